From an optimization exercise on the open Yosys and OpenROAD flow, aimed at small area; shortcuts taken in it are not production practice. RTL that was checked went through simulation tests only; none was proved equivalent to the original. Order is by start time. A run may have started before the one above it ended, and the first run may already hold edits. Not every run is shown, and edits may drop behaviour that the tests do not exercise. Function not checked in runs 9, 18 and 19: the RTL went through the layout flow alone. In runs 5 to 19 the design's own scripts or RTL, not TritonCTS, make the clock network. No driver is modelled on the clock port, so clock power and skew are understated where the tree is cut down; a real chip needs a root buffer or a tree.

## flow/run.sh

```bash
#!/bin/bash
# synth_recipe.tcl (not shown) runs the flow's synth.tcl, then flattens the netlist and writes it again
# the make line also repeats each setting of config.mk as NAME=value (left out here)
make -C /OpenROAD-flow-scripts/flow DESIGN_CONFIG=/design/flow/config.mk WORK_HOME=/design/flow/orfs CLKGATE_MAP_FILE= SYNTH_SCRIPT=/design/flow/synth_recipe.tcl finish
```

## flow/config.mk

```make
export PLATFORM = sky130hd
export DESIGN_NAME = i2c_drive
export DESIGN_NICKNAME = i2c_drive
export VERILOG_FILES = /design/flow/design.v
export SDC_FILE = /design/flow/constraint.sdc
export NUM_CORES = 4
export LEC_CHECK = 0
export CAP_MARGIN = 20
export CORE_MARGIN = 2
export CORE_UTILIZATION = 40
export SLEW_MARGIN = 20
```

## flow/constraint.sdc

```tcl
create_clock -name core_clock -period 5.0 [get_ports {clk}]
set_input_delay 1.0000 -clock core_clock [delete_from_list [all_inputs] [get_ports {clk}]]
set_output_delay 1.0000 -clock core_clock [all_outputs]
set_load 0.01 [all_outputs]
```

## flow/design.v

```verilog
module i2c_drive(clk,rst_n,bit_ctrl,i2c_enable,i2c_rh_wl,i2c_addr,i2c_data_w,i2c_data_r,i2c_done,scl,sda_in,sda_out,sda_dir);
	input clk;
	input rst_n;
	input bit_ctrl;
	input i2c_enable;
	input i2c_rh_wl;
	input [15:0] i2c_addr;
	input [7:0] i2c_data_w;
	output reg [7:0] i2c_data_r;
	output reg i2c_done;
	output reg scl;
	input sda_in;		 
	output reg sda_out;	 
	output reg sda_dir;	 
	parameter idle=8'b0000_0001,send_addr=8'b0000_0010,addr_16=8'b0000_0100,addr_8=8'b0000_1000,
		data_wr=8'b0001_0000,addr_rd=8'b0010_0000,data_rd=8'b0100_0000,stop=8'b1000_0000;
	parameter slave_addr=7'b1010000;
	reg st_done;		 
	reg wr_flag;		 
	reg [6:0] cnt;		 
	reg [7:0] state;	 
	reg [7:0] next_state;	 
	reg [15:0] addr_t;	 
	reg [7:0] data_r;	 
	reg [7:0] data_wr_t;	 
	always @(posedge clk or negedge rst_n)
		begin
			if(!rst_n)
				state<=idle;
			else
				state<=next_state;
		end
	always @(*)
		begin
			case(state)
				idle:begin
					if(i2c_enable)
						next_state<=send_addr;
					else
						next_state<=idle;
					end
				send_addr:begin
					if(st_done)
						begin
							if(bit_ctrl==1'b1)
								next_state<=addr_16;
							else
								next_state<=addr_8;
						end
					else
						next_state<=send_addr;
					end
				addr_16:begin
					if(st_done)
						next_state<=addr_8;
					else
						next_state<=addr_16;
					end
				addr_8:begin
					if(st_done)
						begin
							if(wr_flag==1'b0)
								next_state<=data_wr;
							else
								next_state<=addr_rd;
						end
					else
						next_state<=addr_8;
					end
				data_wr:begin
					if(st_done)
						next_state<=stop;
					else
						next_state<=data_wr;
					end
				stop:begin
					if(st_done)
						next_state<=idle;
					else
						next_state<=stop;
					end
				addr_rd:begin
					if(st_done)
						next_state<=data_rd;
					else
						next_state<=addr_rd;
					end
				data_rd:begin
					if(st_done)
						next_state<=stop;
					else
						next_state<=data_rd;
					end
				default:next_state<=idle;
			endcase
		end
	always @(posedge clk or negedge rst_n)
		begin
			if(!rst_n)
				begin
					scl<=1'b1;
					sda_out<=1'b1;
					sda_dir<=1'b1;
					i2c_done<=1'b0;
					cnt<=7'd0;
					st_done<=1'b0;
					data_r<=8'd0;
					i2c_data_r<=8'd0;
					wr_flag<=1'b0;
					addr_t<=16'd0;
					data_wr_t<=8'd0;
				end
			else
				begin
					st_done<=1'b0;
					cnt<=cnt+1'b1;
					case(state)
						idle:begin
							scl<=1'b1;
							sda_out<=1'b1;
							sda_dir<=1'b1;
							i2c_done<=1'b0;
							cnt<=7'd0;
							if(i2c_enable)
								begin
									wr_flag<=i2c_rh_wl;
									addr_t<=i2c_addr;
									data_wr_t<=i2c_data_w;
								end
							end
						send_addr:begin
							case(cnt)
								7'd1:sda_out<=1'b0;
								7'd3:scl<=1'b0;
								7'd4:sda_out<=slave_addr[6];
								7'd5:scl<=1'b1;
								7'd7:scl<=1'b0;
								7'd8:sda_out<=slave_addr[5];
								7'd9:scl<=1'b1;
								7'd11:scl<=1'b0;
								7'd12:sda_out<=slave_addr[4];
								7'd13:scl<=1'b1;
								7'd15:scl<=1'b0;
								7'd16:sda_out<=slave_addr[3];
								7'd17:scl<=1'b1;
								7'd19:scl<=1'b0;
								7'd20:sda_out<=slave_addr[2];
								7'd21:scl<=1'b1;
								7'd23:scl<=1'b0;
								7'd24:sda_out<=slave_addr[1];
								7'd25:scl<=1'b1;
								7'd27:scl<=1'b0;
								7'd28:sda_out<=slave_addr[0];
								7'd29:scl<=1'b1;
								7'd31:scl<=1'b0;
								7'd32:sda_out<=1'b0;	 
								7'd33:scl<=1'b1;
								7'd35:scl<=1'b0;
								7'd36:begin
									sda_dir<=1'b0;	 
									sda_out<=1'b1;
									end
								7'd37:scl<=1'b1;
								7'd38:st_done<=1'b1;
								7'd39:begin
									scl<=1'b0;
									cnt<=7'd0;
									end
								default:;
							endcase
							end
						addr_16:begin
							case(cnt)
								7'd0:begin
									sda_dir<=1'b1;
									sda_out<=addr_t[15];
									end
								7'd1:scl<=1'b1;
								7'd3:scl<=1'b0;
								7'd4:sda_out<=addr_t[14];
								7'd5:scl<=1'b1;
								7'd7:scl<=1'b0;
								7'd8:sda_out<=addr_t[13];
								7'd9:scl<=1'b1;
								7'd11:scl<=1'b0;
								7'd12:sda_out<=addr_t[12];
								7'd13:scl<=1'b1;
								7'd15:scl<=1'b0;
								7'd16:sda_out<=addr_t[11];
								7'd17:scl<=1'b1;
								7'd19:scl<=1'b0;
								7'd20:sda_out<=addr_t[10];
								7'd21:scl<=1'b1;
								7'd23:scl<=1'b0;
								7'd24:sda_out<=addr_t[9];
								7'd25:scl<=1'b1;
								7'd27:scl<=1'b0;
								7'd28:sda_out<=addr_t[8];
								7'd29:scl<=1'b1;
								7'd31:scl<=1'b0;
								7'd32:begin
									sda_dir<=1'b0;	 
									sda_out<=1'b1;
									end
								7'd33:scl<=1'b1;
								7'd34:st_done<=1'b1;
								7'd35:begin
									scl<=1'b0;
									cnt<=7'd0;
									end
								default:;
							endcase
							end
						addr_8:begin
							case(cnt)
								7'd0:begin
									sda_dir<=1'b1;
									sda_out<=addr_t[7];
									end
								7'd1:scl<=1'b1;
								7'd3:scl<=1'b0;
								7'd4:sda_out<=addr_t[6];
								7'd5:scl<=1'b1;
								7'd7:scl<=1'b0;
								7'd8:sda_out<=addr_t[5];
								7'd9:scl<=1'b1;
								7'd11:scl<=1'b0;
								7'd12:sda_out<=addr_t[4];
								7'd13:scl<=1'b1;
								7'd15:scl<=1'b0;
								7'd16:sda_out<=addr_t[3];
								7'd17:scl<=1'b1;
								7'd19:scl<=1'b0;
								7'd20:sda_out<=addr_t[2];
								7'd21:scl<=1'b1;
								7'd23:scl<=1'b0;
								7'd24:sda_out<=addr_t[1];
								7'd25:scl<=1'b1;
								7'd27:scl<=1'b0;
								7'd28:sda_out<=addr_t[0];
								7'd29:scl<=1'b1;
								7'd31:scl<=1'b0;
								7'd32:begin
									sda_dir<=1'b0;	 
									sda_out<=1'b1;
									end
								7'd33:scl<=1'b1;
								7'd34:st_done<=1'b1;
								7'd35:begin
									scl<=1'b0;
									cnt<=7'd0;
									end
								default:;
							endcase
							end
						data_wr:begin
							case(cnt)
								7'd0:begin
									sda_out<=data_wr_t[7];
									sda_dir<=1'b1;
									end
								7'd1:scl<=1'b1;
								7'd3:scl<=1'b0;
								7'd4:sda_out<=data_wr_t[6];
								7'd5:scl<=1'b1;
								7'd7:scl<=1'b0;
								7'd8:sda_out<=data_wr_t[5];
								7'd9:scl<=1'b1;
								7'd11:scl<=1'b0;
								7'd12:sda_out<=data_wr_t[4];
								7'd13:scl<=1'b1;
								7'd15:scl<=1'b0;
								7'd16:sda_out<=data_wr_t[3];
								7'd17:scl<=1'b1;
								7'd19:scl<=1'b0;
								7'd20:sda_out<=data_wr_t[2];
								7'd21:scl<=1'b1;
								7'd23:scl<=1'b0;
								7'd24:sda_out<=data_wr_t[1];
								7'd25:scl<=1'b1;
								7'd27:scl<=1'b0;
								7'd28:sda_out<=data_wr_t[0];
								7'd29:scl<=1'b1;
								7'd31:scl<=1'b0;
								7'd32:begin
									sda_dir<=1'b0;	 
									sda_out<=1'b1;
									end
								7'd33:scl<=1'b1;
								7'd34:st_done<=1'b1;
								7'd35:begin
									scl<=1'b0;
									cnt<=7'd0;
									end
								default:;
							endcase
							end
						addr_rd:begin
							case(cnt)
								7'd0:begin
									sda_dir<=1'b1;
									sda_out<=1'b1;
									end
								7'd1:scl<=1'b1;
								7'd2:sda_out<=1'b0;	 
								7'd3:scl<=1'b0;
								7'd4:sda_out<=slave_addr[6];
								7'd5:scl<=1'b1;
								7'd7:scl<=1'b0;
								7'd8:sda_out<=slave_addr[5];
								7'd9:scl<=1'b1;
								7'd11:scl<=1'b0;
								7'd12:sda_out<=slave_addr[4];
								7'd13:scl<=1'b1;
								7'd15:scl<=1'b0;
								7'd16:sda_out<=slave_addr[3];
								7'd17:scl<=1'b1;
								7'd19:scl<=1'b0;
								7'd20:sda_out<=slave_addr[2];
								7'd21:scl<=1'b1;
								7'd23:scl<=1'b0;
								7'd24:sda_out<=slave_addr[1];
								7'd25:scl<=1'b1;
								7'd27:scl<=1'b0;
								7'd28:sda_out<=slave_addr[0];
								7'd29:scl<=1'b1;
								7'd31:scl<=1'b0;
								7'd32:sda_out<=1'b1;	 
								7'd33:scl<=1'b1;
								7'd35:scl<=1'b0;
								7'd36:begin
									sda_dir<=1'b0;	 
									sda_out<=1'b1;
									end
								7'd37:scl<=1'b1;
								7'd38:st_done<=1'b1;
								7'd39:begin
									scl<=1'b0;
									cnt<=7'd0;
									end
								default:;
							endcase
							end
						data_rd:begin
							case(cnt)
								7'd0:sda_dir<=1'b0;
								7'd1:begin
									data_r[7]<=sda_in;
									scl<=1'b1;
									end
								7'd3:scl<=1'b0;
								7'd5:begin
									data_r[6]<=sda_in;
									scl<=1'b1;
									end
								7'd7:scl<=1'b0;
								7'd9:begin
									data_r[5]<=sda_in;
									scl<=1'b1;
									end
								7'd11:scl<=1'b0;
								7'd13:begin
									data_r[4]<=sda_in;
									scl<=1'b1;
									end
								7'd15:scl<=1'b0;
								7'd17:begin
									data_r[3]<=sda_in;
									scl<=1'b1;
									end
								7'd19:scl<=1'b0;
								7'd21:begin
									data_r[2]<=sda_in;
									scl<=1'b1;
									end
								7'd23:scl<=1'b0;
								7'd25:begin
									data_r[1]<=sda_in;
									scl<=1'b1;
									end
								7'd27:scl<=1'b0;
								7'd29:begin
									data_r[0]<=sda_in;
									scl<=1'b1;
									end
								7'd31:scl<=1'b0;
								7'd32:begin
									sda_dir<=1'b1;		 
									sda_out<=1'b1;
									end
								7'd33:scl<=1'b1;
								7'd34:st_done<=1'b1;
								7'd35:begin
									scl<=1'b0;
									cnt<=7'd0;
									i2c_data_r<=data_r;
									end
								default:;
							endcase
							end
						stop:begin
							case(cnt)
								7'd0:begin
									sda_dir<=1'b1;
									sda_out<=1'b0;
									end
								7'd1:scl<=1'b1;
								7'd3:sda_out<=1'b1;
								7'd15:st_done<=1'b1;
								7'd16:begin
									cnt<=7'd0;
									i2c_done<=1'b1;
									end
								default:;
							endcase
							end
					endcase
				end
		end
endmodule
```

==> run notes, run 1 <==
status finished clean; CTS HTree Levels 3; grt ovf 0; number of setup buffers added after CTS 0; DRT Wirelength 7.99 mm; Net Count, Synth between 300 and 400; Post-CTS Resized 0; Synth Instances 327; layout cells sized above 1 between 20% and 30%; unrepaired setup endpoints after global routing no; synth warn 1; FF+latch count, synth 61; main combinational cell family by area after synthesis simple AND/OR/NAND/NOR gates; max-slew violations 0; Final period util a little over half; initial antenna violation count 0; synthesized-area fraction occupied by xor and xnor cells under 10%; worst setup margin between 2 and 2.5 ns; R2R Setup Slk between 2 and 2.5 ns; peak per-stage delay on the critical path between 0.9 and 1 ns; Synth-to-Final Area Change 18.8%; GRT Util Overall 17.6%; Seq/Total Area, Yosys around 44%; CTS root buf clkbuf_8; vias in the first global route between 2000 and 3000; Initial Utilization 41.6%; Port Buf Inserts 41; Worst path most repeated cell mux2_2; CTS sink cnt 61; ys flop type dfrtp_1; Fmax achieved roughly 0.37 GHz; Final ANT Viol Nets 0; cts hold-fix bufs 0; Synth Area in Compound Gates 11.1%; DR vias about 2700; Synth Area in Simple Gates about a fifth; Final Hold Fails 0; Final TNS setup 0 ns; Slew HR about a third; Pre-Repair DR Iteration Count 4; Netlist Area Pre-Place around 3400 um^2; clock period minus worst slack roughly 2.7 ns; RD Place Congestion between 0.8 and 0.9; final count of negative-setup-slack endpoints 0; Adder-Cell Fraction of Synth Area 1.45%; EDFF count, synth 0; core area a little over 8000 um^2; critical path startpoint category register; num rows 33; post-placement setup slack between 2 and 2.5 ns; CP cell instances mux2_2 > a221oi_1 > a211oi_1 > or4b_1 > mux2_2; Crit Path Class register to register; WP data required 5.27 ns; Slew @ Worst Pin just under 1 ns; post-synthesis mux area share 16.7%; Final nets roughly 390; worst hold path class register to register; distinct cell type count after synthesis 63; mean post-synth cell area between 10 and 15 um^2; CP endpoint kind register; largest net degree at the start of global routing 62; antenna diode count 0; Worst Clk Skew between 0.01 and 0.015 ns; first-pass GRT wire length 13.5 mm; WP data arrival 2.94 ns; maximum clock insertion buffer count 2; chip height between 90 and 100 um; ys async rst share 100%; DIE AREA roughly 9400 um^2; MaxCap Viol Count 0; Crit-path slowest cell dfrtp_1; Num CTS Buffers 9; Die Wd around 97 um; WL per Instance 17.0 um; DP Wirelength about 5.5 mm; # fillers slightly below 800; worst-skew pair later-pin latency approximately 0.34 ns; Clock transition at path regs 0.07 ns; CTS tree yes; vias per cell about 5.7; DR DRC count 0; DRC marker count from the first detailed-route iteration 191; IO Pins 42; Critical Path Fanout Max 27
-- final cells by class --
cell class / count / area [um^2] / share of cell area, %
inverter: 7 / 26.3 / 0.641
clock buffer: 9 / 124 / 3.02
multi-input combinational: 238 / 1800 / 43.8
sequential: 61 / 1530 / 37.4
timing repair buffer: 42 / 413 / 10.1
clock inverter: 7 / 75.1 / 1.83
tap: 105 / 131 / 3.21
-- logic make-up (layout without fill, tap and decap cells) --
logic type	count (synthesis)	in the layout
AND/OR/NAND/NOR	122	122
adder cells (fa/ha/maj)	4	4
buffers and inverters	28	65
AO/OA/AOI/OAI	52	52
multiplexers	50	50
flip-flops	61	61
XOR/XNOR	10	10
-- synth_stat cells, drive strengths merged (6+ instances only) --
library cell | instances | share of area (%)
nor2b | 6 | 1.1
xor2 | 7 | 1.8
nand2 | 23 | 2.5
clkbuf | 8 | 0.87
nor3 | 10 | 1.9
mux2 | 48 | 16
buf | 13 | 2.2
o21ai | 13 | 1.9
nand3 | 12 | 1.7
nor2 | 31 | 3.5
inv | 7 | 0.76
nand4 | 9 | 1.6
dfrtp | 57 | 41
-- critical path: cells and delay by family (launching register included) --
| family | cells | cell delay [ns] |
|---|---|---|
| muxes | 2 | 0.71 |
| and+or+nand+nor | 1 | 0.47 |
| AOI/OAI and AO/OA | 2 | 0.43 |
| DFF | 1 | 0.99 |
-- layer usage --
metal	vias to the layer above	wire length (um)	GRT usage, %
met4	0	102	5.96
met1	1320	3900	25.3
met2	51	3690	26.7
li1	1275	-	-
met3	8	294	3.68
met5	-	0	0
-- placed cells by master, fill, tap and decap left out, drive strengths merged, types with 3 or more instances in the layout --
cell type	instances
a31oi	3
a21oi	4
nand4	9
mux2	48
inv	8
o2111ai	4
nand2b	4
o2111a	3
dfstp	4
nor2b	6
nand4b	4
and2	3
dfrtp	57
clkdlybuf4s50	40
a32oi	3
o21ai	13
xor2	7
and3	3
a311oi	3
nand2	23
nor3b	3
xnor2	3
nand3	12
nor2	31
clkbuf	9
ha	4
nor3	10
clkinv	5
-- through the flow --
stage               area [um^2]  utilization [%]  instances  hold WS [ns]
floorplan                  3450                -        327         0.470
CTS                        4090             49.3        469         0.500
global route               4100             49.4        469         0.512
global placement           3890             46.9        453         0.480
detailed placement         3890             46.9        453         0.484
finish                     4100             49.4        469         0.501
-- state kept, by name (all words and copies together) (netlist names), 7 cells and up --
name and flops:
addr_t 16, cnt 7, data_r 8, data_wr_t 8, i2c_data_r 8, state 8
-- final timing paths --
path                            from      endpoint  depth (start not counted)
setup / recovery              cnt[2]       sda_out                          5
max in group asynchronous      rst_n        cnt[1]                          2
hold / removal             addr_t[2]     addr_t[2]                          1
min in group asynchronous      rst_n  data_wr_t[7]                          2
hold reg to reg            addr_t[2]     addr_t[2]                          1
setup reg to reg              cnt[2]       sda_out                          5
Power of run 1 is not shown: the default activity estimate is doubtful for this run.
==> run 2: changes to the inputs <==
==> flow/design.v (replaced) <==
module i2c_drive(clk,rst_n,bit_ctrl,i2c_enable,i2c_rh_wl,i2c_addr,i2c_data_w,i2c_data_r,i2c_done,scl,sda_in,sda_out,sda_dir);
	input clk;
	input rst_n;
	input bit_ctrl;
	input i2c_enable;
	input i2c_rh_wl;
	input [15:0] i2c_addr;
	input [7:0] i2c_data_w;
	output reg [7:0] i2c_data_r;
	output i2c_done;
	output scl;
	input sda_in;
	output sda_out;
	output sda_dir;
	localparam IDLE=3'd0, SA=3'd1, A16=3'd2, A8=3'd3, DW=3'd4, AR=3'd5, DR=3'd6, STOP=3'd7;
	reg [2:0] state;
	reg [3:0] slot;		 
	reg [1:0] g;		 
	reg wr_flag;		 
	reg [15:0] addr_t;
	reg [7:0] sh;		 
	wire qa = g==2'b00;	 
	wire qd = g==2'b10;	 
	wire s_idle = state==IDLE;
	wire s_sa   = state==SA;
	wire s_a16  = state==A16;
	wire s_a8   = state==A8;
	wire s_dw   = state==DW;
	wire s_ar   = state==AR;
	wire s_dr   = state==DR;
	wire s_stop = state==STOP;
	wire lng = s_sa | s_ar;
	wire [3:0] last = s_stop ? 4'd3 : lng ? 4'd9 : 4'd8;
	wire ph_end = qd & (slot==last);
	wire shift = ~slot[3] & ((qd & s_dw) | (qa & s_dr));
	always @(posedge clk) begin
		if (s_idle) begin
			addr_t <= i2c_addr;
			sh <= i2c_data_w;
			wr_flag <= i2c_rh_wl;
		end else if (shift)
			sh <= {sh[6:0], sda_in};
	end
	always @(posedge clk) begin
		if (s_idle)
			slot <= 4'd15;
		else if (ph_end)
			slot <= 4'd0;
		else if (qd)
			slot <= slot + 4'd1;
	end
	always @(posedge clk or negedge rst_n) begin
		if (!rst_n) begin
			state <= IDLE;
			g <= 2'b10;
		end else begin
			g <= s_idle ? 2'b10 : {g[0], ~g[1]};
			case (state)
				IDLE: if (i2c_enable) state <= SA;
				SA:   if (ph_end) state <= bit_ctrl ? A16 : A8;
				A16:  if (ph_end) state <= A8;
				A8:   if (ph_end) state <= wr_flag ? AR : DW;
				DW:   if (ph_end) state <= STOP;
				AR:   if (ph_end) state <= DR;
				DR:   if (ph_end) state <= STOP;
				STOP: if (ph_end) state <= IDLE;
			endcase
		end
	end
	always @(posedge clk or negedge rst_n) begin
		if (!rst_n)
			i2c_data_r <= 8'd0;
		else if (s_dr & slot[3] & g==2'b11)
			i2c_data_r <= sh;
	end
	assign i2c_done = s_idle & ~g[1];
	assign scl = g[0] | s_idle | (s_sa & (slot==4'd15 | (slot==4'd0 & ~qd))) | (s_stop & ~(slot==4'd0 & qa));
	assign sda_dir = s_dr ? slot[3] : ~(slot==last & (lng | s_a16 | s_a8 | s_dw));
	reg bitv;
	always @(*) begin
		case (state)
			SA:   bitv = slot==4'd0 ? qa : (slot[0] & (~slot[2] | slot[3]));
			AR:   bitv = slot==4'd0 ? ~g[1] : (slot[0] & (~slot[2] | slot[3])) | (slot[3] & ~slot[0]);
			A16:  bitv = addr_t[{1'b1, ~slot[2:0]}];
			A8:   bitv = addr_t[{1'b0, ~slot[2:0]}];
			DW:   bitv = sh[7];
			STOP: bitv = slot!=4'd0 | qd;
			default: bitv = 1'b1;
		endcase
	end
	assign sda_out = bitv;
endmodule
==> run notes, run 2 <==
status finished clean; Clock transition at path regs 0.08 ns (about the same); Fmax achieved 0.274 GHz (-27%); maximum clock insertion buffer count 2 (unchanged); number of setup buffers added after CTS 0 (unchanged); Synth-to-Final Area Change 29.2%; vias per cell 5.31 (-6.2%); most common cell in the netlist edfxtp_1; DR DRC count 0 (unchanged); mean post-synth cell area 12.6 um^2 (+19%); EDFF count, synth 25 (+25); worst-skew pair later-pin latency 0.28 ns (-0.06 ns); CP cell instances inv_1 > ha_1 > nor3b_1 > nand2_1 > o21ai_0 > and3_1 > o211ai_1 > clkdlybuf4s50_1; CTS HTree Levels 2 (-1); commonest non-fill, non-tap cell in the layout clkdlybuf4s50_1; WP data required 4.00 ns (-1.27 ns); Net Count, Synth 190 (-47%); Storage cell area 1160 um^2 (-24%); Final ANT Viol Nets 0 (unchanged); largest registers addr_t: 16 flops, i2c_data_r: 8 flops, sh: 8 flops; Critical Path Fanout Max 15 (-44%); distinct cell type count after synthesis 45 (-29%); Synth area leader edfxtp_1; GRT Util Overall 15.9% (-1.7 points); Post-CTS Resized 0 (unchanged); Largest register FFs 16 (unchanged); DP Wirelength 2.83 mm (-49%); vias in the first global route 1412 (-46%); Buffers & Inverters on Critical Path 2 (+2); Num CTS Buffers 5 (-4); IO Pins 42 (unchanged); Synth Instances 158 (-52%); Worst Clk Skew 0.00165 ns (-0.0106 ns); max-slew violations 0 (unchanged); Netlist Area Pre-Place 1990 um^2 (-42%); WP data arrival 2.65 ns (-0.29 ns); unrepaired setup endpoints after global routing no; DR vias 1396 (-47%); Seq/Total Area, Yosys 58.3% (+14 points); MaxCap Viol Count 0 (unchanged); DRT Wirelength 3.99 mm (-50%); num rows 25 (-24%); Synth top area share 37.8% (-3.5 points); Die Wd 74.5 um (-23%); layout cells sized above 1 17.3% (-4.9 points); WL per Instance 15.2 um (-11%); Slew HR 51.1% (+17 points); grt ovf 0 (unchanged); worst hold path class register to register; chip height 74.5 um (-23%); Slew @ Worst Pin 0.731 ns (-0.259 ns); CP delay by family, top flip-flops; core area 4750 um^2 (-43%); DRC marker count from the first detailed-route iteration 136 (-29%); # fillers 433 (-44%); RD Place Congestion 0.851 (-2.4%); top cells by area, synth edfxtp_1 (38%), dfrtp_1 (15%), mux2_2 (9.6%); final count of negative-setup-slack endpoints 0 (unchanged); Crit Path Class register to output pin; initial antenna violation count 0 (unchanged); largest net degree at the start of global routing 34 (-45%); synth cell count leaders edfxtp_1 (25), mux2_2 (17), dfrtp_1 (12), nand2_1 (12); CTS root buf clkbuf_8; Final TNS setup 0 ns (unchanged); synth warn 1 (unchanged); CTS tree yes; multi-input logic area 759 um^2 (-58%); clock period minus worst slack 3.65 ns (+0.978 ns); Final period util 73.0% (+20 points); antenna diode count 0 (unchanged); ys async rst share 31.0% (-69 points); Core Util, Final 54.0% (+4.6 points); CTS sink cnt 42 (-31%); ys flop type edfxtp_1; Biggest register addr_t; DIE AREA 5540 um^2 (-41%); critical path startpoint category register; Final nets 227 (-42%); commonest non-fill, non-tap cells in the layout clkdlybuf4s50_1 (41), edfxtp_1 (25), mux2_2 (17); Pre-Repair DR Iteration Count 4 (unchanged); first-pass GRT wire length 6.63 mm (-51%); Port Buf Inserts 41 (unchanged); cts hold-fix bufs 0 (unchanged); Final Hold Fails 0 (unchanged); peak per-stage delay on the critical path 0.70 ns (-0.29 ns); FF+latch count, synth 42 (-31%); Crit-path slowest cell dfxtp_1; Initial Utilization 41.8% (+0.20 points); CP endpoint kind output pin
-- run 2: area by class of cell --
| cell class | count | area share (%) |
|---|---|---|
| timing repair buffer | 42 | 16.3 |
| tap | 67 | 3.27 |
| clock inverter | 3 | 2.49 |
| sequential | 42 | 45.1 |
| inverter | 4 | 0.585 |
| multi-input combinational | 100 | 29.6 |
| clock buffer | 5 | 2.68 |
-- run 2: worst paths after layout --
check	startpoint	end	slack [ns]	cells after the start
worst max-delay path	slot[0]	sda_out	1.35	8
worst min-delay path	sh[3]	i2c_data_r[3]	0.51	1
worst max register to register	state[1]	sh[0]	2.57	4
worst min register to register	sh[3]	i2c_data_r[3]	0.51	1
max in group asynchronous	rst_n	i2c_data_r[1]	3.51	1
min in group asynchronous	rst_n	i2c_data_r[7]	1.09	1
-- run 2: cells by family after synthesis --
logic type                 count (synthesis)  share of synthesized area [%]
adders and majority gates                  2                           1.26
DFF                                       42                           58.3
and+or+nand+nor                           45                           11.6
muxes                                     21                           14.2
buffers and inverters                     16                           3.78
AOI/OAI and AO/OA                         31                           10.5
xor gates and xnor gates                   1                          0.441
-- run 2: stage by stage --
stage	hold WS, ns	area [um^2]	instances	setup WS [ns]
finish	0.509	2570	263	1.35
global route	0.530	2570	263	1.10
CTS	0.511	2570	263	1.32
detailed placement	0.493	2430	255	1.65
global placement	0.484	2430	255	1.73
floorplan	0.477	1990	158	2.52
-- run 2: routing by layer --
layer  part of all wire [%]  GRT usage (%)
met1                     44           21.8
met2                     50           24.0
met3                    5.0           4.34
met4                    1.6           6.94
met5                      0              0
Power of run 2 is not shown: the default activity estimate is doubtful for this run.
==> run 3: changes to the inputs <==
==> flow/flow/run.sh (new file) <==
#!/bin/bash
set -euo pipefail
export BUFFER_PORTS_ARGS="-buffer_cell sky130_fd_sc_hd__buf_1"
export CTS_ARGS="-sink_clustering_enable -repair_clock_nets -dont_use_dummy_load"
bash standard.sh > flow_standard.log 2>&1
==> flow/standard.sh (new file) <==
#!/bin/bash
# synth_recipe.tcl (not shown) runs the flow's synth.tcl, then flattens the netlist and writes it again
# the make line also repeats each setting of config.mk as NAME=value (left out here)
make -C /OpenROAD-flow-scripts/flow DESIGN_CONFIG=/design/flow/config.mk WORK_HOME=/design/flow/orfs CLKGATE_MAP_FILE= SYNTH_SCRIPT=/design/flow/synth_recipe.tcl "${@:-finish}"
removed: flow/run.sh
==> run notes, run 3 <==
commonest non-fill, non-tap cell in the layout buf_1; Biggest register addr_t; critical path startpoint category register; Net Count, Synth 190 (unchanged); DR vias 1374 (-1.6%); Slew @ Worst Pin 0.711 ns (-0.0195 ns); Synth Instances 158 (unchanged); Slew HR 52.6% (+1.5 points); Pre-Repair DR Iteration Count 4 (unchanged); mean post-synth cell area 12.6 um^2 (unchanged); CP endpoint kind output pin; ys flop type edfxtp_1; worst-skew pair later-pin latency 0.29 ns (about the same); CTS tree yes; Initial Utilization 41.8% (unchanged); R2R Path Start state[2]; synth warn 1 (unchanged); WP data required 4.00 ns (about the same); Clock transition at path regs 0.07 ns (about the same); core area 4750 um^2 (unchanged); CTS HTree Levels 2 (unchanged); vias in the first global route 1308 (-7.4%); peak per-stage delay on the critical path 0.70 ns (about the same); commonest non-fill, non-tap cells in the layout buf_1 (41), edfxtp_1 (25), mux2_2 (17); Fmax achieved 0.303 GHz (+11%); layout cells sized above 1 16.6% (-0.77 points); maximum clock insertion buffer count 2 (unchanged); Final TNS setup 0 ns (unchanged); Crit Path Class register to output pin; Reg-to-Reg End sh[2]; most common cell in the netlist edfxtp_1; worst hold path depth 1 (unchanged); EDFF count, synth 25 (unchanged); DRT Wirelength 3.73 mm (-6.6%); Final nets 227 (unchanged); DR DRC count 0 (unchanged); Synth-to-Final Area Change 13.1%; num rows 25 (unchanged); Final Hold Fails 0 (unchanged); Num CTS Buffers 5 (unchanged); GRT Util Overall 14.9% (-1.0 points); max-slew violations 0 (unchanged); RD Place Congestion 0.901 (+5.8%); Synth area leader edfxtp_1; hold worst-path end i2c_data_r[4]; Die Wd 74.5 um (unchanged); largest net degree at the start of global routing 34 (unchanged); top cells by area, synth edfxtp_1 (38%), dfrtp_1 (15%), mux2_2 (9.6%); DIE AREA 5540 um^2 (unchanged); Post-CTS Resized 0 (unchanged); clock period minus worst slack 3.30 ns (-0.351 ns); grt ovf 0 (unchanged); chip height 74.5 um (unchanged); FF+latch count, synth 42 (unchanged); Final ANT Viol Nets 0 (unchanged); status finished clean; number of setup buffers added after CTS 0 (unchanged); CTS root buf clkbuf_8; Largest register FFs 16 (unchanged); initial antenna violation count 0 (unchanged); WP data arrival 2.30 ns (-0.35 ns); WL per Instance 14.3 um (-5.5%); R2R depth 4 (unchanged); worst hold path class register to register; Port Buf Inserts 41 (unchanged); Seq/Total Area, Yosys 58.3% (unchanged); DRC marker count from the first detailed-route iteration 70 (-49%); antenna diode count 0 (unchanged); cts hold-fix bufs 0 (unchanged); Final period util 66.0% (-7.0 points); R2R Setup Slk 2.64 ns (+0.07 ns); ys async rst share 31.0% (unchanged); MaxCap Viol Count 0 (unchanged); Critical Path Fanout Max 15 (unchanged); vias per cell 5.28 (-0.44%); Worst Clk Skew 0.0162 ns (+0.0145 ns); IO Pins 42 (unchanged); unrepaired setup endpoints after global routing no; CTS sink cnt 42 (unchanged); CP cell instances inv_1 > ha_1 > nor2_1 > a211oi_1 > o211a_1 > nor4_1 > o211ai_1 > buf_1; final count of negative-setup-slack endpoints 0 (unchanged); Hold WS 0.503 ns (-0.00638 ns); DP Wirelength 2.67 mm (-5.7%); Crit-path slowest cell dfxtp_1; distinct cell type count after synthesis 45 (unchanged); synth cell count leaders edfxtp_1 (25), mux2_2 (17), dfrtp_1 (12), nand2_1 (12); Netlist Area Pre-Place 1990 um^2 (unchanged); beginning of the worst hold path sh[4]; Synth top area share 37.8% (unchanged); largest registers addr_t: 16 flops, i2c_data_r: 8 flops, sh: 8 flops; first-pass GRT wire length 6.22 mm (-6.2%)
run 3: cell count changes in the layout (fill, tap and decap cells not counted), sizes merged:
cell,change
bufinv,-2
buf,+41
clkinv,-1
clkdlybuf4s50,-41
run 3: worst max-delay path, delay by kind of cell (launching register included):
kind | cells | cell delay (ns)
AOI/OAI and AO/OA | 3 | 0.42
buffers and inverters | 2 | 0.26
DFF | 1 | 0.70
adders and majority gates | 1 | 0.26
and+or+nand+nor | 2 | 0.37
run 3: worst max path at each step:
stage               startpoint       to  slack [ns]  depth (start not counted)
floorplan              slot[0]  sda_out        2.52                          5
global placement       slot[0]  sda_out        2.07                          8
detailed placement     slot[0]  sda_out        2.00                          8
CTS                    slot[0]  sda_out        1.69                          8
global route           slot[0]  sda_out        1.45                          8
finish                 slot[0]  sda_out        1.70                          8
run 3: final cells by class:
cell class,instances,area (um^2)
clock buffers,5,68.8
fillers,464,2510
inverters,4,15.0
multi-input cells,100,759
flip-flops and latches,42,1160
well taps,67,83.8
repair buffers,42,161
run 3: cell families (layout without fill, tap and decap cells):
group	Yosys count	count (layout)	synth area share (%)
simple gates	45	45	11.6
xor+xnor	1	1	0.441
fa+ha+maj	2	2	1.26
compound gates	31	31	10.5
flops	42	42	58.3
buf+inv	16	51	3.78
mux	21	21	14.2
run 3: per-layer routing:
| metal | wire length (um) | global-route usage, % |
|---|---|---|
| met4 | 53 | 5.36 |
| met5 | 0 | 0 |
| met3 | 177 | 3.39 |
| met1 | 1650 | 20.8 |
| met2 | 1850 | 23.1 |
run 3: stage by stage:
stage               util [%]  setup slack, ns  std cells  instance area [um^2]
floorplan                  -             2.52        158                  1990
global placement        45.8             2.07        255                  2180
detailed placement      45.8             2.00        255                  2180
CTS                     47.2             1.69        260                  2250
global route            47.2             1.45        260                  2250
finish                  47.2             1.70        260                  2250
Power of run 3 is not shown: the default activity estimate is doubtful for this run.
==> run 4: changes to the inputs <==
==> flow/flow/run.sh (replaced) <==
#!/bin/bash
# The standard layout with three changes:
#  - Yosys's technology mapping (abc) uses an area-oriented script
#    (flow/abc_area_map.script) in place of ORFS's delay-oriented one;
#  - ports are buffered with the smallest buffer (buf_1);
#  - the clock tree has no dummy loads.
# Registers come from the standard synthesis unchanged (abc maps only the
# combinational logic).
set -euo pipefail
here=$(pwd)
rm -rf "$here/orfs_scripts"
cp -r "$FLOW_HOME/scripts" "$here/orfs_scripts"
cp "$here/flow/abc_area_map.script" "$here/orfs_scripts/abc_speed.script"
cp "$here/flow/abc_area_map.script" "$here/orfs_scripts/abc_area.script"
export SCRIPTS_DIR="$here/orfs_scripts"
export BUFFER_PORTS_ARGS="-buffer_cell sky130_fd_sc_hd__buf_1"
export CTS_ARGS="-sink_clustering_enable -repair_clock_nets -dont_use_dummy_load"
bash standard.sh > "$here/flow_standard.log" 2>&1
==> flow/flow/abc_area_map.script (new file) <==
strash
dch -f
map -a
strash
dch -f
map -a
==> run notes, run 4 <==
MaxCap Viol Count 0 (unchanged); Final ANT Viol Nets 0 (unchanged); Critical Path Fanout Max 13 (-2); worst hold path class register to register; core area 4410 um^2 (-7.2%); vias in the first global route 1387 (+6.0%); worst-skew pair later-pin latency 0.28 ns (about the same); DP Wirelength 2.83 mm (+6.0%); Pre-Repair DR Iteration Count 4 (unchanged); Slew @ Worst Pin 0.788 ns (+0.0770 ns); post-placement setup slack 1.93 ns (-0.0675 ns); Seq/Total Area, Yosys 62.3% (+4.0 points); number of setup buffers added after CTS 0 (unchanged); DIE AREA 5210 um^2 (-6.1%); IO Pins 42 (unchanged); EDFF count, synth 25 (unchanged); worst setup margin 1.62 ns (-0.0815 ns); Synth Instances 176 (+11%); layout cells sized above 1 7.59% (-9.0 points); Final nets 258 (+14%); antenna diode count 0 (unchanged); initial antenna violation count 0 (unchanged); clock period minus worst slack 3.38 ns (+0.0815 ns); Num CTS Buffers 5 (unchanged); RD Place Congestion 0.846 (-6.1%); Slew HR 47.4% (-5.1 points); grt ovf 0 (unchanged); Final Hold Fails 0 (unchanged); CTS tree yes; maximum clock insertion buffer count 2 (unchanged); WP data required 4.00 ns (about the same); Synth top area share 40.4% (+2.6 points); Net Count, Synth 208 (+9.5%); DR vias 1475 (+7.4%); DRC marker count from the first detailed-route iteration 143 (+100%); Fmax achieved 0.296 GHz (-2.4%); Final period util 67.6% (+1.6 points); chip height 72.2 um (-3.1%); num rows 24 (-4.0%); cts hold-fix bufs 0 (unchanged); GRT Util Overall 16.5% (+1.5 points); synth cell count leaders nand2_1 (35), edfxtp_1 (25), nor2_1 (22); commonest non-fill, non-tap cell in the layout buf_1; largest registers addr_t: 16 flops, i2c_data_r: 8 flops, sh: 8 flops; unrepaired setup endpoints after global routing no; # fillers 426 (-8.2%); CP cell instances clkinv_1 > ha_1 > nand2_1 > nor2_1 > nand2_1 > nand2_1 > a21oi_1 > o2111ai_1 > buf_1; Initial Utilization 42.1% (+0.33 points); DRT Wirelength 3.91 mm (+5.0%); Final TNS setup 0 ns (unchanged); mean post-synth cell area 10.6 um^2 (-16%); Synth area leader edfxtp_1; distinct cell type count after synthesis 23 (-49%); Non-Filler Instances 276 (+6.2%); commonest non-fill, non-tap cells in the layout buf_1 (41), nand2_1 (35), edfxtp_1 (25); Biggest register addr_t; most common cell in the netlist nand2_1; Largest register FFs 16 (unchanged); CTS HTree Levels 2 (unchanged); placed cell areas 2090 um^2 (-3.9%); Worst path most repeated cell nand2_1; first-pass GRT wire length 6.55 mm (+5.3%); ys async rst share 31.0% (unchanged); WL per Instance 14.2 um (-1.1%); Cells after DPL 271 (+6.3%); FF+latch count, synth 42 (unchanged); status finished clean; top cells by area, synth edfxtp_1 (40%), dfrtp_1 (16%), nand2_1 (7.1%); max-slew violations 0 (unchanged); CTS root buf clkbuf_8; vias per cell 5.34 (+1.1%); Worst Clk Skew 0.0101 ns (-0.00610 ns); WP data arrival 2.38 ns (+0.08 ns); Design Area, Final 2160 um^2 (-3.8%); Netlist Area Pre-Place 1860 um^2 (-6.4%); Port Buf Inserts 41 (unchanged); Crit-path slowest cell dfxtp_1; CP endpoint kind output pin; Post-CTS Resized 0 (unchanged); DR DRC count 0 (unchanged); critical path startpoint category register; final count of negative-setup-slack endpoints 0 (unchanged); largest net degree at the start of global routing 32 (-5.9%); peak per-stage delay on the critical path 0.61 ns (-0.09 ns); CTS sink cnt 42 (unchanged); Crit Path Class register to output pin; Clock transition at path regs 0.07 ns (about the same); ys flop type edfxtp_1; Synth-to-Final Area Change 16.3%; synth warn 1 (unchanged); Die Wd 72.2 um (-3.1%)
-- run 4: changes by cell type after synthesis, sizes merged, moves of 3 or more --
cell    delta
a31oi      +4
mux2       -9
nand2     +23
mux4       -4
nor2b      -3
o221ai     +4
buf        -6
nor2      +13
clkbuf     -6
o21ai      +9
clkinv    +15
inv        -4
xor2       +3
-- run 4: final cells by class --
class	instances	area [um^2]	area share (%)
Timing Repair Buffer	43	169	7.82
Sequential cell	42	1160	53.6
Clock buffer	5	68.8	3.18
Tap cell	52	65.1	3.01
Inverter	15	56.3	2.61
Multi-Input combinational cell	119	644	29.8
-- run 4: final timing paths --
path,slack (ns),from,endpoint,cells after the start
max,1.62,slot[0],sda_out,9
min reg2reg,0.51,i2c_data_r[5],i2c_data_r[5],1
max in group asynchronous,3.73,rst_n,state[2],1
min in group asynchronous,0.77,rst_n,i2c_data_r[0],1
min,0.51,i2c_data_r[5],i2c_data_r[5],1
max reg2reg,2.40,slot[0],state[2],9
-- run 4: cell families after synthesis --
kind of cell / Yosys count / synth area share [%]
simple gates: 69 / 14.9
flops: 42 / 62.3
compound gates: 37 / 12.2
buf+inv: 15 / 3.03
mux: 8 / 4.85
xor+xnor: 3 / 1.41
fa+ha+maj: 2 / 1.35
-- run 4: metal layers --
metal	GRT usage, %	vias to the layer above	wire [um]	part of all wire, %
li1	-	726	-	-
met1	22.2	697	1790	46
met2	25.1	46	1850	47
met3	4.58	6	218	5.6
met4	7.13	0	60	1.5
met5	0	-	0	0
-- run 4: critical path, delay by kind of cell (launching register included) --
kind,cells,cell delay [ns]
adders and majority gates,1,0.34
DFF,1,0.61
and+or+nand+nor,4,0.33
AOI/OAI and AO/OA,2,0.25
buffers and inverters,2,0.57
-- run 4: per-stage QoR --
step / utilization (%) / hold WS, ns
floorplan: - / 0.475
global placement: 47.4 / 0.490
detailed placement: 47.4 / 0.493
CTS: 49.0 / 0.509
global route: 49.0 / 0.527
finish: 49.0 / 0.506
Power of run 4 is not shown: the default activity estimate is doubtful for this run.
==> run 5: changes to the inputs <==
==> flow/flow/run.sh (replaced) <==
#!/bin/bash
# The standard layout (standard.sh) with these changes:
#  - Yosys's technology mapping (abc) uses an area-oriented script
#    (flow/abc_area_map.script) in place of ORFS's delay-oriented one; the
#    registers come from the standard synthesis unchanged, abc maps only the
#    combinational logic;
#  - ports are buffered with the smallest buffer (buf_1);
#  - the clock tree is built by flow/manual_cts.tcl: the clock port drives one
#    root buffer, which drives one leaf buffer per cluster of registers.
# ORFS's scripts are copied here and patched; each tool's log stays in
# orfs/logs, and make's output in flow_standard.log.
set -euo pipefail
here=$(pwd)
rm -rf "$here/orfs_scripts"
cp -r "$FLOW_HOME/scripts" "$here/orfs_scripts"
cp "$here/flow/abc_area_map.script" "$here/orfs_scripts/abc_speed.script"
cp "$here/flow/abc_area_map.script" "$here/orfs_scripts/abc_area.script"
python3 - "$here/orfs_scripts/cts.tcl" "$here/flow/manual_cts.tcl" <<'PY'
import sys
p, m = sys.argv[1], sys.argv[2]
s = open(p).read()
old = "log_cmd clock_tree_synthesis {*}$cts_args"
assert old in s
s = s.replace(old, "source %s\nmanual_clock_tree sky130_fd_sc_hd__clkbuf_1 sky130_fd_sc_hd__clkbuf_8 3\ndetailed_placement" % m)
open(p, "w").write(s)
PY
export SCRIPTS_DIR="$here/orfs_scripts"
export BUFFER_PORTS_ARGS="-buffer_cell sky130_fd_sc_hd__buf_1"
bash standard.sh > "$here/flow_standard.log" 2>&1
==> flow/flow/abc_area_map.script (replaced) <==
strash
&get -n
&deepsyn -T 20
&put
dch -f
amap
==> flow/flow/manual_cts.tcl (new file) <==
# A two-level clock tree: the clock port drives one root buffer, which drives
# one leaf buffer per cluster of registers (k-means on the clock pins'
# locations); each leaf buffer sits at its cluster's centre.
proc mcts_connect { block master name in_net sinks x y } {
  set buf [odb::dbInst_create $block $master $name]
  set net [odb::dbNet_create $block "clknet_$name"]
  $net setSigType CLOCK
  foreach it $sinks {
    $it disconnect
    $it connect $net
  }
  [$buf findITerm A] connect $in_net
  [$buf findITerm X] connect $net
  $buf setLocation [expr { int($x) }] [expr { int($y) }]
  $buf setPlacementStatus PLACED
}

proc manual_clock_tree { root_name leaf_name k } {
  set block [ord::get_db_block]
  set db [ord::get_db]
  set port_net [[$block findBTerm clk] getNet]
  $port_net setSigType CLOCK
  set sinks {}
  set xs {}
  set ys {}
  foreach it [$port_net getITerms] {
    lappend sinks $it
    set loc [[$it getInst] getLocation]
    lappend xs [lindex $loc 0]
    lappend ys [lindex $loc 1]
  }
  set n [llength $sinks]
  # k-means, seeded with evenly spaced sinks sorted by x
  set order [lsort -integer -indices $xs]
  set cx {}
  set cy {}
  for { set c 0 } { $c < $k } { incr c } {
    set i [lindex $order [expr { int(($c + 0.5) * $n / $k) }]]
    lappend cx [lindex $xs $i]
    lappend cy [lindex $ys $i]
  }
  for { set iter 0 } { $iter < 50 } { incr iter } {
    set asg {}
    for { set i 0 } { $i < $n } { incr i } {
      set best 0
      set bd 1e30
      for { set c 0 } { $c < $k } { incr c } {
        set d [expr { abs([lindex $xs $i] - [lindex $cx $c]) + abs([lindex $ys $i] - [lindex $cy $c]) }]
        if { $d < $bd } { set bd $d; set best $c }
      }
      lappend asg $best
    }
    set ncx {}
    set ncy {}
    for { set c 0 } { $c < $k } { incr c } {
      set sx 0.0; set sy 0.0; set m 0
      for { set i 0 } { $i < $n } { incr i } {
        if { [lindex $asg $i] == $c } {
          set sx [expr { $sx + [lindex $xs $i] }]
          set sy [expr { $sy + [lindex $ys $i] }]
          incr m
        }
      }
      if { $m > 0 } {
        lappend ncx [expr { $sx / $m }]
        lappend ncy [expr { $sy / $m }]
      } else {
        lappend ncx [lindex $cx $c]
        lappend ncy [lindex $cy $c]
      }
    }
    set cx $ncx
    set cy $ncy
  }
  set root_net_sinks {}
  set leaf_master [$db findMaster $leaf_name]
  set rx 0.0; set ry 0.0
  for { set c 0 } { $c < $k } { incr c } {
    set cs {}
    for { set i 0 } { $i < $n } { incr i } {
      if { [lindex $asg $i] == $c } { lappend cs [lindex $sinks $i] }
    }
    if { [llength $cs] == 0 } { continue }
    # the leaf buffer's input starts on the port net; it moves to the root's net below
    mcts_connect $block $leaf_master "clkbuf_1_${c}_clk" $port_net $cs [lindex $cx $c] [lindex $cy $c]
    lappend root_net_sinks [[$block findInst "clkbuf_1_${c}_clk"] findITerm A]
    set rx [expr { $rx + [lindex $cx $c] }]
    set ry [expr { $ry + [lindex $cy $c] }]
    puts "manual clock tree: leaf $c $leaf_name drives [llength $cs] sinks"
  }
  set kk [llength $root_net_sinks]
  mcts_connect $block [$db findMaster $root_name] "clkbuf_0_clk" $port_net $root_net_sinks [expr { $rx / $kk }] [expr { $ry / $kk }]
  puts "manual clock tree: root $root_name drives $kk leaves"
}
==> run notes, run 5 <==
status finished clean; synth cell count leaders edfxtp_1 (25), nor2_1 (19), clkinv_1 (18); EDFF count, synth 25 (unchanged); met1 GRT Util 22.6% (+0.41 points); Reg-to-Reg End sh[6]; worst hold path depth 1 (unchanged); M2 GR Usage 26.7% (+1.7 points); R2R depth 6 (-3); worst hold path class register to register; GRT Util Overall 15.9% (-0.60 points); largest net degree at the start of global routing 30 (-6.3%); number of setup buffers added after CTS 0 (unchanged); CP delay by family, top buffers and inverters; vias in the first global route 1362 (-1.8%); grt ovf 0 (unchanged); WL per Instance 15.8 um (+11%); final count of negative-setup-slack endpoints 0 (unchanged); clock period minus worst slack 3.67 ns (+0.290 ns); MaxCap Viol Count 0 (unchanged); Final TNS setup 0 ns (unchanged); WP data required 4.00 ns (about the same); largest registers addr_t: 16 flops, i2c_data_r: 8 flops, sh: 8 flops; Worst Clk Skew 0.0114 ns (+0.00134 ns); layout cells sized above 1 3.59% (-4.0 points); hold worst-path end i2c_data_r[7]; Crit-path slowest cell clkinv_1; Final ANT Viol Nets 0 (unchanged); CP endpoint kind output pin; critical path startpoint category register; Biggest register addr_t; Top Usage Layer GRT met2; mean post-synth cell area 12.0 um^2 (+14%); Seq/Total Area, Yosys 65.2% (+2.9 points); Post-CTS Resized 0 (unchanged); Synth-to-Final Area Change 15.9%; chip height 70.6 um (-2.1%); FF+latch count, synth 42 (unchanged); initial antenna violation count 0 (unchanged); num rows 24 (unchanged); Buffers & Inverters on Critical Path 4 (+2); Clock transition at path regs 0.10 ns (+0.03 ns); antenna diode count 0 (unchanged); DR DRC count 0 (unchanged); CP cell instances clkinv_1 > nand2_1 > nor2_2 > buf_4 > clkinv_1 > nand2_1 > nor2_1 > o21ai_0 > buf_1; DR vias 1363 (-7.6%); ys flop type edfxtp_1; RD Place Congestion 0.944 (+12%); Pre-Repair DR Iteration Count 4 (unchanged); Port Buf Inserts 41 (unchanged); Netlist Area Pre-Place 1780 um^2 (-4.4%); commonest non-fill, non-tap cells in the layout buf_1 (41), edfxtp_1 (25), clkinv_1 (18), nor2_1 (18), dfrtp_1 (12); most common cell in the netlist edfxtp_1; Largest register FFs 16 (unchanged); Slew @ Worst Pin 0.817 ns (+0.0286 ns); DRT Wirelength 3.90 mm (-0.33%); # fillers 430 (+0.94%); R2R Setup Slk 2.37 ns (-0.03 ns); Final Hold Fails 0 (unchanged); max-slew violations 0 (unchanged); worst-skew pair later-pin latency 0.49 ns (+0.21 ns); Synth top area share 42.3% (+1.9 points); IO Pins 42 (unchanged); Crit Path Class register to output pin; Die Wd 70.6 um (-2.1%); Final period util 73.4% (+5.8 points); ys async rst share 31.0% (unchanged); unrepaired setup endpoints after global routing no; Final nets 229 (-11%); Fmax achieved 0.272 GHz (-7.9%); beginning of the worst hold path i2c_data_r[7]; Synth area leader edfxtp_1; vias per cell 5.52 (+3.3%); distinct cell type count after synthesis 28 (+22%); commonest non-fill, non-tap cell in the layout buf_1; GR Layer Usage met3 1.85% (-2.7 points); R2R Path Start state[1]; DP Wirelength 2.91 mm (+2.9%); DIE AREA 4990 um^2 (-4.2%); Slew HR 45.2% (-2.3 points); Critical Path Fanout Max 29 (+16); DRC marker count from the first detailed-route iteration 131 (-8.4%); synth warn 1 (unchanged); cts hold-fix bufs 0 (unchanged); top cells by area, synth edfxtp_1 (42%), dfrtp_1 (17%), dfxtp_1 (4.5%); Net Count, Synth 180 (-13%); first-pass GRT wire length 6.57 mm (+0.31%); WP data arrival 2.67 ns (+0.29 ns); peak per-stage delay on the critical path 0.49 ns (-0.12 ns); Synth Instances 148 (-16%); core area 4320 um^2 (-2.0%); Initial Utilization 41.1% (-1.0 points)
==> run 5: cell count changes after synthesis, sizes merged, moves of 3 or more <==
cell    previous run  this run
o22a               0         8
o21ai             16         9
clkinv            15        18
nor3               7         4
xor2               3         0
a22o               1         8
mux2               8         0
a21oi              7         1
nand2             35        10
nor2              22        19
==> run 5: final cells by class <==
class	instances	area, um^2	area share (%)
Inverter	18	67.6	3.28
Timing Repair Buffer	43	169	8.21
Buffer	4	45.0	2.19
Sequential cell	42	1160	56.3
Multi-Input combinational cell	88	553	26.9
Tap cell	52	65.1	3.16
==> run 5: per-layer routing <==
metal,vias to the layer above,part of all wire (%)
met1,654,44
met4,0,2.2
met3,7,5.3
met2,38,48
li1,664,-
met5,-,0
==> run 5: worst max path at each step <==
| stage | startpoint | endpoint | slack (ns) | cells past startpoint |
|---|---|---|---|---|
| floorplan | state[1] | sda_dir | 1.16 | 5 |
| global placement | state[1] | scl | 1.92 | 9 |
| detailed placement | state[1] | scl | 1.84 | 9 |
| CTS | state[1] | scl | 1.85 | 9 |
| global route | state[1] | scl | 1.02 | 9 |
| finish | state[1] | scl | 1.33 | 9 |
==> run 5: cells by family (layout without fill, tap and decap cells) <==
family / after synthesis / in the layout / share of synthesized area (%)
compound gates: 47 / 47 / 20.4
flops: 42 / 42 / 65.2
simple gates: 39 / 39 / 9.23
buf+inv: 18 / 65 / 3.81
fa+ha+maj: 2 / 2 / 1.41
==> run 5: per-stage QoR <==
| stage | utilization (%) | setup slack [ns] | std cells | hold slack [ns] | cell area (um^2) |
|---|---|---|---|---|---|
| floorplan | - | 1.16 | 148 | 0.476 | 1780 |
| global placement | 46.5 | 1.92 | 243 | 0.490 | 2010 |
| detailed placement | 46.5 | 1.84 | 243 | 0.504 | 2010 |
| CTS | 47.6 | 1.85 | 247 | 0.504 | 2060 |
| global route | 47.6 | 1.02 | 247 | 0.543 | 2060 |
| finish | 47.6 | 1.33 | 247 | 0.519 | 2060 |
==> run 5: worst register-to-register path: stages, from the launching register on <==
cell and delay, ns:
dfrtp_1 0.42, clkinv_1 0.14, nand2_1 0.13, nor2_2 0.09, buf_4 0.33, clkinv_1 0.50
o21ai_1 0.64
Power of run 5 is not shown: the default activity estimate is doubtful for this run.
==> run 6: changes to the inputs <==
--- a/flow/config.mk
+++ b/flow/config.mk
@@ -5,7 +5,7 @@
 export SDC_FILE = /design/flow/constraint.sdc
 export NUM_CORES = 4
 export LEC_CHECK = 0
-export CAP_MARGIN = 20
+export CAP_MARGIN = 0
 export CORE_MARGIN = 2
 export CORE_UTILIZATION = 40
-export SLEW_MARGIN = 20
+export SLEW_MARGIN = 0
==> run notes, run 6 <==
Worst Clk Skew 0.0115 ns (+0.0000452 ns); Netlist Area Pre-Place 1780 um^2 (unchanged); unrepaired setup endpoints after global routing no; largest net degree at the start of global routing 30 (unchanged); FF+latch count, synth 42 (unchanged); final count of negative-setup-slack endpoints 0 (unchanged); EDFF count, synth 25 (unchanged); Biggest register addr_t; Critical Path Fanout Max 29 (unchanged); mean post-synth cell area 12.0 um^2 (unchanged); Pre-Repair DR Iteration Count 4 (unchanged); commonest non-fill, non-tap cell in the layout buf_1; IO Pins 42 (unchanged); DR vias 1374 (+0.81%); critical path startpoint category register; top cells by area, synth edfxtp_1 (42%), dfrtp_1 (17%), dfxtp_1 (4.5%); vias in the first global route 1362 (unchanged); Final TNS setup 0 ns (unchanged); Die Wd 70.6 um (unchanged); commonest non-fill, non-tap cells in the layout buf_1 (41), edfxtp_1 (25), clkinv_1 (18), nor2_1 (18), dfrtp_1 (12); Port Buf Inserts 41 (unchanged); worst hold path class register to register; clock period minus worst slack 3.69 ns (+0.0198 ns); status finished clean; number of setup buffers added after CTS 0 (unchanged); # fillers 430 (unchanged); worst-skew pair later-pin latency 0.49 ns (about the same); cts hold-fix bufs 0 (unchanged); post-placement setup slack 1.84 ns (+0.00286 ns); antenna diode count 0 (unchanged); multi-input logic area 553 um^2 (unchanged); Synth-to-Final Area Change 15.9% (unchanged); worst setup margin 1.31 ns (-0.0198 ns); synth cell count leaders edfxtp_1 (25), nor2_1 (19), clkinv_1 (18); Critical Path Start state[1]; Fmax achieved 0.271 GHz (-0.54%); Final nets 229 (unchanged); DIE AREA 4990 um^2 (unchanged); Net Count, Synth 180 (unchanged); ys async rst share 31.0% (unchanged); first-pass GRT wire length 6.57 mm (unchanged); Storage cell area 1160 um^2 (unchanged); synth warn 1 (unchanged); Synth top area share 42.3% (unchanged); Post-CTS Resized 0 (unchanged); grt ovf 0 (unchanged); layout cells sized above 1 3.59% (unchanged); R2R Path Start state[1]; RD Place Congestion 0.944 (unchanged); Slew @ Worst Pin 1.28 ns (+0.460 ns); DRT Wirelength 3.91 mm (+0.26%); most common cell in the netlist edfxtp_1; Slew HR 14.0% (-31 points); Cells after DPL 243 (unchanged); Clock transition at path regs 0.10 ns (about the same); GRT Util Overall 15.9% (unchanged); Final ANT Viol Nets 0 (unchanged); Final period util 73.8% (+0.40 points); Seq/Total Area, Yosys 65.2% (unchanged); vias per cell 5.56 (+0.81%); Initial Utilization 41.1% (unchanged); initial antenna violation count 0 (unchanged); WL per Instance 15.8 um (+0.26%); MaxCap Viol Count 0 (unchanged); Non-Filler Instances 247 (unchanged); ys flop type edfxtp_1; distinct cell type count after synthesis 28 (unchanged); WP data required 4.00 ns (about the same); largest registers addr_t: 16 flops, i2c_data_r: 8 flops, sh: 8 flops; Synth Instances 148 (unchanged); Final Hold Fails 0 (unchanged); beginning of the worst hold path i2c_data_r[7]; chip height 70.6 um (unchanged); DR DRC count 0 (unchanged); Largest register FFs 16 (unchanged); Crit Path Class register to output pin; CP endpoint kind output pin; worst hold path depth 1 (unchanged); Synth area leader edfxtp_1; num rows 24 (unchanged); max-slew violations 0 (unchanged); DRC marker count from the first detailed-route iteration 130 (-0.76%); R2R depth 6 (unchanged); core area 4320 um^2 (unchanged); DP Wirelength 2.91 mm (unchanged); WP data arrival 2.69 ns (+0.02 ns)
## run 6: cell counts after synthesis
No cell type changed its count.
## run 6: kinds of logic (layout without fill, tap and decap cells)
| logic type | Yosys count | in the layout | synth area share, % |
|---|---|---|---|
| compound gates | 47 | 47 | 20.4 |
| flops | 42 | 42 | 65.2 |
| simple gates | 39 | 39 | 9.23 |
| buf+inv | 18 | 65 | 3.81 |
| fa+ha+maj | 2 | 2 | 1.41 |
## run 6: cell type report
type	instances	area share [%]
flip-flops and latches	42	56.3
multi-input cells	88	26.9
repair buffers	43	8.21
inverters	18	3.28
well taps	52	3.16
plain buffers	4	2.19
## run 6: worst max-delay path, stage by stage (launching register included)
cell and delay (ns):
dfrtp_1 0.43, clkinv_1 0.14, nand2_1 0.13, nor2_2 0.09
buf_4 0.33, clkinv_1 0.50, nand2_1 0.25, nor2_1 0.05
o21ai_0 0.09, buf_1 0.18
## run 6: worst paths after layout
check,end,slack (ns)
min reg2reg,i2c_data_r[7],0.52
min in group asynchronous,i2c_data_r[0],0.53
min,i2c_data_r[7],0.52
max in group asynchronous,i2c_data_r[7],3.99
max reg2reg,sh[6],2.32
max,scl,1.31
## run 6: layer usage
metal  up-vias  share of wire (%)  track usage, %
met3         7                5.4            1.85
met1       657                 44            22.6
met5         -                  0               0
met2        44                 48            26.7
met4         0                2.2            3.14
li1        666                  -               -
## run 6: through the flow
step           util [%]  area [um^2]  hold slack, ns
2_1_floorplan         -         1780           0.476
3_3_place_gp       46.5         2010           0.490
3_5_place_dp       46.5         2010           0.504
4_1_cts            47.6         2060           0.504
5_1_grt            47.6         2060           0.543
6_report           47.6         2060           0.518
Power of run 6 is not shown: the default activity estimate is doubtful for this run.
==> run 7: changes to the inputs <==
--- a/flow/config.mk
+++ b/flow/config.mk
@@ -7,5 +7,5 @@
 export LEC_CHECK = 0
 export CAP_MARGIN = 0
 export CORE_MARGIN = 2
-export CORE_UTILIZATION = 40
+export CORE_UTILIZATION = 65
 export SLEW_MARGIN = 0
==> run notes, run 7 <==
status finished clean; critical path startpoint category register; Net Count, Synth 180 (unchanged); Synth Instances 148 (unchanged); Pre-Repair DR Iteration Count 4 (unchanged); Slew HR 17.3% (+3.3 points); initial antenna violation count 0 (unchanged); R2R Setup Slk 2.32 ns (about the same); Slew @ Worst Pin 1.23 ns (-0.0486 ns); most common cell in the netlist edfxtp_1; ys flop type edfxtp_1; WP data required 4.00 ns (about the same); number of setup buffers added after CTS 0 (unchanged); RD Place Congestion 0.950 (+0.54%); ys async rst share 31.0% (unchanged); Worst Clk Skew 0.0144 ns (+0.00294 ns); WL per Instance 16.4 um (+3.6%); Final ANT Viol Nets 0 (unchanged); CP cell instances clkinv_1 > nand2_1 > nor2_2 > buf_4 > clkinv_1 > nand2_1 > nor2_1 > o21ai_0 > buf_1; DR vias 1428 (+3.9%); Fmax achieved 0.276 GHz (+1.9%); Final nets 229 (unchanged); DR DRC count 0 (unchanged); Seq/Total Area, Yosys 65.2% (unchanged); Crit Path Class register to output pin; WP data arrival 2.62 ns (-0.07 ns); Final period util 72.4% (-1.4 points); Critical Path Fanout Max 29 (unchanged); GRT Util Overall 24.6% (+8.7 points); unrepaired setup endpoints after global routing no; chip height 56.3 um (-20%); synth cell count leaders edfxtp_1 (25), nor2_1 (19), clkinv_1 (18); mean post-synth cell area 12.0 um^2 (unchanged); Synth-to-Final Area Change 14.3%; worst-skew pair later-pin latency 0.46 ns (-0.03 ns); Largest register FFs 16 (unchanged); Port Buf Inserts 41 (unchanged); MaxCap Viol Count 0 (unchanged); CP endpoint kind output pin; Crit-path slowest cell clkinv_1; DRT Wirelength 3.69 mm (-5.6%); Synth area leader edfxtp_1; grt ovf 0 (unchanged); worst hold path depth 1 (unchanged); worst hold path class register to register; DP Wirelength 2.77 mm (-4.9%); largest registers addr_t: 16 flops, i2c_data_r: 8 flops, sh: 8 flops; largest net degree at the start of global routing 30 (unchanged); first-pass GRT wire length 6.33 mm (-3.7%); Final Hold Fails 0 (unchanged); clock period minus worst slack 3.62 ns (-0.0679 ns); IO Pins 42 (unchanged); Synth top area share 42.3% (unchanged); distinct cell type count after synthesis 28 (unchanged); Clock transition at path regs 0.09 ns (about the same); Die Wd 56.3 um (-20%); num rows 18 (-25%); commonest non-fill, non-tap cell in the layout buf_1; max-slew violations 0 (unchanged); # fillers 167 (-61%); R2R depth 6 (unchanged); DRC marker count from the first detailed-route iteration 118 (-9.2%); final count of negative-setup-slack endpoints 0 (unchanged); EDFF count, synth 25 (unchanged); Post-CTS Resized 0 (unchanged); cts hold-fix bufs 0 (unchanged); FF+latch count, synth 42 (unchanged); core area 2520 um^2 (-42%); vias in the first global route 1420 (+4.3%); synth warn 1 (unchanged); DIE AREA 3170 um^2 (-37%); Netlist Area Pre-Place 1780 um^2 (unchanged); Biggest register addr_t; vias per cell 6.35 (+14%); Initial Utilization 70.4% (+29 points); layout cells sized above 1 3.59% (unchanged); Final TNS setup 0 ns (unchanged); antenna diode count 0 (unchanged); peak per-stage delay on the critical path 0.49 ns (about the same); commonest non-fill, non-tap cells in the layout buf_1 (41), edfxtp_1 (25), clkinv_1 (18), nor2_1 (18), dfrtp_1 (12); top cells by area, synth edfxtp_1 (42%), dfrtp_1 (17%), dfxtp_1 (4.5%)
-- run 7: path summary, 6_finish.rpt --
path | start | to
min reg2reg | i2c_data_r[3] | i2c_data_r[3]
max in group asynchronous | rst_n | i2c_data_r[2]
min | i2c_data_r[3] | i2c_data_r[3]
max reg2reg | state[1] | sh[2]
max | state[1] | scl
min in group asynchronous | rst_n | i2c_data_r[5]
-- run 7: area by class of cell --
| type | count | area, um^2 | share of cell area [%] |
|---|---|---|---|
| flip-flops and latches | 42 | 1160 | 57.0 |
| multi-input cells | 88 | 553 | 27.3 |
| repair buffers | 43 | 169 | 8.32 |
| inverters | 18 | 67.6 | 3.33 |
| plain buffers | 4 | 45.0 | 2.22 |
| well taps | 30 | 37.5 | 1.85 |
-- run 7: critical path: cells and delay by family, from the launching register on --
family          cells  cell delay, ns
buf+inv             4            1.12
simple gates        4            0.52
flops               1            0.43
compound gates      1            0.07
-- run 7: stage by stage --
step / hold WS, ns / instances / worst slack (ns) / utilization, % / cell area (um^2)
global placement: 0.483 / 221 / 1.96 / 78.7 / 1980
finish: 0.516 / 225 / 1.38 / 80.5 / 2030
floorplan: 0.476 / 148 / 1.16 / - / 1780
detailed placement: 0.501 / 221 / 1.93 / 78.7 / 1980
global route: 0.534 / 225 / 1.16 / 80.5 / 2030
CTS: 0.501 / 225 / 1.92 / 80.5 / 2030
-- run 7: kinds of logic (layout without fill, tap and decap cells) --
family / after synthesis / after routing / synth area share, %
buffers and inverters: 18 / 65 / 3.81
DFF: 42 / 42 / 65.2
and+or+nand+nor: 39 / 39 / 9.23
AOI/OAI and AO/OA: 47 / 47 / 20.4
adders and majority gates: 2 / 2 / 1.41
-- run 7: metal layers --
layer,up-vias,GRT usage (%),wire (um)
li1,665,-,-
met1,662,32.2,1460
met4,0,7.82,87
met2,88,42.9,1830
met3,13,3.23,308
met5,-,0,0
Power of run 7 is not shown: the default activity estimate is doubtful for this run.
==> run 8: changes to the inputs <==
--- a/flow/flow/run.sh
+++ b/flow/flow/run.sh
@@ -21,7 +21,7 @@
 s = open(p).read()
 old = "log_cmd clock_tree_synthesis {*}$cts_args"
 assert old in s
-s = s.replace(old, "source %s\nmanual_clock_tree sky130_fd_sc_hd__clkbuf_1 sky130_fd_sc_hd__clkbuf_8 3\ndetailed_placement" % m)
+s = s.replace(old, "source %s\nmanual_clock_tree sky130_fd_sc_hd__clkbuf_1 sky130_fd_sc_hd__buf_6 3\ndetailed_placement" % m)
 open(p, "w").write(s)
 PY
 export SCRIPTS_DIR="$here/orfs_scripts"
--- a/flow/config.mk
+++ b/flow/config.mk
@@ -5,7 +5,7 @@
 export SDC_FILE = /design/flow/constraint.sdc
 export NUM_CORES = 4
 export LEC_CHECK = 0
-export CAP_MARGIN = 0
+export CAP_MARGIN = 20
 export CORE_MARGIN = 2
 export CORE_UTILIZATION = 65
-export SLEW_MARGIN = 0
+export SLEW_MARGIN = 20
==> run notes, run 8 <==
status finished clean; worst hold path class register to register; Cells after DPL 221 (unchanged); vias in the first global route 1420 (unchanged); post-synthesis mux area share 0% (unchanged); R2R Path Start state[1]; Synth Area in Simple Gates 9.23% (unchanged); synth warn 1 (unchanged); num rows 18 (unchanged); distinct cell type count after synthesis 28 (unchanged); final count of negative-setup-slack endpoints 0 (unchanged); number of setup buffers added after CTS 0 (unchanged); chip height 56.3 um (unchanged); IO Pins 42 (unchanged); WP data arrival 2.58 ns (-0.04 ns); cts hold-fix bufs 0 (unchanged); Seq/Total Area, Yosys 65.2% (unchanged); Non-Filler Instances 225 (unchanged); max-slew violations 0 (unchanged); placed cell areas 1980 um^2 (unchanged); Synth top area share 42.3% (unchanged); unrepaired setup endpoints after global routing no; Fmax achieved 0.279 GHz (+1.1%); first-pass GRT wire length 6.33 mm (unchanged); Final nets 229 (unchanged); FF+latch count, synth 42 (unchanged); Initial Utilization 70.4% (unchanged); Synth area leader edfxtp_1; Pre-Repair DR Iteration Count 4 (unchanged); Biggest register addr_t; Design Area, Final 2020 um^2 (-0.37%); Crit Path Class register to output pin; peak per-stage delay on the critical path 0.48 ns (about the same); synthesized-area fraction occupied by xor and xnor cells 0% (unchanged); grt ovf 0 (unchanged); Clock transition at path regs 0.10 ns (about the same); most common cell in the netlist edfxtp_1; EDFF count, synth 25 (unchanged); Post-CTS Resized 0 (unchanged); layout cells sized above 1 3.59% (unchanged); Worst Clk Skew 0.0157 ns (+0.00128 ns); DP Wirelength 2.77 mm (unchanged); WP data required 4.00 ns (about the same); top cells by area, synth edfxtp_1 (42%), dfrtp_1 (17%), dfxtp_1 (4.5%); antenna diode count 0 (unchanged); Final Hold Fails 0 (unchanged); Hold WS 0.517 ns (+0.000992 ns); Final TNS setup 0 ns (unchanged); worst hold path depth 1 (unchanged); R2R depth 6 (unchanged); Largest register FFs 16 (unchanged); Port Buf Inserts 41 (unchanged); WL per Instance 16.3 um (-0.30%); hold worst-path end i2c_data_r[3]; beginning of the worst hold path i2c_data_r[3]; critical path startpoint category register; mean post-synth cell area 12.0 um^2 (unchanged); Synth-to-Final Area Change 13.9%; Net Count, Synth 180 (unchanged); CP endpoint kind output pin; DRC marker count from the first detailed-route iteration 108 (-8.5%); Slew HR 47.0% (+30 points); R2R Setup Slk 2.38 ns (+0.06 ns); initial antenna violation count 0 (unchanged); CP cell instances clkinv_1 > nand2_1 > nor2_2 > buf_4 > clkinv_1 > nand2_1 > nor2_1 > o21ai_0 > buf_1; GRT Util Overall 24.6% (unchanged); Synth Instances 148 (unchanged); MaxCap Viol Count 0 (unchanged); ys async rst share 31.0% (unchanged); Reg-to-Reg End sh[2]; Final period util 71.7% (-0.77 points); # fillers 168 (+0.60%); RD Place Congestion 0.950 (unchanged); DIE AREA 3170 um^2 (unchanged); vias per cell 6.33 (-0.21%); DRT Wirelength 3.68 mm (-0.30%); main combinational cell family by area after synthesis compound AO/OA/AOI/OAI gates; largest net degree at the start of global routing 30 (unchanged); commonest non-fill, non-tap cells in the layout buf_1 (41), edfxtp_1 (25), clkinv_1 (18), nor2_1 (18), dfrtp_1 (12); ys flop type edfxtp_1; DR DRC count 0 (unchanged); DR vias 1425 (-0.21%); Synth Area in Compound Gates 20.4% (unchanged); core area 2520 um^2 (unchanged); Slew @ Worst Pin 0.789 ns (-0.439 ns); Netlist Area Pre-Place 1780 um^2 (unchanged); Critical Path Fanout Max 29 (unchanged); Die Wd 56.3 um (unchanged); Adder-Cell Fraction of Synth Area 1.41% (unchanged); Crit-path slowest cell clkinv_1; clock period minus worst slack 3.58 ns (-0.0385 ns); commonest non-fill, non-tap cell in the layout buf_1; largest registers addr_t: 16 flops, i2c_data_r: 8 flops, sh: 8 flops; Final ANT Viol Nets 0 (unchanged); synth cell count leaders edfxtp_1 (25), nor2_1 (19), clkinv_1 (18); worst-skew pair later-pin latency 0.43 ns (-0.03 ns)
run 8: cell type report:
cell class	count	area (um^2)	share of cell area (%)
tap	30	37.5	1.86
inverter	18	67.6	3.34
sequential	42	1160	57.2
timing repair buffer	43	169	8.35
multi-input combinational	88	553	27.4
buffer	4	37.5	1.86
run 8: worst max path at each step:
stage / cells after the start / to / startpoint
4_1_cts: 9 / scl / state[1]
3_3_place_gp: 9 / scl / state[1]
3_5_place_dp: 9 / scl / state[1]
5_1_grt: 9 / scl / state[1]
6_report: 9 / scl / state[1]
2_1_floorplan: 5 / sda_dir / state[1]
run 8: critical path: cells and delay by family (launching register included):
family	cells	cell delay (ns)
buffers and inverters	4	1.11
AOI/OAI and AO/OA	1	0.07
and+or+nand+nor	4	0.51
DFF	1	0.43
run 8: routing by layer:
layer	share of wire [%]	global-route usage (%)
met1	40	32.2
met2	50	42.9
met3	7.4	3.23
met4	2.7	7.82
met5	0	0
run 8: logic make-up after synthesis:
family,Yosys count
AO/OA/AOI/OAI,47
adder cells (fa/ha/maj),2
buffers and inverters,18
flip-flops,42
AND/OR/NAND/NOR,39
run 8: stage by stage:
step	setup WS, ns	util (%)
after floorplan	1.16	-
after global placement	1.96	78.7
after detailed placement	1.93	78.7
after CTS	1.92	80.2
after global routing	1.17	80.2
final	1.42	80.2
Power of run 8 is not shown: the default activity estimate is doubtful for this run.
==> run 9: changes to the inputs <==
--- a/flow/design.v
+++ b/flow/design.v
@@ -33,13 +33,11 @@
 	wire [3:0] last = s_stop ? 4'd3 : lng ? 4'd9 : 4'd8;
 	wire ph_end = qd & (slot==last);
 	wire shift = ~slot[3] & ((qd & s_dw) | (qa & s_dr));
+	wire hold = ~s_idle & ~shift;
 	always @(posedge clk) begin
-		if (s_idle) begin
-			addr_t <= i2c_addr;
-			sh <= i2c_data_w;
-			wr_flag <= i2c_rh_wl;
-		end else if (shift)
-			sh <= {sh[6:0], sda_in};
+		addr_t <= ({16{s_idle}} & i2c_addr) | ({16{~s_idle}} & addr_t);
+		wr_flag <= (s_idle & i2c_rh_wl) | (~s_idle & wr_flag);
+		sh <= ({8{s_idle}} & i2c_data_w) | ({8{shift}} & {sh[6:0], sda_in}) | ({8{hold}} & sh);
 	end
 	always @(posedge clk) begin
 		if (s_idle)
==> run notes, run 9 <==
ys async rst share 31.0% (unchanged); WL per Instance 15.6 um (-4.3%); max-slew violations 0 (unchanged); Slew @ Worst Pin 0.815 ns (+0.0260 ns); CP endpoint kind output pin; Fmax achieved 0.301 GHz (+8.0%); final count of negative-setup-slack endpoints 0 (unchanged); WP data arrival 2.32 ns (-0.26 ns); Synth Area in Simple Gates 15.3% (+6.1 points); status finished clean; Clock transition at path regs 0.12 ns (+0.02 ns); FF+latch count, synth 42 (unchanged); Net Count, Synth 210 (+17%); unrepaired setup endpoints after global routing no; DIE AREA 3140 um^2 (-0.85%); Crit Path Class register to output pin; ys flop type edfxtp_1; Final ANT Viol Nets 0 (unchanged); commonest non-fill, non-tap cells in the layout buf_1 (41), nor2_1 (29), nand2_1 (23); Final nets 259 (+13%); post-synthesis mux area share 0% (unchanged); top cells by area, synth edfxtp_1 (29%), dfrtp_1 (17%), dfxtp_1 (14%); EDFF count, synth 17 (-32%); number of setup buffers added after CTS 0 (unchanged); Netlist Area Pre-Place 1760 um^2 (-0.92%); DP Wirelength 3.00 mm (+8.4%); first-pass GRT wire length 6.74 mm (+6.5%); Critical Path Fanout Max 28 (-3.4%); DR vias 1540 (+8.1%); grt ovf 0 (unchanged); worst hold path class register to register; vias per cell 6.04 (-4.6%); Buffers & Inverters on Critical Path 4 (unchanged); Seq/Total Area, Yosys 61.2% (-3.9 points); Die Wd 56.0 um (-0.43%); commonest non-fill, non-tap cell in the layout buf_1; most common cell in the netlist nor2_1; vias in the first global route 1474 (+3.8%); Final period util 66.4% (-5.3 points); IO Pins 42 (unchanged); CP delay by family, top buffers and inverters; RD Place Congestion 0.991 (+4.4%); main combinational cell family by area after synthesis compound AO/OA/AOI/OAI gates; cts hold-fix bufs 0 (unchanged); Initial Utilization 69.7% (-0.64 points); MaxCap Viol Count 0 (unchanged); synthesized-area fraction occupied by xor and xnor cells 0% (unchanged); worst-skew pair later-pin latency 0.45 ns (+0.02 ns); Worst path most repeated cell nand2_1; Adder-Cell Fraction of Synth Area 1.42% (+0.013 points); Final Hold Fails 0 (unchanged); peak per-stage delay on the critical path 0.47 ns (about the same); initial antenna violation count 0 (unchanged); num rows 18 (unchanged); Synth Area in Compound Gates 17.6% (-2.8 points); Synth top area share 29.0% (-13 points); WP data required 4.00 ns (about the same); Final TNS setup 0 ns (unchanged); largest net degree at the start of global routing 29 (-3.3%); synth cell count leaders nor2_1 (30), nand2_1 (23), clkinv_1 (21); antenna diode count 0 (unchanged); critical path startpoint category register; layout cells sized above 1 3.56% (-0.034 points); Port Buf Inserts 41 (unchanged); mean post-synth cell area 9.88 um^2 (-18%); clock period minus worst slack 3.32 ns (-0.264 ns); Worst Clk Skew 0.0434 ns (+0.0277 ns); GRT Util Overall 26.5% (+1.9 points); DRT Wirelength 3.99 mm (+8.4%); core area 2520 um^2 (unchanged); Synth area leader edfxtp_1; Crit-path slowest cell dfrtp_1; Synth Instances 178 (+20%); CP cell instances clkinv_1 > nand2_1 > nor2_2 > buf_4 > clkinv_1 > nand2_1 > a21oi_1 > nand2_1 > buf_1; Post-CTS Resized 0 (unchanged); Pre-Repair DR Iteration Count 5 (+1); DR DRC count 0 (unchanged); Core Util, Final 79.8% (-0.40 points); distinct cell type count after synthesis 27 (-3.6%); DRC marker count from the first detailed-route iteration 202 (+87%); Synth-to-Final Area Change 14.4%; chip height 56.0 um (-0.43%); synth warn 1 (unchanged); Slew HR 45.6% (-1.4 points)
## run 9: changes by cell type after synthesis, sizes merged, moves of 4 or more
cell,change
a22o,-8
nand2,+13
a21oi,+13
o221ai,+4
dfxtp,+8
nor2,+11
edfxtp,-8
o22a,-6
## run 9: worst paths after layout
path                            startpoint             to  slack, ns  cells after the start
worst max register to register    state[0]       state[2]       2.46                     10
worst max-delay path              state[2]            scl       1.68                      9
worst min register to register       sh[0]  i2c_data_r[0]       0.46                      2
max in group asynchronous            rst_n           g[0]       3.84                      1
min in group asynchronous            rst_n       state[1]       0.60                      1
worst min-delay path                 sh[0]  i2c_data_r[0]       0.46                      2
## run 9: tightest hold or removal path: stages (launching register included)
cell and delay, ns:
dfxtp_1 0.32, clkinv_1 0.06, a21oi_1 0.06
## run 9: final cells by class
cell class / instances / area (um^2)
fill: 180 / 510
tap: 30 / 37.5
sequential: 42 / 1080
inverter: 21 / 78.8
buffer: 4 / 37.5
multi-input combinational: 115 / 612
timing repair buffer: 43 / 169
## run 9: cell families (layout without fill, tap and decap cells)
logic type | Yosys count | in the layout
buffers and inverters | 21 | 68
AOI/OAI and AO/OA | 47 | 47
adders and majority gates | 2 | 2
and+or+nand+nor | 66 | 66
DFF | 42 | 42
## run 9: routing by layer
layer  vias to the layer above  global-route usage (%)  wire length [um]
li1                        735                       -                 -
met1                       691                    37.6              1620
met2                        91                    43.4              1940
met3                        23                    2.09               266
met4                         0                    8.84               163
met5                         -                       0                 0
## run 9: stage by stage
stage	cells	worst slack [ns]	hold slack, ns	cell area (um^2)
final	255	1.68	0.463	2010
after floorplan	178	1.53	0.424	1760
after detailed placement	251	2.19	0.445	1970
after global placement	251	2.22	0.436	1970
after CTS	255	2.18	0.445	2010
after global routing	255	1.42	0.501	2010
Power of run 9 is not shown: the default activity estimate is doubtful for this run.
==> run 10: changes to the inputs <==
--- a/flow/design.v
+++ b/flow/design.v
@@ -17,8 +17,7 @@
 	reg [3:0] slot;		 
 	reg [1:0] g;		 
 	reg wr_flag;		 
-	reg [15:0] addr_t;
-	reg [7:0] sh;		 
+	reg [23:0] sh;		 
 	wire qa = g==2'b00;	 
 	wire qd = g==2'b10;	 
 	wire s_idle = state==IDLE;
@@ -32,12 +31,13 @@
 	wire lng = s_sa | s_ar;
 	wire [3:0] last = s_stop ? 4'd3 : lng ? 4'd9 : 4'd8;
 	wire ph_end = qd & (slot==last);
-	wire shift = ~slot[3] & ((qd & s_dw) | (qa & s_dr));
+	wire shift = ~slot[3] & ((qd & (s_a16 | s_a8 | s_dw | (s_sa & ~bit_ctrl))) | (qa & s_dr));
+	always @(posedge clk)
+		if (s_idle)
+			wr_flag <= i2c_rh_wl;
 	wire hold = ~s_idle & ~shift;
 	always @(posedge clk) begin
-		addr_t <= ({16{s_idle}} & i2c_addr) | ({16{~s_idle}} & addr_t);
-		wr_flag <= (s_idle & i2c_rh_wl) | (~s_idle & wr_flag);
-		sh <= ({8{s_idle}} & i2c_data_w) | ({8{shift}} & {sh[6:0], sda_in}) | ({8{hold}} & sh);
+		sh <= ({24{s_idle}} & {i2c_addr, i2c_data_w}) | ({24{shift}} & {sh[22:0], sda_in}) | ({24{hold}} & sh);
 	end
 	always @(posedge clk) begin
 		if (s_idle)
@@ -69,7 +69,7 @@
 		if (!rst_n)
 			i2c_data_r <= 8'd0;
 		else if (s_dr & slot[3] & g==2'b11)
-			i2c_data_r <= sh;
+			i2c_data_r <= sh[7:0];
 	end
 	assign i2c_done = s_idle & ~g[1];
 	assign scl = g[0] | s_idle | (s_sa & (slot==4'd15 | (slot==4'd0 & ~qd))) | (s_stop & ~(slot==4'd0 & qa));
@@ -79,9 +79,7 @@
 		case (state)
 			SA:   bitv = slot==4'd0 ? qa : (slot[0] & (~slot[2] | slot[3]));
 			AR:   bitv = slot==4'd0 ? ~g[1] : (slot[0] & (~slot[2] | slot[3])) | (slot[3] & ~slot[0]);
-			A16:  bitv = addr_t[{1'b1, ~slot[2:0]}];
-			A8:   bitv = addr_t[{1'b0, ~slot[2:0]}];
-			DW:   bitv = sh[7];
+			A16, A8, DW: bitv = sh[23];
 			STOP: bitv = slot!=4'd0 | qd;
 			default: bitv = 1'b1;
 		endcase
--- a/flow/flow/run.sh
+++ b/flow/flow/run.sh
@@ -21,7 +21,7 @@
 s = open(p).read()
 old = "log_cmd clock_tree_synthesis {*}$cts_args"
 assert old in s
-s = s.replace(old, "source %s\nmanual_clock_tree sky130_fd_sc_hd__clkbuf_1 sky130_fd_sc_hd__buf_6 3\ndetailed_placement" % m)
+s = s.replace(old, "source %s\nmanual_clock_tree sky130_fd_sc_hd__clkbuf_1 sky130_fd_sc_hd__clkbuf_8 3\ndetailed_placement" % m)
 open(p, "w").write(s)
 PY
 export SCRIPTS_DIR="$here/orfs_scripts"
--- a/flow/config.mk
+++ b/flow/config.mk
@@ -7,5 +7,5 @@
 export LEC_CHECK = 0
 export CAP_MARGIN = 20
 export CORE_MARGIN = 2
-export CORE_UTILIZATION = 65
+export CORE_UTILIZATION = 40
 export SLEW_MARGIN = 20
==> run notes, run 10 <==
DRT Wirelength 3.73 mm (-6.4%); mean post-synth cell area 9.71 um^2 (-1.7%); DIE AREA 4810 um^2 (+53%); Netlist Area Pre-Place 1710 um^2 (-2.8%); commonest non-fill, non-tap cell in the layout clkinv_1; Slew HR 44.4% (-1.2 points); R2R Setup Slk 1.85 ns (-0.61 ns); Final nets 257 (-0.77%); commonest non-fill, non-tap cells in the layout clkinv_1 (43), buf_1 (41), dfxtp_1 (28); worst-skew pair later-pin latency 0.45 ns (about the same); ys async rst share 31.0% (unchanged); antenna diode count 0 (unchanged); EDFF count, synth 1 (-16); FF+latch count, synth 42 (unchanged); Die Wd 69.4 um (+24%); R2R Path Start state[1]; multi-input logic area 638 um^2 (+4.3%); synth cell count leaders clkinv_1 (43), dfxtp_1 (28), a222oi_1 (24); vias per cell 5.50 (-8.9%); Clock transition at path regs 0.08 ns (-0.04 ns); worst hold path depth 2 (unchanged); status finished clean; Synth-to-Final Area Change 16.6%; Worst Clk Skew 0.0207 ns (-0.0227 ns); CP cell instances nor2_1 > clkinv_1 > nor2_2 > buf_4 > clkinv_1 > nand2_1 > nor2_1 > o21ai_0 > buf_1; WL per Instance 13.7 um (-13%); beginning of the worst hold path sh[19]; peak per-stage delay on the critical path 0.43 ns (-0.04 ns); Crit Path Class register to output pin; core area 4060 um^2 (+61%); DP Wirelength 2.73 mm (-9.0%); max-slew violations 0 (unchanged); distinct cell type count after synthesis 25 (-7.4%); critical path startpoint category register; MaxCap Viol Count 0 (unchanged); Net Count, Synth 208 (-0.95%); Storage cell area 917 um^2 (-15%); R2R depth 11 (+1); # fillers 421 (+130%); chip height 69.4 um (+24%); clock period minus worst slack 3.37 ns (+0.0498 ns); Initial Utilization 42.1% (-28 points); Synth top area share 32.8% (+3.8 points); IO Pins 42 (unchanged); Final Hold Fails 0 (unchanged); Synth Instances 176 (-1.1%); Hold WS 0.468 ns (+0.00475 ns); Reg-to-Reg End sh[21]; synth warn 1 (unchanged); num rows 23 (+5); Biggest register sh; DRC marker count from the first detailed-route iteration 188 (-6.9%); Slew @ Worst Pin 0.834 ns (+0.0182 ns); initial antenna violation count 0 (unchanged); CP endpoint kind output pin; Synth area leader dfxtp_1; WP data required 4.00 ns (about the same); RD Place Congestion 0.816 (-18%); worst hold path class register to register; GRT Util Overall 15.2% (-11 points); Port Buf Inserts 41 (unchanged); Fmax achieved 0.297 GHz (-1.5%); DR DRC count 0 (unchanged); number of setup buffers added after CTS 0 (unchanged); WP data arrival 2.37 ns (+0.05 ns); top cells by area, synth dfxtp_1 (33%), dfrtp_1 (18%), a222oi_1 (14%); Critical Path Fanout Max 30 (+7.1%); cts hold-fix bufs 0 (unchanged); DR vias 1502 (-2.5%); Crit-path slowest cell dfrtp_1; Final period util 67.4% (+1.0 points); vias in the first global route 1449 (-1.7%); hold worst-path end sh[20]; Final TNS setup 0 ns (unchanged); Final ANT Viol Nets 0 (unchanged); ys flop type dfxtp_1; unrepaired setup endpoints after global routing no; Largest register FFs 24; first-pass GRT wire length 6.39 mm (-5.2%); layout cells sized above 1 3.59% (+0.032 points); Post-CTS Resized 0 (unchanged); Seq/Total Area, Yosys 53.7% (-7.6 points); largest net degree at the start of global routing 31 (+6.9%); most common cell in the netlist clkinv_1; final count of negative-setup-slack endpoints 0 (unchanged); Pre-Repair DR Iteration Count 5 (unchanged); largest registers sh: 24 flops, i2c_data_r: 8 flops, slot: 4 flops; grt ovf 0 (unchanged)
## run 10: cell types whose count changed after synthesis, moves of 5 or more
cell      before  now
o221ai_1       7    2
a21oi_1       14    3
dfxtp_1       12   28
nor2_1        30   18
clkinv_1      21   43
nand2_1       23    8
edfxtp_1      17    1
a222oi_1       0   24
o22a_1         2    8
## run 10: critical path: cells and delay by family (launching register included)
family / cells / cell delay, ns
compound gates: 1 / 0.17
simple gates: 4 / 0.47
flops: 1 / 0.43
buf+inv: 4 / 0.87
## run 10: cell type report
class | instances | share of cell area, %
sequential | 42 | 46.0
multi-input combinational | 91 | 32.0
timing repair buffer | 43 | 8.47
inverter | 43 | 8.10
tap | 50 | 3.14
buffer | 4 | 2.26
## run 10: worst max path at each step
stage | from | end | slack, ns
floorplan | state[2] | sda_dir | 1.56
global placement | bit_ctrl | sh[16] | 1.60
detailed placement | bit_ctrl | sh[13] | 1.61
CTS | bit_ctrl | sh[13] | 1.59
global route | state[2] | sda_dir | 1.41
finish | state[2] | sda_dir | 1.63
## run 10: cell families after synthesis
| kind of cell | share of synthesized area (%) |
|---|---|
| AOI/OAI and AO/OA | 26.8 |
| adders and majority gates | 1.46 |
| buffers and inverters | 9.44 |
| DFF | 53.7 |
| and+or+nand+nor | 8.64 |
## run 10: through the flow
stage	setup slack, ns	cell area, um^2	utilization, %	instances
global route	1.41	1990	49.1	273
detailed placement	1.61	1940	47.9	269
finish	1.63	1990	49.1	273
global placement	1.60	1940	47.9	269
CTS	1.59	1990	49.0	273
floorplan	1.56	1710	-	176
## run 10: per-layer routing
metal,share of wire [%],vias up,GRT usage (%)
li1,-,753,-
met1,46,701,20.4
met2,48,46,27.2
met3,5.1,2,1.74
met4,0.67,0,1.74
met5,0,-,0
Power of run 10 is not shown: the default activity estimate is doubtful for this run.
==> run 11: changes to the inputs <==
--- a/flow/design.v
+++ b/flow/design.v
@@ -47,12 +47,14 @@
 		else if (qd)
 			slot <= slot + 4'd1;
 	end
+	always @(posedge clk)
+		g[0] <= ~s_idle & ~g[1];
 	always @(posedge clk or negedge rst_n) begin
 		if (!rst_n) begin
 			state <= IDLE;
-			g <= 2'b10;
+			g[1] <= 1'b1;
 		end else begin
-			g <= s_idle ? 2'b10 : {g[0], ~g[1]};
+			g[1] <= s_idle | g[0];
 			case (state)
 				IDLE: if (i2c_enable) state <= SA;
 				SA:   if (ph_end) state <= bit_ctrl ? A16 : A8;
--- a/flow/flow/run.sh
+++ b/flow/flow/run.sh
@@ -21,7 +21,7 @@
 s = open(p).read()
 old = "log_cmd clock_tree_synthesis {*}$cts_args"
 assert old in s
-s = s.replace(old, "source %s\nmanual_clock_tree sky130_fd_sc_hd__clkbuf_1 sky130_fd_sc_hd__clkbuf_8 3\ndetailed_placement" % m)
+s = s.replace(old, "source %s\nmanual_clock_tree sky130_fd_sc_hd__clkbuf_1 sky130_fd_sc_hd__buf_4 5\ndetailed_placement" % m)
 open(p, "w").write(s)
 PY
 export SCRIPTS_DIR="$here/orfs_scripts"
==> run notes, run 11 <==
Critical Path Start state[2]; MaxCap Viol Count 0 (unchanged); Reg-to-Reg End state[1]; commonest non-fill, non-tap cell in the layout buf_1; CP endpoint kind output pin; RD Place Congestion 0.849 (+4.1%); Synth-to-Final Area Change 17.3%; worst hold path class register to register; Biggest register sh; Die Wd 69.0 um (-0.58%); DR vias 1500 (-0.13%); Port Buf Inserts 41 (unchanged); Synth Instances 171 (-2.8%); DP Wirelength 2.84 mm (+4.2%); vias in the first global route 1354 (-6.6%); mean post-synth cell area 9.87 um^2 (+1.6%); distinct cell type count after synthesis 28 (+12%); status finished clean; DIE AREA 4760 um^2 (-1.2%); synth warn 1 (unchanged); max-slew violations 0 (unchanged); Final TNS setup 0 ns (unchanged); commonest non-fill, non-tap cells in the layout buf_1 (41), clkinv_1 (38), dfxtp_1 (29); Crit Path Class register to output pin; EDFF count, synth 1 (unchanged); layout cells sized above 1 4.09% (+0.50 points); IO Pins 42 (unchanged); grt ovf 0 (unchanged); Slew @ Worst Pin 0.974 ns (+0.140 ns); Pre-Repair DR Iteration Count 5 (unchanged); final count of negative-setup-slack endpoints 0 (unchanged); antenna diode count 0 (unchanged); number of setup buffers added after CTS 0 (unchanged); CP cell instances clkinv_1 > nor2_1 > nand2_1 > clkinv_1 > nor2_1 > a2111oi_0 > clkinv_1 > o22a_1 > buf_1; largest registers sh: 24 flops, i2c_data_r: 8 flops, slot: 4 flops; Fmax achieved 0.245 GHz (-18%); clock period minus worst slack 4.09 ns (+0.718 ns); Net Count, Synth 203 (-2.4%); ys async rst share 28.6% (-2.4 points); Synth top area share 34.4% (+1.6 points); critical path startpoint category register; CP delay by family, top compound AO/OA/AOI/OAI gates; initial antenna violation count 0 (unchanged); Netlist Area Pre-Place 1690 um^2 (-1.2%); Final nets 254 (-1.2%); top cells by area, synth dfxtp_1 (34%), dfrtp_1 (16%), a222oi_1 (14%); Largest register FFs 24 (unchanged); worst-skew pair later-pin latency 0.49 ns (+0.04 ns); DR DRC count 0 (unchanged); Final ANT Viol Nets 0 (unchanged); R2R Path Start state[2]; core area 4030 um^2 (-0.71%); Synth area leader dfxtp_1; Worst Clk Skew 0.0328 ns (+0.0121 ns); hold worst-path end sh[13]; WP data arrival 3.09 ns (+0.72 ns); worst hold path depth 2 (unchanged); peak per-stage delay on the critical path 0.81 ns (+0.38 ns); cts hold-fix bufs 0 (unchanged); Final Hold Fails 0 (unchanged); ys flop type dfxtp_1; WP data required 4.00 ns (about the same); Seq/Total Area, Yosys 54.0% (+0.38 points); Clock transition at path regs 0.09 ns (about the same); Post-CTS Resized 0 (unchanged); WL per Instance 14.1 um (+3.3%); DRC marker count from the first detailed-route iteration 198 (+5.3%); R2R depth 11 (unchanged); Worst path most repeated cell clkinv_1; num rows 23 (unchanged); GRT Util Overall 16.4% (+1.1 points); synth cell count leaders clkinv_1 (38), dfxtp_1 (29), a222oi_1 (24); beginning of the worst hold path sh[12]; Crit-path slowest cell a2111oi_0; Critical Path Fanout Max 8 (-73%); Slew HR 33.4% (-11 points); Final period util 81.7% (+14 points); Buffers & Inverters on Critical Path 4 (unchanged); DRT Wirelength 3.81 mm (+2.1%); most common cell in the netlist clkinv_1; unrepaired setup endpoints after global routing no; largest net degree at the start of global routing 32 (+3.2%); R2R Setup Slk 2.00 ns (+0.15 ns); Initial Utilization 41.9% (-0.23 points); FF+latch count, synth 42 (unchanged); chip height 69.0 um (-0.58%); first-pass GRT wire length 6.16 mm (-3.6%); vias per cell 5.56 (+0.98%)
[run 11: cell count changes after synthesis, moves of 2 or more]
cell | before | now
a22o_1 | 0 | 8
o22a_1 | 8 | 1
clkinv_1 | 43 | 38
a31oi_1 | 5 | 1
a2111oi_0 | 0 | 2
a22oi_1 | 2 | 0
nor2_1 | 18 | 16
o21a_1 | 0 | 2
[run 11: how the worst max path moves through the flow]
stage                     endpoint  depth (start not counted)  slack [ns]
after global placement     sda_dir                          9        1.84
final                      sda_dir                          9        0.91
after CTS                  sda_dir                          9        1.46
after detailed placement   sda_dir                          9        1.47
after floorplan             sh[12]                          7        1.05
after global routing       sda_dir                          9        0.67
[run 11: tightest hold or removal path: stages (launching register included)]
cell	delay, ns
dfxtp_1	0.33
a222oi_1	0.08
clkinv_1	0.04
[run 11: kinds of logic after synthesis]
logic type / count (synthesis) / share of synthesized area [%]
and+or+nand+nor: 34 / 8.45
buffers and inverters: 38 / 8.45
adders and majority gates: 2 / 1.48
AOI/OAI and AO/OA: 55 / 27.6
DFF: 42 / 54.0
[run 11: cell type report]
type	count	area, um^2
timing repair buffer	43	169
multi-input combinational	91	652
tap	50	62.6
sequential	42	912
buffer	6	41.3
fill	406	2050
inverter	38	143
[run 11: stage by stage]
step	cell area [um^2]	setup slack, ns	hold WS [ns]	instances	utilization (%)
floorplan	1690	1.05	0.431	171	-
global placement	1940	1.84	0.447	264	48.1
detailed placement	1940	1.47	0.458	264	48.1
CTS	1980	1.46	0.458	270	49.1
global route	1980	0.672	0.466	270	49.1
finish	1980	0.913	0.445	270	49.1
[run 11: metal layers]
layer	GRT usage (%)	routed length, um
met5	0	0
met1	22.3	1700
met3	3.08	300
met2	27.9	1770
met4	1.96	39
Power of run 11 is not shown: the default activity estimate is doubtful for this run.
==> run 12: changes to the inputs <==
--- a/flow/design.v
+++ b/flow/design.v
@@ -47,14 +47,12 @@
 		else if (qd)
 			slot <= slot + 4'd1;
 	end
-	always @(posedge clk)
-		g[0] <= ~s_idle & ~g[1];
 	always @(posedge clk or negedge rst_n) begin
 		if (!rst_n) begin
 			state <= IDLE;
-			g[1] <= 1'b1;
+			g <= 2'b10;
 		end else begin
-			g[1] <= s_idle | g[0];
+			g <= s_idle ? 2'b10 : {g[0], ~g[1]};
 			case (state)
 				IDLE: if (i2c_enable) state <= SA;
 				SA:   if (ph_end) state <= bit_ctrl ? A16 : A8;
==> run notes, run 12 <==
FF+latch count, synth 42 (unchanged); IO Pins 42 (unchanged); DIE AREA 4810 um^2 (+1.2%); Slew @ Worst Pin 0.854 ns (-0.120 ns); met1 GRT Util 20.5% (-1.7 points); antenna diode count 0 (unchanged); DRC marker count from the first detailed-route iteration 179 (-9.6%); distinct cell type count after synthesis 25 (-11%); layout cells sized above 1 4.44% (+0.35 points); Synth Instances 176 (+2.9%); ys async rst share 31.0% (+2.4 points); EDFF count, synth 1 (unchanged); Final period util 68.3% (-13 points); Post-CTS Resized 0 (unchanged); worst hold path class register to register; Pre-Repair DR Iteration Count 5 (unchanged); R2R Setup Slk 1.83 ns (-0.17 ns); WP data required 4.00 ns (about the same); Slew HR 43.1% (+9.7 points); Net Count, Synth 208 (+2.5%); Biggest register sh; ys flop type dfxtp_1; M2 GR Usage 26.4% (-1.5 points); DR vias 1515 (+1.0%); commonest non-fill, non-tap cell in the layout clkinv_1; worst setup margin 1.58 ns (+0.671 ns); synth cell count leaders clkinv_1 (43), dfxtp_1 (28), a222oi_1 (24); GRT Util Overall 15.2% (-1.2 points); Seq/Total Area, Yosys 53.7% (-0.38 points); clock period minus worst slack 3.42 ns (-0.671 ns); Initial Utilization 42.1% (+0.23 points); MaxCap Viol Count 0 (unchanged); final count of negative-setup-slack endpoints 0 (unchanged); num rows 23 (unchanged); RD Place Congestion 0.816 (-3.9%); mean post-synth cell area 9.71 um^2 (-1.6%); initial antenna violation count 0 (unchanged); Synth area leader dfxtp_1; WL per Instance 13.5 um (-4.1%); GR Layer Usage met3 2.33% (-0.76 points); critical path startpoint category register; WP data arrival 2.42 ns (-0.67 ns); chip height 69.4 um (+0.59%); Largest register FFs 24 (unchanged); Netlist Area Pre-Place 1710 um^2 (+1.3%); Fmax achieved 0.293 GHz (+20%); Crit Path Class register to output pin; CP endpoint kind output pin; Final Hold Fails 0 (unchanged); Final nets 259 (+2.0%); Synth-to-Final Area Change 16.4%; max-slew violations 0 (unchanged); post-placement setup slack 1.61 ns (+0.145 ns); vias per cell 5.51 (-0.84%); DRT Wirelength 3.72 mm (-2.3%); core area 4060 um^2 (+0.71%); Clock transition at path regs 0.09 ns (about the same); worst hold path depth 2 (unchanged); most common cell in the netlist clkinv_1; cts hold-fix bufs 0 (unchanged); Final TNS setup 0 ns (unchanged); largest net degree at the start of global routing 31 (-3.1%); vias in the first global route 1432 (+5.8%); grt ovf 0 (unchanged); commonest non-fill, non-tap cells in the layout clkinv_1 (43), buf_1 (41), dfxtp_1 (28); number of setup buffers added after CTS 0 (unchanged); Critical Path Fanout Max 6 (-2); Worst Clk Skew 0.0215 ns (-0.0113 ns); Top Usage Layer GRT met2; status finished clean; Synth top area share 32.8% (-1.6 points); top cells by area, synth dfxtp_1 (33%), dfrtp_1 (18%), a222oi_1 (14%); unrepaired setup endpoints after global routing no; R2R depth 11 (unchanged); first-pass GRT wire length 6.38 mm (+3.5%); Port Buf Inserts 41 (unchanged); DR DRC count 0 (unchanged); Die Wd 69.4 um (+0.59%); synth warn 1 (unchanged); worst-skew pair later-pin latency 0.49 ns (about the same); DP Wirelength 2.73 mm (-4.1%); Final ANT Viol Nets 0 (unchanged); # fillers 418 (+3.0%); largest registers sh: 24 flops, i2c_data_r: 8 flops, slot: 4 flops
-- run 12: changes by cell type in the layout (fill, tap and decap cells not counted), sizes merged, moves of 2 or more --
cell	before	now
a2111oi	2	0
a22o	8	0
a22oi	0	2
a31oi	1	5
clkinv	38	43
nor2	16	18
o21a	2	0
o22a	1	8
-- run 12: final cells by class --
| class | count | area, um^2 | area share, % |
|---|---|---|---|
| plain buffers | 6 | 41.3 | 2.08 |
| well taps | 50 | 62.6 | 3.14 |
| multi-input cells | 91 | 638 | 32.1 |
| repair buffers | 43 | 169 | 8.49 |
| inverters | 43 | 161 | 8.11 |
| flip-flops and latches | 42 | 917 | 46.1 |
-- run 12: worst paths after layout --
check,startpoint,endpoint
min,sh[10],sh[11]
min reg2reg,sh[10],sh[11]
max,g[1],scl
max reg2reg,state[1],sh[13]
min in group asynchronous,rst_n,g[0]
max in group asynchronous,rst_n,i2c_data_r[6]
-- run 12: cells by family (layout without fill, tap and decap cells) --
| group | after synthesis | in the layout | synth area share (%) |
|---|---|---|---|
| compound gates | 54 | 54 | 26.8 |
| buf+inv | 43 | 92 | 9.44 |
| flops | 42 | 42 | 53.7 |
| simple gates | 35 | 35 | 8.64 |
| fa+ha+maj | 2 | 2 | 1.46 |
-- run 12: layer usage --
metal,routed length (um),part of all wire [%]
met1,1640,44
met2,1770,47
met3,265,7.1
met4,51,1.4
met5,0,0
-- run 12: per-stage QoR --
stage	hold WS [ns]	instance area [um^2]	std cells	util, %
finish	0.468	1990	275	49.0
global route	0.488	1990	275	49.0
CTS	0.453	1980	275	48.9
detailed placement	0.452	1940	269	47.9
global placement	0.441	1940	269	47.9
floorplan	0.431	1710	176	-
-- run 12: critical path, cell delays in order (launching register included) --
cell	delay, ns
dfstp_2	0.60
clkinv_1	0.10
nor2_1	0.24
clkinv_1	0.20
nand3_1	0.16
clkinv_1	0.09
a311oi_1	0.24
o221ai_1	0.15
buf_1	0.14
Power of run 12 is not shown: the default activity estimate is doubtful for this run.
==> run 13: changes to the inputs <==
--- a/flow/design.v
+++ b/flow/design.v
@@ -29,8 +29,9 @@
 	wire s_dr   = state==DR;
 	wire s_stop = state==STOP;
 	wire lng = s_sa | s_ar;
-	wire [3:0] last = s_stop ? 4'd3 : lng ? 4'd9 : 4'd8;
-	wire ph_end = qd & (slot==last);
+	wire at9 = slot[3] & ~slot[1] & slot[0];	 
+	wire at_last = s_stop ? (slot[1] & slot[0]) : lng ? at9 : slot[3];
+	wire ph_end = qd & at_last;
 	wire shift = ~slot[3] & ((qd & (s_a16 | s_a8 | s_dw | (s_sa & ~bit_ctrl))) | (qa & s_dr));
 	always @(posedge clk)
 		if (s_idle)
@@ -47,12 +48,14 @@
 		else if (qd)
 			slot <= slot + 4'd1;
 	end
+	always @(posedge clk)
+		g[0] <= ~s_idle & ~g[1];
 	always @(posedge clk or negedge rst_n) begin
 		if (!rst_n) begin
 			state <= IDLE;
-			g <= 2'b10;
+			g[1] <= 1'b1;
 		end else begin
-			g <= s_idle ? 2'b10 : {g[0], ~g[1]};
+			g[1] <= s_idle | g[0];
 			case (state)
 				IDLE: if (i2c_enable) state <= SA;
 				SA:   if (ph_end) state <= bit_ctrl ? A16 : A8;
@@ -72,15 +75,17 @@
 			i2c_data_r <= sh[7:0];
 	end
 	assign i2c_done = s_idle & ~g[1];
-	assign scl = g[0] | s_idle | (s_sa & (slot==4'd15 | (slot==4'd0 & ~qd))) | (s_stop & ~(slot==4'd0 & qa));
-	assign sda_dir = s_dr ? slot[3] : ~(slot==last & (lng | s_a16 | s_a8 | s_dw));
+	assign scl = g[0] | s_idle
+		| (s_sa & ((slot[3] & slot[1]) | (slot==4'd0 & ~qd)))
+		| (s_stop & (slot[1] | slot[0] | ~qa));
+	assign sda_dir = s_dr ? slot[3] : ~(at_last & ~s_idle & ~s_stop);
 	reg bitv;
 	always @(*) begin
 		case (state)
 			SA:   bitv = slot==4'd0 ? qa : (slot[0] & (~slot[2] | slot[3]));
-			AR:   bitv = slot==4'd0 ? ~g[1] : (slot[0] & (~slot[2] | slot[3])) | (slot[3] & ~slot[0]);
+			AR:   bitv = slot==4'd0 ? ~g[1] : (slot[3] | (slot[0] & ~slot[2]));
 			A16, A8, DW: bitv = sh[23];
-			STOP: bitv = slot!=4'd0 | qd;
+			STOP: bitv = slot[1] | slot[0] | qd;
 			default: bitv = 1'b1;
 		endcase
 	end
==> run notes, run 13 <==
Seq/Total Area, Yosys 54.2% (+0.58 points); Final period util 70.8% (+2.5 points); Port Buf Inserts 41 (unchanged); Final ANT Viol Nets 0 (unchanged); number of setup buffers added after CTS 0 (unchanged); Synth area leader dfxtp_1; CP delay by family, top buffers and inverters; Slew HR 45.8% (+2.7 points); Die Wd 68.8 um (-0.76%); status finished clean; commonest non-fill, non-tap cell in the layout buf_1; initial antenna violation count 0 (unchanged); WL per Instance 14.9 um (+9.8%); Critical Path Fanout Max 30 (+24); mean post-synth cell area 9.83 um^2 (+1.3%); Pre-Repair DR Iteration Count 7 (+2); chip height 68.8 um (-0.76%); DP Wirelength 2.97 mm (+8.8%); worst hold path class input port to async pin; CP cell instances nor2_1 > clkinv_1 > nor2_2 > buf_4 > clkinv_1 > nand2_1 > nor2_1 > a21oi_1 > buf_1; Crit. path cell count 9 (+1); Slew @ Worst Pin 0.813 ns (-0.0406 ns); synth cell count leaders clkinv_1 (39), dfxtp_1 (29), a222oi_1 (24); MaxCap Viol Count 0 (unchanged); Final nets 254 (-1.9%); Fmax achieved 0.283 GHz (-3.5%); ys flop type dfxtp_1; core area 4030 um^2 (-0.71%); unrepaired setup endpoints after global routing no; Final TNS setup 0 ns (unchanged); # fillers 416 (-0.48%); max-slew violations 0 (unchanged); worst-skew pair later-pin latency 0.55 ns (+0.06 ns); Worst Clk Skew 0.0291 ns (+0.00759 ns); largest net degree at the start of global routing 31 (unchanged); DRT Wirelength 4.01 mm (+7.8%); Final Hold Fails 0 (unchanged); WP data required 4.00 ns (about the same); num rows 23 (unchanged); clock period minus worst slack 3.54 ns (+0.123 ns); largest registers sh: 24 flops, i2c_data_r: 8 flops, slot: 4 flops; vias in the first global route 1394 (-2.7%); Largest register FFs 24 (unchanged); Crit-path slowest cell dfrtp_1; Synth Instances 171 (-2.8%); top cells by area, synth dfxtp_1 (35%), dfrtp_1 (16%), a222oi_1 (14%); final count of negative-setup-slack endpoints 0 (unchanged); Netlist Area Pre-Place 1680 um^2 (-1.6%); RD Place Congestion 0.894 (+9.5%); vias per cell 5.74 (+4.3%); distinct cell type count after synthesis 26 (+4.0%); first-pass GRT wire length 6.22 mm (-2.5%); DRC marker count from the first detailed-route iteration 144 (-20%); Crit Path Class register to output pin; cts hold-fix bufs 0 (unchanged); Initial Utilization 41.7% (-0.38 points); GRT Util Overall 16.5% (+1.3 points); Clock transition at path regs 0.09 ns (about the same); CP endpoint kind output pin; grt ovf 0 (unchanged); antenna diode count 0 (unchanged); R2R depth 12 (+1); Core Util, Final 48.6% (-0.46 points); layout cells sized above 1 4.09% (-0.35 points); DR vias 1551 (+2.4%); EDFF count, synth 1 (unchanged); DIE AREA 4740 um^2 (-1.5%); synth warn 1 (unchanged); commonest non-fill, non-tap cells in the layout buf_1 (41), clkinv_1 (39), dfxtp_1 (29); Net Count, Synth 203 (-2.4%); peak per-stage delay on the critical path 0.47 ns (-0.13 ns); DR DRC count 0 (unchanged); critical path startpoint category register; FF+latch count, synth 42 (unchanged); most common cell in the netlist clkinv_1; Biggest register sh; WP data arrival 2.54 ns (+0.12 ns); Buffers & Inverters on Critical Path 4 (unchanged); Synth-to-Final Area Change 16.4% (about the same); Post-CTS Resized 0 (unchanged); ys async rst share 28.6% (-2.4 points); Synth top area share 34.5% (+1.7 points); IO Pins 42 (unchanged)
-- run 13: per-layer routing --
metal / part of all wire [%] / routed length [um] / vias up / track usage, %
li1: - / - / 744 / -
met1: 43 / 1740 / 728 / 22.1
met2: 46 / 1860 / 72 / 27.4
met5: 0 / 0 / - / 0
met3: 8.8 / 353 / 7 / 3.41
met4: 1.3 / 54 / 0 / 4.17
-- run 13: final cells by class --
cell class	instances	area (um^2)	area share, %
multi-input combinational	90	626	32.0
inverter	39	146	7.48
buffer	6	41.3	2.11
timing repair buffer	43	169	8.63
sequential	42	912	46.6
tap	50	62.6	3.20
-- run 13: cell families after synthesis --
group	count (synthesis)	synth area share, %
AOI/OAI and AO/OA	54	27.2
DFF	42	54.2
buffers and inverters	39	8.71
and+or+nand+nor	34	8.41
adders and majority gates	2	1.49
-- run 13: path summary, 6_finish.rpt --
kind / from / end / slack [ns]
worst max-delay path: state[1] / sda_dir / 1.46
worst min-delay path: rst_n / i2c_data_r[5] / 0.44
worst max register to register: state[1] / sh[20] / 1.83
max in group asynchronous: rst_n / i2c_data_r[6] / 4.13
min in group core_clock: g[0] / g[1] / 0.46
worst min register to register: g[0] / g[1] / 0.46
-- run 13: per-stage QoR --
stage | setup WS (ns) | hold slack [ns] | instance area [um^2] | instances
after CTS | 1.73 | 0.455 | 1960 | 270
after floorplan | 1.21 | 0.426 | 1680 | 171
after global routing | 1.19 | 0.445 | 1960 | 270
after global placement | 1.88 | 0.444 | 1920 | 264
after detailed placement | 1.72 | 0.450 | 1920 | 264
final | 1.46 | 0.440 | 1960 | 270
Power of run 13 is not shown: the default activity estimate is doubtful for this run.
==> run 14: changes to the inputs <==
--- a/flow/design.v
+++ b/flow/design.v
@@ -29,9 +29,8 @@
 	wire s_dr   = state==DR;
 	wire s_stop = state==STOP;
 	wire lng = s_sa | s_ar;
-	wire at9 = slot[3] & ~slot[1] & slot[0];	 
-	wire at_last = s_stop ? (slot[1] & slot[0]) : lng ? at9 : slot[3];
-	wire ph_end = qd & at_last;
+	wire [3:0] last = s_stop ? 4'd3 : lng ? 4'd9 : 4'd8;
+	wire ph_end = qd & (slot==last);
 	wire shift = ~slot[3] & ((qd & (s_a16 | s_a8 | s_dw | (s_sa & ~bit_ctrl))) | (qa & s_dr));
 	always @(posedge clk)
 		if (s_idle)
@@ -75,17 +74,15 @@
 			i2c_data_r <= sh[7:0];
 	end
 	assign i2c_done = s_idle & ~g[1];
-	assign scl = g[0] | s_idle
-		| (s_sa & ((slot[3] & slot[1]) | (slot==4'd0 & ~qd)))
-		| (s_stop & (slot[1] | slot[0] | ~qa));
-	assign sda_dir = s_dr ? slot[3] : ~(at_last & ~s_idle & ~s_stop);
+	assign scl = g[0] | s_idle | (s_sa & (slot==4'd15 | (slot==4'd0 & ~qd))) | (s_stop & ~(slot==4'd0 & qa));
+	assign sda_dir = s_dr ? slot[3] : ~(slot==last & (lng | s_a16 | s_a8 | s_dw));
 	reg bitv;
 	always @(*) begin
 		case (state)
 			SA:   bitv = slot==4'd0 ? qa : (slot[0] & (~slot[2] | slot[3]));
-			AR:   bitv = slot==4'd0 ? ~g[1] : (slot[3] | (slot[0] & ~slot[2]));
+			AR:   bitv = slot==4'd0 ? ~g[1] : (slot[0] & (~slot[2] | slot[3])) | (slot[3] & ~slot[0]);
 			A16, A8, DW: bitv = sh[23];
-			STOP: bitv = slot[1] | slot[0] | qd;
+			STOP: bitv = slot!=4'd0 | qd;
 			default: bitv = 1'b1;
 		endcase
 	end
--- a/flow/flow/run.sh
+++ b/flow/flow/run.sh
@@ -5,6 +5,8 @@
 #    registers come from the standard synthesis unchanged, abc maps only the
 #    combinational logic;
 #  - ports are buffered with the smallest buffer (buf_1);
+#  - no timing repair at floorplan, and power (size) recovery after global
+#    routing;
 #  - the clock tree is built by flow/manual_cts.tcl: the clock port drives one
 #    root buffer, which drives one leaf buffer per cluster of registers.
 # ORFS's scripts are copied here and patched; each tool's log stays in
@@ -21,9 +23,14 @@
 s = open(p).read()
 old = "log_cmd clock_tree_synthesis {*}$cts_args"
 assert old in s
-s = s.replace(old, "source %s\nmanual_clock_tree sky130_fd_sc_hd__clkbuf_1 sky130_fd_sc_hd__buf_4 5\ndetailed_placement" % m)
+s = s.replace(old, "source %s\nmanual_clock_tree sky130_fd_sc_hd__clkbuf_1 sky130_fd_sc_hd__buf_4 5\ndetailed_placement\nsize_clock_leaves 0.100 {sky130_fd_sc_hd__buf_4 sky130_fd_sc_hd__buf_6 sky130_fd_sc_hd__buf_8 sky130_fd_sc_hd__buf_12}\ndetailed_placement" % m)
 open(p, "w").write(s)
 PY
 export SCRIPTS_DIR="$here/orfs_scripts"
 export BUFFER_PORTS_ARGS="-buffer_cell sky130_fd_sc_hd__buf_1"
+# no timing repair before placement (it upsizes drivers of high-fanout nets
+# that placement buffers anyway), and downsizing of non-critical cells after
+# global routing
+export REMOVE_ABC_BUFFERS=1
+export RECOVER_POWER=100
 bash standard.sh > "$here/flow_standard.log" 2>&1
--- a/flow/flow/manual_cts.tcl
+++ b/flow/flow/manual_cts.tcl
@@ -92,3 +92,33 @@
   mcts_connect $block [$db findMaster $root_name] "clkbuf_0_clk" $port_net $root_net_sinks [expr { $rx / $kk }] [expr { $ry / $kk }]
   puts "manual clock tree: root $root_name drives $kk leaves"
 }
+
+# Upsize each leaf buffer whose registers' clock pins see a slew above
+# max_slew (ns, placement parasitics), through the given list of cells.
+proc size_clock_leaves { max_slew sizes } {
+  set block [ord::get_db_block]
+  set_propagated_clock [all_clocks]
+  estimate_parasitics -placement
+  foreach inst [$block getInsts] {
+    set name [$inst getName]
+    if { ![string match "clkbuf_1_*_clk" $name] } { continue }
+    while { 1 } {
+      set worst 0.0
+      foreach it [[[$inst findITerm X] getNet] getITerms] {
+        if { [$it isInputSignal] || [[$it getMTerm] getName] == "CLK" } {
+          set pin [get_pins "[[$it getInst] getName]/[[$it getMTerm] getName]"]
+          set s [get_property $pin slew_max]
+          if { $s > $worst } { set worst $s }
+        }
+      }
+      set cur [[$inst getMaster] getName]
+      set i [lsearch $sizes $cur]
+      if { $worst <= $max_slew || $i < 0 || $i + 1 >= [llength $sizes] } {
+        puts "clock leaf $name: $cur, worst register clock slew [format %.3f $worst] ns"
+        break
+      }
+      replace_cell $name [lindex $sizes [expr { $i + 1 }]]
+      estimate_parasitics -placement
+    }
+  }
+}
==> run notes, run 14 <==
Final Hold Fails 0 (unchanged); final count of negative-setup-slack endpoints 0 (unchanged); RD Place Congestion 0.905 (+1.2%); max-slew violations 0 (unchanged); ys flop type dfxtp_1; Pre-Repair DR Iteration Count 6 (-1); # fillers 413 (-0.72%); synth warn 1 (unchanged); Biggest register sh; first-pass GRT wire length 6.29 mm (+1.2%); Non-Filler Instances 270 (unchanged); Worst Clk Skew 0.0172 ns (-0.0119 ns); Die Wd 69.0 um (+0.17%); commonest non-fill, non-tap cells in the layout buf_1 (40), clkinv_1 (38), dfxtp_1 (29); core area 4030 um^2 (unchanged); Slew @ Worst Pin 0.842 ns (+0.0288 ns); largest net degree at the start of global routing 32 (+3.2%); Fmax achieved 0.251 GHz (-11%); critical path startpoint category register; Critical Path Fanout Max 8 (-73%); Largest register FFs 24 (unchanged); Clock transition at path regs 0.09 ns (about the same); ys async rst share 28.6% (unchanged); Post-CTS Resized 0 (unchanged); cts hold-fix bufs 0 (unchanged); initial antenna violation count 0 (unchanged); antenna diode count 0 (unchanged); Slew HR 42.4% (-3.4 points); WP data required 4.00 ns (about the same); unrepaired setup endpoints after global routing no; FF+latch count, synth 42 (unchanged); num rows 23 (unchanged); WP data arrival 2.98 ns (+0.44 ns); synth cell count leaders clkinv_1 (38), dfxtp_1 (29), a222oi_1 (24); Hold WS 0.468 ns (+0.0282 ns); DIE AREA 4760 um^2 (+0.35%); Final ANT Viol Nets 0 (unchanged); WL per Instance 14.7 um (-0.90%); clock period minus worst slack 3.98 ns (+0.437 ns); Cells after DPL 264 (unchanged); Synth area leader dfxtp_1; CP endpoint kind output pin; GRT Util Overall 16.8% (+0.26 points); worst hold path class input port to async pin; layout cells sized above 1 3.64% (-0.45 points); vias in the first global route 1389 (-0.36%); chip height 69.0 um (+0.17%); DR DRC count 0 (unchanged); number of setup buffers added after CTS 0 (unchanged); IO Pins 42 (unchanged); DRC marker count from the first detailed-route iteration 148 (+2.8%); Seq/Total Area, Yosys 54.0% (-0.20 points); Initial Utilization 41.9% (+0.16 points); commonest non-fill, non-tap cell in the layout buf_1; Design Area, Final 1970 um^2 (+0.70%); EDFF count, synth 1 (unchanged); Netlist Area Pre-Place 1690 um^2 (+0.37%); Final period util 79.5% (+8.7 points); largest registers sh: 24 flops, i2c_data_r: 8 flops, slot: 4 flops; MaxCap Viol Count 0 (unchanged); Port Buf Inserts 41 (unchanged); vias per cell 5.72 (-0.45%); DR vias 1544 (-0.45%); DP Wirelength 2.98 mm (+0.32%); mean post-synth cell area 9.87 um^2 (+0.37%); Final nets 254 (unchanged); Crit Path Class register to output pin; most common cell in the netlist clkinv_1; DRT Wirelength 3.98 mm (-0.90%); worst-skew pair later-pin latency 0.51 ns (-0.04 ns); placed cell areas 1930 um^2 (+0.52%); grt ovf 0 (unchanged); Synth Instances 171 (unchanged); status finished clean; Synth top area share 34.4% (-0.13 points); top cells by area, synth dfxtp_1 (34%), dfrtp_1 (16%), a222oi_1 (14%); distinct cell type count after synthesis 28 (+7.7%); Synth-to-Final Area Change 16.8%; multi-input logic area 639 um^2 (+2.2%); Storage cell area 912 um^2 (unchanged)
[run 14: cell type report]
class,count,area share (%)
repair buffers,43,8.38
plain buffers,6,2.48
inverters,38,7.24
multi-input cells,91,32.4
flip-flops and latches,42,46.3
well taps,50,3.17
[run 14: through the flow]
stage	utilization (%)	setup slack, ns	setup TNS (ns)
after floorplan	-	-1.18	-28.42
after global placement	47.8	1.83	0
after detailed placement	47.8	1.68	0
after CTS	49.0	1.08	0
after global routing	48.9	0.822	0
final	48.9	1.02	0
[run 14: kinds of logic (layout without fill, tap and decap cells)]
group	count (synthesis)	count (layout)	share of synthesized area [%]
and+or+nand+nor	34	34	8.45
DFF	42	42	54.0
AOI/OAI and AO/OA	55	55	27.6
adders and majority gates	2	2	1.48
buffers and inverters	38	87	8.45
[run 14: per-layer routing]
layer / global-route usage [%] / up-vias / part of all wire [%]
met2: 29.3 / 81 / 48
li1: - / 749 / -
met5: 0 / - / 0
met3: 2.92 / 6 / 8.0
met1: 22.2 / 708 / 43
met4: 2.45 / 0 / 1.2
[run 14: final timing paths]
| check | from | endpoint | cells after the start | slack [ns] |
|---|---|---|---|---|
| setup reg to reg | state[1] | sh[21] | 7 | 1.81 |
| setup / recovery | state[2] | sda_dir | 9 | 1.02 |
| min in group core_clock | sh[17] | sh[18] | 2 | 0.47 |
| max in group asynchronous | rst_n | i2c_data_r[7] | 1 | 4.14 |
| hold reg to reg | sh[17] | sh[18] | 2 | 0.47 |
| hold / removal | rst_n | state[0] | 1 | 0.47 |
[run 14: worst max-delay path: stages, from the launching register on]
cell	delay (ns)
dfrtp_1	0.49
clkinv_1	0.13
nor2_1	0.18
nand2_1	0.13
clkinv_1	0.09
nor2_1	0.05
a2111oi_0	0.71
clkinv_1	0.30
o22a_1	0.28
buf_1	0.13
Power of run 14 is not shown: the default activity estimate is doubtful for this run.
==> run 15: changes to the inputs <==
--- a/flow/design.v
+++ b/flow/design.v
@@ -29,8 +29,9 @@
 	wire s_dr   = state==DR;
 	wire s_stop = state==STOP;
 	wire lng = s_sa | s_ar;
-	wire [3:0] last = s_stop ? 4'd3 : lng ? 4'd9 : 4'd8;
-	wire ph_end = qd & (slot==last);
+	wire at9 = slot[3] & ~slot[1] & slot[0];	 
+	wire at_last = s_stop ? (slot[1] & slot[0]) : lng ? at9 : slot[3];
+	wire ph_end = qd & at_last;
 	wire shift = ~slot[3] & ((qd & (s_a16 | s_a8 | s_dw | (s_sa & ~bit_ctrl))) | (qa & s_dr));
 	always @(posedge clk)
 		if (s_idle)
@@ -74,15 +75,17 @@
 			i2c_data_r <= sh[7:0];
 	end
 	assign i2c_done = s_idle & ~g[1];
-	assign scl = g[0] | s_idle | (s_sa & (slot==4'd15 | (slot==4'd0 & ~qd))) | (s_stop & ~(slot==4'd0 & qa));
-	assign sda_dir = s_dr ? slot[3] : ~(slot==last & (lng | s_a16 | s_a8 | s_dw));
+	assign scl = g[0] | s_idle
+		| (s_sa & ((slot[3] & slot[1]) | (slot==4'd0 & ~qd)))
+		| (s_stop & (slot[1] | slot[0] | ~qa));
+	assign sda_dir = s_dr ? slot[3] : ~(at_last & ~s_idle & ~s_stop);
 	reg bitv;
 	always @(*) begin
 		case (state)
 			SA:   bitv = slot==4'd0 ? qa : (slot[0] & (~slot[2] | slot[3]));
-			AR:   bitv = slot==4'd0 ? ~g[1] : (slot[0] & (~slot[2] | slot[3])) | (slot[3] & ~slot[0]);
+			AR:   bitv = slot==4'd0 ? ~g[1] : (slot[3] | (slot[0] & ~slot[2]));
 			A16, A8, DW: bitv = sh[23];
-			STOP: bitv = slot!=4'd0 | qd;
+			STOP: bitv = slot[1] | slot[0] | qd;
 			default: bitv = 1'b1;
 		endcase
 	end
==> run notes, run 15 <==
CP cell instances nor2_1 > clkinv_1 > nor2_2 > buf_4 > clkinv_1 > nand2_1 > o221ai_1 > o2111a_1 > nor2_1 > clkbuf_1 > a222oi_1 > clkinv_1; Slew HR 42.3% (-0.10 points); Final TNS setup 0 ns (unchanged); Slew @ Worst Pin 0.865 ns (+0.0233 ns); critical path startpoint category register; Worst Clk Skew 0.0330 ns (+0.0158 ns); Final nets 254 (unchanged); Synth area leader dfxtp_1; Final Hold Fails 0 (unchanged); distinct cell type count after synthesis 26 (-7.1%); R2R depth 12 (+5); WP data arrival 4.09 ns (+1.11 ns); R2R Setup Slk 1.40 ns (-0.41 ns); first-pass GRT wire length 6.22 mm (-1.2%); vias in the first global route 1394 (+0.36%); Pre-Repair DR Iteration Count 7 (+1); MaxCap Viol Count 0 (unchanged); WL per Instance 14.8 um (+0.58%); status finished clean; IO Pins 42 (unchanged); grt ovf 0 (unchanged); Seq/Total Area, Yosys 54.2% (+0.20 points); DR vias 1537 (-0.45%); Synth-to-Final Area Change 16.6%; DRC marker count from the first detailed-route iteration 140 (-5.4%); Hold WS 0.423 ns (-0.0451 ns); layout cells sized above 1 3.18% (-0.45 points); cts hold-fix bufs 0 (unchanged); WP data required 5.49 ns (+1.49 ns); Final period util 72.0% (-7.6 points); initial antenna violation count 0 (unchanged); Post-CTS Resized 0 (unchanged); commonest non-fill, non-tap cell in the layout buf_1; core area 4030 um^2 (unchanged); top cells by area, synth dfxtp_1 (35%), dfrtp_1 (16%), a222oi_1 (14%); DP Wirelength 2.97 mm (-0.32%); RD Place Congestion 0.894 (-1.2%); EDFF count, synth 1 (unchanged); number of setup buffers added after CTS 0 (unchanged); synth warn 1 (unchanged); mean post-synth cell area 9.83 um^2 (-0.37%); Crit Path Class register to register; Final ANT Viol Nets 0 (unchanged); num rows 23 (unchanged); final count of negative-setup-slack endpoints 0 (unchanged); CP endpoint kind register; Synth top area share 34.5% (+0.13 points); R2R Path Start state[1]; # fillers 417 (+0.97%); Netlist Area Pre-Place 1680 um^2 (-0.37%); Core Util, Final 48.7% (-0.25 points); ys flop type dfxtp_1; Clock transition at path regs 0.08 ns (about the same); clock period minus worst slack 3.60 ns (-0.378 ns); worst-skew pair later-pin latency 0.57 ns (+0.06 ns); chip height 68.8 um (-0.17%); Biggest register sh; Synth Instances 171 (unchanged); vias per cell 5.69 (-0.45%); Initial Utilization 41.7% (-0.16 points); Die Wd 68.8 um (-0.17%); DRT Wirelength 4.00 mm (+0.58%); worst hold path class input port to async pin; Worst path most repeated cell clkinv_1; commonest non-fill, non-tap cells in the layout buf_1 (40), clkinv_1 (39), dfxtp_1 (29); DR DRC count 0 (unchanged); largest net degree at the start of global routing 31 (-3.1%); DIE AREA 4740 um^2 (-0.35%); Crit-path slowest cell clkbuf_1; synth cell count leaders clkinv_1 (39), dfxtp_1 (29), a222oi_1 (24); Largest register FFs 24 (unchanged); max-slew violations 0 (unchanged); unrepaired setup endpoints after global routing no; Port Buf Inserts 41 (unchanged); Fmax achieved 0.278 GHz (+11%); FF+latch count, synth 42 (unchanged); antenna diode count 0 (unchanged); Critical Path Fanout Max 30 (+22); GRT Util Overall 16.5% (-0.26 points); largest registers sh: 24 flops, i2c_data_r: 8 flops, slot: 4 flops; peak per-stage delay on the critical path 0.69 ns (-0.02 ns); ys async rst share 28.6% (unchanged); most common cell in the netlist clkinv_1; Reg-to-Reg End sh[13]
## run 15: routing by layer
layer / global-route usage [%] / wire length [um]
met1: 22.1 / 1780
met2: 27.4 / 1860
met3: 3.41 / 302
met4: 4.17 / 54
met5: 0 / 0
## run 15: final cells by class
cell class                 instances  area (um^2)  area share [%]
tap                               50         62.6            3.19
sequential                        42          912            46.5
inverter                          39          146            7.47
timing repair buffer              43          165            8.42
buffer                             6         48.8            2.49
multi-input combinational         90          626            31.9
## run 15: logic make-up (layout without fill, tap and decap cells)
family,Yosys count,after routing,share of synthesized area (%)
fa+ha+maj,2,2,1.49
compound gates,54,54,27.2
simple gates,34,34,8.41
flops,42,42,54.2
buf+inv,39,88,8.71
## run 15: worst max path at each step
stage	startpoint	to	slack [ns]	depth (start not counted)
after floorplan	state[1]	sh[10]	1.21	10
after global placement	bit_ctrl	sh[17]	1.88	9
after detailed placement	bit_ctrl	sh[17]	1.72	9
after CTS	state[1]	sda_dir	1.40	9
after global routing	state[1]	sh[16]	1.06	12
final	state[1]	sh[13]	1.40	12
## run 15: worst max-delay path: cells and delay by family, from the launching register on
| kind | cells | cell delay (ns) |
|---|---|---|
| AOI/OAI and AO/OA | 3 | 0.72 |
| buffers and inverters | 5 | 1.49 |
| DFF | 1 | 0.47 |
| and+or+nand+nor | 4 | 0.82 |
## run 15: stage by stage
step | cells | setup slack, ns | instance area, um^2
after floorplan | 171 | 1.21 | 1680
after global placement | 264 | 1.88 | 1920
after detailed placement | 264 | 1.72 | 1920
after CTS | 270 | 1.40 | 1960
after global routing | 270 | 1.06 | 1960
final | 270 | 1.40 | 1960
Power of run 15 is not shown: the default activity estimate is doubtful for this run.
==> run 16: changes to the inputs <==
--- a/flow/flow/manual_cts.tcl
+++ b/flow/flow/manual_cts.tcl
@@ -1,5 +1,5 @@
 # A two-level clock tree: the clock port drives one root buffer, which drives
-# one leaf buffer per cluster of registers (k-means on the clock pins'
+# one leaf buffer per cluster of registers (balanced k-means on the registers'
 # locations); each leaf buffer sits at its cluster's centre.
 proc mcts_connect { block master name in_net sinks x y } {
   set buf [odb::dbInst_create $block $master $name]
@@ -39,16 +39,24 @@
     lappend cx [lindex $xs $i]
     lappend cy [lindex $ys $i]
   }
+  # k-means with balanced clusters: each pass assigns the closest
+  # (register, centre) pairs first, at most cap registers per centre
+  set cap [expr { ($n + $k - 1) / $k }]
   for { set iter 0 } { $iter < 50 } { incr iter } {
-    set asg {}
+    set pairs {}
     for { set i 0 } { $i < $n } { incr i } {
-      set best 0
-      set bd 1e30
       for { set c 0 } { $c < $k } { incr c } {
-        set d [expr { abs([lindex $xs $i] - [lindex $cx $c]) + abs([lindex $ys $i] - [lindex $cy $c]) }]
-        if { $d < $bd } { set bd $d; set best $c }
+        lappend pairs [list [expr { abs([lindex $xs $i] - [lindex $cx $c]) + abs([lindex $ys $i] - [lindex $cy $c]) }] $i $c]
       }
-      lappend asg $best
+    }
+    set asg [lrepeat $n -1]
+    set cnt [lrepeat $k 0]
+    foreach pr [lsort -real -index 0 $pairs] {
+      lassign $pr d i c
+      if { [lindex $asg $i] < 0 && [lindex $cnt $c] < $cap } {
+        lset asg $i $c
+        lset cnt $c [expr { [lindex $cnt $c] + 1 }]
+      }
     }
     set ncx {}
     set ncy {}
==> run notes, run 16 <==
Port Buf Inserts 41 (unchanged); DRC marker count from the first detailed-route iteration 110 (-21%); Synth-to-Final Area Change 16.1%; Slew @ Worst Pin 0.831 ns (-0.0349 ns); core area 4030 um^2 (unchanged); WP data required 4.00 ns (-1.49 ns); Crit Path Class register to output pin; Final period util 70.8% (-1.1 points); Die Wd 68.8 um (unchanged); Final TNS setup 0 ns (unchanged); status finished clean; top cells by area, synth dfxtp_1 (35%), dfrtp_1 (16%), a222oi_1 (14%); DP Wirelength 2.97 mm (unchanged); Slew HR 44.6% (+2.3 points); RD Place Congestion 0.894 (unchanged); num rows 23 (unchanged); worst-skew pair later-pin latency 0.51 ns (-0.06 ns); FF+latch count, synth 42 (unchanged); mean post-synth cell area 9.83 um^2 (unchanged); synth warn 1 (unchanged); IO Pins 42 (unchanged); Synth top area share 34.5% (unchanged); distinct cell type count after synthesis 26 (unchanged); worst hold path class register to register; Initial Utilization 41.7% (unchanged); Final Hold Fails 0 (unchanged); chip height 68.8 um (unchanged); MaxCap Viol Count 0 (unchanged); Core Util, Final 48.5% (-0.19 points); clock period minus worst slack 3.54 ns (-0.0572 ns); DR vias 1521 (-1.0%); Crit-path slowest cell dfrtp_1; vias per cell 5.63 (-1.0%); most common cell in the netlist clkinv_1; WL per Instance 14.7 um (-0.60%); worst hold path depth 2; Post-CTS Resized 0 (unchanged); largest registers sh: 24 flops, i2c_data_r: 8 flops, slot: 4 flops; layout cells sized above 1 3.18% (unchanged); Fmax achieved 0.282 GHz (+1.6%); EDFF count, synth 1 (unchanged); Seq/Total Area, Yosys 54.2% (unchanged); Biggest register sh; initial antenna violation count 0 (unchanged); DRT Wirelength 3.98 mm (-0.60%); commonest non-fill, non-tap cell in the layout buf_1; ys flop type dfxtp_1; first-pass GRT wire length 6.20 mm (-0.32%); synth cell count leaders clkinv_1 (39), dfxtp_1 (29), a222oi_1 (24); Netlist Area Pre-Place 1680 um^2 (unchanged); vias in the first global route 1385 (-0.65%); cts hold-fix bufs 0 (unchanged); Worst Clk Skew 0.0103 ns (-0.0227 ns); final count of negative-setup-slack endpoints 0 (unchanged); unrepaired setup endpoints after global routing no; DR DRC count 0 (unchanged); Pre-Repair DR Iteration Count 6 (-1); peak per-stage delay on the critical path 0.47 ns (-0.22 ns); WP data arrival 2.54 ns (-1.55 ns); GRT Util Overall 16.5% (-0.034 points); CP cell instances nor2_1 > clkinv_1 > nor2_2 > buf_4 > clkinv_1 > nand2_1 > nor2_1 > a21oi_1 > buf_1; Synth Instances 171 (unchanged); Synth area leader dfxtp_1; Clock transition at path regs 0.08 ns (about the same); commonest non-fill, non-tap cells in the layout buf_1 (40), clkinv_1 (39), dfxtp_1 (29); largest net degree at the start of global routing 31 (unchanged); DIE AREA 4740 um^2 (unchanged); grt ovf 0 (unchanged); number of setup buffers added after CTS 0 (unchanged); Final ANT Viol Nets 0 (unchanged); ys async rst share 28.6% (unchanged); Final nets 254 (unchanged); Critical Path Fanout Max 30 (unchanged); Design Area, Final 1950 um^2 (-0.38%); R2R depth 12 (unchanged); CP endpoint kind output pin; max-slew violations 0 (unchanged); critical path startpoint category register; Largest register FFs 24 (unchanged); placed cell areas 1920 um^2 (unchanged); antenna diode count 0 (unchanged)
-- run 16: cell counts after synthesis --
Identical to the previous run, type by type.
-- run 16: metal layers --
metal	global-route usage, %	up-vias	share of wire, %	routed length [um]
li1	-	749	-	-
met1	21.9	711	42	1690
met2	28.2	52	48	1890
met3	2.60	9	7.9	315
met4	3.92	0	2.0	78
met5	0	-	0	0
-- run 16: final cells by class --
type	instances	area, um^2
multi-input combinational	90	626
inverter	39	146
fill	419	2080
sequential	42	912
timing repair buffer	43	165
buffer	6	41.3
tap	50	62.6
-- run 16: path summary, 6_finish.rpt --
check	start	endpoint	slack [ns]
setup / recovery	state[1]	sda_dir	1.46
hold / removal	sh[8]	sh[8]	0.47
setup reg to reg	state[1]	sh[5]	1.46
hold reg to reg	sh[8]	sh[8]	0.47
max in group asynchronous	rst_n	i2c_data_r[4]	4.11
min in group asynchronous	rst_n	state[2]	0.48
-- run 16: kinds of logic after synthesis --
kind of cell / Yosys count / share of synthesized area, %
flops: 42 / 54.2
buf+inv: 39 / 8.71
compound gates: 54 / 27.2
simple gates: 34 / 8.41
fa+ha+maj: 2 / 1.49
-- run 16: per-stage QoR --
step | std cells | hold WS [ns] | setup slack [ns]
after floorplan | 171 | 0.426 | 1.21
after global placement | 264 | 0.444 | 1.88
after detailed placement | 264 | 0.450 | 1.72
after CTS | 270 | 0.463 | 1.39
after global routing | 270 | 0.490 | 1.08
final | 270 | 0.471 | 1.46
-- run 16: critical path, delay by kind of cell, from the launching register on --
family | cells | cell delay [ns]
flip-flops | 1 | 0.47
AO/OA/AOI/OAI | 1 | 0.16
buffers and inverters | 4 | 0.88
AND/OR/NAND/NOR | 4 | 0.51
Power of run 16 is not shown: the default activity estimate is doubtful for this run.
==> run 17: changes to the inputs <==
--- a/flow/design.v
+++ b/flow/design.v
@@ -46,7 +46,7 @@
 		else if (ph_end)
 			slot <= 4'd0;
 		else if (qd)
-			slot <= slot + 4'd1;
+			slot <= {slot[3] ^ (slot[2] & slot[1] & slot[0]), slot[2] ^ (slot[1] & slot[0]), slot[1] ^ slot[0], ~slot[0]};
 	end
 	always @(posedge clk)
 		g[0] <= ~s_idle & ~g[1];
==> run notes, run 17 <==
DP Wirelength 2.80 mm (-5.6%); Clock transition at path regs 0.08 ns (about the same); DIE AREA 4700 um^2 (-0.78%); synth warn 1 (unchanged); ys async rst share 28.6% (unchanged); CP endpoint kind output pin; top cells by area, synth dfxtp_1 (35%), dfrtp_1 (17%), a222oi_1 (14%); Synth-to-Final Area Change 16.1% (about the same); Seq/Total Area, Yosys 54.7% (+0.45 points); WL per Instance 14.1 um (-4.2%); IO Pins 42 (unchanged); vias per cell 5.63 (-0.13%); number of setup buffers added after CTS 0 (unchanged); cts hold-fix bufs 0 (unchanged); Crit-path slowest cell nor2_1; distinct cell type count after synthesis 23 (-12%); Die Wd 68.6 um (-0.39%); status finished clean; Final period util 78.4% (+7.6 points); RD Place Congestion 0.796 (-11%); WP data arrival 2.92 ns (+0.38 ns); Final TNS setup 0 ns (unchanged); Final ANT Viol Nets 0 (unchanged); WP data required 4.00 ns (about the same); Port Buf Inserts 41 (unchanged); DRC marker count from the first detailed-route iteration 167 (+52%); Worst path most repeated cell nor2_1; chip height 68.6 um (-0.39%); critical path startpoint category register; DR DRC count 0 (unchanged); MaxCap Viol Count 0 (unchanged); worst hold path class register to register; first-pass GRT wire length 6.22 mm (+0.44%); worst-skew pair later-pin latency 0.50 ns (about the same); commonest non-fill, non-tap cells in the layout buf_1 (40), clkinv_1 (37), dfxtp_1 (29); synth cell count leaders clkinv_1 (37), dfxtp_1 (29), a222oi_1 (24); Fmax achieved 0.255 GHz (-9.7%); largest registers sh: 24 flops, i2c_data_r: 8 flops, slot: 4 flops; Worst Clk Skew 0.0111 ns (+0.000754 ns); unrepaired setup endpoints after global routing no; final count of negative-setup-slack endpoints 0 (unchanged); num rows 23 (unchanged); Post-CTS Resized 0 (unchanged); initial antenna violation count 0 (unchanged); Synth top area share 34.8% (+0.28 points); core area 4000 um^2 (-0.71%); DRT Wirelength 3.81 mm (-4.2%); clock period minus worst slack 3.92 ns (+0.379 ns); antenna diode count 0 (unchanged); Slew @ Worst Pin 1.12 ns (+0.292 ns); Largest register FFs 24 (unchanged); Crit Path Class register to output pin; Design Area, Final 1940 um^2 (-0.83%); DR vias 1519 (-0.13%); Slew HR 24.9% (-20 points); CP cell instances nor2_1 > clkinv_1 > nor2_1 > clkinv_1 > nor2_1 > buf_1; commonest non-fill, non-tap cell in the layout buf_1; Final Hold Fails 0 (unchanged); placed cell areas 1910 um^2 (-0.52%); post-placement setup slack 1.62 ns (-0.0929 ns); grt ovf 0 (unchanged); Synth Instances 171 (unchanged); vias in the first global route 1455 (+5.1%); Critical Path Fanout Max 17 (-43%); mean post-synth cell area 9.75 um^2 (-0.82%); layout cells sized above 1 2.73% (-0.45 points); Biggest register sh; Initial Utilization 41.7% (-0.044 points); Pre-Repair DR Iteration Count 5 (-1); max-slew violations 0 (unchanged); GRT Util Overall 16.7% (+0.18 points); CP delay by family, top simple AND/OR/NAND/NOR gates; peak per-stage delay on the critical path 0.86 ns (+0.39 ns); worst setup margin 1.08 ns (-0.379 ns); Final nets 254 (unchanged); EDFF count, synth 1 (unchanged); Netlist Area Pre-Place 1670 um^2 (-0.82%); Synth area leader dfxtp_1; most common cell in the netlist clkinv_1; FF+latch count, synth 42 (unchanged); largest net degree at the start of global routing 26 (-16%); ys flop type dfxtp_1; Buffers & Inverters on Critical Path 3 (-1)
[run 17: tightest hold or removal path: stages, from the launching register on]
cell and delay [ns]:
dfxtp_1 0.33, a222oi_1 0.06, clkinv_1 0.05
[run 17: cell families (layout without fill, tap and decap cells)]
| family | after synthesis | after routing | share of synthesized area [%] |
|---|---|---|---|
| flip-flops | 42 | 42 | 54.7 |
| AND/OR/NAND/NOR | 33 | 33 | 8.25 |
| adder cells (fa/ha/maj) | 2 | 2 | 1.50 |
| AO/OA/AOI/OAI | 57 | 57 | 27.2 |
| buffers and inverters | 37 | 86 | 8.33 |
[run 17: path summary, 6_finish.rpt]
path,cells past startpoint,start,to,slack [ns]
worst min register to register,2,sh[14],sh[15],0.47
worst min-delay path,2,sh[14],sh[15],0.47
worst max register to register,8,state[1],sh[18],1.36
worst max-delay path,6,state[1],i2c_done,1.08
min in group asynchronous,1,rst_n,state[2],0.50
max in group asynchronous,1,rst_n,i2c_data_r[1],4.07
[run 17: metrics by stage]
| step | utilization (%) | hold WS, ns | std cells |
|---|---|---|---|
| after floorplan | - | 0.431 | 171 |
| after global placement | 47.6 | 0.438 | 264 |
| after detailed placement | 47.6 | 0.449 | 264 |
| after CTS | 48.7 | 0.470 | 270 |
| after global routing | 48.4 | 0.490 | 270 |
| final | 48.4 | 0.466 | 270 |
[run 17: layer usage]
layer  vias to the layer above  routed length (um)  global-route usage, %
li1                        742                   -                      -
met1                       712                1650                   21.6
met2                        55                1820                   28.6
met3                        10                 240                   2.27
met4                         0                  97                   5.75
met5                         -                   0                      0
[run 17: final cells by class]
class,instances,area (um^2)
Inverter,37,139
Sequential cell,42,912
Tap cell,50,62.6
Fill cell,402,2060
Timing Repair Buffer,43,161
Buffer,6,41.3
Multi-Input combinational cell,92,621
Power of run 17 is not shown: the default activity estimate is doubtful for this run.
==> run 18: changes to the inputs <==
--- a/flow/design.v
+++ b/flow/design.v
@@ -12,7 +12,7 @@
 	input sda_in;
 	output sda_out;
 	output sda_dir;
-	localparam IDLE=3'd0, SA=3'd1, A16=3'd2, A8=3'd3, DW=3'd4, AR=3'd5, DR=3'd6, STOP=3'd7;
+	localparam IDLE=3'd0, SA=3'd2, A16=3'd3, A8=3'd1, DW=3'd5, AR=3'd6, DR=3'd7, STOP=3'd4;
 	reg [2:0] state;
 	reg [3:0] slot;		 
 	reg [1:0] g;		 
==> run notes, run 18 <==
Synth Area in Simple Gates 8.35% (+0.094 points); R2R Path Start state[1]; core area 4000 um^2 (unchanged); Critical Path Start state[1]; EDFF count, synth 1 (unchanged); R2R Setup Slk 2.19 ns (+0.83 ns); synth cell count leaders clkinv_1 (36), dfxtp_1 (29), a222oi_1 (24); Netlist Area Pre-Place 1660 um^2 (-0.23%); Initial Utilization 41.6% (-0.094 points); Seq/Total Area, Yosys 54.8% (+0.12 points); Fmax achieved 0.283 GHz (+11%); vias per cell 5.61 (-0.31%); clock period minus worst slack 3.53 ns (-0.391 ns); peak per-stage delay on the critical path 0.57 ns (-0.29 ns); Slew HR 48.3% (+23 points); top cells by area, synth dfxtp_1 (35%), dfrtp_1 (17%), a222oi_1 (14%); Synth-to-Final Area Change 17.0%; initial antenna violation count 0 (unchanged); Synth Area in Compound Gates 27.2% (about the same); DRC marker count from the first detailed-route iteration 153 (-8.4%); met1 GRT Util 23.5% (+2.0 points); critical path startpoint category register; Synth top area share 34.9% (+0.079 points); number of setup buffers added after CTS 0 (unchanged); DR DRC count 0 (unchanged); GR Layer Usage met3 2.44% (+0.16 points); commonest non-fill, non-tap cells in the layout buf_1 (40), clkinv_1 (36), dfxtp_1 (29); CP cell instances clkinv_1 > nand2_1 > nor2_1 > buf_4 > clkinv_1 > nor2_1 > buf_1; Adder-Cell Fraction of Synth Area 1.50% (+0.0034 points); WP data arrival 2.53 ns (-0.39 ns); Slew @ Worst Pin 0.776 ns (-0.347 ns); largest registers sh: 24 flops, i2c_data_r: 8 flops, slot: 4 flops; placed cell areas 1910 um^2 (+0.33%); Top Usage Layer GRT met2; num rows 23 (unchanged); Final ANT Viol Nets 0 (unchanged); Final period util 70.6% (-7.8 points); IO Pins 42 (unchanged); Die Wd 68.5 um (-0.10%); M2 GR Usage 27.6% (-0.96 points); CP delay by family, top simple AND/OR/NAND/NOR gates; worst hold path depth 2 (unchanged); antenna diode count 0 (unchanged); WP data required 4.00 ns (about the same); Synth Instances 168 (-1.8%); max-slew violations 0 (unchanged); largest net degree at the start of global routing 26 (unchanged); Critical Path Fanout Max 19 (+2); hold worst-path end sh[11]; RD Place Congestion 0.852 (+7.1%); chip height 68.5 um (-0.10%); synthesized-area fraction occupied by xor and xnor cells 0% (unchanged); first-pass GRT wire length 6.10 mm (-2.0%); R2R depth 8 (unchanged); Pre-Repair DR Iteration Count 5 (unchanged); unrepaired setup endpoints after global routing no; cts hold-fix bufs 0 (unchanged); Final Hold Fails 0 (unchanged); FF+latch count, synth 42 (unchanged); CP endpoint kind output pin; synth warn 1 (unchanged); ys flop type dfxtp_1; Largest register FFs 24 (unchanged); most common cell in the netlist clkinv_1; grt ovf 0 (unchanged); Crit Path Class register to output pin; mean post-synth cell area 9.91 um^2 (+1.6%); Biggest register sh; Buffers & Inverters on Critical Path 4 (+1); Clock transition at path regs 0.09 ns (about the same); Design Area, Final 1950 um^2 (+0.52%); MaxCap Viol Count 0 (unchanged); WL per Instance 14.8 um (+4.7%); vias in the first global route 1367 (-6.0%); DIE AREA 4690 um^2 (-0.20%); post-synthesis mux area share 0% (unchanged); Synth area leader dfxtp_1; beginning of the worst hold path sh[11]; ys async rst share 28.6% (unchanged); worst-skew pair later-pin latency 0.48 ns (-0.02 ns); Reg-to-Reg End sh[17]; main combinational cell family by area after synthesis compound AO/OA/AOI/OAI gates; layout cells sized above 1 3.67% (+0.94 points); # fillers 417 (+3.7%); final count of negative-setup-slack endpoints 0 (unchanged); DR vias 1503 (-1.1%); Crit-path slowest cell nor2_1; status finished clean; DRT Wirelength 3.96 mm (+3.9%); Final TNS setup 0 ns (unchanged); Port Buf Inserts 41 (unchanged); GRT Util Overall 16.6% (-0.075 points); Post-CTS Resized 0 (unchanged); commonest non-fill, non-tap cell in the layout buf_1; DP Wirelength 2.94 mm (+5.1%); Worst Clk Skew 0.0236 ns (+0.0126 ns); worst hold path class register to register; distinct cell type count after synthesis 24 (+4.3%); Final nets 252 (-0.79%)
run 18: cell count changes in the layout (fill, tap and decap cells not counted), moves of 2 or more:
cell / delta
o21ai_0: -2
nor2_1: -3
buf_4: +2
nand2_1: +5
nor4_1: +2
nor3_1: -4
run 18: cell families after synthesis:
logic type                 Yosys count
DFF                                 42
adders and majority gates            2
buffers and inverters               36
and+or+nand+nor                     33
AOI/OAI and AO/OA                   55
run 18: how the worst max path moves through the flow:
stage               endpoint  slack (ns)  cells after the start
floorplan              sh[0]        1.72                      6
global placement    i2c_done        2.26                      7
detailed placement  i2c_done        2.20                      7
CTS                 i2c_done        1.64                      7
global route        i2c_done        1.22                      7
finish              i2c_done        1.47                      7
run 18: per-layer routing:
| layer | part of all wire, % | vias to the layer above | routed length, um |
|---|---|---|---|
| li1 | - | 736 | - |
| met1 | 45 | 713 | 1770 |
| met2 | 47 | 50 | 1870 |
| met3 | 7.2 | 4 | 283 |
| met4 | 0.86 | 0 | 34 |
| met5 | 0 | - | 0 |
run 18: metrics by stage:
stage / hold WS, ns / std cells / worst slack, ns / util [%]
5_1_grt: 0.496 / 268 / 1.22 / 48.7
2_1_floorplan: 0.431 / 168 / 1.72 / -
3_5_place_dp: 0.447 / 262 / 2.20 / 47.8
3_3_place_gp: 0.442 / 262 / 2.26 / 47.8
4_1_cts: 0.467 / 268 / 1.64 / 48.8
6_report: 0.470 / 268 / 1.47 / 48.7
run 18: worst register-to-register path: stages, from the launching register on:
cell	delay, ns
dfrtp_1	0.46
clkinv_1	0.11
nand2_1	0.12
nor2_1	0.57
buf_4	0.36
nor2_1	0.16
clkbuf_1	0.36
a222oi_1	0.42
clkinv_1	0.12
run 18: cell type report:
class / instances / area [um^2] / area share, %
buffer: 6 / 41.3 / 2.12
inverter: 36 / 135 / 6.94
multi-input combinational: 90 / 623 / 32.0
sequential: 42 / 912 / 46.9
tap: 50 / 62.6 / 3.21
timing repair buffer: 44 / 173 / 8.87
Power of run 18 is not shown: the default activity estimate is doubtful for this run.
==> run 19: changes to the inputs <==
--- a/flow/design.v
+++ b/flow/design.v
@@ -12,7 +12,7 @@
 	input sda_in;
 	output sda_out;
 	output sda_dir;
-	localparam IDLE=3'd0, SA=3'd2, A16=3'd3, A8=3'd1, DW=3'd5, AR=3'd6, DR=3'd7, STOP=3'd4;
+	localparam IDLE=3'd0, SA=3'd2, A16=3'd1, A8=3'd3, DW=3'd6, AR=3'd7, DR=3'd5, STOP=3'd4;
 	reg [2:0] state;
 	reg [3:0] slot;		 
 	reg [1:0] g;		 
==> run notes, run 19 <==
status finished clean; mean post-synth cell area 9.85 um^2 (-0.59%); DRC marker count from the first detailed-route iteration 130 (-15%); Die Wd 68.5 um (unchanged); DR DRC count 0 (unchanged); grt ovf 0 (unchanged); vias in the first global route 1418 (+3.7%); RD Place Congestion 0.811 (-4.9%); Synth-to-Final Area Change 16.8%; largest net degree at the start of global routing 28 (+7.7%); MaxCap Viol Count 0 (unchanged); WP data arrival 3.79 ns (+1.26 ns); initial antenna violation count 0 (unchanged); Post-CTS Resized 0 (unchanged); Final TNS setup 0 ns (unchanged); Final period util 68.3% (-2.3 points); top cells by area, synth dfxtp_1 (35%), dfrtp_1 (17%), a222oi_1 (14%); Worst Clk Skew 0.0133 ns (-0.0103 ns); CP endpoint kind register; Largest register FFs 24 (unchanged); FF+latch count, synth 42 (unchanged); Synth area leader dfxtp_1; Fmax achieved 0.293 GHz (+3.4%); DIE AREA 4690 um^2 (unchanged); Final ANT Viol Nets 0 (unchanged); number of setup buffers added after CTS 0 (unchanged); Cells after DPL 263 (+0.38%); worst-skew pair later-pin latency 0.50 ns (+0.02 ns); worst hold path class register to register; unrepaired setup endpoints after global routing no; R2R Setup Slk 1.59 ns (-0.60 ns); Clock transition at path regs 0.09 ns (about the same); antenna diode count 0 (unchanged); Netlist Area Pre-Place 1660 um^2 (unchanged); WP data required 5.38 ns (+1.38 ns); placed cell areas 1910 um^2 (unchanged); Slew @ Worst Pin 1.17 ns (+0.397 ns); clock period minus worst slack 3.41 ns (-0.116 ns); ys async rst share 28.6% (unchanged); Slew HR 21.8% (-26 points); commonest non-fill, non-tap cell in the layout buf_1; chip height 68.5 um (unchanged); Pre-Repair DR Iteration Count 5 (unchanged); distinct cell type count after synthesis 22 (-8.3%); Final Hold Fails 0 (unchanged); Synth top area share 34.9% (unchanged); largest registers sh: 24 flops, i2c_data_r: 8 flops, slot: 4 flops; max-slew violations 0 (unchanged); Biggest register sh; layout cells sized above 1 3.20% (-0.47 points); Port Buf Inserts 41 (unchanged); first-pass GRT wire length 6.31 mm (+3.4%); IO Pins 42 (unchanged); GRT Util Overall 17.0% (+0.38 points); cts hold-fix bufs 0 (unchanged); Seq/Total Area, Yosys 54.8% (unchanged); post-placement setup slack 2.05 ns (-0.150 ns); Reg-to-Reg End sh[18]; DRT Wirelength 3.72 mm (-6.0%); ys flop type dfxtp_1; Initial Utilization 41.6% (unchanged); synth cell count leaders clkinv_1 (37), dfxtp_1 (29), a222oi_1 (24); WL per Instance 13.8 um (-6.3%); most common cell in the netlist clkinv_1; vias per cell 5.55 (-1.0%); Crit Path Class register to register; critical path startpoint category register; DR vias 1493 (-0.67%); core area 4000 um^2 (unchanged); Synth Instances 169 (+0.60%); Non-Filler Instances 269 (+0.37%); R2R Path Start state[1]; Critical Path Start state[1]; synth warn 1 (unchanged); crit path to sh[18]; worst setup margin 1.59 ns (+0.116 ns); final count of negative-setup-slack endpoints 0 (unchanged); Final nets 253 (+0.40%); EDFF count, synth 1 (unchanged); DP Wirelength 2.79 mm (-5.3%); R2R depth 8 (unchanged); num rows 23 (unchanged); Design Area, Final 1940 um^2 (-0.19%); commonest non-fill, non-tap cells in the layout buf_1 (40), clkinv_1 (37), dfxtp_1 (29); Critical Path Fanout Max 27 (+8)
[run 19: cell count changes after synthesis, moves of 2 or more]
cell	previous run	this run
o22a_1	1	9
a22o_1	8	1
nand2_1	11	8
o21ai_0	9	12
a31oi_1	2	0
nor2_1	15	17
o211ai_1	2	0
o21a_1	0	2
[run 19: worst min-delay path by stage]
| stage | depth (start not counted) | end | from | slack (ns) |
|---|---|---|---|---|
| after floorplan | 2 | g[1] | g[0] | 0.43 |
| after CTS | 1 | state[0] | rst_n | 0.44 |
| after global placement | 2 | sh[23] | sh[22] | 0.44 |
| after detailed placement | 2 | sh[19] | sh[18] | 0.45 |
| final | 2 | sh[19] | sh[18] | 0.47 |
| after global routing | 1 | i2c_data_r[6] | rst_n | 0.49 |
[run 19: area by class of cell]
| cell class | instances | area, um^2 |
|---|---|---|
| multi-input cells | 90 | 619 |
| flip-flops and latches | 42 | 912 |
| well taps | 50 | 62.6 |
| repair buffers | 44 | 169 |
| inverters | 37 | 139 |
| plain buffers | 6 | 41.3 |
| fillers | 397 | 2060 |
[run 19: through the flow]
| stage | hold slack (ns) | utilization [%] |
|---|---|---|
| 3_3_place_gp | 0.444 | 47.8 |
| 4_1_cts | 0.444 | 48.8 |
| 5_1_grt | 0.488 | 48.6 |
| 2_1_floorplan | 0.427 | - |
| 6_report | 0.470 | 48.6 |
| 3_5_place_dp | 0.451 | 47.8 |
[run 19: cells by family (layout without fill, tap and decap cells)]
group	Yosys count	in the layout	synth area share (%)
simple gates	31	31	7.67
flops	42	42	54.8
fa+ha+maj	2	2	1.50
buf+inv	37	87	8.35
compound gates	57	57	27.7
[run 19: routing by layer]
layer	vias to the layer above	track usage, %	share of wire (%)
met5	-	0	0
met4	0	4.00	1.9
met3	7	2.11	7.0
met2	58	30.5	48
met1	691	21.6	43
li1	737	-	-
[run 19: worst max-delay path, cell delays in order, from the launching register on]
cell and delay (ns):
dfrtp_1 0.42, nor2_1 0.28, clkinv_1 0.23, nor2_1 0.18, clkbuf_1 0.88, nor2_1 0.31
clkbuf_1 0.40, a222oi_1 0.46, clkinv_1 0.11
Power of run 19 is not shown: the default activity estimate is doubtful for this run.

## separate check: timing with driven ports
How much do the figures lean on ideal ports? The routed layouts below were timed once more, with nothing changed but the port constraints.
Step 1 assumes that a clkbuf_16 drives the clock port and a buf_2 every other input.
Step 2 also shifts input and output timing later by t, the mid clock arrival at the registers, as if the neighbouring blocks saw the same clock.
Three values: ideal, step 1, step 2; two values: the first two.
run | t (ns) | slack for setup (ns) | clock arrival spread, ns
run 1 | 0.369 | 2.328 / 2.328 / 2.328 | 0.012 / 0.012
run 2 | 0.311 | 1.350 / 1.324 / 1.635 | 0.003 / 0.002
run 3 | 0.303 | 1.701 / 1.678 / 1.981 | 0.018 / 0.017
run 4 | 0.306 | 1.620 / 1.593 / 1.899 | 0.010 / 0.010
run 5 | 0.510 | 1.330 / 1.308 / 1.818 | 0.012 / 0.012
run 6 | 0.510 | 1.310 / 1.288 / 1.798 | 0.012 / 0.012
run 7 | 0.474 | 1.378 / 1.362 / 1.836 | 0.014 / 0.014
run 8 | 0.441 | 1.417 / 1.400 / 1.841 | 0.016 / 0.016
run 9 | 0.448 | 1.681 / 1.659 / 2.106 | 0.043 / 0.043
run 10 | 0.459 | 1.631 / 1.609 / 1.563 | 0.021 / 0.021
run 11 | 0.495 | 0.913 / 0.891 / 1.386 | 0.033 / 0.033
run 12 | 0.510 | 1.584 / 1.558 / 1.561 | 0.022 / 0.021
run 13 | 0.555 | 1.460 / 1.436 / 1.688 | 0.029 / 0.030
run 14 | 0.520 | 1.024 / 1.001 / 1.520 | 0.017 / 0.017
run 15 | 0.578 | 1.402 / 1.398 / 1.402 | 0.033 / 0.033
run 16 | 0.526 | 1.459 / 1.437 / 1.464 | 0.013 / 0.013
run 17 | 0.515 | 1.080 / 1.058 / 1.314 | 0.012 / 0.012
run 18 | 0.493 | 1.471 / 1.450 / 1.943 | 0.024 / 0.024
run 19 | 0.514 | 1.587 / 1.587 / 1.587 | 0.014 / 0.014
After both steps every run listed still meets setup and hold. The setup slack of run 10, which loses most, moves by -0.022 ns with the drivers and by -0.068 ns with both steps.
